Context: an optimization exercise on an open-source flow, tuned for small area. The choices shown serve that exercise and are no tape-out recipe. The RTL was checked by simulation tests, not by an equivalence proof against the original design. The runs stand in the order in which they began. Some may have run side by side, so a run need not build on the results above it, and the first need not be the original design. The series may have gaps, and a smaller design here may also do less where the tests do not look.

**design/flow/design.v**
```verilog
`timescale 1ns / 1ps
module PCI_IN_DECODER(
	input PHY_CLK33_I,
	input PHY_RSTn_I,
	input IDSEL_I,
	input  FRAMEn_I,
	input  IRDYn_I,
	input [31:0]  AD_I,
	input [3:0] CBEn_I,
	input PAR_I,
	output   reg   ADD_IDSEL_O ,
	output   reg   ADD_FRAMEn_O ,
	output   reg   ADD_IRDYn_O ,
	output   reg   [31:0]  ADD_AD_O ,
	output   reg   [3:0] ADD_CBEn_O ,
	output   reg  CFG_FRAMEn_O,
	output   reg  CFG_IRDYn_O,
	output   reg [31:0]  CFG_AD_O ,
	output   reg [3:0] CFG_CBEn_O ,
	output   reg  MEM_FRAMEn_O,
	output   reg  MEM_IRDYn_O,
	output   reg [31:0]  MEM_AD_O ,
	output   reg [3:0] MEM_CBEn_O ,
	output   reg  HPMEM_FRAMEn_O,
	output   reg  HPMEM_IRDYn_O,
	output   reg [31:0]  HPMEM_AD_O ,
	output   reg [3:0] HPMEM_CBEn_O ,
    output  reg PGEN_PAR_O, 
    output  reg [31:0]  PGEN_AD_O, 
    output  reg [3:0]   PGEN_CBEn_O
    );
	always @(*)
		begin
			ADD_IDSEL_O <= IDSEL_I;
			ADD_FRAMEn_O <= FRAMEn_I;
			ADD_IRDYn_O <= IRDYn_I;
			ADD_AD_O <= AD_I;
			ADD_CBEn_O <= CBEn_I;
			CFG_FRAMEn_O <= FRAMEn_I;
			CFG_IRDYn_O  <= IRDYn_I;
			CFG_AD_O     <= AD_I;
			CFG_CBEn_O   <= CBEn_I;
			MEM_FRAMEn_O <= FRAMEn_I;
			MEM_IRDYn_O  <= IRDYn_I;
			MEM_AD_O     <= AD_I;
			MEM_CBEn_O   <= CBEn_I;
			HPMEM_FRAMEn_O <= FRAMEn_I;
			HPMEM_IRDYn_O  <= IRDYn_I;
			HPMEM_AD_O     <= AD_I;
			HPMEM_CBEn_O   <= CBEn_I;
			PGEN_PAR_O   <= PAR_I;
			PGEN_AD_O    <= AD_I;
			PGEN_CBEn_O  <= CBEn_I;
		end
endmodule
`timescale 1ns / 1ps
module PCI_OUT_ENCODER(
	input PHY_CLK33_I,
	input PHY_RSTn_I,
	output reg   TRDYn_O,
	output reg   TRDYn_DIR_O,
	output reg   DEVSELn_O,
	output reg   DEVSELn_DIR_O,
	output reg   STOPn_O ,
	output reg   STOPn_DIR_O,
	output reg  [31:0]  AD_O,
	output reg  AD_DIR_O,
	output reg INTA_O,
	input   ADD_TRDYn_I,
	input   ADD_TRDYn_DIR_I,
	input   ADD_DEVSELn_I,
	input   ADD_DEVSELn_DIR_I,
	input   ADD_STOPn_I,
	input   ADD_STOPn_DIR_I,
	input   CFG_TRDYn_I,
	input   CFG_TRDYn_DIR_I,
	input   CFG_DEVSELn_I,
	input   CFG_DEVSELn_DIR_I,
	input   CFG_STOPn_I,
	input   CFG_STOPn_DIR_I,
	input               CFG_AD_DIR_I,
	input [31:0]        CFG_AD_I,
    input   MEM_TRDYn_I,
	input   MEM_TRDYn_DIR_I,
	input   MEM_DEVSELn_I,
	input   MEM_DEVSELn_DIR_I,
	input   MEM_STOPn_I,
	input   MEM_STOPn_DIR_I,
	input               MEM_AD_DIR_I,
	input [31:0]        MEM_AD_I,
	input   HPMEM_TRDYn_I,
	input   HPMEM_TRDYn_DIR_I,
	input   HPMEM_DEVSELn_I,
	input   HPMEM_DEVSELn_DIR_I,
	input   HPMEM_STOPn_I,
	input   HPMEM_STOPn_DIR_I,
	input               HPMEM_AD_DIR_I,
	input [31:0]        HPMEM_AD_I,
	input ADD_OUTPUT_EN_I,
	input CFG_OUTPUT_EN_I,
	input MEM_OUTPUT_EN_I,
	input HPMEM_OUTPUT_EN_I
    );
	wire NO_EN = ~(ADD_OUTPUT_EN_I == 1 || CFG_OUTPUT_EN_I == 1 
	|| MEM_OUTPUT_EN_I == 1 || HPMEM_OUTPUT_EN_I == 1);
	always @(*)  
		if (PHY_RSTn_I == 0 || NO_EN == 1)
			begin
				TRDYn_O = 1;
				TRDYn_DIR_O = 0;
				DEVSELn_O = 1;
				DEVSELn_DIR_O = 0;
				STOPn_O = 1 ;
				STOPn_DIR_O = 0;
			    AD_O = 0;
				AD_DIR_O = 0;
				INTA_O = 0;
			end
		else if (ADD_OUTPUT_EN_I == 1)
			begin
				AD_O = 0;
				AD_DIR_O = 0;
				INTA_O = 0;
				TRDYn_O = ADD_TRDYn_I;
				TRDYn_DIR_O = ADD_TRDYn_DIR_I;
				DEVSELn_O = ADD_DEVSELn_I;
				DEVSELn_DIR_O = ADD_DEVSELn_DIR_I;
				STOPn_O = ADD_STOPn_I ;
				STOPn_DIR_O = ADD_STOPn_DIR_I;
			end
		else if (CFG_OUTPUT_EN_I == 1)
			begin
				TRDYn_O = CFG_TRDYn_I;
				TRDYn_DIR_O = CFG_TRDYn_DIR_I;
				DEVSELn_O = CFG_DEVSELn_I;
				DEVSELn_DIR_O = CFG_DEVSELn_DIR_I;
				STOPn_O = CFG_STOPn_I ;
				STOPn_DIR_O = CFG_STOPn_DIR_I;
				AD_O = CFG_AD_I;
				AD_DIR_O = CFG_AD_DIR_I;
				INTA_O = 0;
			end
		else if (MEM_OUTPUT_EN_I == 1)
			begin
				TRDYn_O = MEM_TRDYn_I;
				TRDYn_DIR_O = MEM_TRDYn_DIR_I;
				DEVSELn_O = MEM_DEVSELn_I;
				DEVSELn_DIR_O = MEM_DEVSELn_DIR_I;
				STOPn_O = MEM_STOPn_I ;
				STOPn_DIR_O = MEM_STOPn_DIR_I;
				AD_O = MEM_AD_I;
				AD_DIR_O = MEM_AD_DIR_I;
				INTA_O = 0;
			end
		else  
			begin
				TRDYn_O = HPMEM_TRDYn_I;
				TRDYn_DIR_O = HPMEM_TRDYn_DIR_I;
				DEVSELn_O = HPMEM_DEVSELn_I;
				DEVSELn_DIR_O = HPMEM_DEVSELn_DIR_I;
				STOPn_O = HPMEM_STOPn_I ;
				STOPn_DIR_O = HPMEM_STOPn_DIR_I;
				AD_O = HPMEM_AD_I;
				AD_DIR_O = HPMEM_AD_DIR_I;
				INTA_O = 0;
			end
endmodule
`timescale 1ns / 1ps
module PCI_DEFSM_ADD_DECODER(
	input PHY_CLK33_I,
	input PHY_RSTn_I,
	output reg DEFSM_ADD2CFG_O,
	output reg CFG_WR_O,
	input 	   DEFSM_CFG_END_I,
	output reg DEFSM_ADD2MEM_O,
	output reg MEM_WR_O,
	input 	   DEFSM_MEM_END_I,
	output reg DEFSM_ADD2HPMEM_O,
	output reg HPMEM_WR_O,
	input 	   DEFSM_HPMEM_END_I,
	output reg ADD_OUTPUT_EN_O,
	input [31:0] CFG_REG_0x04_I,
	input [31:0] CFG_REG_0x10_I,
	input [31:0] CFG_REG_0x11_I,
	output reg [23:2] PCI_ADD_O,
	input ADD_IDSEL_I,
	input  ADD_FRAMEn_I,
	input  ADD_IRDYn_I,
	output reg   ADD_TRDYn_O,
	output reg   ADD_TRDYn_DIR_O,
	output reg   ADD_DEVSELn_O,
	output reg   ADD_DEVSELn_DIR_O,
	output reg   ADD_STOPn_O ,
	output reg   ADD_STOPn_DIR_O,
	input [31:0]  ADD_AD_I,
	input [3:0] ADD_CBEn_I
    );
	localparam CFGREAD  = 4'b1010;
	localparam CFGWRITE = 4'b1011;
	localparam MEMREAD  = 4'b0110;
	localparam MEMWRITE = 4'b0111;
	localparam IDLE = 0;
	localparam CFG_ADD_DECODE = 1;
	localparam MEM_ADD_DECODE = 2;
	localparam HPMEM_ADD_DECODE = 3;
	localparam ADD_DECODED = 4;
	localparam ADD_ANALYZE = 5;
	reg [2:0] ADD_STATE;
	reg [3:0] BUS_CMD;
	reg [31:0] BUS_ADD;
	reg BUS_IDSEL;
	reg MEM_ADD_SEL;
	reg HPMEM_ADD_SEL;
	reg  ADD_DEVSELn_DIR_O_n;
	reg  ADD_DEVSELn_O_n;
	reg  ADD_OUTPUT_EN_O_n;
	reg [2:0] ADD_STATE_n;
	reg  ADD_STOPn_DIR_O_n;
	reg  ADD_STOPn_O_n;
	reg  ADD_TRDYn_DIR_O_n;
	reg  ADD_TRDYn_O_n;
	reg [31:0] BUS_ADD_n;
	reg [3:0] BUS_CMD_n;
	reg  BUS_IDSEL_n;
	reg  CFG_WR_O_n;
	reg  DEFSM_ADD2CFG_O_n;
	reg  DEFSM_ADD2HPMEM_O_n;
	reg  DEFSM_ADD2MEM_O_n;
	reg  HPMEM_ADD_SEL_n;
	reg  HPMEM_WR_O_n;
	reg  MEM_ADD_SEL_n;
	reg  MEM_WR_O_n;
	reg [23:2] PCI_ADD_O_n;
	always @(posedge PHY_CLK33_I)
		begin
			ADD_DEVSELn_DIR_O_n = ADD_DEVSELn_DIR_O;
			ADD_DEVSELn_O_n = ADD_DEVSELn_O;
			ADD_OUTPUT_EN_O_n = ADD_OUTPUT_EN_O;
			ADD_STATE_n = ADD_STATE;
			ADD_STOPn_DIR_O_n = ADD_STOPn_DIR_O;
			ADD_STOPn_O_n = ADD_STOPn_O;
			ADD_TRDYn_DIR_O_n = ADD_TRDYn_DIR_O;
			ADD_TRDYn_O_n = ADD_TRDYn_O;
			BUS_ADD_n = BUS_ADD;
			BUS_CMD_n = BUS_CMD;
			BUS_IDSEL_n = BUS_IDSEL;
			CFG_WR_O_n = CFG_WR_O;
			DEFSM_ADD2CFG_O_n = DEFSM_ADD2CFG_O;
			DEFSM_ADD2HPMEM_O_n = DEFSM_ADD2HPMEM_O;
			DEFSM_ADD2MEM_O_n = DEFSM_ADD2MEM_O;
			HPMEM_ADD_SEL_n = HPMEM_ADD_SEL;
			HPMEM_WR_O_n = HPMEM_WR_O;
			MEM_ADD_SEL_n = MEM_ADD_SEL;
			MEM_WR_O_n = MEM_WR_O;
			PCI_ADD_O_n = PCI_ADD_O;
		if ( PHY_RSTn_I == 0)
			begin
				DEFSM_ADD2CFG_O_n = 0;
				CFG_WR_O_n = 0;
				DEFSM_ADD2MEM_O_n = 0;
				MEM_WR_O_n = 0;
				DEFSM_ADD2HPMEM_O_n = 0;
				HPMEM_WR_O_n = 0;
				ADD_OUTPUT_EN_O_n = 0;
				PCI_ADD_O_n = 0;
				ADD_TRDYn_O_n = 1;
				ADD_TRDYn_DIR_O_n = 0;
				ADD_DEVSELn_O_n = 1;
				ADD_DEVSELn_DIR_O_n = 0;
				ADD_STOPn_O_n = 1;
				ADD_STOPn_DIR_O_n = 0;
				ADD_STATE_n = IDLE;
				BUS_CMD_n = 0;
				MEM_ADD_SEL_n = 0;
				HPMEM_ADD_SEL_n = 0;
			end
		else 
			begin
				case (ADD_STATE_n)
					IDLE :
						begin
							ADD_OUTPUT_EN_O_n = 1;
							ADD_TRDYn_O_n = 1;
							ADD_TRDYn_DIR_O_n = 0;
							ADD_DEVSELn_O_n = 1;
							ADD_DEVSELn_DIR_O_n = 0;
							ADD_STOPn_O_n = 1;
							ADD_STOPn_DIR_O_n = 0;	
							if (ADD_FRAMEn_I == 0)
								begin
									BUS_CMD_n = ADD_CBEn_I;
									BUS_ADD_n[31:0] = ADD_AD_I[31:0];
									BUS_IDSEL_n = ADD_IDSEL_I;
									PCI_ADD_O_n[23:2] = ADD_AD_I[23:2];
								    ADD_STATE_n = ADD_ANALYZE;
									if (BUS_IDSEL_n == 1 && BUS_ADD_n[10:8] == 3'b000 
										&& BUS_ADD_n[1:0] == 2'b00)
										ADD_STATE_n = CFG_ADD_DECODE;
									else if (CFG_REG_0x04_I[1] == 1 && BUS_ADD_n[31:20] == CFG_REG_0x11_I[31:20] )
										ADD_STATE_n = MEM_ADD_DECODE;
									else if (CFG_REG_0x04_I[1] == 1 && BUS_ADD_n[31:20] == CFG_REG_0x10_I[31:20])
										ADD_STATE_n = HPMEM_ADD_DECODE;
									else 
										ADD_STATE_n = IDLE;
							end
						end
					CFG_ADD_DECODE :
						begin
							if (BUS_CMD_n == CFGREAD)
								begin
									ADD_DEVSELn_DIR_O_n = 1;
									ADD_DEVSELn_O_n = 0;
									ADD_TRDYn_DIR_O_n = 1;
									ADD_STOPn_DIR_O_n = 1;
									ADD_STATE_n = ADD_DECODED;
									DEFSM_ADD2CFG_O_n = 1;
									CFG_WR_O_n = 0;
								end
							else if (BUS_CMD_n == CFGWRITE)
								begin
									ADD_DEVSELn_DIR_O_n = 1;
									ADD_DEVSELn_O_n = 0;
									ADD_TRDYn_DIR_O_n = 1;
									ADD_STOPn_DIR_O_n = 1;
									DEFSM_ADD2CFG_O_n = 1;
									ADD_STATE_n = ADD_DECODED;
									CFG_WR_O_n = 1;
								end
							else 
								ADD_STATE_n = IDLE;
						end
					MEM_ADD_DECODE :
						begin
							if (BUS_CMD_n == MEMREAD)
								begin
									ADD_DEVSELn_DIR_O_n = 1;
									ADD_DEVSELn_O_n = 0;
									ADD_TRDYn_DIR_O_n = 1;
									ADD_STOPn_DIR_O_n = 1;
									DEFSM_ADD2MEM_O_n = 1;
									ADD_STATE_n = ADD_DECODED;
									MEM_WR_O_n = 0;
								end
							else if (BUS_CMD_n == MEMWRITE)
								begin
									ADD_DEVSELn_DIR_O_n = 1;
									ADD_DEVSELn_O_n = 0;
									ADD_TRDYn_DIR_O_n = 1;
									ADD_STOPn_DIR_O_n = 1;
									DEFSM_ADD2MEM_O_n = 1;
									ADD_STATE_n = ADD_DECODED;
									MEM_WR_O_n = 1;
								end
							else 
								ADD_STATE_n = IDLE;
						end
					HPMEM_ADD_DECODE :
						begin
							if (BUS_CMD_n == MEMREAD)
								begin
									ADD_DEVSELn_DIR_O_n = 1;
									ADD_DEVSELn_O_n = 0;
									ADD_TRDYn_DIR_O_n = 1;
									ADD_STOPn_DIR_O_n = 1;
									DEFSM_ADD2HPMEM_O_n = 1;
									ADD_STATE_n = ADD_DECODED;
									HPMEM_WR_O_n = 0;
								end
							else if (BUS_CMD_n == MEMWRITE)
								begin
									ADD_DEVSELn_DIR_O_n = 1;
									ADD_DEVSELn_O_n = 0;
									ADD_TRDYn_DIR_O_n = 1;
									ADD_STOPn_DIR_O_n = 1;
									DEFSM_ADD2HPMEM_O_n = 1;
									ADD_STATE_n = ADD_DECODED;
									HPMEM_WR_O_n = 1;
								end
							else 
								ADD_STATE_n = IDLE;
						end
					ADD_DECODED :
						begin
							ADD_OUTPUT_EN_O_n = 0;  
							DEFSM_ADD2CFG_O_n = 0;
							DEFSM_ADD2MEM_O_n = 0 ;
							DEFSM_ADD2HPMEM_O_n = 0;
							if (DEFSM_CFG_END_I == 1 || DEFSM_MEM_END_I == 1 || DEFSM_HPMEM_END_I == 1)
								begin
									ADD_STATE_n = IDLE;
									ADD_OUTPUT_EN_O_n = 1;
									ADD_TRDYn_O_n = 1;
									ADD_TRDYn_DIR_O_n = 0;
									ADD_DEVSELn_O_n = 1;
									ADD_DEVSELn_DIR_O_n = 0;
									ADD_STOPn_O_n = 1;
									ADD_STOPn_DIR_O_n = 0;	
								end
						end
				endcase
			end
			ADD_DEVSELn_DIR_O <= ADD_DEVSELn_DIR_O_n;
			ADD_DEVSELn_O <= ADD_DEVSELn_O_n;
			ADD_OUTPUT_EN_O <= ADD_OUTPUT_EN_O_n;
			ADD_STATE <= ADD_STATE_n;
			ADD_STOPn_DIR_O <= ADD_STOPn_DIR_O_n;
			ADD_STOPn_O <= ADD_STOPn_O_n;
			ADD_TRDYn_DIR_O <= ADD_TRDYn_DIR_O_n;
			ADD_TRDYn_O <= ADD_TRDYn_O_n;
			BUS_ADD <= BUS_ADD_n;
			BUS_CMD <= BUS_CMD_n;
			BUS_IDSEL <= BUS_IDSEL_n;
			CFG_WR_O <= CFG_WR_O_n;
			DEFSM_ADD2CFG_O <= DEFSM_ADD2CFG_O_n;
			DEFSM_ADD2HPMEM_O <= DEFSM_ADD2HPMEM_O_n;
			DEFSM_ADD2MEM_O <= DEFSM_ADD2MEM_O_n;
			HPMEM_ADD_SEL <= HPMEM_ADD_SEL_n;
			HPMEM_WR_O <= HPMEM_WR_O_n;
			MEM_ADD_SEL <= MEM_ADD_SEL_n;
			MEM_WR_O <= MEM_WR_O_n;
			PCI_ADD_O <= PCI_ADD_O_n;
		end
endmodule
`timescale 1ns / 1ps
module PCI_DEFSM_CFG_MNG(
	input PHY_CLK33_I,
	input PHY_RSTn_I,
	output reg DEFSM_CFG_END_O,
	input      CFG_WR_I,
	input      DEFSM_ADD2CFG_I,
	output reg CFG_OUTPUT_EN_O,
	input CFG_STATE_ABORT_I,
	input [23:2] PCI_ADD_I,
	output reg [31:0] CFG_REG_0x04_O,
	output reg [31:0] CFG_REG_0x10_O,
	output reg [31:0] CFG_REG_0x11_O,
	output reg [31:0] CFG_REG_0x3C_O,
	input [31:0] CFG_REG_0x00_I,
	input [31:0] CFG_REG_0x08_I,
	input [31:0] CFG_REG_0x2C_I,
	output reg CFG_PAR_REQ_O,
	input  CFG_FRAMEn_I,
	input  CFG_IRDYn_I,
	output reg   CFG_TRDYn_O,
	output reg   CFG_TRDYn_DIR_O,
	output reg   CFG_DEVSELn_O,
	output reg   CFG_DEVSELn_DIR_O,
	output reg   CFG_STOPn_O ,
	output reg   CFG_STOPn_DIR_O,
	output reg  [31:0]  CFG_AD_O,
	output reg          CFG_AD_DIR_O,
	input [31:0]        CFG_AD_I,
	input [3:0]         CFG_CBEn_I
    );
	localparam READY = 0;
	localparam TERMINATE = 2;
	localparam WAITE = 1;
	reg [2:0] CFG_STATE;
	reg  CFG_AD_DIR_O_n;
	reg [31:0] CFG_AD_O_n;
	reg  CFG_DEVSELn_DIR_O_n;
	reg  CFG_DEVSELn_O_n;
	reg  CFG_OUTPUT_EN_O_n;
	reg  CFG_PAR_REQ_O_n;
	reg [31:0] CFG_REG_0x04_O_n;
	reg [31:0] CFG_REG_0x10_O_n;
	reg [31:0] CFG_REG_0x11_O_n;
	reg [31:0] CFG_REG_0x3C_O_n;
	reg [2:0] CFG_STATE_n;
	reg  CFG_STOPn_DIR_O_n;
	reg  CFG_STOPn_O_n;
	reg  CFG_TRDYn_DIR_O_n;
	reg  CFG_TRDYn_O_n;
	reg  DEFSM_CFG_END_O_n;
	always @(posedge PHY_CLK33_I)
		begin
			CFG_AD_DIR_O_n = CFG_AD_DIR_O;
			CFG_AD_O_n = CFG_AD_O;
			CFG_DEVSELn_DIR_O_n = CFG_DEVSELn_DIR_O;
			CFG_DEVSELn_O_n = CFG_DEVSELn_O;
			CFG_OUTPUT_EN_O_n = CFG_OUTPUT_EN_O;
			CFG_PAR_REQ_O_n = CFG_PAR_REQ_O;
			CFG_REG_0x04_O_n = CFG_REG_0x04_O;
			CFG_REG_0x10_O_n = CFG_REG_0x10_O;
			CFG_REG_0x11_O_n = CFG_REG_0x11_O;
			CFG_REG_0x3C_O_n = CFG_REG_0x3C_O;
			CFG_STATE_n = CFG_STATE;
			CFG_STOPn_DIR_O_n = CFG_STOPn_DIR_O;
			CFG_STOPn_O_n = CFG_STOPn_O;
			CFG_TRDYn_DIR_O_n = CFG_TRDYn_DIR_O;
			CFG_TRDYn_O_n = CFG_TRDYn_O;
			DEFSM_CFG_END_O_n = DEFSM_CFG_END_O;
		if (PHY_RSTn_I == 0)
			begin
				CFG_TRDYn_O_n = 1;
				CFG_TRDYn_DIR_O_n = 1;
				CFG_DEVSELn_O_n = 0;
				CFG_DEVSELn_DIR_O_n = 1;
				CFG_STOPn_O_n = 1;
				CFG_STOPn_DIR_O_n = 1;
				CFG_AD_O_n = 0;
				CFG_AD_DIR_O_n = 0;
				CFG_REG_0x04_O_n = 0;
				CFG_REG_0x04_O_n[21] = 1;
				CFG_REG_0x10_O_n = 0;
				CFG_REG_0x11_O_n = 0;
				CFG_REG_0x3C_O_n = 0;
				CFG_REG_0x3C_O_n[8] = 1;
				CFG_STATE_n = READY;
				CFG_PAR_REQ_O_n = 0;
				CFG_OUTPUT_EN_O_n = 0;
				DEFSM_CFG_END_O_n = 0;
			end
		else 
			begin
				if (CFG_STATE_ABORT_I == 1)
					CFG_REG_0x04_O_n[27] = 1;
				case (CFG_STATE_n)
					READY : 
						begin
							if (DEFSM_ADD2CFG_I == 1 || CFG_OUTPUT_EN_O_n == 1)
								begin
									CFG_OUTPUT_EN_O_n = 1;
									CFG_DEVSELn_O_n = 0;
									CFG_TRDYn_DIR_O_n = 1;
									CFG_DEVSELn_DIR_O_n = 1;
									CFG_STOPn_DIR_O_n = 1;
									if (CFG_WR_I == 0)  
										begin
											if (CFG_IRDYn_I == 0)
												begin
													CFG_AD_DIR_O_n = 1;
													case (PCI_ADD_I[7:2])
														6'b000000 :
															begin
																CFG_AD_O_n[31:24] = CFG_CBEn_I[3] == 0 ? CFG_REG_0x00_I[31:24] : 8'h00;
																CFG_AD_O_n[23:16] = CFG_CBEn_I[2] == 0 ? CFG_REG_0x00_I[23:16] : 8'h00;
																CFG_AD_O_n[15:8]  = CFG_CBEn_I[1] == 0 ? CFG_REG_0x00_I[15:8]  : 8'h00;
																CFG_AD_O_n[7:0]   = CFG_CBEn_I[0] == 0 ? CFG_REG_0x00_I[7:0]   : 8'h00;
															end
														6'b000001 : 
															begin
																CFG_AD_O_n[31:24] = CFG_CBEn_I[3] == 0 ? CFG_REG_0x04_O_n[31:24] : 8'h00;
																CFG_AD_O_n[23:16] = CFG_CBEn_I[2] == 0 ? CFG_REG_0x04_O_n[23:16] : 8'h00;
																CFG_AD_O_n[15:8]  = CFG_CBEn_I[1] == 0 ? CFG_REG_0x04_O_n[15:8]  : 8'h00;
																CFG_AD_O_n[7:0]   = CFG_CBEn_I[0] == 0 ? CFG_REG_0x04_O_n[7:0]   : 8'h00;
															end
														6'b000010 :
															begin
																CFG_AD_O_n[31:24] = CFG_CBEn_I[3] == 0 ? CFG_REG_0x08_I[31:24] : 8'h00;
																CFG_AD_O_n[23:16] = CFG_CBEn_I[2] == 0 ? CFG_REG_0x08_I[23:16] : 8'h00;
																CFG_AD_O_n[15:8]  = CFG_CBEn_I[1] == 0 ? CFG_REG_0x08_I[15:8]  : 8'h00;
																CFG_AD_O_n[7:0]   = CFG_CBEn_I[0] == 0 ? CFG_REG_0x08_I[7:0]   : 8'h00;
															end
														6'b000101 :
															begin
																CFG_AD_O_n[31:24] = CFG_CBEn_I[3] == 0 ? CFG_REG_0x11_O_n[31:24] : 8'h00;
																CFG_AD_O_n[23:20] = CFG_CBEn_I[2] == 0 ? CFG_REG_0x11_O_n[23:20] : 4'h00;
																CFG_AD_O_n[19:0] = 0;
															end
														6'b000100 :
															begin
																CFG_AD_O_n[31:24] = CFG_CBEn_I[3] == 0 ? CFG_REG_0x10_O_n[31:24] : 8'h00;
																CFG_AD_O_n[23:20] = CFG_CBEn_I[2] == 0 ? CFG_REG_0x10_O_n[23:20] : 4'h00;
																CFG_AD_O_n[19:4] = 0;
																CFG_AD_O_n[3:0] = 0;
															end
														6'b001011 : 
															begin
																CFG_AD_O_n[31:24] = CFG_CBEn_I[3] == 0 ? CFG_REG_0x2C_I[31:24] : 8'h00;
																CFG_AD_O_n[23:16] = CFG_CBEn_I[2] == 0 ? CFG_REG_0x2C_I[23:16] : 8'h00;
																CFG_AD_O_n[15:8]  = CFG_CBEn_I[1] == 0 ? CFG_REG_0x2C_I[15:8]  : 8'h00;
																CFG_AD_O_n[7:0]   = CFG_CBEn_I[0] == 0 ? CFG_REG_0x2C_I[7:0]   : 8'h00;
															end
														6'b001111 : 
															begin
																CFG_AD_O_n[31:24] = CFG_CBEn_I[3] == 0 ? CFG_REG_0x3C_O_n[31:24] : 8'h00;
																CFG_AD_O_n[23:16] = CFG_CBEn_I[2] == 0 ? CFG_REG_0x3C_O_n[23:16] : 8'h00;
																CFG_AD_O_n[15:8]  = CFG_CBEn_I[1] == 0 ? CFG_REG_0x3C_O_n[15:8]  : 8'h00;
																CFG_AD_O_n[7:0]   = CFG_CBEn_I[0] == 0 ? CFG_REG_0x3C_O_n[7:0]   : 8'h00;
															end
														default :
															CFG_AD_O_n = 0;
													endcase	
													CFG_TRDYn_O_n = 0;
													CFG_STOPn_O_n = 0;
													CFG_PAR_REQ_O_n = 1;
													CFG_STATE_n = WAITE;
												end
											end
										else	
											begin
												if (CFG_IRDYn_I == 0)
													begin
														case (PCI_ADD_I[7:2])
															6'b000001 :
																begin
																	if (CFG_CBEn_I[3] == 0 && CFG_AD_I[27] == 1)
																		CFG_REG_0x04_O_n[27] = 0;
																	if (CFG_CBEn_I[0] == 0)
																		begin
																			CFG_REG_0x04_O_n[1] = CFG_AD_I[1];
																			CFG_REG_0x04_O_n[10] = CFG_AD_I[10];
																		end
																end
															6'b000101 :
																begin
																	if (CFG_CBEn_I[3] == 0)
																		CFG_REG_0x11_O_n[31:24] = CFG_AD_I[31:24];
																	if (CFG_CBEn_I[2] == 0)
																		CFG_REG_0x11_O_n[23:20] = CFG_AD_I[23:20];
																end
															6'b000100 :
																begin
																	if (CFG_CBEn_I[3] == 0)
																		CFG_REG_0x10_O_n[31:24] = CFG_AD_I[31:24];
																	if (CFG_CBEn_I[2] == 0)
																		CFG_REG_0x10_O_n[23:20] = CFG_AD_I[23:20];
																end
															6'b001111 :
																begin
																	if (CFG_CBEn_I[0] == 0)
																		CFG_REG_0x3C_O_n[7:0] = CFG_AD_I[7:0];
																end
														endcase
														CFG_TRDYn_O_n = 0;
														CFG_STOPn_O_n = 0;
														CFG_STATE_n = WAITE;
													end
											end
									end
						end
						WAITE :
							begin
								CFG_STATE_n = TERMINATE;
								DEFSM_CFG_END_O_n = 1;
								CFG_PAR_REQ_O_n = 0;
								CFG_AD_DIR_O_n = 0;
								CFG_DEVSELn_O_n = 1;
								CFG_TRDYn_O_n = 1;
								CFG_STOPn_O_n = 1;
							end
						TERMINATE :
							begin
								CFG_OUTPUT_EN_O_n = 0;
								DEFSM_CFG_END_O_n = 0;
								CFG_STATE_n = READY;
							end
				endcase
			end
			CFG_AD_DIR_O <= CFG_AD_DIR_O_n;
			CFG_AD_O <= CFG_AD_O_n;
			CFG_DEVSELn_DIR_O <= CFG_DEVSELn_DIR_O_n;
			CFG_DEVSELn_O <= CFG_DEVSELn_O_n;
			CFG_OUTPUT_EN_O <= CFG_OUTPUT_EN_O_n;
			CFG_PAR_REQ_O <= CFG_PAR_REQ_O_n;
			CFG_REG_0x04_O <= CFG_REG_0x04_O_n;
			CFG_REG_0x10_O <= CFG_REG_0x10_O_n;
			CFG_REG_0x11_O <= CFG_REG_0x11_O_n;
			CFG_REG_0x3C_O <= CFG_REG_0x3C_O_n;
			CFG_STATE <= CFG_STATE_n;
			CFG_STOPn_DIR_O <= CFG_STOPn_DIR_O_n;
			CFG_STOPn_O <= CFG_STOPn_O_n;
			CFG_TRDYn_DIR_O <= CFG_TRDYn_DIR_O_n;
			CFG_TRDYn_O <= CFG_TRDYn_O_n;
			DEFSM_CFG_END_O <= DEFSM_CFG_END_O_n;
		end
endmodule
`timescale 1ns / 1ps
module PCI_DEFSM_MEM_MNG(
	input PHY_CLK33_I,
	input PHY_RSTn_I,
	output reg DEFSM_MEM_END_O,
	input      MEM_WR_I,
	input      DEFSM_ADD2MEM_I,
	output reg MEM_OUTPUT_EN_O,
	input [23:2] PCI_ADD_I,
	input [31:0] CFG_REG_0x04_I,
	output reg CFG_STATE_MEM_ABORT_O,
	output reg MEM_PAR_REQ_O,
	input  MEM_FRAMEn_I,
	input  MEM_IRDYn_I,
	output reg   MEM_TRDYn_O,
	output reg   MEM_TRDYn_DIR_O,
	output reg   MEM_DEVSELn_O,
	output reg   MEM_DEVSELn_DIR_O,
	output reg   MEM_STOPn_O ,
	output reg   MEM_STOPn_DIR_O,
	output reg  [31:0]  MEM_AD_O,
	output reg          MEM_AD_DIR_O,
	input [31:0]        MEM_AD_I,
	input [3:0]         MEM_CBEn_I,
	output reg [31:0] WB_DATA_O,
	input [31:0] WB_DATA_I,
	input WB_ACK_I,
	input WB_VALID_I,
	output reg [31:0] WB_ADD_O,
	output reg WB_STB_O,
	output reg WB_WE_O
    );
	localparam WB_MAX_LAT          = 4'd13;
	localparam READY       = 0;
	localparam MEM_READ_1  = 1;
	localparam MEM_READ_2  = 2;
	localparam MEM_WRITE_1 = 3;
	localparam TERMINATE   = 4;
	reg [2:0] MEM_STATE;
	reg [3:0] WISHBONE_WAIT;
	reg  CFG_STATE_MEM_ABORT_O_n;
	reg  DEFSM_MEM_END_O_n;
	reg  MEM_AD_DIR_O_n;
	reg [31:0] MEM_AD_O_n;
	reg  MEM_DEVSELn_DIR_O_n;
	reg  MEM_DEVSELn_O_n;
	reg  MEM_OUTPUT_EN_O_n;
	reg  MEM_PAR_REQ_O_n;
	reg [2:0] MEM_STATE_n;
	reg  MEM_STOPn_DIR_O_n;
	reg  MEM_STOPn_O_n;
	reg  MEM_TRDYn_DIR_O_n;
	reg  MEM_TRDYn_O_n;
	reg [31:0] WB_ADD_O_n;
	reg [31:0] WB_DATA_O_n;
	reg  WB_STB_O_n;
	reg  WB_WE_O_n;
	reg [3:0] WISHBONE_WAIT_n;
	always @(posedge PHY_CLK33_I)
		begin
			CFG_STATE_MEM_ABORT_O_n = CFG_STATE_MEM_ABORT_O;
			DEFSM_MEM_END_O_n = DEFSM_MEM_END_O;
			MEM_AD_DIR_O_n = MEM_AD_DIR_O;
			MEM_AD_O_n = MEM_AD_O;
			MEM_DEVSELn_DIR_O_n = MEM_DEVSELn_DIR_O;
			MEM_DEVSELn_O_n = MEM_DEVSELn_O;
			MEM_OUTPUT_EN_O_n = MEM_OUTPUT_EN_O;
			MEM_PAR_REQ_O_n = MEM_PAR_REQ_O;
			MEM_STATE_n = MEM_STATE;
			MEM_STOPn_DIR_O_n = MEM_STOPn_DIR_O;
			MEM_STOPn_O_n = MEM_STOPn_O;
			MEM_TRDYn_DIR_O_n = MEM_TRDYn_DIR_O;
			MEM_TRDYn_O_n = MEM_TRDYn_O;
			WB_ADD_O_n = WB_ADD_O;
			WB_DATA_O_n = WB_DATA_O;
			WB_STB_O_n = WB_STB_O;
			WB_WE_O_n = WB_WE_O;
			WISHBONE_WAIT_n = WISHBONE_WAIT;
		if (PHY_RSTn_I == 0)
			begin
				MEM_TRDYn_O_n = 1;
				MEM_TRDYn_DIR_O_n = 0;
				MEM_DEVSELn_O_n = 1;
				MEM_DEVSELn_DIR_O_n = 0;
				MEM_STOPn_O_n = 1;
				MEM_STOPn_DIR_O_n = 0;
				MEM_AD_O_n = 0;
				MEM_AD_DIR_O_n = 0;
				DEFSM_MEM_END_O_n = 0;
				MEM_OUTPUT_EN_O_n = 0;
				CFG_STATE_MEM_ABORT_O_n = 0;
				MEM_PAR_REQ_O_n = 0;	
				MEM_STATE_n = READY;	
				WISHBONE_WAIT_n = 0;
				WB_DATA_O_n = 0;
				WB_ADD_O_n = 0;
				WB_STB_O_n = 0;
				WB_WE_O_n = 0;
			end
		else
			begin
				case (MEM_STATE_n)
					READY :
						begin
							if (DEFSM_ADD2MEM_I == 1 || MEM_OUTPUT_EN_O_n == 1)
								begin
									MEM_OUTPUT_EN_O_n = 1;
									MEM_DEVSELn_O_n = 0;
									MEM_TRDYn_DIR_O_n = 1;
									MEM_DEVSELn_DIR_O_n = 1;
									MEM_STOPn_DIR_O_n = 1;
									if (MEM_WR_I == 0)  
										begin
											if (MEM_IRDYn_I == 0)
												MEM_AD_DIR_O_n = 1;  
												WB_ADD_O_n [19:2] = PCI_ADD_I[19:2];
												WB_ADD_O_n[1:0] = 0;
												WB_ADD_O_n[31:20] = 0;
												WB_STB_O_n = 1;
												WB_WE_O_n = 0;
												MEM_STATE_n = MEM_READ_1;
												WISHBONE_WAIT_n = 0;
										end
									else	 
										begin
												WB_ADD_O_n [19:2] = PCI_ADD_I[19:2];
												WB_ADD_O_n[1:0] = 0;
												WB_ADD_O_n[31:20] = 0;
												WB_DATA_O_n = MEM_AD_I;
												WB_STB_O_n = 1;
												WB_WE_O_n = 1;
												WISHBONE_WAIT_n = 0;
												MEM_STATE_n = MEM_WRITE_1;
										end
								end
						end
					MEM_WRITE_1 :
						begin
							if(WB_ACK_I == 1)
								begin
									WB_ADD_O_n = 0;
									WB_STB_O_n = 0;
									WB_WE_O_n = 0;
									WB_DATA_O_n = 0;
									MEM_TRDYn_O_n = 0;
									MEM_STOPn_O_n = 0;
									DEFSM_MEM_END_O_n = 1;
									MEM_STATE_n = TERMINATE;
								end
							else if (WISHBONE_WAIT_n == WB_MAX_LAT)
								begin
									WB_ADD_O_n = 0;
									WB_STB_O_n = 0;
									WB_WE_O_n  = 0;
									MEM_DEVSELn_O_n = 1;
									MEM_STOPn_O_n = 0;
									CFG_STATE_MEM_ABORT_O_n = 1;
									DEFSM_MEM_END_O_n = 1;
									MEM_STATE_n = TERMINATE;
								end
							else 
									WISHBONE_WAIT_n = WISHBONE_WAIT_n + 1;
						end
					MEM_READ_1 :
						begin
							if (WB_VALID_I == 1)
								begin
									WB_ADD_O_n = 0; 
									WB_STB_O_n = 0;
									WB_WE_O_n  = 0;
									MEM_TRDYn_O_n = 0;
									MEM_STOPn_O_n = 0;
									MEM_AD_O_n = WB_DATA_I;
									MEM_PAR_REQ_O_n = 1;
									DEFSM_MEM_END_O_n = 1;
									MEM_STATE_n = TERMINATE;
								end
							else if(WISHBONE_WAIT_n == WB_MAX_LAT)  
								begin
									WB_ADD_O_n = 0;
									WB_STB_O_n = 0;
									WB_WE_O_n  = 0;
									MEM_DEVSELn_O_n = 1;
									MEM_STOPn_O_n = 0;
									CFG_STATE_MEM_ABORT_O_n = 1;
									DEFSM_MEM_END_O_n = 1;
									MEM_STATE_n = TERMINATE;
								end
							else
								WISHBONE_WAIT_n = WISHBONE_WAIT_n + 1;
						end
					TERMINATE :
						begin
							WISHBONE_WAIT_n = 0;
							MEM_OUTPUT_EN_O_n = 0;
							CFG_STATE_MEM_ABORT_O_n = 0;
							MEM_STATE_n = READY;
							MEM_DEVSELn_O_n = 1;
							MEM_DEVSELn_DIR_O_n = 0;
							MEM_TRDYn_O_n = 1;
							MEM_AD_DIR_O_n = 0;
							MEM_STOPn_O_n = 1;
							MEM_STOPn_DIR_O_n = 0;
							MEM_PAR_REQ_O_n = 0;
							DEFSM_MEM_END_O_n = 0;
						end
				endcase			
			end
			CFG_STATE_MEM_ABORT_O <= CFG_STATE_MEM_ABORT_O_n;
			DEFSM_MEM_END_O <= DEFSM_MEM_END_O_n;
			MEM_AD_DIR_O <= MEM_AD_DIR_O_n;
			MEM_AD_O <= MEM_AD_O_n;
			MEM_DEVSELn_DIR_O <= MEM_DEVSELn_DIR_O_n;
			MEM_DEVSELn_O <= MEM_DEVSELn_O_n;
			MEM_OUTPUT_EN_O <= MEM_OUTPUT_EN_O_n;
			MEM_PAR_REQ_O <= MEM_PAR_REQ_O_n;
			MEM_STATE <= MEM_STATE_n;
			MEM_STOPn_DIR_O <= MEM_STOPn_DIR_O_n;
			MEM_STOPn_O <= MEM_STOPn_O_n;
			MEM_TRDYn_DIR_O <= MEM_TRDYn_DIR_O_n;
			MEM_TRDYn_O <= MEM_TRDYn_O_n;
			WB_ADD_O <= WB_ADD_O_n;
			WB_DATA_O <= WB_DATA_O_n;
			WB_STB_O <= WB_STB_O_n;
			WB_WE_O <= WB_WE_O_n;
			WISHBONE_WAIT <= WISHBONE_WAIT_n;
		end
endmodule
`timescale 1ns / 1ps
module PCI_DEFSM_HPMEM_MNG(
	input PHY_CLK33_I,
	input PHY_RSTn_I,
	output reg DEFSM_HPMEM_END_O,
	input      HPMEM_WR_I,
	input      DEFSM_ADD2HPMEM_I,
	output reg HPMEM_OUTPUT_EN_O,
	input [23:2] PCI_ADD_I,
	input [31:0] CFG_REG_0x04_I,
	output reg CFG_STATE_HPMEM_ABORT_O,
	output reg HPMEM_PAR_REQ_O,
	input  HPMEM_FRAMEn_I,
	input  HPMEM_IRDYn_I,
	output reg   HPMEM_TRDYn_O,
	output reg   HPMEM_TRDYn_DIR_O,
	output reg   HPMEM_DEVSELn_O,
	output reg   HPMEM_DEVSELn_DIR_O,
	output reg   HPMEM_STOPn_O ,
	output reg   HPMEM_STOPn_DIR_O,
	output reg  [31:0]  HPMEM_AD_O,
	output reg          HPMEM_AD_DIR_O,
	input [31:0]        HPMEM_AD_I,
	input [3:0]         HPMEM_CBEn_I,
	output HP_MEM_IDLE_O,
	input [31:0] HPRAM_DATA_I,
	output reg [31:0] HPRAM_DATA_O,
	output reg [11:0] HPRAM_ADD_O,
	output reg [3:0]  HPRAM_WEN_O
    );
	localparam READY       = 0;
	localparam WRITE       = 1;
	localparam READ        = 2;
	localparam TERMINATE   = 3;
	localparam WAITE_WRITE = 4;
	localparam WAITE_READ  = 5;
	reg [2:0] HPMEM_STATE;
	reg [31:0] prv_data;
	reg FIRST;
	assign HP_MEM_IDLE_O = (HPMEM_STATE == READY) ? 1'b1 : 1'b0;
	reg  CFG_STATE_HPMEM_ABORT_O_n;
	reg  DEFSM_HPMEM_END_O_n;
	reg  FIRST_n;
	reg  HPMEM_AD_DIR_O_n;
	reg [31:0] HPMEM_AD_O_n;
	reg  HPMEM_DEVSELn_DIR_O_n;
	reg  HPMEM_DEVSELn_O_n;
	reg  HPMEM_OUTPUT_EN_O_n;
	reg  HPMEM_PAR_REQ_O_n;
	reg [2:0] HPMEM_STATE_n;
	reg  HPMEM_STOPn_DIR_O_n;
	reg  HPMEM_STOPn_O_n;
	reg  HPMEM_TRDYn_DIR_O_n;
	reg  HPMEM_TRDYn_O_n;
	reg [11:0] HPRAM_ADD_O_n;
	reg [31:0] HPRAM_DATA_O_n;
	reg [3:0] HPRAM_WEN_O_n;
	always @(posedge PHY_CLK33_I)
		begin
			CFG_STATE_HPMEM_ABORT_O_n = CFG_STATE_HPMEM_ABORT_O;
			DEFSM_HPMEM_END_O_n = DEFSM_HPMEM_END_O;
			FIRST_n = FIRST;
			HPMEM_AD_DIR_O_n = HPMEM_AD_DIR_O;
			HPMEM_AD_O_n = HPMEM_AD_O;
			HPMEM_DEVSELn_DIR_O_n = HPMEM_DEVSELn_DIR_O;
			HPMEM_DEVSELn_O_n = HPMEM_DEVSELn_O;
			HPMEM_OUTPUT_EN_O_n = HPMEM_OUTPUT_EN_O;
			HPMEM_PAR_REQ_O_n = HPMEM_PAR_REQ_O;
			HPMEM_STATE_n = HPMEM_STATE;
			HPMEM_STOPn_DIR_O_n = HPMEM_STOPn_DIR_O;
			HPMEM_STOPn_O_n = HPMEM_STOPn_O;
			HPMEM_TRDYn_DIR_O_n = HPMEM_TRDYn_DIR_O;
			HPMEM_TRDYn_O_n = HPMEM_TRDYn_O;
			HPRAM_ADD_O_n = HPRAM_ADD_O;
			HPRAM_DATA_O_n = HPRAM_DATA_O;
			HPRAM_WEN_O_n = HPRAM_WEN_O;
		if (PHY_RSTn_I == 0)
			begin
				HPMEM_TRDYn_O_n = 1;
				HPMEM_TRDYn_DIR_O_n = 0;
				HPMEM_DEVSELn_O_n = 1;
				HPMEM_DEVSELn_DIR_O_n = 0;
				HPMEM_STOPn_O_n = 1;
				HPMEM_STOPn_DIR_O_n = 0;
				HPMEM_AD_O_n = 0;
				HPMEM_AD_DIR_O_n = 0;
				DEFSM_HPMEM_END_O_n = 0;
				HPMEM_OUTPUT_EN_O_n = 0;
				CFG_STATE_HPMEM_ABORT_O_n = 0;
				HPMEM_PAR_REQ_O_n = 0;
				HPRAM_WEN_O_n = 0;
				HPRAM_ADD_O_n = 0;				
				HPRAM_DATA_O_n = 0;	
				HPMEM_STATE_n = READY;				
			end
		else
			begin
				case (HPMEM_STATE_n)
					READY :
						begin
						DEFSM_HPMEM_END_O_n = 0;
							if (DEFSM_ADD2HPMEM_I == 1)
								begin
									HPMEM_OUTPUT_EN_O_n = 1;
									HPMEM_DEVSELn_O_n = 0;
									HPMEM_TRDYn_DIR_O_n = 1;
									HPMEM_DEVSELn_DIR_O_n = 1;
									HPMEM_STOPn_DIR_O_n = 1;
									HPMEM_STOPn_O_n = 1;
									HPMEM_TRDYn_O_n = 1;		
									HPRAM_ADD_O_n[11:0] = PCI_ADD_I[13:2];
									FIRST_n = 1;
									if (HPMEM_WR_I == 0)  
										begin
											HPMEM_AD_DIR_O_n = 1;  
											HPMEM_STATE_n = WAITE_READ;
										end
									else	 
										begin
										HPMEM_STATE_n = WRITE;
										end
								end
						end
					WAITE_READ :
					if (HPMEM_IRDYn_I == 0)
						begin
							HPMEM_STATE_n = READ;
							HPRAM_ADD_O_n = HPRAM_ADD_O_n + 1;
							HPMEM_AD_O_n[31:24] = HPMEM_CBEn_I[3] == 0 ? HPRAM_DATA_I[31:24] : 8'h00;
							HPMEM_AD_O_n[23:16] = HPMEM_CBEn_I[2] == 0 ? HPRAM_DATA_I[23:16] : 8'h00;
							HPMEM_AD_O_n[15:8]  = HPMEM_CBEn_I[1] == 0 ? HPRAM_DATA_I[15:8]  : 8'h00;
							HPMEM_AD_O_n[7:0]   = HPMEM_CBEn_I[0] == 0 ? HPRAM_DATA_I[7:0]   : 8'h00;
						end
					WAITE_WRITE :
						if (HPMEM_IRDYn_I == 0)
							begin
								HPMEM_STATE_n = WRITE;	
							end
					READ :
						begin
							if (HPMEM_IRDYn_I == 0)
								begin
									HPRAM_ADD_O_n = HPRAM_ADD_O_n + 1;
									HPMEM_AD_O_n[31:24] = HPMEM_CBEn_I[3] == 0 ? HPRAM_DATA_I[31:24] : 8'h00;
									HPMEM_AD_O_n[23:16] = HPMEM_CBEn_I[2] == 0 ? HPRAM_DATA_I[23:16] : 8'h00;
									HPMEM_AD_O_n[15:8]  = HPMEM_CBEn_I[1] == 0 ? HPRAM_DATA_I[15:8]  : 8'h00;
									HPMEM_AD_O_n[7:0]   = HPMEM_CBEn_I[0] == 0 ? HPRAM_DATA_I[7:0]   : 8'h00;
									HPMEM_TRDYn_O_n = 0;
									HPMEM_PAR_REQ_O_n = 1;
									FIRST_n = 0;
								end
							else if (FIRST_n == 0 && HPMEM_FRAMEn_I == 1)
									begin
										HPMEM_AD_DIR_O_n = 0;
										HPMEM_PAR_REQ_O_n = 0;
										HPMEM_TRDYn_O_n = 1;	
										DEFSM_HPMEM_END_O_n = 1;
										HPMEM_OUTPUT_EN_O_n = 0;
										CFG_STATE_HPMEM_ABORT_O_n = 0;
										HPMEM_STATE_n = READY;
										HPMEM_DEVSELn_O_n = 1;
										HPMEM_DEVSELn_DIR_O_n = 0;
										HPMEM_STOPn_O_n = 1;
										HPMEM_STOPn_DIR_O_n = 0;		
									end
							else 
							begin
								HPMEM_TRDYn_O_n = 1;
								HPMEM_PAR_REQ_O_n = 1;
							end
						end
					WRITE :
						begin
								HPRAM_DATA_O_n = HPMEM_AD_I;
							if (HPMEM_IRDYn_I == 0)
								begin
									if (HPMEM_CBEn_I[3] == 0)
										begin
											HPRAM_WEN_O_n[3] = 1;
										end
									else
										HPRAM_WEN_O_n[3] = 0;
									if (HPMEM_CBEn_I[2] == 0)
										begin
											HPRAM_WEN_O_n[2] = 1;
										end
									else
										HPRAM_WEN_O_n[2] = 0;
									if (HPMEM_CBEn_I[1] == 0)
										begin
											HPRAM_WEN_O_n[1] = 1;
										end
									else	
										HPRAM_WEN_O_n[1] = 0;
									if (HPMEM_CBEn_I[0] == 0)
										begin 
											HPRAM_WEN_O_n[0] = 1;
										end
									else
										HPRAM_WEN_O_n[0] = 0;
									HPMEM_TRDYn_O_n = 0;
									if (HPMEM_FRAMEn_I == 0 && FIRST_n == 0)
										begin
											HPRAM_ADD_O_n = HPRAM_ADD_O_n + 1;
										end
									FIRST_n = 0;
								end	
							else if (FIRST_n == 0 && HPMEM_FRAMEn_I == 1)
								begin
									HPMEM_STATE_n = TERMINATE;
									HPMEM_TRDYn_O_n = 1;
									DEFSM_HPMEM_END_O_n = 1;
									HPRAM_WEN_O_n = 0;
								end
							else
								HPRAM_WEN_O_n = 0;
						end
					TERMINATE :
						begin
							HPMEM_OUTPUT_EN_O_n = 0;
							CFG_STATE_HPMEM_ABORT_O_n = 0;
							HPRAM_WEN_O_n = 0;
							HPMEM_STATE_n = READY;
							HPMEM_DEVSELn_O_n = 1;
							HPMEM_DEVSELn_DIR_O_n = 0;
							HPMEM_TRDYn_O_n = 1;
							HPMEM_AD_DIR_O_n = 0;
							HPMEM_STOPn_O_n = 1;
							HPMEM_STOPn_DIR_O_n = 0;
							HPMEM_PAR_REQ_O_n = 0;
							DEFSM_HPMEM_END_O_n = 0;
						end	
				endcase			
			end
			CFG_STATE_HPMEM_ABORT_O <= CFG_STATE_HPMEM_ABORT_O_n;
			DEFSM_HPMEM_END_O <= DEFSM_HPMEM_END_O_n;
			FIRST <= FIRST_n;
			HPMEM_AD_DIR_O <= HPMEM_AD_DIR_O_n;
			HPMEM_AD_O <= HPMEM_AD_O_n;
			HPMEM_DEVSELn_DIR_O <= HPMEM_DEVSELn_DIR_O_n;
			HPMEM_DEVSELn_O <= HPMEM_DEVSELn_O_n;
			HPMEM_OUTPUT_EN_O <= HPMEM_OUTPUT_EN_O_n;
			HPMEM_PAR_REQ_O <= HPMEM_PAR_REQ_O_n;
			HPMEM_STATE <= HPMEM_STATE_n;
			HPMEM_STOPn_DIR_O <= HPMEM_STOPn_DIR_O_n;
			HPMEM_STOPn_O <= HPMEM_STOPn_O_n;
			HPMEM_TRDYn_DIR_O <= HPMEM_TRDYn_DIR_O_n;
			HPMEM_TRDYn_O <= HPMEM_TRDYn_O_n;
			HPRAM_ADD_O <= HPRAM_ADD_O_n;
			HPRAM_DATA_O <= HPRAM_DATA_O_n;
			HPRAM_WEN_O <= HPRAM_WEN_O_n;
		end
endmodule
`timescale 1ns / 1ps
module PCI_DEFSM_PAR(
	input PHY_CLK33_I,
	input PHY_RSTn_I,
	input  	     PGEN_PAR_I,
	output reg   PGEN_PAR_O,
	output reg   PGEN_PAR_DIR_O,
	input [31:0] PGEN_AD_I,
	input [3:0]  PGEN_CBEn_I,
	input MEM_PAR_REQ_I,
	input HPMEM_PAR_REQ_I,
	input CFG_PAR_REQ_I
    );
	wire PAR_REQ = (MEM_PAR_REQ_I == 1 || HPMEM_PAR_REQ_I == 1 || CFG_PAR_REQ_I == 1);
	always @(negedge PHY_CLK33_I)
		if (PHY_RSTn_I == 0)
			begin
				PGEN_PAR_DIR_O = 0;
				PGEN_PAR_O = 0;
			end
		else
			begin
				if (PAR_REQ == 1)
					begin
						PGEN_PAR_DIR_O = 1;
						PGEN_PAR_O =
						  ((  PGEN_AD_I[31] ^ PGEN_AD_I[30] ^ PGEN_AD_I[29] ^ PGEN_AD_I[28] ) ^
							( PGEN_AD_I[27] ^ PGEN_AD_I[26] ^ PGEN_AD_I[25] ^ PGEN_AD_I[24] ) ^
							( PGEN_AD_I[23] ^ PGEN_AD_I[22] ^ PGEN_AD_I[21] ^ PGEN_AD_I[20] ) ^
							( PGEN_AD_I[19] ^ PGEN_AD_I[18] ^ PGEN_AD_I[17] ^ PGEN_AD_I[16] ) ^
							( PGEN_AD_I[15] ^ PGEN_AD_I[14] ^ PGEN_AD_I[13] ^ PGEN_AD_I[12] ) ^
							( PGEN_AD_I[11] ^ PGEN_AD_I[10] ^ PGEN_AD_I[9]  ^ PGEN_AD_I[8]  ) ^
							( PGEN_AD_I[7]  ^ PGEN_AD_I[6]  ^ PGEN_AD_I[5]  ^ PGEN_AD_I[4]  ) ^
							( PGEN_AD_I[3]  ^ PGEN_AD_I[2]  ^ PGEN_AD_I[1]  ^ PGEN_AD_I[0]  ) ^
							( PGEN_CBEn_I[3] ^ PGEN_CBEn_I[2] ^ PGEN_CBEn_I[1] ^ PGEN_CBEn_I[0] ));
					end
				else
					begin
						PGEN_PAR_DIR_O = 0;
						PGEN_PAR_O  = 0;
					end
			end		
endmodule
`timescale 1ns / 1ps
module PCI_WB_DeFSM(
	input  PHY_CLK33_I,
	input  PHY_RSTn_I,
	input  IDSEL_I,
	input  FRAMEn_I,
	input  IRDYn_I,
	output    TRDYn_O ,
	output    TRDYn_DIR_O,
	output    DEVSELn_O ,
	output    DEVSELn_DIR_O ,
	output    STOPn_O ,
	output    STOPn_DIR_O ,
	input  	     PAR_I,
	output    PAR_O ,
	output    PAR_DIR_O ,
	output    PERRn_O,
	output    PERRn_DIR_O,
	output    SERRn_O,
	output    SERRn_DIR_O ,
	output   [31:0]  AD_O ,
	output   AD_DIR_O ,
	input [31:0]  AD_I,
	input [3:0] CBEn_I,
	output  INTA_O,
	output[31:0] WB_DATA_O ,
	input [31:0] WB_DATA_I,
	input WB_ACK_I,
	input WB_VALID_I,
	output  [31:0] WB_ADD_O ,
	output  WB_STB_O ,
	output  WB_WE_O ,
	output HP_MEM_IDLE_O,
	input  [31:0] HPRAM_DATA_I,
	output [31:0] HPRAM_DATA_O,
	output [11:0] HPRAM_ADD_O, 
	output [3:0] HPRAM_WEN_O
    );
	assign PERRn_O = 1'b1;
	assign PERRn_DIR_O = 1'b0;
	assign SERRn_O = 1'b1;
	assign SERRn_DIR_O = 1'b0;
	wire [31:0] ADD_AD_O;
	wire [3:0]  ADD_CBEn;
	wire [31:0] CFG_AD_O;
	wire [3:0]  CFG_CBEn; 
	wire [31:0] MEM_AD_O;
	wire [3:0]  MEM_CBEn; 
	wire [31:0] HPMEM_AD_O;
	wire [3:0]  HPMEM_CBEn; 
	wire [31:0] PGEN_AD_O;
	wire [3:0]  PGEN_CBEn; 
PCI_IN_DECODER PCI_IN_DECODER0 (
    .PHY_CLK33_I(PHY_CLK33_I), 
    .PHY_RSTn_I(PHY_RSTn_I), 
    .IDSEL_I(IDSEL_I), 
    .FRAMEn_I(FRAMEn_I), 
    .IRDYn_I(IRDYn_I), 
    .AD_I(AD_I), 
    .CBEn_I(CBEn_I), 
    .ADD_IDSEL_O(ADD_IDSEL), 
    .ADD_FRAMEn_O(ADD_FRAMEn), 
    .ADD_IRDYn_O(ADD_IRDYn), 
    .ADD_AD_O(ADD_AD_O), 
    .ADD_CBEn_O(ADD_CBEn), 
    .CFG_FRAMEn_O(CFG_FRAMEn), 
    .CFG_IRDYn_O(CFG_IRDYn), 
    .CFG_AD_O(CFG_AD_O), 
    .CFG_CBEn_O(CFG_CBEn),
	.MEM_FRAMEn_O(MEM_FRAMEn), 
    .MEM_IRDYn_O(MEM_IRDYn), 
    .MEM_AD_O(MEM_AD_O), 
    .MEM_CBEn_O(MEM_CBEn), 
	.HPMEM_FRAMEn_O(HPMEM_FRAMEn), 
    .HPMEM_IRDYn_O(HPMEM_IRDYn), 
    .HPMEM_AD_O(HPMEM_AD_O), 
    .HPMEM_CBEn_O(HPMEM_CBEn), 
    .PGEN_PAR_O(PGEN_PAR_O), 
    .PGEN_AD_O(PGEN_AD_O), 
    .PGEN_CBEn_O(PGEN_CBEn)
    );
	wire [31:0] CFG_AD_I;
	wire [31:0] MEM_AD_I;
	wire [31:0] HPMEM_AD_I;
PCI_OUT_ENCODER PCI_OUT_ENCODER0 (
    .PHY_CLK33_I(PHY_CLK33_I), 
    .PHY_RSTn_I(PHY_RSTn_I), 
    .TRDYn_O(TRDYn_O), 
    .TRDYn_DIR_O(TRDYn_DIR_O), 
    .DEVSELn_O(DEVSELn_O), 
    .DEVSELn_DIR_O(DEVSELn_DIR_O), 
    .STOPn_O(STOPn_O), 
    .STOPn_DIR_O(STOPn_DIR_O), 
    .AD_O(AD_O), 
    .AD_DIR_O(AD_DIR_O), 
    .INTA_O(INTA_O), 
    .ADD_TRDYn_I(ADD_TRDYn), 
    .ADD_TRDYn_DIR_I(ADD_TRDYn_DIR), 
    .ADD_DEVSELn_I(ADD_DEVSELn), 
    .ADD_DEVSELn_DIR_I(ADD_DEVSELn_DIR), 
    .ADD_STOPn_I(ADD_STOPn), 
    .ADD_STOPn_DIR_I(ADD_STOPn_DIR), 
    .CFG_TRDYn_I(CFG_TRDYn), 
    .CFG_TRDYn_DIR_I(CFG_TRDYn_DIR), 
    .CFG_DEVSELn_I(CFG_DEVSELn), 
    .CFG_DEVSELn_DIR_I(CFG_DEVSELn_DIR), 
    .CFG_STOPn_I(CFG_STOPn), 
    .CFG_STOPn_DIR_I(CFG_STOPn_DIR), 
    .CFG_AD_DIR_I(CFG_AD_DIR), 
    .CFG_AD_I(CFG_AD_I), 
	.MEM_TRDYn_I(MEM_TRDYn), 
    .MEM_TRDYn_DIR_I(MEM_TRDYn_DIR), 
    .MEM_DEVSELn_I(MEM_DEVSELn), 
    .MEM_DEVSELn_DIR_I(MEM_DEVSELn_DIR), 
    .MEM_STOPn_I(MEM_STOPn), 
    .MEM_STOPn_DIR_I(MEM_STOPn_DIR), 
    .MEM_AD_DIR_I(MEM_AD_DIR), 
    .MEM_AD_I(MEM_AD_I), 
	.HPMEM_TRDYn_I(HPMEM_TRDYn), 
    .HPMEM_TRDYn_DIR_I(HPMEM_TRDYn_DIR), 
    .HPMEM_DEVSELn_I(HPMEM_DEVSELn), 
    .HPMEM_DEVSELn_DIR_I(HPMEM_DEVSELn_DIR), 
    .HPMEM_STOPn_I(HPMEM_STOPn), 
    .HPMEM_STOPn_DIR_I(HPMEM_STOPn_DIR), 
    .HPMEM_AD_DIR_I(HPMEM_AD_DIR), 
    .HPMEM_AD_I(HPMEM_AD_I), 
    .ADD_OUTPUT_EN_I(ADD_OUTPUT_EN), 
    .CFG_OUTPUT_EN_I(CFG_OUTPUT_EN),
	.MEM_OUTPUT_EN_I(MEM_OUTPUT_EN),
	.HPMEM_OUTPUT_EN_I(HPMEM_OUTPUT_EN)
    );
	wire [23:2] PCI_ADD;
	parameter DEVICE_ID 		  = 16'hBBCC;
	parameter VENDOR_ID 		  = 16'h00AA;
	parameter DEVICE_CLASS 		  = 24'h118000;
	parameter DEVICE_REV  		  = 8'hF8;
	parameter SUBSYSTEM_ID 		  = 16'h0001;
	parameter SUBSYSTEM_VENDOR_ID = 16'h9876;
	wire [31:0] CFG_REG_0x00 = {DEVICE_ID,VENDOR_ID};
	wire [31:0] CFG_REG_0x08 = {DEVICE_CLASS ,DEVICE_REV};
	wire [31:0] CFG_REG_0x2C = {SUBSYSTEM_ID ,SUBSYSTEM_VENDOR_ID};
	wire [31:0] CFG_REG_0x04;
	wire [31:0] CFG_REG_0x10;
	wire [31:0] CFG_REG_0x11;
PCI_DEFSM_ADD_DECODER PCI_DEFSM_ADD_DECODER0 (
    .PHY_CLK33_I(PHY_CLK33_I), 
    .PHY_RSTn_I(PHY_RSTn_I), 
    .DEFSM_ADD2CFG_O(DEFSM_ADD2CFG), 
    .CFG_WR_O(CFG_WR), 
    .DEFSM_CFG_END_I(DEFSM_CFG_END), 
    .DEFSM_ADD2MEM_O(DEFSM_ADD2MEM), 
    .MEM_WR_O(MEM_WR), 
    .DEFSM_MEM_END_I(DEFSM_MEM_END), 
	.DEFSM_ADD2HPMEM_O(DEFSM_ADD2HPMEM), 
    .HPMEM_WR_O(HPMEM_WR), 
    .DEFSM_HPMEM_END_I(DEFSM_HPMEM_END),
    .ADD_OUTPUT_EN_O(ADD_OUTPUT_EN), 
    .CFG_REG_0x04_I(CFG_REG_0x04), 
    .CFG_REG_0x10_I(CFG_REG_0x10), 
	.CFG_REG_0x11_I(CFG_REG_0x11), 
    .PCI_ADD_O(PCI_ADD), 
    .ADD_IDSEL_I(ADD_IDSEL), 
    .ADD_FRAMEn_I(ADD_FRAMEn), 
    .ADD_IRDYn_I(ADD_IRDYn), 
    .ADD_TRDYn_O(ADD_TRDYn), 
    .ADD_TRDYn_DIR_O(ADD_TRDYn_DIR), 
    .ADD_DEVSELn_O(ADD_DEVSELn), 
    .ADD_DEVSELn_DIR_O(ADD_DEVSELn_DIR), 
    .ADD_STOPn_O(ADD_STOPn), 
    .ADD_STOPn_DIR_O(ADD_STOPn_DIR), 
    .ADD_AD_I(ADD_AD_O), 
    .ADD_CBEn_I(ADD_CBEn)
    );
PCI_DEFSM_CFG_MNG PCI_DEFSM_CFG_MNG0 (
    .PHY_CLK33_I(PHY_CLK33_I), 
    .PHY_RSTn_I(PHY_RSTn_I), 
    .DEFSM_CFG_END_O(DEFSM_CFG_END), 
    .CFG_WR_I(CFG_WR),
    .DEFSM_ADD2CFG_I(DEFSM_ADD2CFG), 
    .CFG_OUTPUT_EN_O(CFG_OUTPUT_EN), 
	.CFG_STATE_ABORT_I(CFG_STATE_MEM_ABORT || CFG_STATE_HPMEM_ABORT),
    .PCI_ADD_I(PCI_ADD), 
    .CFG_REG_0x04_O(CFG_REG_0x04), 
    .CFG_REG_0x10_O(CFG_REG_0x10), 
	.CFG_REG_0x11_O(CFG_REG_0x11),
    .CFG_REG_0x00_I(CFG_REG_0x00), 
    .CFG_REG_0x08_I(CFG_REG_0x08), 
    .CFG_REG_0x2C_I(CFG_REG_0x2C), 
    .CFG_PAR_REQ_O(CFG_PAR_REQ), 
    .CFG_FRAMEn_I(CFG_FRAMEn), 
    .CFG_IRDYn_I(CFG_IRDYn), 
    .CFG_TRDYn_O(CFG_TRDYn), 
    .CFG_TRDYn_DIR_O(CFG_TRDYn_DIR), 
    .CFG_DEVSELn_O(CFG_DEVSELn), 
    .CFG_DEVSELn_DIR_O(CFG_DEVSELn_DIR), 
    .CFG_STOPn_O(CFG_STOPn), 
    .CFG_STOPn_DIR_O(CFG_STOPn_DIR), 
    .CFG_AD_O(CFG_AD_I), 
    .CFG_AD_DIR_O(CFG_AD_DIR), 
    .CFG_AD_I(CFG_AD_O), 
    .CFG_CBEn_I(CFG_CBEn)
    );
PCI_DEFSM_MEM_MNG PCI_DEFSM_MEM_MNG0 (
    .PHY_CLK33_I(PHY_CLK33_I), 
    .PHY_RSTn_I(PHY_RSTn_I), 
    .DEFSM_MEM_END_O(DEFSM_MEM_END), 
    .MEM_WR_I(MEM_WR), 
    .DEFSM_ADD2MEM_I(DEFSM_ADD2MEM), 
    .MEM_OUTPUT_EN_O(MEM_OUTPUT_EN), 
    .PCI_ADD_I(PCI_ADD), 
    .CFG_REG_0x04_I(CFG_REG_0x04), 
    .CFG_STATE_MEM_ABORT_O(CFG_STATE_MEM_ABORT), 
    .MEM_PAR_REQ_O(MEM_PAR_REQ), 
    .MEM_FRAMEn_I(MEM_FRAMEn), 
    .MEM_IRDYn_I(MEM_IRDYn), 
    .MEM_TRDYn_O(MEM_TRDYn), 
    .MEM_TRDYn_DIR_O(MEM_TRDYn_DIR), 
    .MEM_DEVSELn_O(MEM_DEVSELn), 
    .MEM_DEVSELn_DIR_O(MEM_DEVSELn_DIR), 
    .MEM_STOPn_O(MEM_STOPn), 
    .MEM_STOPn_DIR_O(MEM_STOPn_DIR), 
    .MEM_AD_O(MEM_AD_I), 
    .MEM_AD_DIR_O(MEM_AD_DIR), 
    .MEM_AD_I(MEM_AD_O), 
    .MEM_CBEn_I(MEM_CBEn), 
    .WB_DATA_O(WB_DATA_O), 
    .WB_DATA_I(WB_DATA_I), 
    .WB_ACK_I(WB_ACK_I), 
    .WB_VALID_I(WB_VALID_I), 
    .WB_ADD_O(WB_ADD_O), 
    .WB_STB_O(WB_STB_O), 
    .WB_WE_O(WB_WE_O)
    );
PCI_DEFSM_HPMEM_MNG PCI_DEFSM_HPMEM_MNG0 (
    .PHY_CLK33_I(PHY_CLK33_I), 
    .PHY_RSTn_I(PHY_RSTn_I), 
    .DEFSM_HPMEM_END_O(DEFSM_HPMEM_END), 
    .HPMEM_WR_I(HPMEM_WR), 
    .DEFSM_ADD2HPMEM_I(DEFSM_ADD2HPMEM), 
    .HPMEM_OUTPUT_EN_O(HPMEM_OUTPUT_EN), 
    .PCI_ADD_I(PCI_ADD), 
    .CFG_REG_0x04_I(CFG_REG_0x04), 
    .CFG_STATE_HPMEM_ABORT_O(CFG_STATE_HPMEM_ABORT), 
    .HPMEM_PAR_REQ_O(HPMEM_PAR_REQ), 
    .HPMEM_FRAMEn_I(HPMEM_FRAMEn), 
    .HPMEM_IRDYn_I(HPMEM_IRDYn), 
    .HPMEM_TRDYn_O(HPMEM_TRDYn), 
    .HPMEM_TRDYn_DIR_O(HPMEM_TRDYn_DIR), 
    .HPMEM_DEVSELn_O(HPMEM_DEVSELn), 
    .HPMEM_DEVSELn_DIR_O(HPMEM_DEVSELn_DIR), 
    .HPMEM_STOPn_O(HPMEM_STOPn), 
    .HPMEM_STOPn_DIR_O(HPMEM_STOPn_DIR), 
    .HPMEM_AD_O(HPMEM_AD_I), 
    .HPMEM_AD_DIR_O(HPMEM_AD_DIR), 
    .HPMEM_AD_I(HPMEM_AD_O), 
    .HPMEM_CBEn_I(HPMEM_CBEn),
	.HP_MEM_IDLE_O(HP_MEM_IDLE_O),
	.HPRAM_DATA_I(HPRAM_DATA_I),
	.HPRAM_DATA_O(HPRAM_DATA_O),
	.HPRAM_ADD_O(HPRAM_ADD_O),
	.HPRAM_WEN_O(HPRAM_WEN_O)
    );
PCI_DEFSM_PAR PCI_DEFSM_PAR0 (
    .PHY_CLK33_I(PHY_CLK33_I), 
    .PHY_RSTn_I(PHY_RSTn_I), 
    .PGEN_PAR_I(PGEN_PAR_O), 
    .PGEN_PAR_O(PAR_O), 
    .PGEN_PAR_DIR_O(PAR_DIR_O), 
    .PGEN_AD_I(PGEN_AD_O), 
    .PGEN_CBEn_I(PGEN_CBEn), 
    .MEM_PAR_REQ_I(MEM_PAR_REQ),
    .HPMEM_PAR_REQ_I(HPMEM_PAR_REQ), 	
    .CFG_PAR_REQ_I(CFG_PAR_REQ)
    );
endmodule
```
**design/flow/run.sh**
```bash
#!/bin/bash
# synth_recipe.tcl (not shown) runs the flow's synth.tcl, then flattens the netlist and writes it again
# the make line also repeats each setting of config.mk as NAME=value (left out here)
make -C /OpenROAD-flow-scripts/flow DESIGN_CONFIG=/design/flow/config.mk WORK_HOME=/design/flow/orfs CLKGATE_MAP_FILE= SYNTH_SCRIPT=/design/flow/synth_recipe.tcl finish
```
**design/flow/config.mk**
```make
export PLATFORM = sky130hd
export DESIGN_NAME = PCI_WB_DeFSM
export DESIGN_NICKNAME = PCI_WB_DeFSM
export VERILOG_FILES = /design/flow/design.v
export SDC_FILE = /design/flow/constraint.sdc
export NUM_CORES = 4
export LEC_CHECK = 0
export CAP_MARGIN = 20
export CORE_MARGIN = 2
export CORE_UTILIZATION = 40
export SLEW_MARGIN = 20
```
**design/flow/constraint.sdc**
```tcl
create_clock -name core_clock -period 10.0 [get_ports {PHY_CLK33_I}]
set_input_delay 2.0000 -clock core_clock [delete_from_list [all_inputs] [get_ports {PHY_CLK33_I}]]
set_output_delay 2.0000 -clock core_clock [all_outputs]
set_load 0.01 [all_outputs]
```
==> impl_metrics.tcl, run 1 <==
set metrics [dict create \
    firstDrtPassIters 5 \
    slew_headroom_pct 30.6 \
    core_mm2 0.0334 \
    wl_per_cell_um 18.3 \
    ys_seq_area_share_pct 45.9 \
    fin_ws_ns 1.27 \
    die_w_um 187 \
    insertion_delay_ns 0.58 \
    post_cts_buffers 0 \
    ant_nets 0 \
    multi_input_area_mm2 0.00666 \
    crit_type "input port to register" \
    final-setup-viol-count 0 \
    wl_mm 42.0 \
    synthArstFlopShare_pct 0 \
    rsz0062_at_grt "false" \
    cts_buffers 36 \
    ctsLongestPathBuffers 3 \
    cts.clk_slew.worst_paths_ns 0.06 \
    nFillCells 3238 \
    dp_slack_ns 0.703 \
    path_cells "clkdlybuf4s50_1, xnor2_1, xnor2_1, xnor2_1, xnor3_1, xnor2_1, and2_1" \
    hold_viol_final 0 \
    tightest_slew_ns 1.04 \
    cts_tree "done" \
    fp-row-count 67 \
    area_delta_synth_final_pct 29.1 \
    ys_warn_count 62 \
    die_height_um 187 \
    grtUsageTotal_pct 23.3 \
    cpPeakStageDelay_ns 0.68 \
    final.setup.tns_ns 0 \
    cts_resized 0 \
    cts_sinks 308 \
    cp.required_ns 5.51 \
    portBuffers 262 \
    cp-end-kind "register" \
    antenna_found_initial 0 \
    crit_top_cell "xnor2_1" \
    crit_path_max_fanout 7 \
    grt_pass1_wl_mm 65.6 \
    drc_errors 0 \
    grt_max_degree 77 \
    gp_congestion 0.895 \
    synthCells 1636 \
    dp_hpwl_mm 29.2 \
    vias 12100 \
    final_nets 1939 \
    skew_ns 0.0678 \
    yosys.cell_types.count 65 \
    drv_cap 0 \
    drt-vias-per-instance 5.26 \
    io_pins 269 \
    outcome "no timing/DRC/antenna violations" \
    start_kind "input port" \
    whs_ns 0.448 \
    htree_levels 2 \
    synth_area_mm2 0.0135 \
    hold_class "register to register" \
    antenna_cells 0 \
    slowest_stage "clkdlybuf4s50_1" \
    cts_root_buf "clkbuf_16" \
    drtIter0Drc 944 \
    synthFlopType "dfxtp_1" \
    synth-seq-cells 308 \
    drive_gt1_share_pct 5.73 \
    register_area_mm2 0.00618 \
    synth_edf_count 1 \
    floorplan.initialDensity_pct 40.3 \
    grt-ovfl-total 0 \
    dieArea_mm2 0.0351 \
    cts_hold_buf 0 \
    grt_pass1_vias 11500 \
    crit_arrival_ns 4.25 \
    slew_viol_final 0 \
    syn_avg_cell_area_um2 8.23 \
]
==> final cells by class <==
class | instances | area share, %
multi-input cells | 1177 | 38.3
flip-flops and latches | 308 | 35.6
repair buffers | 284 | 16.0
inverters | 16 | 0.374
well taps | 448 | 3.23
clock buffers | 52 | 6.00
clock inverters | 13 | 0.490
==> cell usage after synthesis, drive strengths merged, types with 16 or more instances <==
library cell  number  share of area (%)
dfxtp            307                 46
nand2            276                7.7
nor2             205                5.8
a21oi            183                6.8
clkbuf            80                2.2
mux2i             70                5.2
buf               57                2.1
xnor2             53                3.5
o21ai             42                1.6
a21boi            36                2.0
a22oi             36                2.0
nor3              29                1.2
nand3b            28                1.6
nand3             22               0.82
and2              20               0.93
a22o              19                1.2
inv               16               0.45
==> critical path, delay by kind of cell <==
family                 cells  cell delay, ns
XOR/XNOR                   5            1.40
AND/OR/NAND/NOR            1            0.16
buffers and inverters      1            0.68
==> layout by cell type, fill, tap and decap left out, types with 36 or more instances in the layout <==
| cell | n |
|---|---|
| clkbuf_16 | 37 |
| dfxtp_1 | 305 |
| clkdlybuf4s50_1 | 261 |
| nand2_1 | 276 |
| a22oi_1 | 36 |
| o21ai_0 | 38 |
| a21oi_1 | 183 |
| mux2i_1 | 70 |
| nor2_1 | 200 |
| xnor2_1 | 52 |
==> worst paths after layout <==
| check | from | end | slack [ns] | cells past startpoint |
|---|---|---|---|---|
| worst min register to register | PCI_DEFSM_HPMEM_MNG0.HPMEM_AD_O[18]$_SDFFE_PN0P_ | PCI_DEFSM_HPMEM_MNG0.HPMEM_AD_O[18]$_SDFFE_PN0P_ | 0.45 | 2 |
| worst max register to register | PCI_DEFSM_CFG_MNG0.CFG_AD_DIR_O$_SDFFE_PN0P_ | PCI_DEFSM_PAR0.PGEN_PAR_O$_SDFF_NN0_ | 3.82 | 3 |
| worst max-delay path | AD_I[21] | PCI_DEFSM_PAR0.PGEN_PAR_O$_SDFF_NN0_ | 1.27 | 7 |
| worst min-delay path | PCI_DEFSM_HPMEM_MNG0.HPMEM_AD_O[18]$_SDFFE_PN0P_ | PCI_DEFSM_HPMEM_MNG0.HPMEM_AD_O[18]$_SDFFE_PN0P_ | 0.45 | 2 |
==> logic make-up after synthesis <==
| logic type | Yosys count | synth area share [%] |
|---|---|---|
| fa+ha+maj | 6 | 0.558 |
| buf+inv | 154 | 4.85 |
| mux | 76 | 5.71 |
| xor+xnor | 60 | 4.06 |
| compound gates | 376 | 17.1 |
| flops | 308 | 45.9 |
| simple gates | 654 | 21.7 |
| other cells | 2 | 0.0558 |
==> flip-flops by register name, indices dropped and copies added (netlist names), 8 cells and up <==
register and flops:
PCI_DEFSM_ADD_DECODER0.PCI_ADD_O 18, PCI_DEFSM_CFG_MNG0.CFG_AD_O 25, PCI_DEFSM_CFG_MNG0.CFG_REG_0x10_O 12, PCI_DEFSM_CFG_MNG0.CFG_REG_0x11_O 12, PCI_DEFSM_CFG_MNG0.CFG_REG_0x3C_O 8, PCI_DEFSM_HPMEM_MNG0.HPMEM_AD_O 32, PCI_DEFSM_HPMEM_MNG0.HPRAM_ADD_O 12, PCI_DEFSM_HPMEM_MNG0.HPRAM_DATA_O 32
PCI_DEFSM_MEM_MNG0.MEM_AD_O 32, PCI_DEFSM_MEM_MNG0.WB_ADD_O 32, PCI_DEFSM_MEM_MNG0.WB_DATA_O 32
==> metrics by stage <==
stage / instance area (um^2) / utilization (%) / cells
floorplan: 13500 / - / 1639
global placement: 16300 / 48.7 / 2234
detailed placement: 16300 / 48.7 / 2234
CTS: 17400 / 52.1 / 2298
global route: 17400 / 52.1 / 2298
finish: 17400 / 52.1 / 2298
==> layer usage <==
layer | vias to the layer above | global-route usage [%] | routed length (um)
met5 | - | 0 | 0
met1 | 5761 | 32.6 | 19800
li1 | 5932 | - | -
met3 | 66 | 4.18 | 2110
met2 | 326 | 36.8 | 19000
met4 | 0 | 6.72 | 1100
Power of run 1 is not shown: the default activity estimate is doubtful for this run.
==> run 2: changes to the inputs <==
==> design/flow/design.v (replaced) <==
`timescale 1ns / 1ps
module PCI_WB_DeFSM(
	input  PHY_CLK33_I,
	input  PHY_RSTn_I,
	input  IDSEL_I,
	input  FRAMEn_I,
	input  IRDYn_I,
	output TRDYn_O,
	output TRDYn_DIR_O,
	output DEVSELn_O,
	output DEVSELn_DIR_O,
	output STOPn_O,
	output STOPn_DIR_O,
	input  PAR_I,
	output reg PAR_O,
	output reg PAR_DIR_O,
	output PERRn_O,
	output PERRn_DIR_O,
	output SERRn_O,
	output SERRn_DIR_O,
	output [31:0] AD_O,
	output AD_DIR_O,
	input  [31:0] AD_I,
	input  [3:0] CBEn_I,
	output INTA_O,
	output [31:0] WB_DATA_O,
	input  [31:0] WB_DATA_I,
	input  WB_ACK_I,
	input  WB_VALID_I,
	output [31:0] WB_ADD_O,
	output WB_STB_O,
	output WB_WE_O,
	output HP_MEM_IDLE_O,
	input  [31:0] HPRAM_DATA_I,
	output [31:0] HPRAM_DATA_O,
	output reg [11:0] HPRAM_ADD_O,
	output reg [3:0] HPRAM_WEN_O
    );
	assign PERRn_O = 1'b1;
	assign PERRn_DIR_O = 1'b0;
	assign SERRn_O = 1'b1;
	assign SERRn_DIR_O = 1'b0;
	assign INTA_O = 1'b0;
	localparam S_IDLE     = 4'd0;   
	localparam S_DEC      = 4'd1;   
	localparam S_DEAD     = 4'd2;   
	localparam S_CLAIM    = 4'd3;   
	localparam S_CFG_ACK  = 4'd4;
	localparam S_CFG_TERM = 4'd5;
	localparam S_MEM_BUSY = 4'd6;   
	localparam S_MEM_TERM = 4'd7;
	localparam S_HP_WREAD = 4'd8;
	localparam S_HP_READ  = 4'd9;
	localparam S_HP_WRITE = 4'd10;
	localparam S_HP_TERM  = 4'd11;
	localparam T_CFG = 2'd0;
	localparam T_MEM = 2'd1;
	localparam T_HP  = 2'd2;
	reg [3:0]  st;
	reg [1:0]  tgt;
	reg        wr;
	reg [19:2] pci_add;
	reg        cmd1, cmd10, sta27;
	reg [11:0] bar10, bar14;
	reg [7:0]  intl;
	reg [3:0]  cnt;        
	reg        f1;         
	reg        f2;         
	reg [31:0] mem_ad;
	reg        mem_vld;
	reg [31:0] hp_ad;
	reg [3:0]  hp_be;
	reg [31:0] dreg;       
	wire rst = ~PHY_RSTn_I;
	wire hit_cfg = IDSEL_I && AD_I[10:8] == 3'b000 && AD_I[1:0] == 2'b00;
	wire hit_mem = cmd1 && AD_I[31:20] == bar14;
	wire hit_hp  = cmd1 && AD_I[31:20] == bar10;
	wire cmd_cfg = CBEn_I[3:1] == 3'b101;
	wire cmd_mem = CBEn_I[3:1] == 3'b011;
	wire s_idle  = st == S_IDLE;
	wire s_claim = st == S_CLAIM;
	wire s_cack  = st == S_CFG_ACK;
	wire s_cterm = st == S_CFG_TERM;
	wire s_mbusy = st == S_MEM_BUSY;
	wire s_mterm = st == S_MEM_TERM;
	wire s_hwrd  = st == S_HP_WREAD;
	wire s_hrd   = st == S_HP_READ;
	wire s_hwr   = st == S_HP_WRITE;
	wire s_hterm = st == S_HP_TERM;
	wire irdy = ~IRDYn_I;
	wire mem_done = wr ? WB_ACK_I : WB_VALID_I;
	wire hp_par  = ~f1 | f2;
	wire hp_trdy = ~f1 & f2;
	always @(posedge PHY_CLK33_I) begin
		if (rst) begin
			st <= S_IDLE;
			cmd1 <= 1'b0;
			cmd10 <= 1'b0;
			sta27 <= 1'b0;
			bar10 <= 12'd0;
			bar14 <= 12'd0;
			intl <= 8'd0;
			mem_vld <= 1'b0;
			hp_be <= 4'hF;
			HPRAM_ADD_O <= 12'd0;
		end else begin
			case (st)
				S_IDLE:
					if (!FRAMEn_I) begin
						if (hit_cfg)
							st <= cmd_cfg ? S_DEC : S_DEAD;
						else if (hit_mem || hit_hp)
							st <= cmd_mem ? S_DEC : S_DEAD;
					end
				S_DEC:  st <= S_CLAIM;
				S_DEAD: st <= S_IDLE;
				S_CLAIM:
					case (tgt)
						T_CFG:
							if (irdy) begin
								st <= S_CFG_ACK;
								if (wr)
									case (pci_add[7:2])
										6'd1: begin
											if (!CBEn_I[3] && AD_I[27]) sta27 <= 1'b0;
											if (!CBEn_I[0]) begin
												cmd1 <= AD_I[1];
												cmd10 <= AD_I[10];
											end
										end
										6'd4: begin
											if (!CBEn_I[3]) bar10[11:4] <= AD_I[31:24];
											if (!CBEn_I[2]) bar10[3:0] <= AD_I[23:20];
										end
										6'd5: begin
											if (!CBEn_I[3]) bar14[11:4] <= AD_I[31:24];
											if (!CBEn_I[2]) bar14[3:0] <= AD_I[23:20];
										end
										6'd15:
											if (!CBEn_I[0]) intl <= AD_I[7:0];
										default: ;
									endcase
							end
						T_MEM: st <= S_MEM_BUSY;
						default: begin
							HPRAM_ADD_O <= pci_add[13:2];
							st <= wr ? S_HP_WRITE : S_HP_WREAD;
						end
					endcase
				S_CFG_ACK:  st <= S_CFG_TERM;
				S_CFG_TERM: st <= S_IDLE;
				S_MEM_BUSY:
					if (mem_done) begin
						st <= S_MEM_TERM;
						if (!wr) mem_vld <= 1'b1;
					end else if (cnt == 4'd13) begin
						st <= S_MEM_TERM;
						sta27 <= 1'b1;
					end
				S_MEM_TERM: st <= S_IDLE;
				S_HP_WREAD:
					if (irdy) begin
						st <= S_HP_READ;
						HPRAM_ADD_O <= HPRAM_ADD_O + 12'd1;
						hp_be <= CBEn_I;
					end
				S_HP_READ:
					if (irdy) begin
						HPRAM_ADD_O <= HPRAM_ADD_O + 12'd1;
						hp_be <= CBEn_I;
					end else if (!f1 && FRAMEn_I)
						st <= S_DEAD;
				S_HP_WRITE:
					if (irdy) begin
						if (!FRAMEn_I && !f1) HPRAM_ADD_O <= HPRAM_ADD_O + 12'd1;
					end else if (!f1 && FRAMEn_I)
						st <= S_HP_TERM;
				S_HP_TERM: st <= S_IDLE;
				default: st <= S_IDLE;
			endcase
		end
	end
	always @(posedge PHY_CLK33_I) begin
		if (s_idle) begin
			pci_add <= AD_I[19:2];
			wr <= CBEn_I[0];
			tgt <= hit_cfg ? T_CFG : hit_mem ? T_MEM : T_HP;
		end
		if (s_claim)
			cnt <= (tgt == T_MEM) ? 4'd0 : CBEn_I;
		else if (s_mbusy)
			cnt <= cnt + 4'd1;
		if (s_claim) begin
			f1 <= ~wr & irdy;    
			if (tgt == T_HP) f1 <= 1'b1;
		end else if (s_mbusy) begin
			f2 <= mem_done;
		end else if (s_hwrd) begin
			f2 <= 1'b0;
		end else if (s_hrd) begin
			if (irdy) begin
				f1 <= 1'b0;
				f2 <= 1'b1;
			end else
				f2 <= f1;
		end else if (s_hwr) begin
			if (irdy) f1 <= 1'b0;
		end
		if (s_mbusy && mem_done && !wr)
			mem_ad <= WB_DATA_I;
		if ((s_hwrd || s_hrd) && irdy)
			hp_ad <= HPRAM_DATA_I;
		if (!(s_mbusy && wr))
			dreg <= AD_I;
	end
	always @(posedge PHY_CLK33_I)
		HPRAM_WEN_O <= (!rst && s_hwr && irdy) ? ~CBEn_I : 4'b0000;
	reg [31:0] cfg_rd;
	always @(*)
		case (pci_add[7:2])
			6'd0:  cfg_rd = 32'hBBCC00AA;
			6'd1:  cfg_rd = {4'b0, sta27, 5'b0, 1'b1, 10'b0, cmd10, 8'b0, cmd1, 1'b0};
			6'd2:  cfg_rd = 32'h118000F8;
			6'd4:  cfg_rd = {bar10, 20'd0};
			6'd5:  cfg_rd = {bar14, 20'd0};
			6'd11: cfg_rd = 32'h00019876;
			6'd15: cfg_rd = {23'd0, 1'b1, intl};
			default: cfg_rd = 32'd0;
		endcase
	wire [31:0] cfg_msk = {{8{~cnt[3]}}, {8{~cnt[2]}}, {8{~cnt[1]}}, {8{~cnt[0]}}};
	wire [31:0] hp_msk  = {{8{~hp_be[3]}}, {8{~hp_be[2]}}, {8{~hp_be[1]}}, {8{~hp_be[0]}}};
	assign AD_O = (tgt == T_CFG) ? (cfg_rd & cfg_msk) :
	              (tgt == T_MEM) ? (mem_vld ? mem_ad : 32'd0) :
	                               (hp_ad & hp_msk);
	wire act = !(s_idle || st == S_DEC || st == S_DEAD);
	assign TRDYn_DIR_O   = PHY_RSTn_I & act;
	assign DEVSELn_DIR_O = PHY_RSTn_I & act;
	assign STOPn_DIR_O   = PHY_RSTn_I & act;
	assign TRDYn_O   = ~(s_cack || (s_mterm && f2) || (s_hrd && hp_trdy) || (s_hwr && !f1));
	assign DEVSELn_O = s_cterm || (s_mterm && !f2);
	assign STOPn_O   = ~(s_cack || s_mterm);
	assign AD_DIR_O  = PHY_RSTn_I & ((s_cack && !wr) || ((s_mbusy || s_mterm) && f1) || s_hwrd || s_hrd);
	wire par_req = (s_cack && !wr) || (s_mterm && f2 && !wr) || (s_hrd && hp_par);
	always @(negedge PHY_CLK33_I) begin
		PAR_DIR_O <= PHY_RSTn_I & par_req;
		PAR_O <= ^{AD_I, CBEn_I};
	end
	assign WB_STB_O  = s_mbusy;
	assign WB_WE_O   = wr;
	assign WB_ADD_O  = {12'd0, pci_add[19:2], 2'b00};
	assign WB_DATA_O = dreg;
	assign HPRAM_DATA_O = dreg;
	assign HP_MEM_IDLE_O = !(s_hwrd || s_hrd || s_hwr || s_hterm);
endmodule
==> impl_metrics.tcl, run 2 <==
set metrics [dict create \
    outcome "no timing/DRC/antenna violations" \
    slew_viol_final 0 \
    final_nets 1089 \
    dp.cells 1231 \
    fp-row-count 53 \
    cts_resized 0 \
    synth-seq-cells 185 \
    synthTopCellsByCount "edfxtp_1 (123), nand2_1 (64), dfxtp_1 (62), buf_4 (54), xnor2_1 (54)" \
    fin_util_pct 54.7 \
    ys_seq_area_share_pct 56.7 \
    grt_use_met2_pct 33.7 \
    dp_hpwl_mm 18.2 \
    rsz0062_at_grt "false" \
    top_regs "dreg x32, hp_ad x32, mem_ad x32" \
    mostFrequentLayoutCell "clkdlybuf4s50_1" \
    die_w_um 151 \
    ctsLongestPathBuffers 2 \
    floorplan.initialDensity_pct 41.1 \
    wl_mm 24.5 \
    cp.required_ns 5.38 \
    yosys.cell_types.count 62 \
    grt_max_degree 50 \
    crit_path_max_fanout 3 \
    drt-vias-per-instance 5.28 \
    grt_pass1_vias 6185 \
    synth_area_mm2 0.00870 \
    post_cts_buffers 0 \
    core_mm2 0.0212 \
    wl_per_cell_um 19.4 \
    tightest_slew_ns 0.890 \
    grt_busiest_layer "met2" \
    drv_cap 0 \
    cts_hold_buf 0 \
    gr-usage-met3_pct 6.35 \
    antenna_found_initial 1 \
    skew_ns 0.0264 \
    synthCells 788 \
    synthFlopType "edfxtp_1" \
    syn_avg_cell_area_um2 11.0 \
    ant_nets 0 \
    yosys-top-cells-area "edfxtp_1 (42%), dfxtp_1 (14%), xnor2_1 (5.4%)" \
    cts_root_buf "clkbuf_16" \
    crit_type "input port to register" \
    drtIter0Drc 432 \
    ys_warn_count 1 \
    htree_levels 4 \
    io_pins 269 \
    cts_sinks 185 \
    synth_area_leader_cell "edfxtp_1" \
    final-setup-viol-count 0 \
    grt_pass1_wl_mm 36.1 \
    cts_tree "done" \
    slew_headroom_pct 40.4 \
    drive_gt1_share_pct 5.36 \
    synth_top_area_share_pct 42.5 \
    drc_errors 0 \
    final_cell_mix "clkdlybuf4s50_1 (248), edfxtp_1 (123), nand2_1 (64)" \
    cts_buffers 17 \
    final.setup.tns_ns 0 \
    synthArstFlopShare_pct 0 \
    area_delta_synth_final_pct 33.1 \
    yosysMostFrequentCell "edfxtp_1" \
    hold_class "register to register" \
    dieArea_mm2 0.0229 \
    insertion_delay_ns 0.45 \
    crit_arrival_ns 3.93 \
    antenna_cells 0 \
    synth_edf_count 123 \
    firstDrtPassIters 5 \
    gp_congestion 0.838 \
    cp-end-kind "register" \
    grtUsageMet1_pct 28.5 \
    vias 6679 \
    final_cells 1264 \
    hold_viol_final 0 \
    portBuffers 248 \
    start_kind "input port" \
    grt-ovfl-total 0 \
    cts.clk_slew.worst_paths_ns 0.07 \
    grtUsageTotal_pct 21.1 \
    die_height_um 151 \
]
-- run 2: layer usage --
layer / up-vias / routed length (um)
met5: - / 12
met4: 2 / 252
met3: 22 / 2420
met2: 294 / 11300
met1: 3191 / 10500
li1: 3170 / -
-- run 2: path summary, 6_finish.rpt --
check | startpoint | to | slack, ns | depth (start not counted)
hold / removal | intl[3]$_SDFFE_PN0P_ | intl[3]$_SDFFE_PN0P_ | 0.47 | 2
hold reg to reg | intl[3]$_SDFFE_PN0P_ | intl[3]$_SDFFE_PN0P_ | 0.47 | 2
setup reg to reg | st[1]$_SDFFE_PN0P_ | PAR_DIR_O$_DFF_N_ | 3.31 | 4
setup / recovery | AD_I[8] | PAR_O$_DFF_N_ | 1.45 | 9
-- run 2: layout make-up --
cell class,count,area (um^2)
fill,1875,9570
sequential,185,4930
clock inverter,15,130
inverter,18,67.6
timing repair buffer,255,2530
tap,275,344
multi-input combinational,497,3090
clock buffer,19,475
-- run 2: critical path, cell delays in order --
cell	delay, ns
clkdlybuf4s50_1	0.52
inv_1	0.06
ha_1	0.31
xnor2_1	0.22
xnor2_1	0.16
xnor2_1	0.16
xnor2_1	0.11
xnor2_1	0.23
xnor2_1	0.14
-- run 2: cell families after synthesis --
group	synth area share, %
AO/OA/AOI/OAI	12.5
AND/OR/NAND/NOR	13.1
flip-flops	56.7
XOR/XNOR	6.03
adder cells (fa/ha/maj)	0.719
buffers and inverters	8.66
other	0.0863
multiplexers	2.19
-- run 2: per-stage QoR --
step / area [um^2] / hold slack (ns) / worst slack [ns]
floorplan: 8760 / 0.431 / 1.73
global placement: 11000 / 0.442 / 0.971
detailed placement: 11000 / 0.446 / 0.955
CTS: 11600 / 0.465 / 1.41
global route: 11600 / 0.485 / 1.34
finish: 11600 / 0.468 / 1.45
Power of run 2 is not shown: the default activity estimate is doubtful for this run.
==> run 3: changes to the inputs <==
==> design/flow/flow/run.sh (new file) <==
#!/bin/bash
# The standard layout (standard.sh: unchanged synthesis, floorplan, power grid
# and tap cells), with two placement/CTS arguments changed:
#  - every input and output port still gets a buffer, but a sky130_fd_sc_hd__buf_1
#  - clock tree synthesis without dummy loads
# Each tool's full output stays in orfs/logs/; make's own output goes to flow_make.log.
set -euo pipefail
export BUFFER_PORTS_ARGS="-buffer_cell sky130_fd_sc_hd__buf_1"
export CTS_ARGS="-sink_clustering_enable -repair_clock_nets -dont_use_dummy_load"
bash standard.sh finish > flow_make.log 2>&1
==> design/flow/standard.sh (new file) <==
#!/bin/bash
# synth_recipe.tcl (not shown) runs the flow's synth.tcl, then flattens the netlist and writes it again
# the make line also repeats each setting of config.mk as NAME=value (left out here)
make -C /OpenROAD-flow-scripts/flow DESIGN_CONFIG=/design/flow/config.mk WORK_HOME=/design/flow/orfs CLKGATE_MAP_FILE= SYNTH_SCRIPT=/design/flow/synth_recipe.tcl "${@:-finish}"
removed: design/flow/run.sh
==> impl_metrics.tcl, run 3 <==
set metrics [dict create \
    htree_levels 4 \
    insertion_delay_ns 0.46 \
    holdPathStages 2 \
    yosys-top-cells-area "edfxtp_1 (42%), dfxtp_1 (14%), xnor2_1 (5.4%)" \
    synth_top_area_share_pct 42.5 \
    ys_warn_count 1 \
    final_cell_mix "buf_1 (248), edfxtp_1 (123), nand2_1 (64)" \
    die_w_um 151 \
    top_regs "dreg x32, hp_ad x32, mem_ad x32" \
    nFillCells 2031 \
    cts_resized 0 \
    skew_ns 0.0585 \
    wl_mm 24.0 \
    portBuffers 248 \
    drc_errors 0 \
    cp.required_ns 5.37 \
    cp-startpoint "AD_I[9]" \
    die_height_um 151 \
    yosysMostFrequentCell "edfxtp_1" \
    grt_pass1_wl_mm 35.1 \
    slew_viol_final 0 \
    cp-end-kind "register" \
    fp-row-count 53 \
    drive_gt1_share_pct 3.90 \
    synth_edf_count 123 \
    crit_arrival_ns 3.58 \
    slew_headroom_pct 39.4 \
    grt_max_degree 50 \
    final-setup-viol-count 0 \
    ctsLongestPathBuffers 2 \
    rsz0062_at_grt "false" \
    mostFrequentLayoutCell "buf_1" \
    synthCells 788 \
    syn_avg_cell_area_um2 11.0 \
    register_area_mm2 0.00493 \
    ant_nets 0 \
    crit_type "input port to register" \
    r2r_setup_slack_ns 3.39 \
    cts_sinks 185 \
    tightest_slew_ns 0.909 \
    ys_seq_area_share_pct 56.7 \
    r2r-start "st[1]$_SDFFE_PN0P_" \
    vias 6553 \
    core_mm2 0.0212 \
    io_pins 269 \
    cts_root_buf "clkbuf_16" \
    final_nets 1089 \
    floorplan.initialDensity_pct 41.1 \
    drtIter0Drc 454 \
    drt-vias-per-instance 5.24 \
    cts.clk_slew.worst_paths_ns 0.05 \
    final.setup.tns_ns 0 \
    reg2regPathDepth 4 \
    start_kind "input port" \
    dp_hpwl_mm 17.6 \
    post_cts_buffers 0 \
    cts_hold_buf 0 \
    drv_cap 0 \
    wl_per_cell_um 19.2 \
    dp_slack_ns 1.25 \
    yosys.cell_types.count 62 \
    area_delta_synth_final_pct 13.3 \
    gp_congestion 0.806 \
    crit_path_max_fanout 3 \
    cts_tree "done" \
    synthFlopType "edfxtp_1" \
    synth-seq-cells 185 \
    synth_area_leader_cell "edfxtp_1" \
    grt_pass1_vias 6121 \
    grt-ovfl-total 0 \
    synthTopCellsByCount "edfxtp_1 (123), nand2_1 (64), dfxtp_1 (62), buf_4 (54), xnor2_1 (54)" \
    antenna_found_initial 1 \
    hold_start "intl[4]$_SDFFE_PN0P_" \
    multi_input_area_mm2 0.00309 \
    synth_area_mm2 0.00870 \
    outcome "no timing/DRC/antenna violations" \
    grtUsageTotal_pct 20.8 \
    hold_viol_final 0 \
    hold_class "register to register" \
    firstDrtPassIters 5 \
    dieArea_mm2 0.0229 \
    fin_ws_ns 1.79 \
    synthArstFlopShare_pct 0 \
    cts_buffers 17 \
]
## run 3: cell count changes in the layout (fill, tap and decap cells not counted), moves of 2 or more
cell / change
buf_1: +248
clkdlybuf4s50_1: -248
inv_8: -4
clkinv_4: -3
clkbuf_16: -2
inv_4: -2
inv_6: -2
## run 3: path summary, 6_finish.rpt
| path | to |
|---|---|
| max reg2reg | PAR_DIR_O$_DFF_N_ |
| max | PAR_O$_DFF_N_ |
| min reg2reg | intl[4]$_SDFFE_PN0P_ |
| min | intl[4]$_SDFFE_PN0P_ |
## run 3: layout make-up
type,instances,area share [%]
sequential,185,50.1
multi-input combinational,497,31.4
timing repair buffer,255,9.97
clock buffer,17,4.31
tap,275,3.49
inverter,18,0.685
clock inverter,2,0.0761
antenna,1,0.0254
## run 3: routing by layer
metal	vias up	GRT usage (%)	part of all wire [%]	routed length [um]
met3	10	5.39	8.3	1990
li1	3159	-	-	-
met4	0	4.11	0.65	157
met5	-	0	0	0
met1	3078	28.5	45	10900
met2	306	33.4	46	11000
## run 3: worst max-delay path, cell delays in order
cell	delay, ns
buf_1	0.14
inv_1	0.06
ha_1	0.29
xnor2_1	0.25
xnor2_1	0.17
xnor2_1	0.16
xnor2_1	0.11
xnor2_1	0.24
xnor2_1	0.15
## run 3: metrics by stage
step | util (%) | instance area [um^2] | cells | hold WS, ns
floorplan | - | 8760 | 805 | 0.431
global placement | 44.6 | 9430 | 1231 | 0.439
detailed placement | 44.6 | 9430 | 1231 | 0.450
CTS | 46.6 | 9860 | 1249 | 0.458
global route | 46.6 | 9860 | 1249 | 0.472
finish | 46.6 | 9860 | 1250 | 0.457
## run 3: cells by family (layout without fill, tap and decap cells)
kind of cell	count (synthesis)	after routing	synth area share, %
other	2	20	0.0863
AOI/OAI and AO/OA	162	162	12.5
muxes	19	19	2.19
adders and majority gates	5	5	0.719
xor gates and xnor gates	59	59	6.03
and+or+nand+nor	233	233	13.1
DFF	185	185	56.7
buffers and inverters	123	292	8.66
Power of run 3 is not shown: the default activity estimate is doubtful for this run.
==> run 4: changes to the inputs <==
--- a/design/flow/flow/run.sh
+++ b/design/flow/flow/run.sh
@@ -6,5 +6,5 @@
 # Each tool's full output stays in orfs/logs/; make's own output goes to flow_make.log.
 set -euo pipefail
 export BUFFER_PORTS_ARGS="-buffer_cell sky130_fd_sc_hd__buf_1"
-export CTS_ARGS="-sink_clustering_enable -repair_clock_nets -dont_use_dummy_load"
+export CTS_ARGS="-sink_clustering_enable -repair_clock_nets -dont_use_dummy_load -buf_list {sky130_fd_sc_hd__clkbuf_8} -sink_clustering_size 20 -sink_clustering_max_diameter 80"
 bash standard.sh finish > flow_make.log 2>&1
==> impl_metrics.tcl, run 4 <==
set metrics [dict create \
    synth_top_family_by_area "simple AND/OR/NAND/NOR gates" \
    cp.required_ns 5.38 \
    final_cell_mix "buf_1 (248), edfxtp_1 (123), nand2_1 (64)" \
    crit_arrival_ns 3.58 \
    io_pins 269 \
    drt-vias-per-instance 5.26 \
    die_w_um 151 \
    fp-row-count 53 \
    drive_gt1_share_pct 3.90 \
    die_height_um 151 \
    hold_viol_final 0 \
    synth_top_area_share_pct 42.5 \
    start_kind "input port" \
    drv_cap 0 \
    synth-seq-cells 185 \
    synthTopCellsByCount "edfxtp_1 (123), nand2_1 (64), dfxtp_1 (62), buf_4 (54), xnor2_1 (54)" \
    core_mm2 0.0212 \
    grt_pass1_vias 6155 \
    hold_class "register to register" \
    skew_ns 0.0490 \
    synth_compound_area_share_pct 12.5 \
    ys_seq_area_share_pct 56.7 \
    yosys.area_share.adder_pct 0.719 \
    cts_hold_buf 0 \
    ys_warn_count 1 \
    synthCells 788 \
    final_cells 1250 \
    synthFlopType "edfxtp_1" \
    yosysMostFrequentCell "edfxtp_1" \
    whs_ns 0.460 \
    synthXorXnorAreaFrac_pct 6.03 \
    synthArstFlopShare_pct 0 \
    outcome "no timing/DRC/antenna violations" \
    synth_area_leader_cell "edfxtp_1" \
    dieArea_mm2 0.0229 \
    grt_max_degree 50 \
    cts_buffers 17 \
    hold_start "intl[4]$_SDFFE_PN0P_" \
    slew_viol_final 0 \
    grtUsageTotal_pct 20.7 \
    antenna_found_initial 1 \
    final_nets 1089 \
    crit_type "input port to register" \
    slew_headroom_pct 39.7 \
    cts.clk_slew.worst_paths_ns 0.06 \
    synth_area_mm2 0.00870 \
    ant_nets 0 \
    final.setup.tns_ns 0 \
    r2r-start "st[1]$_SDFFE_PN0P_" \
    rsz0062_at_grt "false" \
    final-setup-viol-count 0 \
    wl_mm 24.0 \
    portBuffers 248 \
    grt-ovfl-total 0 \
    synthMuxAreaShare_pct 2.19 \
    fin_util_pct 45.7 \
    cpPeakStageDelay_ns 0.29 \
    drtIter0Drc 444 \
    yosys-top-cells-area "edfxtp_1 (42%), dfxtp_1 (14%), xnor2_1 (5.4%)" \
    insertion_delay_ns 0.47 \
    cts_tree "done" \
    top_regs "dreg x32, hp_ad x32, mem_ad x32" \
    htree_levels 4 \
    gp_congestion 0.806 \
    wl_per_cell_um 19.2 \
    floorplan.initialDensity_pct 41.1 \
    crit_path_max_fanout 3 \
    dp_hpwl_mm 17.6 \
    post_cts_buffers 0 \
    mostFrequentLayoutCell "buf_1" \
    ctsLongestPathBuffers 2 \
    tightest_slew_ns 0.905 \
    yosys.cell_types.count 62 \
    cts_root_buf "clkbuf_8" \
    firstDrtPassIters 6 \
    dp.cells 1231 \
    cts_resized 0 \
    synthSimpleGateAreaFrac_pct 13.1 \
    vias 6577 \
    slowest_stage "ha_1" \
    cp-startpoint "AD_I[9]" \
    drc_errors 0 \
    synth_edf_count 123 \
    cp-end-kind "register" \
    area_delta_synth_final_pct 11.1 \
    crit_top_cell "xnor2_1" \
    cts_sinks 185 \
    path_cells "buf_1, inv_1, ha_1, xnor2_1, xnor2_1, xnor2_1, xnor2_1, xnor2_1, xnor2_1" \
    grt_pass1_wl_mm 35.1 \
    syn_avg_cell_area_um2 11.0 \
]
run 4: cell counts after synthesis:
No cell type changed its count.
run 4: routing by layer:
metal,vias to the layer above,global-route usage (%),wire [um]
li1,3155,-,-
met1,3101,28.5,10800
met2,309,33.5,11000
met3,12,5.00,2000
met4,0,4.39,188
met5,-,0,0
run 4: worst max-delay path, delay by kind of cell:
kind | cells | cell delay [ns]
adders and majority gates | 1 | 0.29
buffers and inverters | 2 | 0.20
xor gates and xnor gates | 6 | 1.08
run 4: cell type report:
type / count / area (um^2)
Multi-Input combinational cell: 497 / 3090
Tap cell: 275 / 344
Timing Repair Buffer: 255 / 983
Fill cell: 2049 / 11500
Inverter: 18 / 67.6
Clock buffer: 17 / 234
Clock inverter: 2 / 7.51
Sequential cell: 185 / 4930
Antenna cell: 1 / 2.50
run 4: path summary, 6_finish.rpt:
kind | cells past startpoint | slack, ns | to
hold reg to reg | 2 | 0.46 | intl[4]$_SDFFE_PN0P_
hold / removal | 2 | 0.46 | intl[4]$_SDFFE_PN0P_
setup reg to reg | 4 | 3.36 | PAR_DIR_O$_DFF_N_
setup / recovery | 9 | 1.80 | PAR_O$_DFF_N_
run 4: cell families (layout without fill, tap and decap cells):
family,Yosys count,count (layout)
buffers and inverters,123,292
AND/OR/NAND/NOR,233,233
XOR/XNOR,59,59
other,2,20
adder cells (fa/ha/maj),5,5
multiplexers,19,19
flip-flops,185,185
AO/OA/AOI/OAI,162,162
run 4: through the flow:
stage | setup slack [ns] | instance area [um^2]
after detailed placement | 1.25 | 9430
final | 1.80 | 9670
after floorplan | 1.73 | 8760
after global routing | 1.63 | 9670
after global placement | 1.25 | 9430
after CTS | 1.71 | 9670
Power of run 4 is not shown: the default activity estimate is doubtful for this run.
==> run 5: changes to the inputs <==
--- a/design/flow/flow/run.sh
+++ b/design/flow/flow/run.sh
@@ -6,5 +6,5 @@
 # Each tool's full output stays in orfs/logs/; make's own output goes to flow_make.log.
 set -euo pipefail
 export BUFFER_PORTS_ARGS="-buffer_cell sky130_fd_sc_hd__buf_1"
-export CTS_ARGS="-sink_clustering_enable -repair_clock_nets -dont_use_dummy_load -buf_list {sky130_fd_sc_hd__clkbuf_8} -sink_clustering_size 20 -sink_clustering_max_diameter 80"
+export CTS_ARGS="-sink_clustering_enable -repair_clock_nets -dont_use_dummy_load -sink_clustering_size 40 -sink_clustering_max_diameter 120"
 bash standard.sh finish > flow_make.log 2>&1
==> impl_metrics.tcl, run 5 <==
set metrics [dict create \
    r2r_setup_slack_ns 3.39 \
    mostFrequentLayoutCell "buf_1" \
    syn_avg_cell_area_um2 11.0 \
    area_delta_synth_final_pct 13.3 \
    synthCells 788 \
    antenna_found_initial 1 \
    path_cells "buf_1, inv_1, ha_1, xnor2_1, xnor2_1, xnor2_1, xnor2_1, xnor2_1, xnor2_1" \
    worstReg2RegEnd "PAR_DIR_O$_DFF_N_" \
    cp-end-kind "register" \
    synth_edf_count 123 \
    nFillCells 2031 \
    critPathTopFamily "XOR/XNOR gates" \
    gr-usage-met3_pct 5.39 \
    final-setup-viol-count 0 \
    grt-ovfl-total 0 \
    io_pins 269 \
    skew_ns 0.0585 \
    cts.clk_slew.worst_paths_ns 0.05 \
    synthFlopType "edfxtp_1" \
    drive_gt1_share_pct 3.90 \
    synth-seq-cells 185 \
    ys_warn_count 1 \
    firstDrtPassIters 5 \
    hold_class "register to register" \
    portBuffers 248 \
    gp_congestion 0.806 \
    grtUsageMet1_pct 28.5 \
    reg2regPathDepth 4 \
    ant_nets 0 \
    tightest_slew_ns 0.909 \
    cpPeakStageDelay_ns 0.29 \
    drtIter0Drc 454 \
    synthTopCellsByCount "edfxtp_1 (123), nand2_1 (64), dfxtp_1 (62), buf_4 (54), xnor2_1 (54)" \
    grt_use_met2_pct 33.4 \
    grt_pass1_vias 6121 \
    r2r-start "st[1]$_SDFFE_PN0P_" \
    post_cts_buffers 0 \
    min_to "intl[4]$_SDFFE_PN0P_" \
    synth_top_area_share_pct 42.5 \
    floorplan.initialDensity_pct 41.1 \
    slew_viol_final 0 \
    rsz0062_at_grt "false" \
    cts_tree "done" \
    wl_per_cell_um 19.2 \
    die_w_um 151 \
    crit_path_max_fanout 3 \
    slew_headroom_pct 39.4 \
    cts_root_buf "clkbuf_16" \
    start_kind "input port" \
    hold_viol_final 0 \
    holdPathStages 2 \
    cts_resized 0 \
    drc_errors 0 \
    crit_type "input port to register" \
    fp-row-count 53 \
    grt_busiest_layer "met2" \
    insertion_delay_ns 0.46 \
    synth_area_mm2 0.00870 \
    final.setup.tns_ns 0 \
    grt_max_degree 50 \
    htree_levels 4 \
    synthArstFlopShare_pct 0 \
    grt_pass1_wl_mm 35.1 \
    dieArea_mm2 0.0229 \
    cts_hold_buf 0 \
    hold_start "intl[4]$_SDFFE_PN0P_" \
    vias 6553 \
    dp_hpwl_mm 17.6 \
    cp.required_ns 5.37 \
    crit_arrival_ns 3.58 \
    cts_sinks 185 \
    die_height_um 151 \
    drt-vias-per-instance 5.24 \
    cts_buffers 17 \
    slowest_stage "ha_1" \
    outcome "no timing/DRC/antenna violations" \
    top_regs "dreg x32, hp_ad x32, mem_ad x32" \
    grtUsageTotal_pct 20.8 \
    core_mm2 0.0212 \
    yosys.cell_types.count 62 \
    yosys-top-cells-area "edfxtp_1 (42%), dfxtp_1 (14%), xnor2_1 (5.4%)" \
    final_nets 1089 \
    ctsLongestPathBuffers 2 \
    final_cell_mix "buf_1 (248), edfxtp_1 (123), nand2_1 (64)" \
    drv_cap 0 \
    synth_area_leader_cell "edfxtp_1" \
    crit_top_cell "xnor2_1" \
    yosysMostFrequentCell "edfxtp_1" \
    wl_mm 24.0 \
    cp.buffers_inverters 2 \
    ys_seq_area_share_pct 56.7 \
]
## run 5: cell counts after synthesis
Identical to the previous run, type by type.
## run 5: logic make-up (layout without fill, tap and decap cells)
group | count (synthesis) | after routing | share of synthesized area [%]
other | 2 | 20 | 0.0863
AND/OR/NAND/NOR | 233 | 233 | 13.1
XOR/XNOR | 59 | 59 | 6.03
flip-flops | 185 | 185 | 56.7
AO/OA/AOI/OAI | 162 | 162 | 12.5
multiplexers | 19 | 19 | 2.19
buffers and inverters | 123 | 292 | 8.66
adder cells (fa/ha/maj) | 5 | 5 | 0.719
## run 5: worst max path at each step
stage / endpoint / slack, ns / depth (start not counted) / from
2_1_floorplan: PAR_O$_DFF_N_ / 1.73 / 8 / AD_I[8]
3_3_place_gp: PAR_O$_DFF_N_ / 1.25 / 9 / AD_I[9]
3_5_place_dp: PAR_O$_DFF_N_ / 1.25 / 9 / AD_I[8]
4_1_cts: PAR_O$_DFF_N_ / 1.70 / 9 / AD_I[8]
5_1_grt: PAR_O$_DFF_N_ / 1.62 / 9 / AD_I[9]
6_report: PAR_O$_DFF_N_ / 1.79 / 9 / AD_I[9]
## run 5: final cells by class
cell class                 count  area, um^2  share of cell area [%]
sequential                   185        4930                    50.1
inverter                      18        67.6                   0.685
timing repair buffer         255         983                    9.97
multi-input combinational    497        3090                    31.4
tap                          275         344                    3.49
antenna                        1        2.50                  0.0254
clock inverter                 2        7.51                  0.0761
clock buffer                  17         425                    4.31
## run 5: per-stage QoR
stage / instance area [um^2] / setup slack (ns) / instances / utilization, % / hold slack [ns]
after global routing: 9860 / 1.62 / 1249 / 46.6 / 0.472
final: 9860 / 1.79 / 1250 / 46.6 / 0.457
after CTS: 9860 / 1.70 / 1249 / 46.6 / 0.458
after global placement: 9430 / 1.25 / 1231 / 44.6 / 0.439
after detailed placement: 9430 / 1.25 / 1231 / 44.6 / 0.450
after floorplan: 8760 / 1.73 / 805 / - / 0.431
## run 5: layer usage
| layer | share of wire, % | vias up | wire, um |
|---|---|---|---|
| li1 | - | 3159 | - |
| met1 | 45 | 3078 | 10900 |
| met2 | 46 | 306 | 11000 |
| met3 | 8.3 | 10 | 1990 |
| met4 | 0.65 | 0 | 157 |
| met5 | 0 | - | 0 |
## run 5: tightest hold or removal path, cell delays in order (launching register included)
cell and delay [ns]:
dfxtp_1 0.30, nand2_1 0.05, a21oi_1 0.06
Power of run 5 is not shown: the default activity estimate is doubtful for this run.
==> run 6: changes to the inputs <==
--- a/design/flow/flow/run.sh
+++ b/design/flow/flow/run.sh
@@ -6,5 +6,5 @@
 # Each tool's full output stays in orfs/logs/; make's own output goes to flow_make.log.
 set -euo pipefail
 export BUFFER_PORTS_ARGS="-buffer_cell sky130_fd_sc_hd__buf_1"
-export CTS_ARGS="-sink_clustering_enable -repair_clock_nets -dont_use_dummy_load -sink_clustering_size 40 -sink_clustering_max_diameter 120"
+export CTS_ARGS="-repair_clock_nets -dont_use_dummy_load -buf_list {sky130_fd_sc_hd__clkbuf_8}"
 bash standard.sh finish > flow_make.log 2>&1
==> impl_metrics.tcl, run 6 <==
set metrics [dict create \
    outcome "no timing/DRC/antenna violations" \
    crit_path_max_fanout 3 \
    final_nets 1089 \
    hold_class "register to register" \
    grtUsageTotal_pct 20.7 \
    mostFrequentLayoutCell "buf_1" \
    gp_congestion 0.806 \
    fp-row-count 53 \
    reg2regPathDepth 4 \
    drc_errors 0 \
    grt_pass1_vias 6155 \
    crit_arrival_ns 3.58 \
    rsz0062_at_grt "false" \
    top_regs "dreg x32, hp_ad x32, mem_ad x32" \
    area_delta_synth_final_pct 11.1 \
    start_kind "input port" \
    synth_area_leader_cell "edfxtp_1" \
    insertion_delay_ns 0.47 \
    drt-vias-per-instance 5.26 \
    core_mm2 0.0212 \
    portBuffers 248 \
    dp.cells 1231 \
    slew_viol_final 0 \
    drv_cap 0 \
    final_cells 1250 \
    yosys-top-cells-area "edfxtp_1 (42%), dfxtp_1 (14%), xnor2_1 (5.4%)" \
    cts_root_buf "clkbuf_8" \
    wl_mm 24.0 \
    ctsLongestPathBuffers 2 \
    drive_gt1_share_pct 3.90 \
    hold_viol_final 0 \
    whs_ns 0.460 \
    antenna_found_initial 1 \
    grt_pass1_wl_mm 35.1 \
    synthArstFlopShare_pct 0 \
    syn_avg_cell_area_um2 11.0 \
    grt-ovfl-total 0 \
    synthTopCellsByCount "edfxtp_1 (123), nand2_1 (64), dfxtp_1 (62), buf_4 (54), xnor2_1 (54)" \
    crit_type "input port to register" \
    cts_buffers 17 \
    synth_top_area_share_pct 42.5 \
    wl_per_cell_um 19.2 \
    final-setup-viol-count 0 \
    grt_max_degree 50 \
    synthFlopType "edfxtp_1" \
    skew_ns 0.0490 \
    cp-end-kind "register" \
    dp_hpwl_mm 17.6 \
    die_w_um 151 \
    tightest_slew_ns 0.905 \
    cts_sinks 185 \
    dieArea_mm2 0.0229 \
    drtIter0Drc 444 \
    cp.required_ns 5.38 \
    synthCells 788 \
    ys_seq_area_share_pct 56.7 \
    post_cts_buffers 0 \
    ant_nets 0 \
    ys_warn_count 1 \
    cts.clk_slew.worst_paths_ns 0.06 \
    slew_headroom_pct 39.7 \
    final_cell_mix "buf_1 (248), edfxtp_1 (123), nand2_1 (64)" \
    yosys.cell_types.count 62 \
    holdPathStages 2 \
    yosysMostFrequentCell "edfxtp_1" \
    cts_hold_buf 0 \
    firstDrtPassIters 6 \
    io_pins 269 \
    htree_levels 4 \
    vias 6577 \
    cts_resized 0 \
    synth_edf_count 123 \
    final.setup.tns_ns 0 \
    synth-seq-cells 185 \
    die_height_um 151 \
    cts_tree "done" \
    synth_area_mm2 0.00870 \
    floorplan.initialDensity_pct 41.1 \
]
run 6: metrics by stage:
step	setup slack [ns]	instance area, um^2	utilization (%)
after detailed placement	1.25	9430	44.6
after global routing	1.63	9670	45.7
after CTS	1.71	9670	45.7
final	1.80	9670	45.7
after floorplan	1.73	8760	-
after global placement	1.25	9430	44.6
run 6: cell families after synthesis:
family | Yosys count | synth area share (%)
simple gates | 233 | 13.1
flops | 185 | 56.7
compound gates | 162 | 12.5
buf+inv | 123 | 8.66
xor+xnor | 59 | 6.03
mux | 19 | 2.19
fa+ha+maj | 5 | 0.719
other cells | 2 | 0.0863
run 6: per-layer routing:
metal | routed length (um) | global-route usage (%) | vias up
met5 | 0 | 0 | -
met4 | 188 | 4.39 | 0
met3 | 2000 | 5.00 | 12
met2 | 11000 | 33.5 | 309
met1 | 10800 | 28.5 | 3101
li1 | - | - | 3155
run 6: final cells by class:
class	instances	area [um^2]
Tap cell	275	344
Clock inverter	2	7.51
Sequential cell	185	4930
Multi-Input combinational cell	497	3090
Timing Repair Buffer	255	983
Inverter	18	67.6
Clock buffer	17	234
Fill cell	2049	11500
Antenna cell	1	2.50
run 6: final timing paths:
kind                        startpoint              endpoint  slack [ns]
setup / recovery               AD_I[9]         PAR_O$_DFF_N_        1.80
hold / removal    intl[4]$_SDFFE_PN0P_  intl[4]$_SDFFE_PN0P_        0.46
setup reg to reg    st[1]$_SDFFE_PN0P_     PAR_DIR_O$_DFF_N_        3.36
hold reg to reg   intl[4]$_SDFFE_PN0P_  intl[4]$_SDFFE_PN0P_        0.46
run 6: worst max-delay path, cell delays in order:
cell and delay (ns):
buf_1 0.14, inv_1 0.06, ha_1 0.29, xnor2_1 0.25, xnor2_1 0.17, xnor2_1 0.16
xnor2_1 0.11, xnor2_1 0.24, xnor2_1 0.15
Power of run 6 is not shown: the default activity estimate is doubtful for this run.
==> run 7: changes to the inputs <==
--- a/design/flow/flow/run.sh
+++ b/design/flow/flow/run.sh
@@ -6,5 +6,5 @@
 # Each tool's full output stays in orfs/logs/; make's own output goes to flow_make.log.
 set -euo pipefail
 export BUFFER_PORTS_ARGS="-buffer_cell sky130_fd_sc_hd__buf_1"
-export CTS_ARGS="-repair_clock_nets -dont_use_dummy_load -buf_list {sky130_fd_sc_hd__clkbuf_8}"
+export CTS_ARGS="-sink_clustering_enable -repair_clock_nets -dont_use_dummy_load -buf_list {sky130_fd_sc_hd__clkbuf_8} -sink_clustering_size 30 -sink_clustering_max_diameter 150 -distance_between_buffers 200"
 bash standard.sh finish > flow_make.log 2>&1
==> impl_metrics.tcl, run 7 <==
set metrics [dict create \
    outcome "no timing/DRC/antenna violations" \
    grt_max_degree 50 \
    hold_viol_final 0 \
    final_cell_mix "buf_1 (248), edfxtp_1 (123), nand2_1 (64)" \
    holdPathStages 2 \
    dp_hpwl_mm 17.6 \
    vias 6560 \
    die_w_um 151 \
    hold_class "register to register" \
    insertion_delay_ns 0.48 \
    multi_input_area_mm2 0.00309 \
    yosys-top-cells-area "edfxtp_1 (42%), dfxtp_1 (14%), xnor2_1 (5.4%)" \
    mostFrequentLayoutCell "buf_1" \
    worstReg2RegEnd "PAR_DIR_O$_DFF_N_" \
    core_mm2 0.0212 \
    final_nets 1089 \
    rsz0062_at_grt "false" \
    path_cells "buf_1, inv_1, ha_1, xnor2_1, xnor2_1, xnor2_1, xnor2_1, xnor2_1, xnor2_1" \
    start_kind "input port" \
    io_pins 269 \
    ctsLongestPathBuffers 2 \
    critPathTopFamily "XOR/XNOR gates" \
    gp_congestion 0.806 \
    synth_area_mm2 0.00870 \
    synth_area_leader_cell "edfxtp_1" \
    cts_hold_buf 0 \
    slew_viol_final 0 \
    cp.buffers_inverters 2 \
    synthFlopType "edfxtp_1" \
    drv_cap 0 \
    ys_warn_count 1 \
    firstDrtPassIters 5 \
    synth_edf_count 123 \
    cts_buffers 17 \
    crit_arrival_ns 3.59 \
    area_delta_synth_final_pct 11.1 \
    drtIter0Drc 446 \
    final-setup-viol-count 0 \
    hold_start "intl[4]$_SDFFE_PN0P_" \
    ant_nets 0 \
    cts_root_buf "clkbuf_8" \
    synth_top_area_share_pct 42.5 \
    top_regs "dreg x32, hp_ad x32, mem_ad x32" \
    drt-vias-per-instance 5.25 \
    cts_tree "done" \
    r2r_setup_slack_ns 3.37 \
    cts_sinks 185 \
    min_to "intl[4]$_SDFFE_PN0P_" \
    drive_gt1_share_pct 3.90 \
    grtUsageTotal_pct 20.9 \
    synth-seq-cells 185 \
    portBuffers 248 \
    ys_seq_area_share_pct 56.7 \
    crit_path_max_fanout 3 \
    r2r-start "st[1]$_SDFFE_PN0P_" \
    cp-startpoint "AD_I[9]" \
    cts.clk_slew.worst_paths_ns 0.06 \
    wl_mm 24.0 \
    register_area_mm2 0.00493 \
    syn_avg_cell_area_um2 11.0 \
    cts_resized 0 \
    cp-end-kind "register" \
    crit_top_cell "xnor2_1" \
    antenna_found_initial 1 \
    skew_ns 0.0417 \
    yosys.cell_types.count 62 \
    cpPeakStageDelay_ns 0.29 \
    nFillCells 2049 \
    drc_errors 0 \
    grt-ovfl-total 0 \
    cp.required_ns 5.39 \
    wl_per_cell_um 19.2 \
    floorplan.initialDensity_pct 41.1 \
    post_cts_buffers 0 \
    grt_pass1_wl_mm 35.1 \
    tightest_slew_ns 0.909 \
    synthCells 788 \
    yosysMostFrequentCell "edfxtp_1" \
    crit_type "input port to register" \
    reg2regPathDepth 4 \
    final.setup.tns_ns 0 \
    slew_headroom_pct 39.4 \
    slowest_stage "ha_1" \
    htree_levels 4 \
    fp-row-count 53 \
    synthTopCellsByCount "edfxtp_1 (123), nand2_1 (64), dfxtp_1 (62), buf_4 (54), xnor2_1 (54)" \
    grt_pass1_vias 6135 \
    synthArstFlopShare_pct 0 \
    dieArea_mm2 0.0229 \
    die_height_um 151 \
]
## run 7: tightest hold or removal path: cells and delay by family (launching register included)
kind            cells  cell delay (ns)
flops               1             0.31
compound gates      1             0.06
simple gates        1             0.05
## run 7: cell families (layout without fill, tap and decap cells)
group / count (synthesis) / in the layout / synth area share [%]
compound gates: 162 / 162 / 12.5
xor+xnor: 59 / 59 / 6.03
fa+ha+maj: 5 / 5 / 0.719
buf+inv: 123 / 292 / 8.66
flops: 185 / 185 / 56.7
mux: 19 / 19 / 2.19
other cells: 2 / 20 / 0.0863
simple gates: 233 / 233 / 13.1
## run 7: cell type report
class                      count  share of cell area [%]
antenna                        1                  0.0259
clock buffer                  17                    2.42
clock inverter                 2                  0.0776
inverter                      18                   0.699
multi-input combinational    497                    32.0
sequential                   185                    51.0
tap                          275                    3.56
timing repair buffer         255                    10.2
## run 7: how the worst max path moves through the flow
| stage | to | slack [ns] | depth (start not counted) |
|---|---|---|---|
| floorplan | PAR_O$_DFF_N_ | 1.73 | 8 |
| global placement | PAR_O$_DFF_N_ | 1.25 | 9 |
| detailed placement | PAR_O$_DFF_N_ | 1.25 | 9 |
| CTS | PAR_O$_DFF_N_ | 1.73 | 9 |
| global route | PAR_O$_DFF_N_ | 1.65 | 9 |
| finish | PAR_O$_DFF_N_ | 1.80 | 9 |
## run 7: stage by stage
step | setup slack, ns | std cells | hold slack, ns | util (%) | cell area, um^2
floorplan | 1.73 | 805 | 0.431 | - | 8760
global placement | 1.25 | 1231 | 0.439 | 44.6 | 9430
detailed placement | 1.25 | 1231 | 0.450 | 44.6 | 9430
CTS | 1.73 | 1249 | 0.460 | 45.7 | 9670
global route | 1.65 | 1249 | 0.474 | 45.7 | 9670
finish | 1.80 | 1250 | 0.458 | 45.7 | 9670
## run 7: routing by layer
| layer | global-route usage (%) | part of all wire (%) | up-vias |
|---|---|---|---|
| li1 | - | - | 3159 |
| met1 | 28.4 | 45 | 3073 |
| met2 | 33.3 | 46 | 313 |
| met3 | 5.30 | 8.3 | 15 |
| met4 | 5.51 | 0.86 | 0 |
| met5 | 0 | 0 | - |
Power of run 7 is not shown: the default activity estimate is doubtful for this run.
==> run 8: changes to the inputs <==
--- a/design/flow/design.v
+++ b/design/flow/design.v
@@ -72,6 +72,17 @@
 	reg [3:0]  hp_be;
 	reg [31:0] dreg;       
 	wire rst = ~PHY_RSTn_I;
+	wire        a_inc;
+	wire [12:0] a_c;
+	wire [11:0] a_sum;
+	assign a_c[0] = a_inc;
+	genvar gi;
+	generate
+		for (gi = 0; gi < 12; gi = gi + 1) begin : g_ainc
+			assign a_sum[gi]   = HPRAM_ADD_O[gi] ^ a_c[gi];
+			assign a_c[gi + 1] = HPRAM_ADD_O[gi] & a_c[gi];
+		end
+	endgenerate
 	wire hit_cfg = IDSEL_I && AD_I[10:8] == 3'b000 && AD_I[1:0] == 2'b00;
 	wire hit_mem = cmd1 && AD_I[31:20] == bar14;
 	wire hit_hp  = cmd1 && AD_I[31:20] == bar10;
@@ -88,6 +99,7 @@
 	wire s_hwr   = st == S_HP_WRITE;
 	wire s_hterm = st == S_HP_TERM;
 	wire irdy = ~IRDYn_I;
+	assign a_inc = irdy && (s_hwrd || s_hrd || (s_hwr && !FRAMEn_I && !f1));
 	wire mem_done = wr ? WB_ACK_I : WB_VALID_I;
 	wire hp_par  = ~f1 | f2;
 	wire hp_trdy = ~f1 & f2;
@@ -161,23 +173,21 @@
 				S_HP_WREAD:
 					if (irdy) begin
 						st <= S_HP_READ;
-						HPRAM_ADD_O <= HPRAM_ADD_O + 12'd1;
 						hp_be <= CBEn_I;
 					end
 				S_HP_READ:
 					if (irdy) begin
-						HPRAM_ADD_O <= HPRAM_ADD_O + 12'd1;
 						hp_be <= CBEn_I;
 					end else if (!f1 && FRAMEn_I)
 						st <= S_DEAD;
 				S_HP_WRITE:
-					if (irdy) begin
-						if (!FRAMEn_I && !f1) HPRAM_ADD_O <= HPRAM_ADD_O + 12'd1;
-					end else if (!f1 && FRAMEn_I)
+					if (!irdy && !f1 && FRAMEn_I)
 						st <= S_HP_TERM;
 				S_HP_TERM: st <= S_IDLE;
 				default: st <= S_IDLE;
 			endcase
+			if (!(s_claim && tgt == T_HP))
+				HPRAM_ADD_O <= a_sum;
 		end
 	end
 	always @(posedge PHY_CLK33_I) begin
@@ -229,9 +239,10 @@
 		endcase
 	wire [31:0] cfg_msk = {{8{~cnt[3]}}, {8{~cnt[2]}}, {8{~cnt[1]}}, {8{~cnt[0]}}};
 	wire [31:0] hp_msk  = {{8{~hp_be[3]}}, {8{~hp_be[2]}}, {8{~hp_be[1]}}, {8{~hp_be[0]}}};
-	assign AD_O = (tgt == T_CFG) ? (cfg_rd & cfg_msk) :
-	              (tgt == T_MEM) ? (mem_vld ? mem_ad : 32'd0) :
-	                               (hp_ad & hp_msk);
+	wire sel_c = tgt == T_CFG;
+	wire sel_m = tgt == T_MEM && mem_vld;
+	wire sel_h = tgt == T_HP;
+	assign AD_O = (cfg_rd & cfg_msk & {32{sel_c}}) | (mem_ad & {32{sel_m}}) | (hp_ad & hp_msk & {32{sel_h}});
 	wire act = !(s_idle || st == S_DEC || st == S_DEAD);
 	assign TRDYn_DIR_O   = PHY_RSTn_I & act;
 	assign DEVSELn_DIR_O = PHY_RSTn_I & act;
==> design/flow/flow/run.sh (replaced) <==
#!/bin/bash
# The standard layout (standard.sh: unchanged synthesis, floorplan, power grid
# and tap cells), with two placement/CTS arguments changed:
#  - every input and output port still gets a buffer, but a sky130_fd_sc_hd__buf_1
#  - clock tree synthesis without dummy loads, with clkbuf_8 buffers in clusters of up to 20 sinks
# Each tool's full output stays in orfs/logs/; make's own output goes to flow_make.log.
set -euo pipefail
export BUFFER_PORTS_ARGS="-buffer_cell sky130_fd_sc_hd__buf_1"
export CTS_ARGS="-sink_clustering_enable -repair_clock_nets -dont_use_dummy_load -buf_list {sky130_fd_sc_hd__clkbuf_8} -sink_clustering_size 20 -sink_clustering_max_diameter 80"
bash standard.sh finish > flow_make.log 2>&1
==> impl_metrics.tcl, run 8 <==
set metrics [dict create \
    crit_type "input port to register" \
    ant_nets 0 \
    grtUsageTotal_pct 20.0 \
    grt_pass1_wl_mm 33.7 \
    final-setup-viol-count 0 \
    die_w_um 151 \
    final_cell_mix "buf_1 (248), edfxtp_1 (123), dfxtp_1 (62)" \
    hold_start "mem_vld$_SDFFE_PN0P_" \
    yosysMostFrequentCell "edfxtp_1" \
    ys_warn_count 1 \
    insertion_delay_ns 0.46 \
    slew_headroom_pct 32.6 \
    slew_viol_final 0 \
    final.setup.tns_ns 0 \
    synth_top_family_by_area "simple AND/OR/NAND/NOR gates" \
    antenna_found_initial 0 \
    cts_root_buf "clkbuf_8" \
    synth_area_leader_cell "edfxtp_1" \
    dieArea_mm2 0.0229 \
    drt-vias-per-instance 5.13 \
    wl_mm 23.0 \
    cts_tree "done" \
    final_nets 1070 \
    synth_compound_area_share_pct 9.34 \
    hold_class "register to register" \
    skew_ns 0.0236 \
    grt_max_degree 53 \
    ctsLongestPathBuffers 2 \
    gp_congestion 0.788 \
    synth_area_mm2 0.00868 \
    drive_gt1_share_pct 4.44 \
    synthCells 757 \
    hold_viol_final 0 \
    cp.required_ns 5.38 \
    tightest_slew_ns 1.01 \
    grt-ovfl-total 0 \
    synth_top_area_share_pct 42.5 \
    placed_cell_area_mm2 0.00948 \
    firstDrtPassIters 5 \
    area_delta_synth_final_pct 12.2 \
    r2r_setup_slack_ns 3.29 \
    synthMuxAreaShare_pct 5.09 \
    io_pins 269 \
    r2r-start "st[3]$_SDFFE_PN0P_" \
    core_mm2 0.0212 \
    post_cts_buffers 0 \
    cts_resized 0 \
    cp-startpoint "CBEn_I[2]" \
    ys_seq_area_share_pct 56.8 \
    cts_hold_buf 0 \
    drtIter0Drc 319 \
    yosys.cell_types.count 60 \
    dp_hpwl_mm 17.0 \
    rsz0062_at_grt "false" \
    antenna_cells 0 \
    grt_pass1_vias 5858 \
    cts_sinks 185 \
    synthArstFlopShare_pct 0 \
    crit_path_max_fanout 8 \
    fp-row-count 53 \
    synthFlopType "edfxtp_1" \
    fin_util_pct 46.0 \
    synthTopCellsByCount "edfxtp_1 (123), dfxtp_1 (62), nor2_1 (62), xnor2_1 (57), buf_4 (54)" \
    mostFrequentLayoutCell "buf_1" \
    vias 6262 \
    postLayoutCellArea_mm2 0.00974 \
    top_regs "dreg x32, hp_ad x32, mem_ad x32" \
    cts.clk_slew.worst_paths_ns 0.07 \
    floorplan.initialDensity_pct 41.0 \
    drc_errors 0 \
    crit_arrival_ns 3.57 \
    outcome "no timing/DRC/antenna violations" \
    cts_buffers 17 \
    synth_edf_count 123 \
    htree_levels 4 \
    yosys.area_share.adder_pct 2.16 \
    synthXorXnorAreaFrac_pct 6.15 \
    synth-seq-cells 185 \
    drv_cap 0 \
    start_kind "input port" \
    syn_avg_cell_area_um2 11.5 \
    portBuffers 248 \
    cp-end-kind "register" \
    synthSimpleGateAreaFrac_pct 12.4 \
    wl_per_cell_um 18.9 \
    die_height_um 151 \
    yosys-top-cells-area "edfxtp_1 (43%), dfxtp_1 (14%), xnor2_1 (5.7%)" \
]
[run 8: cell count changes after synthesis, sizes merged, moves of 10 or more]
cell   change
mux2i     +24
nor2      +15
nand2     -13
buf       -10
a21oi     -19
ha        +10
nand3     -28
[run 8: cells by family after synthesis]
kind of cell    Yosys count
compound gates          121
xor+xnor                 61
fa+ha+maj                15
buf+inv                 121
flops                   185
mux                      44
other cells               2
simple gates            208
[run 8: path summary, 6_finish.rpt]
kind,end,cells past startpoint
worst min register to register,mem_vld$_SDFFE_PN0P_,2
worst min-delay path,mem_vld$_SDFFE_PN0P_,2
worst max-delay path,PAR_O$_DFF_N_,7
worst max register to register,PAR_DIR_O$_DFF_N_,4
[run 8: per-stage QoR]
stage               instances  setup WS, ns  hold slack, ns
floorplan                 774          1.73           0.440
global placement         1201          1.33           0.452
detailed placement       1201          1.28           0.467
CTS                      1219          1.75           0.486
global route             1220          1.67           0.520
finish                   1220          1.80           0.482
[run 8: per-layer routing]
| metal | share of wire, % | GRT usage (%) |
|---|---|---|
| met3 | 8.5 | 5.27 |
| met2 | 45 | 31.3 |
| met4 | 1.7 | 5.51 |
| met5 | 0 | 0 |
| met1 | 45 | 27.4 |
[run 8: worst max-delay path: stages]
cell	delay, ns
buf_1	0.55
xor2_1	0.16
xnor2_1	0.22
xnor2_1	0.15
xnor2_1	0.16
xnor2_1	0.18
xnor2_1	0.14
[run 8: layout make-up]
type	count	area (um^2)
Clock buffer	17	234
Clock inverter	2	7.51
Fill cell	2017	11400
Inverter	17	63.8
Multi-Input combinational cell	468	3150
Sequential cell	185	4930
Tap cell	275	344
Timing Repair Buffer	256	1000
Power of run 8 is not shown: the default activity estimate is doubtful for this run.
==> run 9: changes to the inputs <==
--- a/design/flow/design.v
+++ b/design/flow/design.v
@@ -34,7 +34,7 @@
 	input  [31:0] HPRAM_DATA_I,
 	output [31:0] HPRAM_DATA_O,
 	output reg [11:0] HPRAM_ADD_O,
-	output reg [3:0] HPRAM_WEN_O
+	output [3:0] HPRAM_WEN_O
     );
 	assign PERRn_O = 1'b1;
 	assign PERRn_DIR_O = 1'b0;
@@ -196,12 +196,15 @@
 			wr <= CBEn_I[0];
 			tgt <= hit_cfg ? T_CFG : hit_mem ? T_MEM : T_HP;
 		end
-		if (s_claim)
-			cnt <= (tgt == T_MEM) ? 4'd0 : CBEn_I;
+		if ((s_claim && tgt != T_MEM) || s_hwr)
+			cnt <= CBEn_I;
+		else if (s_claim)
+			cnt <= 4'd0;
 		else if (s_mbusy)
 			cnt <= cnt + 4'd1;
 		if (s_claim) begin
 			f1 <= ~wr & irdy;    
+			f2 <= 1'b0;
 			if (tgt == T_HP) f1 <= 1'b1;
 		end else if (s_mbusy) begin
 			f2 <= mem_done;
@@ -214,6 +217,7 @@
 			end else
 				f2 <= f1;
 		end else if (s_hwr) begin
+			f2 <= irdy;
 			if (irdy) f1 <= 1'b0;
 		end
 		if (s_mbusy && mem_done && !wr)
@@ -223,8 +227,7 @@
 		if (!(s_mbusy && wr))
 			dreg <= AD_I;
 	end
-	always @(posedge PHY_CLK33_I)
-		HPRAM_WEN_O <= (!rst && s_hwr && irdy) ? ~CBEn_I : 4'b0000;
+	assign HPRAM_WEN_O = (s_hwr && f2) ? ~cnt : 4'b0000;
 	reg [31:0] cfg_rd;
 	always @(*)
 		case (pci_add[7:2])
==> impl_metrics.tcl, run 9 <==
set metrics [dict create \
    tightest_slew_ns 0.963 \
    antenna_cells 0 \
    grtUsageMet1_pct 27.6 \
    drv_cap 0 \
    final.setup.tns_ns 0 \
    grt-ovfl-total 0 \
    fin_ws_ns 1.88 \
    dieArea_mm2 0.0227 \
    cp.required_ns 5.38 \
    yosys.cell_types.count 65 \
    final_nets 1083 \
    crit_top_cell "xnor2_1" \
    die_height_um 151 \
    cts_buffers 17 \
    hold_viol_final 0 \
    synthFlopType "edfxtp_1" \
    yosys-top-cells-area "edfxtp_1 (43%), dfxtp_1 (14%), xnor2_1 (5.8%)" \
    synth_area_mm2 0.00859 \
    drt-vias-per-instance 5.11 \
    grt_pass1_wl_mm 33.9 \
    vias 6296 \
    gr-usage-met3_pct 5.24 \
    cts_tree "done" \
    drive_gt1_share_pct 4.38 \
    start_kind "input port" \
    cts_root_buf "clkbuf_8" \
    cts.clk_slew.worst_paths_ns 0.07 \
    synth-seq-cells 181 \
    slew_headroom_pct 35.3 \
    hold_class "register to register" \
    path_cells "buf_1, inv_1, ha_1, xnor2_1, xnor2_1, xnor2_1, xnor2_1, xnor2_1, xnor2_1" \
    grt_pass1_vias 5888 \
    synth_top_area_share_pct 42.6 \
    final_cells 1233 \
    crit_path_max_fanout 3 \
    ys_seq_area_share_pct 56.4 \
    rsz0062_at_grt "false" \
    mostFrequentLayoutCell "buf_1" \
    wl_mm 22.9 \
    area_delta_synth_final_pct 12.6 \
    crit_type "input port to register" \
    portBuffers 248 \
    skew_ns 0.0392 \
    die_w_um 151 \
    io_pins 269 \
    gp_congestion 0.858 \
    cp-end-kind "register" \
    crit_arrival_ns 3.50 \
    synthCells 761 \
    ctsLongestPathBuffers 2 \
    post_cts_buffers 0 \
    synthArstFlopShare_pct 0 \
    cts_resized 0 \
    wl_per_cell_um 18.6 \
    dp_slack_ns 1.40 \
    placed_cell_area_mm2 0.00944 \
    ant_nets 0 \
    synth_edf_count 122 \
    grt_use_met2_pct 32.5 \
    htree_levels 4 \
    ys_warn_count 1 \
    cp.buffers_inverters 2 \
    critPathTopFamily "XOR/XNOR gates" \
    nFillCells 2031 \
    cts_sinks 181 \
    cpPeakStageDelay_ns 0.32 \
    slew_viol_final 0 \
    cts_hold_buf 0 \
    drc_errors 0 \
    dp_hpwl_mm 16.9 \
    grtUsageTotal_pct 20.2 \
    fp-row-count 53 \
    yosysMostFrequentCell "edfxtp_1" \
    grt_max_degree 54 \
    postLayoutCellArea_mm2 0.00968 \
    final_cell_mix "buf_1 (248), edfxtp_1 (122), nand2_1 (64)" \
    core_mm2 0.0210 \
    antenna_found_initial 0 \
    outcome "no timing/DRC/antenna violations" \
    grt_busiest_layer "met2" \
    synthTopCellsByCount "edfxtp_1 (122), nand2_1 (64), dfxtp_1 (59), xnor2_1 (57), nor2_1 (56)" \
    dp.cells 1215 \
    final-setup-viol-count 0 \
    slowest_stage "ha_1" \
    drtIter0Drc 350 \
    syn_avg_cell_area_um2 11.3 \
    top_regs "dreg x32, hp_ad x32, mem_ad x32" \
    insertion_delay_ns 0.47 \
    firstDrtPassIters 5 \
    floorplan.initialDensity_pct 40.9 \
    synth_area_leader_cell "edfxtp_1" \
]
-- run 9: logic make-up after synthesis --
family,synth area share [%]
other,0.0874
buffers and inverters,7.92
multiplexers,5.24
AO/OA/AOI/OAI,9.67
XOR/XNOR,6.22
adder cells (fa/ha/maj),2.18
flip-flops,56.4
AND/OR/NAND/NOR,12.3
-- run 9: per-layer routing --
layer,wire length [um],share of wire [%]
met1,10300,45
met2,10500,46
met3,1920,8.4
met4,211,0.92
met5,0,0
-- run 9: final timing paths --
path	from	to	slack, ns	cells after the start
worst max-delay path	AD_I[8]	PAR_O$_DFF_N_	1.88	9
worst min-delay path	cmd10$_SDFFE_PN0P_	cmd10$_SDFFE_PN0P_	0.48	2
worst max register to register	st[3]$_SDFFE_PN0P_	PAR_DIR_O$_DFF_N_	3.22	4
worst min register to register	cmd10$_SDFFE_PN0P_	cmd10$_SDFFE_PN0P_	0.48	2
-- run 9: area by class of cell --
cell class | instances | area, um^2 | share of cell area, %
inverter | 28 | 105 | 1.09
tap | 275 | 344 | 3.56
multi-input combinational | 474 | 3150 | 32.5
timing repair buffer | 256 | 991 | 10.2
clock inverter | 2 | 7.51 | 0.0776
sequential | 181 | 4840 | 50.1
clock buffer | 17 | 234 | 2.42
-- run 9: per-stage QoR --
step                hold slack (ns)  utilization, %
floorplan                     0.433               -
finish                        0.477            46.0
CTS                           0.473            46.0
global route                  0.498            46.0
detailed placement            0.457            44.9
global placement              0.446            44.9
-- run 9: worst register-to-register path, stage by stage, from the launching register on --
cell	delay, ns
dfxtp_1	0.81
or3b_1	0.47
o32ai_1	0.15
a21oi_1	0.11
nor2_1	0.16
Power of run 9 is not shown: the default activity estimate is doubtful for this run.
==> run 10: changes to the inputs <==
--- a/design/flow/design.v
+++ b/design/flow/design.v
@@ -41,22 +41,16 @@
 	assign SERRn_O = 1'b1;
 	assign SERRn_DIR_O = 1'b0;
 	assign INTA_O = 1'b0;
-	localparam S_IDLE     = 4'd0;   
-	localparam S_DEC      = 4'd1;   
-	localparam S_DEAD     = 4'd2;   
-	localparam S_CLAIM    = 4'd3;   
-	localparam S_CFG_ACK  = 4'd4;
-	localparam S_CFG_TERM = 4'd5;
-	localparam S_MEM_BUSY = 4'd6;   
-	localparam S_MEM_TERM = 4'd7;
-	localparam S_HP_WREAD = 4'd8;
-	localparam S_HP_READ  = 4'd9;
-	localparam S_HP_WRITE = 4'd10;
-	localparam S_HP_TERM  = 4'd11;
+	localparam S_IDLE  = 3'd0;   
+	localparam S_DEC   = 3'd1;   
+	localparam S_DEAD  = 3'd2;   
+	localparam S_CLAIM = 3'd3;   
+	localparam S_P1    = 3'd4;
+	localparam S_P2    = 3'd5;
 	localparam T_CFG = 2'd0;
 	localparam T_MEM = 2'd1;
 	localparam T_HP  = 2'd2;
-	reg [3:0]  st;
+	reg [2:0]  st;
 	reg [1:0]  tgt;
 	reg        wr;
 	reg [19:2] pci_add;
@@ -90,14 +84,19 @@
 	wire cmd_mem = CBEn_I[3:1] == 3'b011;
 	wire s_idle  = st == S_IDLE;
 	wire s_claim = st == S_CLAIM;
-	wire s_cack  = st == S_CFG_ACK;
-	wire s_cterm = st == S_CFG_TERM;
-	wire s_mbusy = st == S_MEM_BUSY;
-	wire s_mterm = st == S_MEM_TERM;
-	wire s_hwrd  = st == S_HP_WREAD;
-	wire s_hrd   = st == S_HP_READ;
-	wire s_hwr   = st == S_HP_WRITE;
-	wire s_hterm = st == S_HP_TERM;
+	wire p1 = st == S_P1;
+	wire p2 = st == S_P2;
+	wire t_c = tgt == T_CFG;
+	wire t_m = tgt == T_MEM;
+	wire t_h = tgt == T_HP;
+	wire s_cack  = p1 && t_c;
+	wire s_cterm = p2 && t_c;
+	wire s_mbusy = p1 && t_m;
+	wire s_mterm = p2 && t_m;
+	wire s_hwrd  = p1 && t_h && !wr;
+	wire s_hrd   = p2 && t_h && !wr;
+	wire s_hwr   = p1 && t_h && wr;
+	wire s_hterm = p2 && t_h && wr;
 	wire irdy = ~IRDYn_I;
 	assign a_inc = irdy && (s_hwrd || s_hrd || (s_hwr && !FRAMEn_I && !f1));
 	wire mem_done = wr ? WB_ACK_I : WB_VALID_I;
@@ -130,7 +129,7 @@
 					case (tgt)
 						T_CFG:
 							if (irdy) begin
-								st <= S_CFG_ACK;
+								st <= S_P1;
 								if (wr)
 									case (pci_add[7:2])
 										6'd1: begin
@@ -153,37 +152,38 @@
 										default: ;
 									endcase
 							end
-						T_MEM: st <= S_MEM_BUSY;
+						T_MEM: st <= S_P1;
 						default: begin
 							HPRAM_ADD_O <= pci_add[13:2];
-							st <= wr ? S_HP_WRITE : S_HP_WREAD;
+							st <= S_P1;
 						end
 					endcase
-				S_CFG_ACK:  st <= S_CFG_TERM;
-				S_CFG_TERM: st <= S_IDLE;
-				S_MEM_BUSY:
-					if (mem_done) begin
-						st <= S_MEM_TERM;
-						if (!wr) mem_vld <= 1'b1;
-					end else if (cnt == 4'd13) begin
-						st <= S_MEM_TERM;
-						sta27 <= 1'b1;
-					end
-				S_MEM_TERM: st <= S_IDLE;
-				S_HP_WREAD:
-					if (irdy) begin
-						st <= S_HP_READ;
-						hp_be <= CBEn_I;
-					end
-				S_HP_READ:
-					if (irdy) begin
-						hp_be <= CBEn_I;
-					end else if (!f1 && FRAMEn_I)
-						st <= S_DEAD;
-				S_HP_WRITE:
-					if (!irdy && !f1 && FRAMEn_I)
-						st <= S_HP_TERM;
-				S_HP_TERM: st <= S_IDLE;
+				S_P1:
+					if (t_c)
+						st <= S_P2;
+					else if (t_m) begin
+						if (mem_done) begin
+							st <= S_P2;
+							if (!wr) mem_vld <= 1'b1;
+						end else if (cnt == 4'd13) begin
+							st <= S_P2;
+							sta27 <= 1'b1;
+						end
+					end else if (!wr) begin
+						if (irdy) begin
+							st <= S_P2;
+							hp_be <= CBEn_I;
+						end
+					end else if (!irdy && !f1 && FRAMEn_I)
+						st <= S_P2;
+				S_P2:
+					if (t_h && !wr) begin
+						if (irdy)
+							hp_be <= CBEn_I;
+						else if (!f1 && FRAMEn_I)
+							st <= S_DEAD;
+					end else
+						st <= S_IDLE;
 				default: st <= S_IDLE;
 			endcase
 			if (!(s_claim && tgt == T_HP))
@@ -246,7 +246,7 @@
 	wire sel_m = tgt == T_MEM && mem_vld;
 	wire sel_h = tgt == T_HP;
 	assign AD_O = (cfg_rd & cfg_msk & {32{sel_c}}) | (mem_ad & {32{sel_m}}) | (hp_ad & hp_msk & {32{sel_h}});
-	wire act = !(s_idle || st == S_DEC || st == S_DEAD);
+	wire act = st[2] | (st == S_CLAIM);
 	assign TRDYn_DIR_O   = PHY_RSTn_I & act;
 	assign DEVSELn_DIR_O = PHY_RSTn_I & act;
 	assign STOPn_DIR_O   = PHY_RSTn_I & act;
==> impl_metrics.tcl, run 10 <==
set metrics [dict create \
    synthArstFlopShare_pct 0 \
    core_mm2 0.0208 \
    crit_type "input port to register" \
    fp-row-count 53 \
    cts_resized 0 \
    path_cells "buf_1, inv_1, ha_1, xnor2_1, xnor2_1, xnor2_1, xnor2_1, xnor2_1, xnor2_1" \
    cp.buffers_inverters 2 \
    cpPeakStageDelay_ns 0.36 \
    cts_hold_buf 0 \
    grt_pass1_vias 5725 \
    yosys.cell_types.count 60 \
    cts_buffers 17 \
    synthFlopType "edfxtp_1" \
    critPathTopFamily "XOR/XNOR gates" \
    die_height_um 149 \
    start_kind "input port" \
    grt-ovfl-total 0 \
    dp_slack_ns 1.18 \
    cp-end-kind "register" \
    hold_class "register to register" \
    crit_top_cell "xnor2_1" \
    yosysMostFrequentCell "edfxtp_1" \
    final-setup-viol-count 0 \
    cts_sinks 180 \
    synth-seq-cells 180 \
    cts_root_buf "clkbuf_8" \
    synth_area_leader_cell "edfxtp_1" \
    synthMuxAreaShare_pct 2.77 \
    portBuffers 248 \
    drtIter0Drc 267 \
    wl_mm 22.6 \
    antenna_found_initial 0 \
    cp.required_ns 5.34 \
    grtUsageTotal_pct 20.1 \
    synthXorXnorAreaFrac_pct 6.35 \
    yosys.area_share.adder_pct 2.23 \
    yosys-top-cells-area "edfxtp_1 (44%), dfxtp_1 (14%), xnor2_1 (5.9%)" \
    synthCells 759 \
    grt_pass1_wl_mm 33.1 \
    htree_levels 4 \
    mostFrequentLayoutCell "buf_1" \
    final_cells 1228 \
    final.setup.tns_ns 0 \
    synthTopCellsByCount "edfxtp_1 (122), nand2_1 (101), dfxtp_1 (58), xnor2_1 (57), buf_4 (53)" \
    dp_hpwl_mm 17.0 \
    ant_nets 0 \
    io_pins 269 \
    vias 6180 \
    tightest_slew_ns 0.959 \
    crit_arrival_ns 3.64 \
    slowest_stage "ha_1" \
    synth_top_area_share_pct 43.5 \
    antenna_cells 0 \
    crit_path_max_fanout 3 \
    wl_per_cell_um 18.4 \
    gp_congestion 0.853 \
    hold_viol_final 0 \
    firstDrtPassIters 4 \
    synth_area_mm2 0.00841 \
    synth_edf_count 122 \
    area_delta_synth_final_pct 12.9 \
    skew_ns 0.0233 \
    synthSimpleGateAreaFrac_pct 13.6 \
    r2r-start "st[2]$_SDFFE_PN0P_" \
    ys_seq_area_share_pct 57.3 \
    synth_top_family_by_area "simple AND/OR/NAND/NOR gates" \
    slew_headroom_pct 35.9 \
    ctsLongestPathBuffers 2 \
    cts.clk_slew.worst_paths_ns 0.08 \
    insertion_delay_ns 0.45 \
    cp-startpoint "AD_I[8]" \
    cts_tree "done" \
    final_cell_mix "buf_1 (248), edfxtp_1 (122), nand2_1 (100)" \
    post_cts_buffers 0 \
    dp.cells 1210 \
    drive_gt1_share_pct 4.30 \
    slew_viol_final 0 \
    die_w_um 149 \
    ys_warn_count 1 \
    top_regs "dreg x32, hp_ad x32, mem_ad x32" \
    drv_cap 0 \
    hold_start "intl[4]$_SDFFE_PN0P_" \
    drt-vias-per-instance 5.03 \
    outcome "no timing/DRC/antenna violations" \
    drc_errors 0 \
    fin_ws_ns 1.70 \
    grt_max_degree 51 \
    rsz0062_at_grt "false" \
    syn_avg_cell_area_um2 11.1 \
    dieArea_mm2 0.0222 \
    synth_compound_area_share_pct 10.2 \
    final_nets 1078 \
    floorplan.initialDensity_pct 40.4 \
]
run 10: cell types whose count changed after synthesis, moves of 6 or more:
cell | before | now
nor2_1 | 56 | 47
a21oi_1 | 41 | 47
mux2i_1 | 45 | 21
inv_1 | 27 | 14
clkbuf_1 | 27 | 37
a222oi_1 | 11 | 2
a22oi_1 | 7 | 14
nand2_1 | 64 | 101
nand3_1 | 24 | 17
buf_2 | 10 | 4
run 10: routing by layer:
layer | routed length (um) | global-route usage [%] | up-vias
li1 | - | - | 3013
met1 | 10100 | 26.8 | 2863
met5 | 0 | 0 | -
met4 | 273 | 5.33 | 0
met3 | 1800 | 5.17 | 15
met2 | 10400 | 32.7 | 289
run 10: tightest hold or removal path, stage by stage, from the launching register on:
cell and delay (ns):
dfxtp_1 0.31, nand2_1 0.05, a21oi_1 0.05
run 10: kinds of logic after synthesis:
family / after synthesis
compound gates: 133
xor+xnor: 61
fa+ha+maj: 15
buf+inv: 111
flops: 180
mux: 23
other cells: 2
simple gates: 234
run 10: area by class of cell:
cell class | count | area [um^2]
Tap cell | 275 | 344
Clock inverter | 2 | 7.51
Inverter | 14 | 52.6
Fill cell | 2013 | 11300
Multi-Input combinational cell | 485 | 3050
Clock buffer | 17 | 234
Timing Repair Buffer | 255 | 983
Sequential cell | 180 | 4820
run 10: worst paths after layout:
| check | to | slack [ns] | cells after the start |
|---|---|---|---|
| setup / recovery | PAR_O$_DFF_N_ | 1.70 | 9 |
| hold / removal | intl[4]$_SDFFE_PN0P_ | 0.46 | 2 |
| setup reg to reg | PAR_DIR_O$_DFF_N_ | 3.38 | 5 |
| hold reg to reg | intl[4]$_SDFFE_PN0P_ | 0.46 | 2 |
run 10: metrics by stage:
step	cell area (um^2)	utilization, %	hold WS, ns
2_1_floorplan	8480	-	0.427
3_3_place_gp	9260	44.5	0.438
3_5_place_dp	9260	44.5	0.441
4_1_cts	9500	45.6	0.459
5_1_grt	9500	45.6	0.476
6_report	9500	45.6	0.460
Power of run 10 is not shown: the default activity estimate is doubtful for this run.
==> run 11: changes to the inputs <==
--- a/design/flow/design.v
+++ b/design/flow/design.v
@@ -165,7 +165,7 @@
 						if (mem_done) begin
 							st <= S_P2;
 							if (!wr) mem_vld <= 1'b1;
-						end else if (cnt == 4'd13) begin
+						end else if (cnt == 4'b0100) begin
 							st <= S_P2;
 							sta27 <= 1'b1;
 						end
@@ -201,7 +201,7 @@
 		else if (s_claim)
 			cnt <= 4'd0;
 		else if (s_mbusy)
-			cnt <= cnt + 4'd1;
+			cnt <= {cnt[2:0], ~(cnt[3] ^ cnt[2])};   
 		if (s_claim) begin
 			f1 <= ~wr & irdy;    
 			f2 <= 1'b0;
==> impl_metrics.tcl, run 11 <==
set metrics [dict create \
    portBuffers 248 \
    antenna_cells 0 \
    skew_ns 0.0343 \
    synthCells 732 \
    ys_warn_count 1 \
    cp-end-kind "register" \
    io_pins 269 \
    top_regs "dreg x32, hp_ad x32, mem_ad x32" \
    ctsLongestPathBuffers 2 \
    final_nets 1049 \
    drive_gt1_share_pct 3.68 \
    start_kind "input port" \
    fp-row-count 53 \
    post_cts_buffers 0 \
    dieArea_mm2 0.0222 \
    core_mm2 0.0208 \
    synth_area_leader_cell "edfxtp_1" \
    antenna_found_initial 0 \
    cts_root_buf "clkbuf_8" \
    cts_tree "done" \
    area_delta_synth_final_pct 12.5 \
    mostFrequentLayoutCell "buf_1" \
    synth_top_area_share_pct 43.6 \
    drv_cap 0 \
    synth_area_mm2 0.00840 \
    drtIter0Drc 370 \
    r2r_setup_slack_ns 3.22 \
    syn_avg_cell_area_um2 11.5 \
    cp.required_ns 5.39 \
    ant_nets 0 \
    grt-ovfl-total 0 \
    grt_pass1_wl_mm 33.7 \
    final_cell_mix "buf_1 (248), edfxtp_1 (122), nor2_1 (72)" \
    htree_levels 4 \
    whs_ns 0.477 \
    die_w_um 149 \
    floorplan.initialDensity_pct 40.3 \
    outcome "no timing/DRC/antenna violations" \
    vias 6052 \
    synth_edf_count 122 \
    ys_seq_area_share_pct 57.4 \
    synth-seq-cells 180 \
    synthFlopType "edfxtp_1" \
    final-setup-viol-count 0 \
    cts_resized 0 \
    rsz0062_at_grt "false" \
    grt_max_degree 52 \
    cts_buffers 17 \
    drt-vias-per-instance 5.04 \
    crit_type "input port to register" \
    cts_sinks 180 \
    hold_class "register to register" \
    slew_headroom_pct 34.9 \
    dp_hpwl_mm 17.0 \
    final.setup.tns_ns 0 \
    wl_mm 22.6 \
    drc_errors 0 \
    yosys.cell_types.count 57 \
    synthTopCellsByCount "edfxtp_1 (122), nor2_1 (73), nand2_1 (61), dfxtp_1 (58), xnor2_1 (56)" \
    slew_viol_final 0 \
    grtUsageTotal_pct 20.4 \
    cts.clk_slew.worst_paths_ns 0.07 \
    hold_viol_final 0 \
    synthArstFlopShare_pct 0 \
    die_height_um 149 \
    crit_arrival_ns 3.56 \
    insertion_delay_ns 0.47 \
    crit_path_max_fanout 3 \
    yosys-top-cells-area "edfxtp_1 (44%), dfxtp_1 (14%), xnor2_1 (5.8%)" \
    wl_per_cell_um 18.8 \
    cts_hold_buf 0 \
    firstDrtPassIters 5 \
    gp_congestion 0.838 \
    grt_pass1_vias 5740 \
    yosysMostFrequentCell "edfxtp_1" \
    tightest_slew_ns 0.974 \
]
run 11: logic make-up (layout without fill, tap and decap cells):
| kind of cell | count (synthesis) | count (layout) | synth area share (%) |
|---|---|---|---|
| multiplexers | 49 | 49 | 5.85 |
| flip-flops | 180 | 180 | 57.4 |
| AND/OR/NAND/NOR | 214 | 214 | 12.5 |
| AO/OA/AOI/OAI | 100 | 100 | 8.18 |
| other | 2 | 19 | 0.0894 |
| XOR/XNOR | 59 | 59 | 6.15 |
| buffers and inverters | 114 | 290 | 7.75 |
| adder cells (fa/ha/maj) | 14 | 14 | 2.09 |
run 11: path summary, 6_finish.rpt:
path                                            from                   end  cells after the start
worst max-delay path                         AD_I[9]         PAR_O$_DFF_N_                      9
worst min-delay path            mem_vld$_SDFFE_PN0P_  mem_vld$_SDFFE_PN0P_                      2
worst max register to register    st[2]$_SDFFE_PN0P_     PAR_DIR_O$_DFF_N_                      5
worst min register to register  mem_vld$_SDFFE_PN0P_  mem_vld$_SDFFE_PN0P_                      2
run 11: routing by layer:
metal	global-route usage [%]	part of all wire, %
met5	0	0
met1	27.6	44
met2	32.5	46
met4	5.57	1.1
met3	5.60	8.9
run 11: worst max-delay path, cell delays in order:
cell,delay [ns]
buf_1,0.16
inv_1,0.06
ha_1,0.31
xnor2_1,0.21
xnor2_1,0.16
xnor2_1,0.11
xnor2_1,0.24
xnor2_1,0.16
xnor2_1,0.15
run 11: cell type report:
| class | instances | area, um^2 |
|---|---|---|
| fillers | 2020 | 11400 |
| multi-input cells | 455 | 3000 |
| well taps | 275 | 344 |
| repair buffers | 254 | 976 |
| flip-flops and latches | 180 | 4820 |
| clock buffers | 17 | 234 |
| clock inverters | 2 | 7.51 |
| inverters | 17 | 63.8 |
run 11: through the flow:
stage | utilization (%) | cells | setup slack (ns) | area (um^2)
2_1_floorplan | - | 749 | 1.73 | 8460
3_3_place_gp | 44.3 | 1182 | 1.33 | 9220
3_5_place_dp | 44.3 | 1182 | 1.31 | 9220
4_1_cts | 45.4 | 1200 | 1.79 | 9450
5_1_grt | 45.4 | 1200 | 1.59 | 9450
6_report | 45.4 | 1200 | 1.83 | 9450
Power of run 11 is not shown: the default activity estimate is doubtful for this run.
==> run 12: changes to the inputs <==
--- a/design/flow/config.mk
+++ b/design/flow/config.mk
@@ -7,5 +7,5 @@
 export LEC_CHECK = 0
 export CAP_MARGIN = 20
 export CORE_MARGIN = 2
-export CORE_UTILIZATION = 40
+export CORE_UTILIZATION = 60
 export SLEW_MARGIN = 20
==> impl_metrics.tcl, run 12 <==
set metrics [dict create \
    critPathTopFamily "XOR/XNOR gates" \
    cts_buffers 17 \
    drt-vias-per-instance 5.52 \
    crit_type "input port to register" \
    hold_viol_final 0 \
    cts.clk_slew.worst_paths_ns 0.07 \
    cts_hold_buf 0 \
    cts_resized 0 \
    final_nets 1050 \
    final.setup.tns_ns 0 \
    wl_mm 20.3 \
    ant_nets 0 \
    drtIter0Drc 514 \
    nFillCells 1135 \
    top_regs "dreg x32, hp_ad x32, mem_ad x32" \
    slew_viol_final 0 \
    skew_ns 0.0234 \
    firstDrtPassIters 6 \
    grtUsageTotal_pct 27.1 \
    wl_met1_mm 8.10 \
    cp.required_ns 5.38 \
    die_w_um 122 \
    floorplan.initialDensity_pct 61.0 \
    crit_top_cell "xnor2_1" \
    slew_headroom_pct 35.9 \
    crit_path_max_fanout 3 \
    dp_hpwl_mm 15.2 \
    die_height_um 122 \
    synth-seq-cells 180 \
    rsz0062_at_grt "false" \
    drc_errors 0 \
    drv_cap 0 \
    vias 6100 \
    core_mm2 0.0138 \
    cp.buffers_inverters 2 \
    synth_area_mm2 0.00840 \
    multi_input_area_mm2 0.00300 \
    ys_seq_area_share_pct 57.4 \
    final-setup-viol-count 0 \
    cts_root_buf "clkbuf_8" \
    hold_class "register to register" \
    final_cell_mix "buf_1 (248), edfxtp_1 (122), nor2_1 (72)" \
    cp-end-kind "register" \
    antenna_found_initial 0 \
    io_pins 269 \
    insertion_delay_ns 0.46 \
    mostFrequentLayoutCell "buf_1" \
    dr_wl_met3_mm 1.20 \
    ctsLongestPathBuffers 2 \
    grt-ovfl-total 0 \
    synth_edf_count 122 \
    ys_warn_count 1 \
    synthTopCellsByCount "edfxtp_1 (122), nor2_1 (73), nand2_1 (61), dfxtp_1 (58), xnor2_1 (56)" \
    yosys.cell_types.count 57 \
    synth_top_area_share_pct 43.6 \
    cts_sinks 180 \
    portBuffers 248 \
    synthCells 732 \
    cpPeakStageDelay_ns 0.33 \
    antenna_cells 0 \
    htree_levels 4 \
    register_area_mm2 0.00482 \
    synthArstFlopShare_pct 0 \
    slowest_stage "ha_1" \
    post_cts_buffers 0 \
    start_kind "input port" \
    grt_pass1_vias 5882 \
    path_cells "buf_1, inv_1, ha_1, xnor2_1, xnor2_1, xnor2_1, xnor2_1, xnor2_1, xnor2_1" \
    cts_tree "done" \
    wl_met2_mm 10.6 \
    outcome "no timing/DRC/antenna violations" \
    crit_arrival_ns 3.53 \
    wl_per_cell_um 18.4 \
    fp-row-count 43 \
    grt_max_degree 52 \
    synth_area_leader_cell "edfxtp_1" \
    synthFlopType "edfxtp_1" \
    drive_gt1_share_pct 3.67 \
    top_layer "met4" \
    grt_pass1_wl_mm 30.6 \
    syn_avg_cell_area_um2 11.5 \
    yosys-top-cells-area "edfxtp_1 (44%), dfxtp_1 (14%), xnor2_1 (5.8%)" \
    yosysMostFrequentCell "edfxtp_1" \
    tightest_slew_ns 0.959 \
    dieArea_mm2 0.0150 \
    area_delta_synth_final_pct 11.2 \
    gp_congestion 0.850 \
]
[run 12: layout make-up]
cell class	instances	area share, %
clock buffer	17	2.51
clock inverter	2	0.0804
inverter	17	0.683
multi-input combinational	455	32.1
sequential	180	51.7
tap	180	2.41
timing repair buffer	255	10.5
[run 12: worst register-to-register path, cell delays in order (launching register included)]
cell     delay (ns)
dfxtp_1        0.52
nor2b_1        0.44
nand4_1        0.36
inv_1          0.17
a21oi_1        0.13
nor2_1         0.12
[run 12: path summary, 6_finish.rpt]
kind,start,endpoint,slack [ns],cells after the start
max,AD_I[8],PAR_O$_DFF_N_,1.86,9
min,mem_vld$_SDFFE_PN0P_,mem_vld$_SDFFE_PN0P_,0.47,2
max reg2reg,st[2]$_SDFFE_PN0P_,PAR_DIR_O$_DFF_N_,3.21,5
min reg2reg,mem_vld$_SDFFE_PN0P_,mem_vld$_SDFFE_PN0P_,0.47,2
[run 12: kinds of logic (layout without fill, tap and decap cells)]
logic type               Yosys count  after routing  synth area share (%)
AND/OR/NAND/NOR                  214            214                  12.5
AO/OA/AOI/OAI                    100            100                  8.18
other                              2             19                0.0894
buffers and inverters            114            291                  7.75
adder cells (fa/ha/maj)           14             14                  2.09
flip-flops                       180            180                  57.4
multiplexers                      49             49                  5.85
XOR/XNOR                          59             59                  6.15
[run 12: through the flow]
| step | std cells | hold slack (ns) | instance area [um^2] | util [%] | setup WS (ns) |
|---|---|---|---|---|---|
| floorplan | 749 | 0.432 | 8460 | - | 1.73 |
| global placement | 1088 | 0.444 | 9100 | 66.1 | 1.40 |
| detailed placement | 1088 | 0.457 | 9100 | 66.1 | 1.41 |
| CTS | 1106 | 0.474 | 9340 | 67.8 | 1.87 |
| global route | 1106 | 0.500 | 9340 | 67.8 | 1.76 |
| finish | 1106 | 0.472 | 9340 | 67.8 | 1.86 |
[run 12: metal layers]
metal / global-route usage (%) / up-vias
met5: 0 / -
met4: 9.20 / 0
met3: 5.76 / 37
met2: 46.5 / 227
met1: 34.3 / 2931
li1: - / 2905
Power of run 12 is not shown: the default activity estimate is doubtful for this run.
==> run 13: changes to the inputs <==
--- a/design/flow/flow/run.sh
+++ b/design/flow/flow/run.sh
@@ -6,5 +6,6 @@
 # Each tool's full output stays in orfs/logs/; make's own output goes to flow_make.log.
 set -euo pipefail
 export BUFFER_PORTS_ARGS="-buffer_cell sky130_fd_sc_hd__buf_1"
+export SKIP_REPAIR_TIE_FANOUT=1
 export CTS_ARGS="-sink_clustering_enable -repair_clock_nets -dont_use_dummy_load -buf_list {sky130_fd_sc_hd__clkbuf_8} -sink_clustering_size 20 -sink_clustering_max_diameter 80"
 bash standard.sh finish > flow_make.log 2>&1
--- a/design/flow/config.mk
+++ b/design/flow/config.mk
@@ -7,5 +7,5 @@
 export LEC_CHECK = 0
 export CAP_MARGIN = 20
 export CORE_MARGIN = 2
-export CORE_UTILIZATION = 60
+export CORE_UTILIZATION = 40
 export SLEW_MARGIN = 20
==> impl_metrics.tcl, run 13 <==
set metrics [dict create \
    outcome "no timing/DRC/antenna violations" \
    post_cts_buffers 0 \
    start_kind "input port" \
    synth_edf_count 122 \
    cts_resized 0 \
    slew_headroom_pct 33.6 \
    tightest_slew_ns 0.993 \
    skew_ns 0.0461 \
    yosys.cell_types.count 57 \
    crit_type "input port to register" \
    mostFrequentLayoutCell "buf_1" \
    grt_pass1_vias 5747 \
    cp-end-kind "register" \
    htree_levels 4 \
    slew_viol_final 0 \
    ant_nets 0 \
    drc_errors 0 \
    crit_path_max_fanout 3 \
    synthFlopType "edfxtp_1" \
    top_regs "dreg x32, hp_ad x32, mem_ad x32" \
    core_mm2 0.0208 \
    gp_congestion 0.822 \
    wl_per_cell_um 18.7 \
    hold_class "register to register" \
    fin_util_pct 45.1 \
    yosysMostFrequentCell "edfxtp_1" \
    cts_tree "done" \
    ys_seq_area_share_pct 57.4 \
    floorplan.initialDensity_pct 40.3 \
    drtIter0Drc 324 \
    synthCells 732 \
    yosys-top-cells-area "edfxtp_1 (44%), dfxtp_1 (14%), xnor2_1 (5.8%)" \
    synth_top_area_share_pct 43.6 \
    final_cell_mix "buf_1 (248), edfxtp_1 (122), nor2_1 (72)" \
    cts.clk_slew.worst_paths_ns 0.06 \
    vias 6066 \
    fp-row-count 53 \
    synth_area_mm2 0.00840 \
    synthArstFlopShare_pct 0 \
    antenna_cells 0 \
    syn_avg_cell_area_um2 11.5 \
    synthTopCellsByCount "edfxtp_1 (122), nor2_1 (73), nand2_1 (61), dfxtp_1 (58), xnor2_1 (56)" \
    firstDrtPassIters 5 \
    crit_arrival_ns 3.50 \
    cts_hold_buf 0 \
    cp.required_ns 5.38 \
    synth_area_leader_cell "edfxtp_1" \
    grtUsageTotal_pct 19.8 \
    dp_slack_ns 1.40 \
    synth-seq-cells 180 \
    grt-ovfl-total 0 \
    fin_ws_ns 1.88 \
    cts_root_buf "clkbuf_8" \
    die_height_um 149 \
    final.setup.tns_ns 0 \
    area_delta_synth_final_pct 11.8 \
    die_w_um 149 \
    drive_gt1_share_pct 3.74 \
    drv_cap 0 \
    final_nets 1033 \
    ys_warn_count 1 \
    grt_pass1_wl_mm 32.9 \
    rsz0062_at_grt "false" \
    hold_viol_final 0 \
    drt-vias-per-instance 5.12 \
    nFillCells 2048 \
    antenna_found_initial 0 \
    final-setup-viol-count 0 \
    insertion_delay_ns 0.47 \
    ctsLongestPathBuffers 2 \
    dieArea_mm2 0.0222 \
    cts_sinks 180 \
    grt_max_degree 51 \
    portBuffers 248 \
    dp_hpwl_mm 16.6 \
    io_pins 269 \
    cts_buffers 17 \
    wl_mm 22.2 \
]
-- run 13: cell counts after synthesis --
No cell type changed its count.
-- run 13: path summary, 6_finish.rpt --
kind | slack [ns] | cells after the start | startpoint | endpoint
setup / recovery | 1.88 | 9 | AD_I[8] | PAR_O$_DFF_N_
hold / removal | 0.47 | 2 | mem_vld$_SDFFE_PN0P_ | mem_vld$_SDFFE_PN0P_
setup reg to reg | 3.25 | 5 | st[2]$_SDFFE_PN0P_ | PAR_DIR_O$_DFF_N_
hold reg to reg | 0.47 | 2 | mem_vld$_SDFFE_PN0P_ | mem_vld$_SDFFE_PN0P_
-- run 13: through the flow --
step / instance area (um^2) / hold WS (ns) / instances
after floorplan: 8400 / 0.432 / 732
after global placement: 9160 / 0.443 / 1166
after detailed placement: 9160 / 0.453 / 1166
after CTS: 9390 / 0.469 / 1184
after global routing: 9390 / 0.484 / 1184
final: 9390 / 0.468 / 1184
-- run 13: worst max-delay path, cell delays in order --
cell and delay, ns:
buf_1 0.14, inv_1 0.06, ha_1 0.31, xnor2_1 0.20, xnor2_1 0.16, xnor2_1 0.16
xnor2_1 0.17, xnor2_1 0.16, xnor2_1 0.13
-- run 13: layout make-up --
| type | instances | area, um^2 | share of cell area (%) |
|---|---|---|---|
| Clock buffer | 17 | 234 | 2.49 |
| Clock inverter | 2 | 7.51 | 0.0799 |
| Inverter | 17 | 63.8 | 0.679 |
| Timing Repair Buffer | 255 | 983 | 10.5 |
| Multi-Input combinational cell | 438 | 2940 | 31.3 |
| Tap cell | 275 | 344 | 3.66 |
| Sequential cell | 180 | 4820 | 51.4 |
-- run 13: cell families (layout without fill, tap and decap cells) --
family / after synthesis / in the layout / share of synthesized area [%]
compound gates: 100 / 100 / 8.18
flops: 180 / 180 / 57.4
buf+inv: 114 / 291 / 7.75
xor+xnor: 59 / 59 / 6.15
simple gates: 214 / 214 / 12.5
mux: 49 / 49 / 5.85
other cells: 2 / 2 / 0.0894
fa+ha+maj: 14 / 14 / 2.09
-- run 13: metal layers --
metal	vias up	share of wire (%)	track usage [%]
met4	0	0.89	4.10
met3	16	8.6	6.06
met2	289	46	31.9
li1	2892	-	-
met5	-	0	0
met1	2869	44	26.5
Power of run 13 is not shown: the default activity estimate is doubtful for this run.
==> run 14: changes to the inputs <==
--- a/design/flow/flow/run.sh
+++ b/design/flow/flow/run.sh
@@ -1,8 +1,10 @@
 #!/bin/bash
 # The standard layout (standard.sh: unchanged synthesis, floorplan, power grid
-# and tap cells), with two placement/CTS arguments changed:
+# and tap cells), with these placement/CTS settings changed:
 #  - every input and output port still gets a buffer, but a sky130_fd_sc_hd__buf_1
-#  - clock tree synthesis without dummy loads, with clkbuf_8 buffers in clusters of up to 20 sinks
+#  - the constant outputs keep synthesis's single tie-high and tie-low cells
+#    instead of one tie cell per output
+#  - clock tree synthesis without dummy loads, with clkbuf_8 buffers
 # Each tool's full output stays in orfs/logs/; make's own output goes to flow_make.log.
 set -euo pipefail
 export BUFFER_PORTS_ARGS="-buffer_cell sky130_fd_sc_hd__buf_1"
==> impl_metrics.tcl, run 14 <==
set metrics [dict create \
    grt_pass1_vias 5747 \
    insertion_delay_ns 0.47 \
    skew_ns 0.0461 \
    cp-startpoint "AD_I[8]" \
    cp-end-kind "register" \
    htree_levels 4 \
    cts.clk_slew.worst_paths_ns 0.06 \
    critPathTopFamily "XOR/XNOR gates" \
    grtUsageTotal_pct 19.8 \
    worstReg2RegEnd "PAR_DIR_O$_DFF_N_" \
    core_mm2 0.0208 \
    yosys.cell_types.count 57 \
    syn_avg_cell_area_um2 11.5 \
    cts_sinks 180 \
    hold_class "register to register" \
    crit_arrival_ns 3.50 \
    die_height_um 149 \
    final_cell_mix "buf_1 (248), edfxtp_1 (122), nor2_1 (72)" \
    slew_headroom_pct 33.6 \
    wl_per_cell_um 18.7 \
    drv_cap 0 \
    final.setup.tns_ns 0 \
    crit_type "input port to register" \
    drive_gt1_share_pct 3.74 \
    crit_top_cell "xnor2_1" \
    whs_ns 0.468 \
    synthFlopType "edfxtp_1" \
    grt_pass1_wl_mm 32.9 \
    worst-path-stages 9 \
    portBuffers 248 \
    ctsLongestPathBuffers 2 \
    cts_tree "done" \
    nFillCells 2048 \
    synth_area_leader_cell "edfxtp_1" \
    reg2regPathDepth 5 \
    yosys-top-cells-area "edfxtp_1 (44%), dfxtp_1 (14%), xnor2_1 (5.8%)" \
    wl_mm 22.2 \
    fp-row-count 53 \
    cpPeakStageDelay_ns 0.31 \
    cts_resized 0 \
    synth_top_area_share_pct 43.6 \
    slew_viol_final 0 \
    yosysMostFrequentCell "edfxtp_1" \
    cts_root_buf "clkbuf_8" \
    crit_path_max_fanout 3 \
    floorplan.initialDensity_pct 40.3 \
    synth_area_mm2 0.00840 \
    firstDrtPassIters 5 \
    r2r_setup_slack_ns 3.25 \
    ys_warn_count 1 \
    synthArstFlopShare_pct 0 \
    hold_viol_final 0 \
    final_nets 1033 \
    rsz0062_at_grt "false" \
    antenna_found_initial 0 \
    synthCells 732 \
    outcome "no timing/DRC/antenna violations" \
    post_cts_buffers 0 \
    ant_nets 0 \
    tightest_slew_ns 0.993 \
    vias 6066 \
    cts_buffers 17 \
    synthTopCellsByCount "edfxtp_1 (122), nor2_1 (73), nand2_1 (61), dfxtp_1 (58), xnor2_1 (56)" \
    postLayoutCellArea_mm2 0.00939 \
    io_pins 269 \
    grt-ovfl-total 0 \
    fin_ws_ns 1.88 \
    antenna_cells 0 \
    start_kind "input port" \
    final-setup-viol-count 0 \
    mostFrequentLayoutCell "buf_1" \
    ys_seq_area_share_pct 57.4 \
    r2r-start "st[2]$_SDFFE_PN0P_" \
    drtIter0Drc 324 \
    cp.required_ns 5.38 \
    synth_edf_count 122 \
    area_delta_synth_final_pct 11.8 \
    die_w_um 149 \
    drt-vias-per-instance 5.12 \
    top_regs "dreg x32, hp_ad x32, mem_ad x32" \
    dp_hpwl_mm 16.6 \
    path_cells "buf_1, inv_1, ha_1, xnor2_1, xnor2_1, xnor2_1, xnor2_1, xnor2_1, xnor2_1" \
    cp.buffers_inverters 2 \
    gp_congestion 0.822 \
    dieArea_mm2 0.0222 \
    placed_cell_area_mm2 0.00916 \
    drc_errors 0 \
    cts_hold_buf 0 \
    crit_path_end "PAR_O$_DFF_N_" \
    synth-seq-cells 180 \
    dp_slack_ns 1.40 \
    grt_max_degree 51 \
    slowest_stage "ha_1" \
]
-- run 14: cell counts after synthesis --
Identical to the previous run, type by type.
-- run 14: worst min-delay path by stage --
stage,start,end,slack [ns],depth (start not counted)
final,mem_vld$_SDFFE_PN0P_,mem_vld$_SDFFE_PN0P_,0.47,2
after global routing,mem_vld$_SDFFE_PN0P_,mem_vld$_SDFFE_PN0P_,0.48,2
after CTS,mem_vld$_SDFFE_PN0P_,mem_vld$_SDFFE_PN0P_,0.47,2
after detailed placement,mem_vld$_SDFFE_PN0P_,mem_vld$_SDFFE_PN0P_,0.45,2
after global placement,mem_vld$_SDFFE_PN0P_,mem_vld$_SDFFE_PN0P_,0.44,2
after floorplan,mem_vld$_SDFFE_PN0P_,mem_vld$_SDFFE_PN0P_,0.43,2
-- run 14: cell type report --
type	count	area, um^2	area share (%)
Clock buffer	17	234	2.49
Tap cell	275	344	3.66
Clock inverter	2	7.51	0.0799
Timing Repair Buffer	255	983	10.5
Inverter	17	63.8	0.679
Multi-Input combinational cell	438	2940	31.3
Sequential cell	180	4820	51.4
-- run 14: logic make-up after synthesis --
| family | synth area share (%) |
|---|---|
| AO/OA/AOI/OAI | 8.18 |
| multiplexers | 5.85 |
| other | 0.0894 |
| adder cells (fa/ha/maj) | 2.09 |
| AND/OR/NAND/NOR | 12.5 |
| flip-flops | 57.4 |
| XOR/XNOR | 6.15 |
| buffers and inverters | 7.75 |
-- run 14: metrics by stage --
stage	utilization, %	cells
final	45.1	1184
after CTS	45.1	1184
after global placement	44.0	1166
after detailed placement	44.0	1166
after global routing	45.1	1184
after floorplan	-	732
-- run 14: worst register-to-register path: cells and delay by family (launching register included) --
family / cells / cell delay (ns)
AND/OR/NAND/NOR: 3 / 0.90
flip-flops: 1 / 0.53
buffers and inverters: 1 / 0.16
AO/OA/AOI/OAI: 1 / 0.09
-- run 14: routing by layer --
| metal | wire [um] | share of wire, % | global-route usage [%] | vias up |
|---|---|---|---|---|
| met2 | 10300 | 46 | 31.9 | 289 |
| met4 | 198 | 0.89 | 4.10 | 0 |
| met3 | 1900 | 8.6 | 6.06 | 16 |
| met5 | 0 | 0 | 0 | - |
| li1 | - | - | - | 2892 |
| met1 | 9790 | 44 | 26.5 | 2869 |
Power of run 14 is not shown: the default activity estimate is doubtful for this run.
==> run 15: changes to the inputs <==
==> design/flow/run.sh (new file) <==
#!/bin/bash
# synth_recipe.tcl (not shown) runs the flow's synth.tcl, then flattens the netlist and writes it again
# the make line also repeats each setting of config.mk as NAME=value (left out here)
make -C /OpenROAD-flow-scripts/flow DESIGN_CONFIG=/design/flow/config.mk WORK_HOME=/design/flow/orfs CLKGATE_MAP_FILE= SYNTH_SCRIPT=/design/flow/synth_recipe.tcl finish
--- a/design/flow/config.mk
+++ b/design/flow/config.mk
@@ -8,4 +8,5 @@
 export CAP_MARGIN = 20
 export CORE_MARGIN = 2
 export CORE_UTILIZATION = 40
+export CTS_BUF_LIST = sky130_fd_sc_hd__clkbuf_8
 export SLEW_MARGIN = 20
removed: design/flow/flow/run.sh
removed: design/flow/standard.sh
==> impl_metrics.tcl, run 15 <==
set metrics [dict create \
    outcome "no timing/DRC/antenna violations" \
    post_cts_buffers 0 \
    wl_mm 23.0 \
    wl_per_cell_um 18.9 \
    antenna_found_initial 0 \
    core_mm2 0.0208 \
    ys_warn_count 1 \
    cpPeakStageDelay_ns 0.54 \
    slew_viol_final 0 \
    synth_area_mm2 0.00840 \
    drc_errors 0 \
    mostFrequentLayoutCell "clkdlybuf4s50_1" \
    fp-row-count 53 \
    hold_viol_final 0 \
    grt_pass1_wl_mm 34.6 \
    crit_arrival_ns 3.95 \
    grt-ovfl-total 0 \
    synthArstFlopShare_pct 0 \
    crit_top_cell "xnor2_1" \
    antenna_cells 0 \
    crit_path_max_fanout 3 \
    slowest_stage "clkdlybuf4s50_1" \
    dp_hpwl_mm 17.2 \
    die_w_um 149 \
    synth_top_area_share_pct 43.6 \
    cts_buffers 17 \
    nFillCells 1865 \
    slew_headroom_pct 34.8 \
    synthFlopType "edfxtp_1" \
    floorplan.initialDensity_pct 40.3 \
    drt-vias-per-instance 5.02 \
    top_regs "dreg x32, hp_ad x32, mem_ad x32" \
    tightest_slew_ns 0.976 \
    firstDrtPassIters 5 \
    yosys-top-cells-area "edfxtp_1 (44%), dfxtp_1 (14%), xnor2_1 (5.8%)" \
    synthTopCellsByCount "edfxtp_1 (122), nor2_1 (73), nand2_1 (61), dfxtp_1 (58), xnor2_1 (56)" \
    cts_root_buf "clkbuf_8" \
    final-setup-viol-count 0 \
    drtIter0Drc 324 \
    final.setup.tns_ns 0 \
    synthCells 732 \
    path_cells "clkdlybuf4s50_1, inv_1, ha_1, xnor2_1, xnor2_1, xnor2_1, xnor2_1, xnor2_1, xnor2_1" \
    grtUsageTotal_pct 20.8 \
    ctsLongestPathBuffers 2 \
    htree_levels 4 \
    dp_slack_ns 0.946 \
    grt_pass1_vias 5944 \
    fin_util_pct 53.5 \
    fin_ws_ns 1.44 \
    cts_tree "done" \
    placed_cell_area_mm2 0.0108 \
    die_height_um 149 \
    dieArea_mm2 0.0222 \
    rsz0062_at_grt "false" \
    synth-seq-cells 180 \
    cp.required_ns 5.39 \
    syn_avg_cell_area_um2 11.5 \
    skew_ns 0.00733 \
    drive_gt1_share_pct 5.31 \
    yosys.cell_types.count 57 \
    yosysMostFrequentCell "edfxtp_1" \
    cp-end-kind "register" \
    start_kind "input port" \
    final_nets 1050 \
    area_delta_synth_final_pct 32.7 \
    postLayoutCellArea_mm2 0.0111 \
    ant_nets 0 \
    final_cell_mix "clkdlybuf4s50_1 (248), edfxtp_1 (122), nor2_1 (72)" \
    synth_area_leader_cell "edfxtp_1" \
    grt_max_degree 51 \
    cts_sinks 180 \
    portBuffers 248 \
    insertion_delay_ns 0.46 \
    io_pins 269 \
    cts_resized 0 \
    ys_seq_area_share_pct 57.4 \
    drv_cap 0 \
    gp_congestion 0.822 \
    cts_hold_buf 0 \
    vias 6103 \
    synth_edf_count 122 \
    crit_type "input port to register" \
    cts.clk_slew.worst_paths_ns 0.10 \
    hold_class "register to register" \
]
run 15: changes by cell type in the layout (fill, tap and decap cells not counted), moves of 2 or more:
cell	delta
conb_1	+17
clkdlybuf4s50_1	+248
buf_1	-248
inv_8	+4
clkinv_4	+2
inv_6	+2
clkinvlp_4	+4
run 15: metrics by stage:
step / cells / hold WS (ns)
3_3_place_gp: 1183 / 0.447
4_1_cts: 1216 / 0.492
2_1_floorplan: 749 / 0.432
6_report: 1216 / 0.486
5_1_grt: 1216 / 0.511
3_5_place_dp: 1183 / 0.467
run 15: cell type report:
| class | count | area, um^2 | area share (%) |
|---|---|---|---|
| Clock buffer | 18 | 248 | 2.22 |
| Clock inverter | 16 | 129 | 1.16 |
| Inverter | 17 | 63.8 | 0.572 |
| Multi-Input combinational cell | 455 | 3000 | 26.9 |
| Sequential cell | 180 | 4820 | 43.3 |
| Tap cell | 275 | 344 | 3.09 |
| Timing Repair Buffer | 255 | 2530 | 22.7 |
run 15: final timing paths:
kind / from / to / slack (ns) / cells past startpoint
worst max-delay path: AD_I[8] / PAR_O$_DFF_N_ / 1.44 / 9
worst min-delay path: mem_vld$_SDFFE_PN0P_ / mem_vld$_SDFFE_PN0P_ / 0.49 / 2
worst max register to register: st[2]$_SDFFE_PN0P_ / PAR_DIR_O$_DFF_N_ / 3.25 / 5
worst min register to register: mem_vld$_SDFFE_PN0P_ / mem_vld$_SDFFE_PN0P_ / 0.49 / 2
run 15: worst max-delay path: cells and delay by family:
kind                     cells  cell delay (ns)
XOR/XNOR                     6             1.00
buffers and inverters        2             0.61
adder cells (fa/ha/maj)      1             0.33
run 15: cell families after synthesis:
| family | share of synthesized area (%) |
|---|---|
| DFF | 57.4 |
| muxes | 5.85 |
| xor gates and xnor gates | 6.15 |
| and+or+nand+nor | 12.5 |
| adders and majority gates | 2.09 |
| AOI/OAI and AO/OA | 8.18 |
| buffers and inverters | 7.75 |
| other | 0.0894 |
run 15: layer usage:
metal | part of all wire [%] | track usage [%] | vias up
met4 | 1.2 | 5.43 | 0
met1 | 43 | 27.1 | 2874
met5 | 0 | 0 | -
met3 | 9.2 | 6.39 | 19
li1 | - | - | 2927
met2 | 46 | 34.0 | 283
Power of run 15 is not shown: the default activity estimate is doubtful for this run.
==> run 16: changes to the inputs <==
==> design/flow/flow/run.sh (new file) <==
#!/bin/bash
# The standard layout (standard.sh: unchanged synthesis, floorplan, power grid
# and tap cells), with these placement/CTS settings changed:
#  - every input and output port still gets a buffer, but a sky130_fd_sc_hd__buf_1
#  - the constant outputs keep synthesis's single tie-high and tie-low cells
#    instead of one tie cell per output
#  - clock tree synthesis without dummy loads, with clkbuf_8 buffers
# Each tool's full output stays in orfs/logs/; make's own output goes to flow_make.log.
set -euo pipefail
export BUFFER_PORTS_ARGS="-buffer_cell sky130_fd_sc_hd__buf_1"
export SKIP_REPAIR_TIE_FANOUT=1
export RECOVER_POWER=100
export CTS_ARGS="-sink_clustering_enable -repair_clock_nets -dont_use_dummy_load -buf_list {sky130_fd_sc_hd__clkbuf_8} -sink_clustering_size 20 -sink_clustering_max_diameter 80"
bash standard.sh finish > flow_make.log 2>&1
==> design/flow/standard.sh (new file) <==
#!/bin/bash
# synth_recipe.tcl (not shown) runs the flow's synth.tcl, then flattens the netlist and writes it again
# the make line also repeats each setting of config.mk as NAME=value (left out here)
make -C /OpenROAD-flow-scripts/flow DESIGN_CONFIG=/design/flow/config.mk WORK_HOME=/design/flow/orfs CLKGATE_MAP_FILE= SYNTH_SCRIPT=/design/flow/synth_recipe.tcl "${@:-finish}"
--- a/design/flow/config.mk
+++ b/design/flow/config.mk
@@ -8,5 +8,4 @@
 export CAP_MARGIN = 20
 export CORE_MARGIN = 2
 export CORE_UTILIZATION = 40
-export CTS_BUF_LIST = sky130_fd_sc_hd__clkbuf_8
 export SLEW_MARGIN = 20
removed: design/flow/run.sh
==> impl_metrics.tcl, run 16 <==
set metrics [dict create \
    cts_hold_buf 0 \
    wl_met1_mm 9.72 \
    synth_area_mm2 0.00840 \
    cts_resized 0 \
    min_to "mem_vld$_SDFFE_PN0P_" \
    grt_max_degree 51 \
    so_faults "max-capacitance violations, max-slew violations" \
    cts_root_buf "clkbuf_8" \
    drc_errors 0 \
    start_kind "input port" \
    dp_hpwl_mm 16.6 \
    antenna_found_initial 0 \
    dr_wl_met3_mm 1.91 \
    slew_headroom_pct -92.3 \
    crit_arrival_ns 3.50 \
    dp.cells 1166 \
    wl_mm 22.2 \
    firstDrtPassIters 5 \
    dieArea_mm2 0.0222 \
    grt-ovfl-total 0 \
    drv_cap 5 \
    vias 6089 \
    floorplan.initialDensity_pct 40.3 \
    synthCells 732 \
    cts_tree "done" \
    synth_top_area_share_pct 43.6 \
    slew_viol_final 160 \
    hold_start "mem_vld$_SDFFE_PN0P_" \
    ant_nets 0 \
    final_cell_mix "buf_1 (224), edfxtp_1 (122), nor2_1 (73)" \
    crit_path_max_fanout 3 \
    wl_per_cell_um 18.7 \
    nFillCells 2067 \
    crit_type "input port to register" \
    core_mm2 0.0208 \
    yosys.cell_types.count 57 \
    grt_pass1_vias 5747 \
    htree_levels 4 \
    synthTopCellsByCount "edfxtp_1 (122), nor2_1 (73), nand2_1 (61), dfxtp_1 (58), xnor2_1 (56)" \
    antenna_cells 0 \
    synth-seq-cells 180 \
    synthArstFlopShare_pct 0 \
    final_cells 1184 \
    portBuffers 248 \
    yosys-top-cells-area "edfxtp_1 (44%), dfxtp_1 (14%), xnor2_1 (5.8%)" \
    die_w_um 149 \
    ctsLongestPathBuffers 2 \
    synth_edf_count 122 \
    rsz0062_at_grt "false" \
    grtUsageTotal_pct 19.8 \
    r2r_setup_slack_ns 3.26 \
    final-setup-viol-count 0 \
    top_regs "dreg x32, hp_ad x32, mem_ad x32" \
    r2r-start "st[2]$_SDFFE_PN0P_" \
    io_pins 269 \
    post_cts_buffers 0 \
    final_nets 1033 \
    drtIter0Drc 344 \
    cp.required_ns 5.38 \
    whs_ns 0.467 \
    synthFlopType "edfxtp_1" \
    reg2regPathDepth 5 \
    skew_ns 0.0466 \
    cts_buffers 17 \
    top_layer "met4" \
    ys_warn_count 1 \
    drt-vias-per-instance 5.14 \
    tightest_slew_ns 2.87 \
    insertion_delay_ns 0.47 \
    outcome "finished with violations" \
    worstReg2RegEnd "PAR_DIR_O$_DFF_N_" \
    holdPathStages 2 \
    placed_cell_area_mm2 0.00916 \
    hold_class "register to register" \
    cts_sinks 180 \
    area_delta_synth_final_pct 10.9 \
    drive_gt1_share_pct 2.31 \
    cp-end-kind "register" \
    final.setup.tns_ns 0 \
    syn_avg_cell_area_um2 11.5 \
    synth_area_leader_cell "edfxtp_1" \
    yosysMostFrequentCell "edfxtp_1" \
    gp_congestion 0.822 \
    die_height_um 149 \
    mostFrequentLayoutCell "buf_1" \
    ys_seq_area_share_pct 57.4 \
    hold_viol_final 0 \
    cts.clk_slew.worst_paths_ns 0.06 \
    grt_pass1_wl_mm 32.9 \
    wl_met2_mm 10.3 \
    postLayoutCellArea_mm2 0.00932 \
    fp-row-count 53 \
]
## run 16: cell counts after synthesis
No cell type changed its count.
## run 16: worst max-delay path, stage by stage
cell     delay [ns]
buf_1          0.14
inv_1          0.06
ha_1           0.31
xnor2_1        0.20
xnor2_1        0.16
xnor2_1        0.16
xnor2_1        0.17
xnor2_1        0.16
xnor2_1        0.13
## run 16: worst max-delay path by stage
stage / start / endpoint / slack [ns] / cells after the start
finish: AD_I[8] / PAR_O$_DFF_N_ / 1.88 / 9
global route: AD_I[8] / PAR_O$_DFF_N_ / 1.75 / 9
CTS: AD_I[8] / PAR_O$_DFF_N_ / 1.85 / 9
detailed placement: AD_I[8] / PAR_O$_DFF_N_ / 1.40 / 9
global placement: AD_I[8] / PAR_O$_DFF_N_ / 1.36 / 9
floorplan: AD_I[8] / PAR_O$_DFF_N_ / 1.73 / 8
## run 16: per-stage QoR
step	util (%)	setup slack, ns
2_1_floorplan	-	1.73
3_3_place_gp	44.0	1.36
3_5_place_dp	44.0	1.40
4_1_cts	45.1	1.85
5_1_grt	44.7	1.75
6_report	44.7	1.88
## run 16: cell type report
type	instances	area (um^2)	share of cell area (%)
Inverter	17	63.8	0.685
Sequential cell	180	4820	51.8
Timing Repair Buffer	255	961	10.3
Tap cell	275	344	3.69
Clock inverter	2	7.51	0.0806
Clock buffer	17	234	2.51
Multi-Input combinational cell	438	2880	30.9
## run 16: kinds of logic after synthesis
group / share of synthesized area, %
XOR/XNOR: 6.15
AND/OR/NAND/NOR: 12.5
other: 0.0894
buffers and inverters: 7.75
flip-flops: 57.4
AO/OA/AOI/OAI: 8.18
multiplexers: 5.85
adder cells (fa/ha/maj): 2.09
## run 16: routing by layer
layer  global-route usage, %  vias up
met5                       0        -
met3                    6.06       12
met4                    4.10        0
met1                    26.5     2887
li1                        -     2892
met2                    31.9      298
Power of run 16 is not shown: the default activity estimate is doubtful for this run.
==> run 17: changes to the inputs <==
--- a/design/flow/flow/run.sh
+++ b/design/flow/flow/run.sh
@@ -4,11 +4,13 @@
 #  - every input and output port still gets a buffer, but a sky130_fd_sc_hd__buf_1
 #  - the constant outputs keep synthesis's single tie-high and tie-low cells
 #    instead of one tie cell per output
+#  - after global placement, gates off the critical paths are downsized
+#    (flow/post_gpl.tcl); repair_design runs after it as usual
 #  - clock tree synthesis without dummy loads, with clkbuf_8 buffers
 # Each tool's full output stays in orfs/logs/; make's own output goes to flow_make.log.
 set -euo pipefail
 export BUFFER_PORTS_ARGS="-buffer_cell sky130_fd_sc_hd__buf_1"
 export SKIP_REPAIR_TIE_FANOUT=1
-export RECOVER_POWER=100
+export POST_GLOBAL_PLACE_TCL="$(pwd)/flow/post_gpl.tcl"
 export CTS_ARGS="-sink_clustering_enable -repair_clock_nets -dont_use_dummy_load -buf_list {sky130_fd_sc_hd__clkbuf_8} -sink_clustering_size 20 -sink_clustering_max_diameter 80"
 bash standard.sh finish > flow_make.log 2>&1
==> design/flow/flow/post_gpl.tcl (new file) <==
# After global placement: downsize gates on paths with positive slack
# (synthesis maps for speed); the next step's repair_design then fixes any
# slew or capacitance limit this breaks.
log_cmd repair_timing -recover_power 100 -verbose
==> impl_metrics.tcl, run 17 <==
set metrics [dict create \
    outcome "no timing/DRC/antenna violations" \
    reg2regPathDepth 5 \
    dp_hpwl_mm 16.9 \
    grtUsageMet1_pct 26.2 \
    drv_cap 0 \
    htree_levels 4 \
    cts_buffers 17 \
    r2r_setup_slack_ns 3.31 \
    grt_max_degree 36 \
    drc_errors 0 \
    grt_busiest_layer "met2" \
    cts_tree "done" \
    r2r-start "st[2]$_SDFFE_PN0P_" \
    start_kind "input port" \
    cts_resized 0 \
    tightest_slew_ns 0.874 \
    cp-startpoint "AD_I[8]" \
    antenna_found_initial 0 \
    area_delta_synth_final_pct 12.5 \
    ctsLongestPathBuffers 2 \
    drtIter0Drc 361 \
    multi_input_area_mm2 0.00290 \
    wl_mm 22.1 \
    dieArea_mm2 0.0222 \
    top_regs "dreg x32, hp_ad x32, mem_ad x32" \
    cts_hold_buf 0 \
    slew_viol_final 0 \
    drt-vias-per-instance 5.04 \
    antenna_cells 0 \
    worstReg2RegEnd "PAR_DIR_O$_DFF_N_" \
    grt_pass1_wl_mm 32.9 \
    grt-ovfl-total 0 \
    hold_viol_final 0 \
    insertion_delay_ns 0.47 \
    nFillCells 2016 \
    hold_class "register to register" \
    ys_seq_area_share_pct 57.4 \
    floorplan.initialDensity_pct 40.3 \
    critPathTopFamily "XOR/XNOR gates" \
    slew_headroom_pct 41.5 \
    mostFrequentLayoutCell "buf_1" \
    synthCells 732 \
    cp-end-kind "register" \
    grt_pass1_vias 5718 \
    cts_root_buf "clkbuf_8" \
    crit_path_max_fanout 3 \
    min_to "mem_vld$_SDFFE_PN0P_" \
    die_w_um 149 \
    die_height_um 149 \
    synthTopCellsByCount "edfxtp_1 (122), nor2_1 (73), nand2_1 (61), dfxtp_1 (58), xnor2_1 (56)" \
    path_cells "buf_1, inv_1, ha_1, xnor2_1, xnor2_1, xnor2_1, xnor2_1, xnor2_1, xnor2_1" \
    crit_top_cell "xnor2_1" \
    portBuffers 248 \
    synthArstFlopShare_pct 0 \
    cp.buffers_inverters 2 \
    synthFlopType "edfxtp_1" \
    cts.clk_slew.worst_paths_ns 0.07 \
    core_mm2 0.0208 \
    gr-usage-met3_pct 5.32 \
    cts_sinks 180 \
    grt_use_met2_pct 31.9 \
    cpPeakStageDelay_ns 0.31 \
    grtUsageTotal_pct 19.8 \
    synth_edf_count 122 \
    yosysMostFrequentCell "edfxtp_1" \
    slowest_stage "ha_1" \
    yosys.cell_types.count 57 \
    rsz0062_at_grt "false" \
    cp.required_ns 5.38 \
    wl_per_cell_um 18.6 \
    final-setup-viol-count 0 \
    crit_arrival_ns 3.51 \
    drive_gt1_share_pct 3.72 \
    io_pins 269 \
    register_area_mm2 0.00482 \
    fp-row-count 53 \
    synth_area_leader_cell "edfxtp_1" \
    yosys-top-cells-area "edfxtp_1 (44%), dfxtp_1 (14%), xnor2_1 (5.8%)" \
    skew_ns 0.0446 \
    holdPathStages 2 \
    hold_start "mem_vld$_SDFFE_PN0P_" \
    ys_warn_count 1 \
    final_cell_mix "buf_1 (225), edfxtp_1 (122), nor2_1 (72)" \
    synth_top_area_share_pct 43.6 \
    vias 5993 \
    synth_area_mm2 0.00840 \
    crit_type "input port to register" \
    firstDrtPassIters 6 \
    post_cts_buffers 0 \
    syn_avg_cell_area_um2 11.5 \
    ant_nets 0 \
    final.setup.tns_ns 0 \
    synth-seq-cells 180 \
    final_nets 1038 \
]
==> run 17: layer usage <==
metal	wire length [um]	up-vias
met5	0	-
met2	10300	281
met3	1860	21
met1	9590	2791
li1	-	2900
met4	335	0
==> run 17: logic make-up (layout without fill, tap and decap cells) <==
logic type / Yosys count / after routing / synth area share (%)
fa+ha+maj: 14 / 14 / 2.09
xor+xnor: 59 / 59 / 6.15
buf+inv: 114 / 296 / 7.75
simple gates: 214 / 214 / 12.5
other cells: 2 / 2 / 0.0894
mux: 49 / 49 / 5.85
flops: 180 / 180 / 57.4
compound gates: 100 / 100 / 8.18
==> run 17: layout make-up <==
| cell class | instances | area share [%] |
|---|---|---|
| clock buffers | 17 | 2.48 |
| repair buffers | 260 | 11.4 |
| clock inverters | 2 | 0.0795 |
| multi-input cells | 438 | 30.7 |
| inverters | 17 | 0.675 |
| well taps | 275 | 3.64 |
| flip-flops and latches | 180 | 51.1 |
==> run 17: stage by stage <==
step	instance area (um^2)	cells	setup WS, ns	util (%)	hold WS (ns)
after floorplan	8400	732	1.73	-	0.432
after global placement	9160	1166	1.36	44.0	0.443
after detailed placement	9210	1171	1.39	44.2	0.456
after CTS	9450	1189	1.84	45.4	0.472
after global routing	9450	1189	1.76	45.4	0.489
final	9450	1189	1.87	45.4	0.472
==> run 17: worst min-delay path, delay by kind of cell, from the launching register on <==
kind | cells | cell delay (ns)
flops | 1 | 0.32
simple gates | 2 | 0.11
==> run 17: how the worst max path moves through the flow <==
stage | cells past startpoint | to
detailed placement | 9 | PAR_O$_DFF_N_
CTS | 9 | PAR_O$_DFF_N_
floorplan | 8 | PAR_O$_DFF_N_
global route | 9 | PAR_O$_DFF_N_
finish | 9 | PAR_O$_DFF_N_
global placement | 9 | PAR_O$_DFF_N_
Power of run 17 is not shown: the default activity estimate is doubtful for this run.
==> run 18: changes to the inputs <==
==> design/flow/flow/run.sh (replaced) <==
#!/bin/bash
# The standard layout (standard.sh: unchanged synthesis, floorplan, power grid
# and tap cells), with these placement/CTS settings changed:
#  - every input and output port still gets a buffer, but a sky130_fd_sc_hd__buf_1
#  - the constant outputs keep synthesis's single tie-high and tie-low cells
#    instead of one tie cell per output
#  - clock tree synthesis without dummy loads, with clkbuf_8 buffers
# Each tool's full output stays in orfs/logs/; make's own output goes to flow_make.log.
set -euo pipefail
export BUFFER_PORTS_ARGS="-buffer_cell sky130_fd_sc_hd__buf_1"
export SKIP_REPAIR_TIE_FANOUT=1
export CTS_ARGS="-sink_clustering_enable -repair_clock_nets -dont_use_dummy_load -buf_list {sky130_fd_sc_hd__clkbuf_8} -sink_clustering_size 20 -sink_clustering_max_diameter 80 -sink_clustering_levels 2"
bash standard.sh finish > flow_make.log 2>&1
removed: design/flow/flow/post_gpl.tcl
==> impl_metrics.tcl, run 18 <==
set metrics [dict create \
    wl_per_cell_um 18.7 \
    grt_pass1_wl_mm 32.9 \
    hold_viol_final 0 \
    antenna_found_initial 0 \
    final_cell_mix "buf_1 (248), edfxtp_1 (122), nor2_1 (72)" \
    synthTopCellsByCount "edfxtp_1 (122), nor2_1 (73), nand2_1 (61), dfxtp_1 (58), xnor2_1 (56)" \
    yosysMostFrequentCell "edfxtp_1" \
    synth_edf_count 122 \
    synthArstFlopShare_pct 0 \
    antenna_cells 0 \
    synth_top_area_share_pct 43.6 \
    floorplan.initialDensity_pct 40.3 \
    crit_type "input port to register" \
    register_area_mm2 0.00482 \
    syn_avg_cell_area_um2 11.5 \
    nFillCells 2048 \
    mostFrequentLayoutCell "buf_1" \
    slew_headroom_pct 33.6 \
    drv_cap 0 \
    io_pins 269 \
    wl_mm 22.2 \
    critPathTopFamily "XOR/XNOR gates" \
    cts_resized 0 \
    slew_viol_final 0 \
    core_mm2 0.0208 \
    rsz0062_at_grt "false" \
    firstDrtPassIters 5 \
    top_regs "dreg x32, hp_ad x32, mem_ad x32" \
    gp_congestion 0.822 \
    final-setup-viol-count 0 \
    tightest_slew_ns 0.993 \
    ys_warn_count 1 \
    drive_gt1_share_pct 3.74 \
    post_cts_buffers 0 \
    dp_hpwl_mm 16.6 \
    cts_sinks 180 \
    cts_buffers 17 \
    synth_area_mm2 0.00840 \
    skew_ns 0.0461 \
    yosys-top-cells-area "edfxtp_1 (44%), dfxtp_1 (14%), xnor2_1 (5.8%)" \
    final_cells 1184 \
    outcome "no timing/DRC/antenna violations" \
    area_delta_synth_final_pct 11.8 \
    r2r-start "st[2]$_SDFFE_PN0P_" \
    cts_tree "done" \
    drtIter0Drc 324 \
    start_kind "input port" \
    dp_slack_ns 1.40 \
    yosys.cell_types.count 57 \
    slowest_stage "ha_1" \
    grt_pass1_vias 5747 \
    reg2regPathDepth 5 \
    synth-seq-cells 180 \
    cp.buffers_inverters 2 \
    holdPathStages 2 \
    dieArea_mm2 0.0222 \
    final.setup.tns_ns 0 \
    whs_ns 0.468 \
    crit_arrival_ns 3.50 \
    die_w_um 149 \
    grtUsageTotal_pct 19.8 \
    vias 6066 \
    synthCells 732 \
    hold_class "register to register" \
    die_height_um 149 \
    path_cells "buf_1, inv_1, ha_1, xnor2_1, xnor2_1, xnor2_1, xnor2_1, xnor2_1, xnor2_1" \
    crit_path_max_fanout 3 \
    portBuffers 248 \
    synthFlopType "edfxtp_1" \
    cts.clk_slew.worst_paths_ns 0.06 \
    worst-path-stages 9 \
    cpPeakStageDelay_ns 0.31 \
    cp-startpoint "AD_I[8]" \
    cp.required_ns 5.38 \
    ys_seq_area_share_pct 57.4 \
    final_nets 1033 \
    crit_top_cell "xnor2_1" \
    grt-ovfl-total 0 \
    cts_hold_buf 0 \
    synth_area_leader_cell "edfxtp_1" \
    cp-end-kind "register" \
    drt-vias-per-instance 5.12 \
    grt_max_degree 51 \
    cts_root_buf "clkbuf_8" \
    ant_nets 0 \
    drc_errors 0 \
    fp-row-count 53 \
    insertion_delay_ns 0.47 \
    hold_start "mem_vld$_SDFFE_PN0P_" \
    fin_ws_ns 1.88 \
    multi_input_area_mm2 0.00294 \
    dp.cells 1166 \
    ctsLongestPathBuffers 2 \
    htree_levels 4 \
]
[run 18: changes by cell type in the layout (fill, tap and decap cells not counted), sizes merged]
cell / delta
clkbuf: -29
buf: +24
[run 18: kinds of logic (layout without fill, tap and decap cells)]
| kind of cell | after synthesis | count (layout) | synth area share, % |
|---|---|---|---|
| XOR/XNOR | 59 | 59 | 6.15 |
| AND/OR/NAND/NOR | 214 | 214 | 12.5 |
| multiplexers | 49 | 49 | 5.85 |
| flip-flops | 180 | 180 | 57.4 |
| other | 2 | 2 | 0.0894 |
| adder cells (fa/ha/maj) | 14 | 14 | 2.09 |
| AO/OA/AOI/OAI | 100 | 100 | 8.18 |
| buffers and inverters | 114 | 291 | 7.75 |
[run 18: final timing paths]
check | end | slack, ns
max | PAR_O$_DFF_N_ | 1.88
min | mem_vld$_SDFFE_PN0P_ | 0.47
max reg2reg | PAR_DIR_O$_DFF_N_ | 3.25
min reg2reg | mem_vld$_SDFFE_PN0P_ | 0.47
[run 18: tightest hold or removal path, delay by kind of cell (launching register included)]
| kind | cells | cell delay [ns] |
|---|---|---|
| flops | 1 | 0.32 |
| simple gates | 2 | 0.11 |
[run 18: routing by layer]
metal	vias up	track usage [%]	part of all wire, %
li1	2892	-	-
met1	2869	26.5	44
met2	289	31.9	46
met3	16	6.06	8.6
met4	0	4.10	0.89
met5	-	0	0
[run 18: per-stage QoR]
stage,cell area [um^2],utilization [%]
after floorplan,8400,-
after global placement,9160,44.0
after detailed placement,9160,44.0
after CTS,9390,45.1
after global routing,9390,45.1
final,9390,45.1
[run 18: final cells by class]
type	instances	share of cell area, %
clock buffer	17	2.49
clock inverter	2	0.0799
inverter	17	0.679
multi-input combinational	438	31.3
sequential	180	51.4
tap	275	3.66
timing repair buffer	255	10.5
Power of run 18 is not shown: the default activity estimate is doubtful for this run.
==> run 19: changes to the inputs <==
--- a/design/flow/flow/run.sh
+++ b/design/flow/flow/run.sh
@@ -9,5 +9,5 @@
 set -euo pipefail
 export BUFFER_PORTS_ARGS="-buffer_cell sky130_fd_sc_hd__buf_1"
 export SKIP_REPAIR_TIE_FANOUT=1
-export CTS_ARGS="-sink_clustering_enable -repair_clock_nets -dont_use_dummy_load -buf_list {sky130_fd_sc_hd__clkbuf_8} -sink_clustering_size 20 -sink_clustering_max_diameter 80 -sink_clustering_levels 2"
+export CTS_ARGS="-sink_clustering_enable -repair_clock_nets -dont_use_dummy_load -buf_list {sky130_fd_sc_hd__clkbuf_8} -sink_clustering_size 20 -sink_clustering_max_diameter 80 -sink_clustering_levels 1"
 bash standard.sh finish > flow_make.log 2>&1
==> impl_metrics.tcl, run 19 <==
set metrics [dict create \
    core_mm2 0.0208 \
    yosysMostFrequentCell "edfxtp_1" \
    syn_avg_cell_area_um2 11.5 \
    top_regs "dreg x32, hp_ad x32, mem_ad x32" \
    outcome "no timing/DRC/antenna violations" \
    area_delta_synth_final_pct 11.8 \
    drtIter0Drc 324 \
    yosys-top-cells-area "edfxtp_1 (44%), dfxtp_1 (14%), xnor2_1 (5.8%)" \
    fp-row-count 53 \
    slew_headroom_pct 33.6 \
    start_kind "input port" \
    ys_seq_area_share_pct 57.4 \
    final_cells 1184 \
    reg2regPathDepth 5 \
    grt-ovfl-total 0 \
    synth_edf_count 122 \
    wl_mm 22.2 \
    synth_top_area_share_pct 43.6 \
    synth_area_mm2 0.00840 \
    drc_errors 0 \
    worstReg2RegEnd "PAR_DIR_O$_DFF_N_" \
    insertion_delay_ns 0.47 \
    ys_warn_count 1 \
    post_cts_buffers 0 \
    cts.clk_slew.worst_paths_ns 0.06 \
    grt_max_degree 51 \
    grtUsageTotal_pct 19.8 \
    tightest_slew_ns 0.993 \
    r2r-start "st[2]$_SDFFE_PN0P_" \
    grt_pass1_vias 5747 \
    cp.required_ns 5.38 \
    drv_cap 0 \
    rsz0062_at_grt "false" \
    vias 6066 \
    antenna_found_initial 0 \
    antenna_cells 0 \
    final_cell_mix "buf_1 (248), edfxtp_1 (122), nor2_1 (72)" \
    drive_gt1_share_pct 3.74 \
    dp_hpwl_mm 16.6 \
    die_w_um 149 \
    wl_per_cell_um 18.7 \
    dp.cells 1166 \
    mostFrequentLayoutCell "buf_1" \
    yosys.cell_types.count 57 \
    final_nets 1033 \
    cts_resized 0 \
    drt-vias-per-instance 5.12 \
    cts_root_buf "clkbuf_8" \
    final.setup.tns_ns 0 \
    crit_path_max_fanout 3 \
    skew_ns 0.0461 \
    cts_tree "done" \
    holdPathStages 2 \
    hold_viol_final 0 \
    r2r_setup_slack_ns 3.25 \
    crit_arrival_ns 3.50 \
    cts_hold_buf 0 \
    synthArstFlopShare_pct 0 \
    cts_buffers 17 \
    grt_use_met2_pct 31.9 \
    final-setup-viol-count 0 \
    grtUsageMet1_pct 26.5 \
    cp-end-kind "register" \
    synth_area_leader_cell "edfxtp_1" \
    portBuffers 248 \
    floorplan.initialDensity_pct 40.3 \
    grt_busiest_layer "met2" \
    hold_class "register to register" \
    gr-usage-met3_pct 6.06 \
    firstDrtPassIters 5 \
    hold_start "mem_vld$_SDFFE_PN0P_" \
    grt_pass1_wl_mm 32.9 \
    synth-seq-cells 180 \
    htree_levels 4 \
    slew_viol_final 0 \
    ant_nets 0 \
    whs_ns 0.468 \
    cts_sinks 180 \
    synthCells 732 \
    cp-startpoint "AD_I[8]" \
    min_to "mem_vld$_SDFFE_PN0P_" \
    synthTopCellsByCount "edfxtp_1 (122), nor2_1 (73), nand2_1 (61), dfxtp_1 (58), xnor2_1 (56)" \
    crit_type "input port to register" \
    io_pins 269 \
    die_height_um 149 \
    synthFlopType "edfxtp_1" \
    ctsLongestPathBuffers 2 \
    dieArea_mm2 0.0222 \
    gp_congestion 0.822 \
]
-- run 19: how the worst max path moves through the flow --
| stage | endpoint | slack (ns) | depth (start not counted) |
|---|---|---|---|
| 6_report | PAR_O$_DFF_N_ | 1.88 | 9 |
| 5_1_grt | PAR_O$_DFF_N_ | 1.75 | 9 |
| 4_1_cts | PAR_O$_DFF_N_ | 1.85 | 9 |
| 3_5_place_dp | PAR_O$_DFF_N_ | 1.40 | 9 |
| 3_3_place_gp | PAR_O$_DFF_N_ | 1.36 | 9 |
| 2_1_floorplan | PAR_O$_DFF_N_ | 1.73 | 8 |
-- run 19: metrics by stage --
| stage | setup slack [ns] | area [um^2] | util, % |
|---|---|---|---|
| 2_1_floorplan | 1.73 | 8400 | - |
| 3_3_place_gp | 1.36 | 9160 | 44.0 |
| 3_5_place_dp | 1.40 | 9160 | 44.0 |
| 4_1_cts | 1.85 | 9390 | 45.1 |
| 5_1_grt | 1.75 | 9390 | 45.1 |
| 6_report | 1.88 | 9390 | 45.1 |
-- run 19: layout make-up --
| cell class | instances | area [um^2] |
|---|---|---|
| clock buffers | 17 | 234 |
| clock inverters | 2 | 7.51 |
| fillers | 2048 | 11400 |
| inverters | 17 | 63.8 |
| multi-input cells | 438 | 2940 |
| flip-flops and latches | 180 | 4820 |
| well taps | 275 | 344 |
| repair buffers | 255 | 983 |
-- run 19: worst max-delay path, stage by stage --
cell and delay, ns:
buf_1 0.14, inv_1 0.06, ha_1 0.31, xnor2_1 0.20, xnor2_1 0.16, xnor2_1 0.16, xnor2_1 0.17, xnor2_1 0.16
xnor2_1 0.13
-- run 19: cells by family (layout without fill, tap and decap cells) --
kind of cell	count (synthesis)	after routing	share of synthesized area, %
simple gates	214	214	12.5
flops	180	180	57.4
buf+inv	114	291	7.75
other cells	2	2	0.0894
fa+ha+maj	14	14	2.09
xor+xnor	59	59	6.15
compound gates	100	100	8.18
mux	49	49	5.85
-- run 19: routing by layer --
metal,vias to the layer above,wire length (um)
met5,-,0
met4,0,198
met3,16,1900
li1,2892,-
met2,289,10300
met1,2869,9790
Power of run 19 is not shown: the default activity estimate is doubtful for this run.
==> run 20: changes to the inputs <==
--- a/design/flow/flow/run.sh
+++ b/design/flow/flow/run.sh
@@ -9,5 +9,6 @@
 set -euo pipefail
 export BUFFER_PORTS_ARGS="-buffer_cell sky130_fd_sc_hd__buf_1"
 export SKIP_REPAIR_TIE_FANOUT=1
-export CTS_ARGS="-sink_clustering_enable -repair_clock_nets -dont_use_dummy_load -buf_list {sky130_fd_sc_hd__clkbuf_8} -sink_clustering_size 20 -sink_clustering_max_diameter 80 -sink_clustering_levels 1"
+export REMOVE_ABC_BUFFERS=1
+export CTS_ARGS="-sink_clustering_enable -repair_clock_nets -dont_use_dummy_load -buf_list {sky130_fd_sc_hd__clkbuf_8} -sink_clustering_size 20 -sink_clustering_max_diameter 80"
 bash standard.sh finish > flow_make.log 2>&1
--- a/design/flow/config.mk
+++ b/design/flow/config.mk
@@ -8,4 +8,5 @@
 export CAP_MARGIN = 20
 export CORE_MARGIN = 2
 export CORE_UTILIZATION = 40
+export GPL_TIMING_DRIVEN = 0
 export SLEW_MARGIN = 20
==> impl_metrics.tcl, run 20 <==
set metrics [dict create \
    synthSimpleGateAreaFrac_pct 12.5 \
    start_kind "input port" \
    final_cells 1185 \
    antenna_found_initial 0 \
    synthMuxAreaShare_pct 5.85 \
    cp-startpoint "AD_I[8]" \
    wl_mm 22.2 \
    area_delta_synth_final_pct 12.9 \
    syn_avg_cell_area_um2 11.5 \
    nFillCells 2038 \
    synthFlopType "edfxtp_1" \
    synth_edf_count 122 \
    final_cell_mix "buf_1 (248), edfxtp_1 (122), nor2_1 (72)" \
    drt-vias-per-instance 5.05 \
    cts_root_buf "clkbuf_8" \
    crit_top_cell "xnor2_1" \
    synth-seq-cells 180 \
    synth_compound_area_share_pct 8.18 \
    top_regs "dreg x32, hp_ad x32, mem_ad x32" \
    placed_cell_area_mm2 0.00924 \
    antenna_cells 0 \
    synth_top_family_by_area "simple AND/OR/NAND/NOR gates" \
    slew_viol_final 0 \
    yosys.area_share.adder_pct 2.09 \
    cts_tree "done" \
    post_cts_buffers 0 \
    crit_path_max_fanout 3 \
    cts_resized 0 \
    drc_errors 0 \
    firstDrtPassIters 5 \
    htree_levels 4 \
    mostFrequentLayoutCell "buf_1" \
    synth_area_mm2 0.00840 \
    yosys-top-cells-area "edfxtp_1 (44%), dfxtp_1 (14%), xnor2_1 (5.8%)" \
    grt_pass1_vias 5853 \
    skew_ns 0.0249 \
    crit_arrival_ns 3.58 \
    yosys.cell_types.count 57 \
    cts_sinks 180 \
    hold_start "mem_vld$_SDFFE_PN0P_" \
    drtIter0Drc 307 \
    synthXorXnorAreaFrac_pct 6.15 \
    cp-end-kind "register" \
    synthTopCellsByCount "edfxtp_1 (122), nor2_1 (73), nand2_1 (61), dfxtp_1 (58), xnor2_1 (56)" \
    synth_area_leader_cell "edfxtp_1" \
    ys_warn_count 1 \
    io_pins 269 \
    insertion_delay_ns 0.46 \
    path_cells "buf_1, inv_1, ha_1, xnor2_1, xnor2_1, xnor2_1, xnor2_1, xnor2_1, xnor2_1" \
    drv_cap 0 \
    grtUsageTotal_pct 19.9 \
    crit_path_end "PAR_O$_DFF_N_" \
    hold_class "register to register" \
    hold_viol_final 0 \
    cpPeakStageDelay_ns 0.34 \
    reg2regPathDepth 5 \
    final.setup.tns_ns 0 \
    postLayoutCellArea_mm2 0.00948 \
    synth_top_area_share_pct 43.6 \
    synthArstFlopShare_pct 0 \
    cts_buffers 17 \
    tightest_slew_ns 0.873 \
    wl_per_cell_um 18.7 \
    worstReg2RegEnd "PAR_DIR_O$_DFF_N_" \
    rsz0062_at_grt "false" \
    floorplan.initialDensity_pct 40.3 \
    die_height_um 149 \
    yosysMostFrequentCell "edfxtp_1" \
    r2r-start "st[2]$_SDFFE_PN0P_" \
    grt_pass1_wl_mm 32.9 \
    cts.clk_slew.worst_paths_ns 0.07 \
    r2r_setup_slack_ns 3.28 \
    outcome "no timing/DRC/antenna violations" \
    final-setup-viol-count 0 \
    ctsLongestPathBuffers 2 \
    dp_hpwl_mm 16.8 \
    grt_max_degree 36 \
    drive_gt1_share_pct 4.40 \
    final_nets 1034 \
    cp.required_ns 5.39 \
    fp-row-count 53 \
    ys_seq_area_share_pct 57.4 \
    synthCells 732 \
    vias 5984 \
    slew_headroom_pct 41.6 \
    core_mm2 0.0208 \
    cts_hold_buf 0 \
    portBuffers 248 \
    slowest_stage "ha_1" \
    dp.cells 1167 \
    ant_nets 0 \
    die_w_um 149 \
    gp_congestion 0.889 \
    dieArea_mm2 0.0222 \
    grt-ovfl-total 0 \
    crit_type "input port to register" \
]
run 20: cell counts after synthesis:
No cell type changed its count.
run 20: layer usage:
layer	vias to the layer above	GRT usage [%]	part of all wire, %
li1	2904	-	-
met3	16	5.11	7.1
met2	261	32.8	47
met5	-	0	0
met1	2803	26.4	45
met4	0	4.62	0.89
run 20: worst max-delay path, delay by kind of cell:
kind	cells	cell delay, ns
buffers and inverters	2	0.20
adder cells (fa/ha/maj)	1	0.34
XOR/XNOR	6	1.03
run 20: metrics by stage:
stage | util (%) | setup slack, ns | hold slack [ns]
after detailed placement | 44.4 | 1.27 | 0.465
after global placement | 43.7 | 0.723 | 0.445
after floorplan | - | 1.73 | 0.432
after CTS | 45.5 | 1.74 | 0.484
final | 45.5 | 1.81 | 0.478
after global routing | 45.5 | 1.68 | 0.527
run 20: cell type report:
class                      instances  area, um^2  share of cell area (%)
inverter                          17        65.1                   0.686
tap                              275         344                    3.63
timing repair buffer             256        1060                    11.2
sequential                       180        4820                    50.9
clock buffer                      17         234                    2.47
multi-input combinational        438        2950                    31.1
clock inverter                     2        7.51                  0.0792
run 20: worst min path at each step:
stage	cells after the start	end
finish	2	mem_vld$_SDFFE_PN0P_
global route	2	intl[1]$_SDFFE_PN0P_
CTS	2	hp_be[0]$_SDFFE_PN1P_
detailed placement	2	mem_vld$_SDFFE_PN0P_
global placement	2	mem_vld$_SDFFE_PN0P_
floorplan	2	mem_vld$_SDFFE_PN0P_
run 20: kinds of logic after synthesis:
kind of cell               after synthesis
AOI/OAI and AO/OA                      100
xor gates and xnor gates                59
adders and majority gates               14
buffers and inverters                  114
DFF                                    180
muxes                                   49
other                                    2
and+or+nand+nor                        214
Power of run 20 is not shown: the default activity estimate is doubtful for this run.
